This is an optimization exercise on Yosys and OpenROAD, whose aim is small area, a short achievable clock period and few clock cycles per item, not a production implementation.
The RTL was checked by simulation tests, not by an equivalence proof against the original design.
Runs are listed by start time; runs that overlapped did not see each other's results, and the first one shown may already differ from the original design.
Some runs may be left out. An edit can pass the tests and still lose a function that they never use.
Power figures rest on the tool's default switching activity, not on a simulated workload.

## config.mk

```make
export PLATFORM = sky130hd
export DESIGN_NAME = polar_decoder
export DESIGN_NICKNAME = polar_decoder
export VERILOG_FILES = /design/flow/design.v
export SDC_FILE = /design/flow/constraint.sdc
export NUM_CORES = 8
export LEC_CHECK = 0
export CAP_MARGIN = 20
export CORE_MARGIN = 2
export CORE_UTILIZATION = 40
export SLEW_MARGIN = 20
```

## constraint.sdc

```tcl
create_clock -name core_clock -period 12.0 [get_ports {clk}]
set_input_delay 2.4000 -clock core_clock [delete_from_list [all_inputs] [get_ports {clk}]]
set_output_delay 2.4000 -clock core_clock [all_outputs]
set_load 0.01 [all_outputs]
```

## design.v

```verilog
module reliability_LUT(
    input   [6:0]   K,
    output  [127:0] fz,
    output  [31:0]  r0_4,
    output  [15:0]  r0_8,
    output  [7:0]   r0_16,
    output  [3:0]   r0_32,
    output  [1:0]   r0_64,
    output  [15:0]  r1_8
);
    wire [128:1] lt;
    genvar c;
    generate for (c = 1; c <= 128; c = c + 1) begin: g_lt
        assign lt[c] = ({1'b0, K} < c);
    end endgenerate
    assign fz[0] = lt[128];
    assign fz[1] = lt[127];
    assign fz[2] = lt[126];
    assign fz[3] = lt[124];
    assign fz[4] = lt[120];
    assign fz[5] = lt[112];
    assign fz[6] = lt[96];
    assign fz[7] = lt[125];
    assign fz[8] = lt[123];
    assign fz[9] = lt[64];
    assign fz[10] = lt[119];
    assign fz[11] = lt[122];
    assign fz[12] = lt[111];
    assign fz[13] = lt[118];
    assign fz[14] = lt[110];
    assign fz[15] = lt[116];
    assign fz[16] = lt[95];
    assign fz[17] = lt[63];
    assign fz[18] = lt[108];
    assign fz[19] = lt[94];
    assign fz[20] = lt[104];
    assign fz[21] = lt[92];
    assign fz[22] = lt[121];
    assign fz[23] = lt[62];
    assign fz[24] = lt[117];
    assign fz[25] = lt[88];
    assign fz[26] = lt[60];
    assign fz[27] = lt[109];
    assign fz[28] = lt[115];
    assign fz[29] = lt[80];
    assign fz[30] = lt[114];
    assign fz[31] = lt[56];
    assign fz[32] = lt[107];
    assign fz[33] = lt[93];
    assign fz[34] = lt[102];
    assign fz[35] = lt[48];
    assign fz[36] = lt[91];
    assign fz[37] = lt[103];
    assign fz[38] = lt[106];
    assign fz[39] = lt[90];
    assign fz[40] = lt[32];
    assign fz[41] = lt[61];
    assign fz[42] = lt[87];
    assign fz[43] = lt[100];
    assign fz[44] = lt[59];
    assign fz[45] = lt[86];
    assign fz[46] = lt[79];
    assign fz[47] = lt[54];
    assign fz[48] = lt[58];
    assign fz[49] = lt[84];
    assign fz[50] = lt[47];
    assign fz[51] = lt[78];
    assign fz[52] = lt[55];
    assign fz[53] = lt[113];
    assign fz[54] = lt[76];
    assign fz[55] = lt[105];
    assign fz[56] = lt[52];
    assign fz[57] = lt[46];
    assign fz[58] = lt[72];
    assign fz[59] = lt[101];
    assign fz[60] = lt[31];
    assign fz[61] = lt[89];
    assign fz[62] = lt[44];
    assign fz[63] = lt[99];
    assign fz[64] = lt[85];
    assign fz[65] = lt[30];
    assign fz[66] = lt[40];
    assign fz[67] = lt[98];
    assign fz[68] = lt[57];
    assign fz[69] = lt[83];
    assign fz[70] = lt[28];
    assign fz[71] = lt[77];
    assign fz[72] = lt[82];
    assign fz[73] = lt[53];
    assign fz[74] = lt[24];
    assign fz[75] = lt[75];
    assign fz[76] = lt[51];
    assign fz[77] = lt[74];
    assign fz[78] = lt[45];
    assign fz[79] = lt[71];
    assign fz[80] = lt[16];
    assign fz[81] = lt[50];
    assign fz[82] = lt[43];
    assign fz[83] = lt[70];
    assign fz[84] = lt[29];
    assign fz[85] = lt[42];
    assign fz[86] = lt[68];
    assign fz[87] = lt[39];
    assign fz[88] = lt[27];
    assign fz[89] = lt[97];
    assign fz[90] = lt[38];
    assign fz[91] = lt[26];
    assign fz[92] = lt[23];
    assign fz[93] = lt[36];
    assign fz[94] = lt[81];
    assign fz[95] = lt[22];
    assign fz[96] = lt[73];
    assign fz[97] = lt[15];
    assign fz[98] = lt[49];
    assign fz[99] = lt[20];
    assign fz[100] = lt[69];
    assign fz[101] = lt[14];
    assign fz[102] = lt[41];
    assign fz[103] = lt[12];
    assign fz[104] = lt[67];
    assign fz[105] = lt[37];
    assign fz[106] = lt[8];
    assign fz[107] = lt[66];
    assign fz[108] = lt[25];
    assign fz[109] = lt[35];
    assign fz[110] = lt[21];
    assign fz[111] = lt[34];
    assign fz[112] = lt[19];
    assign fz[113] = lt[13];
    assign fz[114] = lt[18];
    assign fz[115] = lt[11];
    assign fz[116] = lt[10];
    assign fz[117] = lt[7];
    assign fz[118] = lt[6];
    assign fz[119] = lt[65];
    assign fz[120] = lt[4];
    assign fz[121] = lt[33];
    assign fz[122] = lt[17];
    assign fz[123] = lt[9];
    assign fz[124] = lt[5];
    assign fz[125] = lt[3];
    assign fz[126] = lt[2];
    assign fz[127] = lt[1];
    assign r0_4[0] = lt[124];
    assign r0_4[1] = lt[96];
    assign r0_4[2] = lt[64];
    assign r0_4[3] = lt[110];
    assign r0_4[4] = lt[63];
    assign r0_4[5] = lt[62];
    assign r0_4[6] = lt[60];
    assign r0_4[7] = lt[56];
    assign r0_4[8] = lt[48];
    assign r0_4[9] = lt[90];
    assign r0_4[10] = lt[32];
    assign r0_4[11] = lt[54];
    assign r0_4[12] = lt[47];
    assign r0_4[13] = lt[55];
    assign r0_4[14] = lt[46];
    assign r0_4[15] = lt[31];
    assign r0_4[16] = lt[30];
    assign r0_4[17] = lt[28];
    assign r0_4[18] = lt[24];
    assign r0_4[19] = lt[45];
    assign r0_4[20] = lt[16];
    assign r0_4[21] = lt[29];
    assign r0_4[22] = lt[26];
    assign r0_4[23] = lt[22];
    assign r0_4[24] = lt[15];
    assign r0_4[25] = lt[12];
    assign r0_4[26] = lt[8];
    assign r0_4[27] = lt[21];
    assign r0_4[28] = lt[11];
    assign r0_4[29] = lt[6];
    assign r0_4[30] = lt[4];
    assign r0_4[31] = lt[1];
    assign r0_8[0] = lt[96];
    assign r0_8[1] = lt[64];
    assign r0_8[2] = lt[62];
    assign r0_8[3] = lt[56];
    assign r0_8[4] = lt[48];
    assign r0_8[5] = lt[32];
    assign r0_8[6] = lt[47];
    assign r0_8[7] = lt[31];
    assign r0_8[8] = lt[28];
    assign r0_8[9] = lt[24];
    assign r0_8[10] = lt[16];
    assign r0_8[11] = lt[22];
    assign r0_8[12] = lt[12];
    assign r0_8[13] = lt[8];
    assign r0_8[14] = lt[6];
    assign r0_8[15] = lt[1];
    assign r0_16[0] = lt[64];
    assign r0_16[1] = lt[56];
    assign r0_16[2] = lt[32];
    assign r0_16[3] = lt[31];
    assign r0_16[4] = lt[24];
    assign r0_16[5] = lt[16];
    assign r0_16[6] = lt[8];
    assign r0_16[7] = lt[1];
    assign r0_32[0] = lt[56];
    assign r0_32[1] = lt[31];
    assign r0_32[2] = lt[16];
    assign r0_32[3] = lt[1];
    assign r0_64[0] = lt[31];
    assign r0_64[1] = lt[1];
    assign r1_8[0] = ~lt[128];
    assign r1_8[1] = ~lt[123];
    assign r1_8[2] = ~lt[121];
    assign r1_8[3] = ~lt[117];
    assign r1_8[4] = ~lt[107];
    assign r1_8[5] = ~lt[100];
    assign r1_8[6] = ~lt[113];
    assign r1_8[7] = ~lt[101];
    assign r1_8[8] = ~lt[98];
    assign r1_8[9] = ~lt[82];
    assign r1_8[10] = ~lt[70];
    assign r1_8[11] = ~lt[97];
    assign r1_8[12] = ~lt[73];
    assign r1_8[13] = ~lt[67];
    assign r1_8[14] = ~lt[65];
    assign r1_8[15] = ~lt[33];
endmodule
module pe #(parameter W = 14) (
    input  signed [W-1:0] a,
    input  signed [W-1:0] b,
    input                 g,       
    input                 u,
    output signed [W:0]   z,
    output                sS,      
    output                sD       
);
    wire signed [W:0] S = a + b;
    wire signed [W:0] D = b - a;
    wire sa = a[W-1];
    wire sb = b[W-1];
    wire sel = (sa == sb) ? (D[W] ^ ~sa) : (S[W] ^ sa);
    wire signed [W-1:0] m = sel ? a : b;
    wire neg = m[W-1] ^ sa ^ sb;
    wire signed [W:0] mx = m;
    wire signed [W:0] fz = neg ? -mx : mx;
    assign z  = g ? (u ? D : S) : fz;
    assign sS = S[W];
    assign sD = D[W];
endmodule
module polar_decoder (
    input           clk,
    input           rst_n,
    input           module_en,
    output          proc_done,
    output  [ 10:0] raddr,
    input   [191:0] rdata,
    output  [  5:0] waddr,
    output  [139:0] wdata
);
    integer i, j;
    genvar gi;
    localparam ST_IDLE = 3'd0, ST_P1 = 3'd1, ST_PZ = 3'd2, ST_TOP = 3'd3,
               ST_TREE = 3'd4, ST_CWZ = 3'd5, ST_KF = 3'd6, ST_DONE = 3'd7;
    reg [2:0]  st;
    reg [6:0]  K, Kn, P;
    reg        knv, kf2, pcap;
    reg [5:0]  p;
    reg [10:0] cwbase;       
    reg [1:0]  q;
    reg [3:0]  ts;
    reg [2:0]  lv;
    reg [2:0]  pos;
    reg        actg;
    reg [1:0]  lstep;
    reg [1:0]  blr, ul;
    reg [10:0] raddr_r;
    reg [5:0]  waddr_r;
    reg        wd_clr;
    reg        done;
    reg [126:0] wd;
    reg [6:0]  dec_idx;
    assign raddr = raddr_r;
    assign waddr = waddr_r;
    assign wdata = {13'd0, wd};
    assign proc_done = done;
    reg [191:0] hold, hold2;
    reg signed [13:0] B5 [0:31];
    reg signed [14:0] B4 [0:15];
    reg signed [15:0] B3 [0:7];
    reg signed [16:0] B2 [0:3];
    reg signed [17:0] B1 [0:1];
    reg [3:0]  PS4;
    reg [7:0]  PS8;
    reg [15:0] PS16;
    reg [31:0] PS32;
    reg [63:0] PS64;
    wire [127:0] fz;
    wire [31:0]  r0_4;
    wire [15:0]  r0_8, r1_8;
    wire [7:0]   r0_16;
    wire [3:0]   r0_32;
    wire [1:0]   r0_64;
    reliability_LUT lut (.K(K), .fz(fz), .r0_4(r0_4), .r0_8(r0_8), .r0_16(r0_16),
                         .r0_32(r0_32), .r0_64(r0_64), .r1_8(r1_8));
    wire [6:0] Kx = (st == ST_KF) ? rdata[16:10] : Kn;
    wire [127:0] fzx_unused;
    wire [31:0]  r0x_4;
    wire [15:0]  r0x_8, r1x_8;
    wire [7:0]   r0x_16;
    wire [3:0]   r0x_32;
    wire [1:0]   r0x_64;
    reliability_LUT lutx (.K(Kx), .fz(fzx_unused), .r0_4(r0x_4), .r0_8(r0x_8), .r0_16(r0x_16),
                          .r0_32(r0x_32), .r0_64(r0x_64), .r1_8(r1x_8));
    wire [1:0] firstq_x = !r0x_32[0] ? 2'd0 : !r0x_32[1] ? 2'd1 : !r0x_32[2] ? 2'd2 : 2'd3;
    wire       zero_x   = (Kx == 7'd0);
    wire [1:0] firstq   = !r0_32[0] ? 2'd0 : !r0_32[1] ? 2'd1 : !r0_32[2] ? 2'd2 : 2'd3;
    wire [4:0] Q  = {q, pos};           
    wire [3:0] fzq = fz[{Q, 2'b00} +: 4];
    wire in_top  = (st == ST_TOP);
    wire in_tree = (st == ST_TREE);
    wire m_topa  = in_top & ts[0] & (ts != 4'd1) & (ts != 4'd11);    
    wire m_topb  = in_top & ((ts == 4'd6) | (ts == 4'd10));
    wire m_l5    = in_tree & (lv == 3'd5);
    wire m_l4    = in_tree & (lv == 3'd4);
    wire m_l3    = in_tree & (lv == 3'd3);
    wire m_l2    = in_tree & (lv == 3'd2);
    reg r0left;
    always @* begin
        case (lv)
        3'd5: r0left = r0_16[{q, 1'b0}];
        3'd4: r0left = r0_8[{q, pos[2], 1'b0}];
        default: r0left = r0_4[{q, pos[2:1], 1'b0}];
        endcase
    end
    wire tree_g = actg | r0left;              
    wire tree_u_en = actg & ~r0left;
    reg [1:0] topk;
    always @* begin
        case (ts)
        4'd3: topk = 2'd2;
        4'd5: topk = 2'd0;
        4'd7: topk = 2'd3;
        default: topk = 2'd1;
        endcase
    end
    wire signed [18:0] pz [0:15];
    wire ps_S [0:15];
    wire ps_D [0:15];
    generate for (gi = 0; gi < 16; gi = gi + 1) begin: g_pe
        localparam W = (gi < 2) ? 17 : (gi < 4) ? 16 : (gi < 8) ? 15 : 14;
        localparam [3:0] GI = gi;
        reg signed [W-1:0] a, b;
        reg gg, uu;
        wire signed [W-1:0] la, lb;
        wire lg, lu;
        if (gi >= 8) begin: c5
            assign la = B5[16 + gi]; assign lb = B5[gi];
            assign lg = tree_g; assign lu = tree_u_en & PS16[gi];
        end else if (gi >= 4) begin: c4
            assign la = m_l5 ? B5[16 + gi] : B4[gi];
            assign lb = m_l5 ? B5[gi]      : B4[8 + gi];
            assign lg = tree_g;
            assign lu = tree_u_en & (m_l5 ? PS16[gi] : PS8[gi]);
        end else if (gi >= 2) begin: c3
            assign la = m_l5 ? B5[16 + gi] : m_l4 ? B4[gi]     : B3[gi];
            assign lb = m_l5 ? B5[gi]      : m_l4 ? B4[8 + gi] : B3[4 + gi];
            assign lg = tree_g;
            assign lu = tree_u_en & (m_l5 ? PS16[gi] : m_l4 ? PS8[gi] : PS4[gi]);
        end else begin: c2
            assign la = m_l5 ? B5[16 + gi] : m_l4 ? B4[gi]     : m_l3 ? B3[gi]     : B2[gi];
            assign lb = m_l5 ? B5[gi]      : m_l4 ? B4[8 + gi] : m_l3 ? B3[4 + gi] : B2[2 + gi];
            assign lg = m_l2 ? lstep[1] : tree_g;
            assign lu = m_l2 ? blr[gi] : tree_u_en & (m_l5 ? PS16[gi] : m_l4 ? PS8[gi] : PS4[gi]);
        end
        always @* begin
            if (m_topa) begin
                a = $signed(hold2[12*gi +: 12]);
                b = $signed(hold[12*gi +: 12]);
                gg = q[1];
                uu = q[1] & ~r0_64[0] & PS64[{topk, GI}];
            end else if (m_topb) begin
                a = B4[gi];
                b = B5[gi];
                gg = q[0];
                uu = q[0] & ~r0_32[{q[1], 1'b0}] & PS32[{ts[3], GI}];
            end else begin
                a = la; b = lb; gg = lg; uu = lu;
            end
        end
        wire signed [W:0] z;
        pe #(.W(W)) u_pe (.a(a), .b(b), .g(gg), .u(uu), .z(z), .sS(ps_S[gi]), .sD(ps_D[gi]));
        assign pz[gi] = z;
    end endgenerate
    wire [3:0] sgn2, nz2;
    generate for (gi = 0; gi < 4; gi = gi + 1) begin: g_l2
        assign sgn2[gi] = B2[gi][16];
        assign nz2[gi]  = |B2[gi];
    end endgenerate
    wire caseL = fzq[0] & ~fzq[1];
    wire caseR = fzq[2] & ~fzq[3];
    wire signed [18:0] b1sum = B1[0] + B1[1];
    wire sl0 = (sgn2[0] ^ sgn2[2]) & nz2[0] & nz2[2];
    wire sl1 = (sgn2[1] ^ sgn2[3]) & nz2[1] & nz2[3];
    wire lu0 = ~fzq[0] & (sl0 ^ sl1);
    wire lu1 = ~fzq[1] & (fzq[0] ? b1sum[18] : sl1);
    wire lbl0 = lu0 ^ lu1;
    wire lbl1 = lu1;
    wire sr0 = lbl0 ? ps_D[0] : ps_S[0];
    wire sr1 = lbl1 ? ps_D[1] : ps_S[1];
    wire lu2 = ~fzq[2] & (sr0 ^ sr1);
    wire lu3 = ~fzq[3] & sr1;            
    wire [7:0] sgn3;
    wire nozero3;
    reg  [7:0] nz3;
    generate for (gi = 0; gi < 8; gi = gi + 1) begin: g_l3
        assign sgn3[gi] = B3[gi][15];
        always @* nz3[gi] = |B3[gi];
    end endgenerate
    assign nozero3 = &nz3;
    wire r1ok = m_l3 & ~actg & r1_8[{q, pos[2:1]}] & nozero3;
    reg [7:0] r1u;
    always @* begin
        r1u = sgn3;
        for (i = 0; i < 8; i = i + 1) if ((i & 1) == 0) r1u[i] = r1u[i] ^ r1u[i+1];
        for (i = 0; i < 8; i = i + 1) if ((i & 2) == 0) r1u[i] = r1u[i] ^ r1u[i+2];
        for (i = 0; i < 8; i = i + 1) if ((i & 4) == 0) r1u[i] = r1u[i] ^ r1u[i+4];
    end
    reg [2:0]  st_n;
    reg [6:0]  K_n, Kn_n, P_n;
    reg        knv_n, kf2_n, pcap_n;
    reg [5:0]  p_n;
    reg [10:0] cwbase_n, raddr_n;
    reg [1:0]  q_n;
    reg [3:0]  ts_n;
    reg [2:0]  lv_n, pos_n;
    reg        actg_n;
    reg [1:0]  lstep_n, blr_n, ul_n;
    reg        wd_clr_n, done_n;
    reg        fin;           
    reg [2:0]  fs;            
    reg [3:0]  leafu;         
    reg [3:0]  b4;
    reg [7:0]  b8;
    reg [15:0] b16;
    reg [31:0] b32;
    reg [63:0] b64;
    reg        w4, w8, w16, w32, w64;
    reg        cw_done;
    reg [7:0]  outc;          
    reg [3:0]  outn;
    reg        go;
    reg [2:0]  k;
    always @* begin
        st_n = st; K_n = K; Kn_n = Kn; P_n = P; knv_n = knv; kf2_n = 1'b0; pcap_n = 1'b0;
        p_n = p; cwbase_n = cwbase; raddr_n = raddr_r; q_n = q; ts_n = ts;
        lv_n = lv; pos_n = pos; actg_n = actg; lstep_n = lstep; blr_n = blr; ul_n = ul;
        wd_clr_n = 1'b0; done_n = 1'b0;
        fin = 1'b0; fs = 3'd2; leafu = 4'd0;
        b4 = 0; b8 = 0; b16 = 0; b32 = 0; b64 = 0;
        w4 = 0; w8 = 0; w16 = 0; w32 = 0; w64 = 0;
        cw_done = 1'b0; outc = 8'd0; outn = 4'd0; go = 1'b0;
        case (st)
        ST_IDLE: begin
            raddr_n = 11'd1;
            if (module_en && !done) begin
                K_n = rdata[16:10];
                p_n = 6'd0;
                cwbase_n = 11'd2;
                knv_n = 1'b0;
                wd_clr_n = 1'b1;
                raddr_n = 11'd0;
                st_n = ST_P1;
            end
        end
        ST_P1: begin
            if (K == 7'd0) begin
                st_n = ST_PZ;
            end else begin
                st_n = ST_TOP; ts_n = 4'd0; q_n = firstq;
                raddr_n = cwbase + 11'd2;
                pcap_n = 1'b1;
            end
        end
        ST_PZ: begin
            P_n = rdata[6:0];
            st_n = ST_CWZ;
        end
        ST_CWZ: begin
            cw_done = 1'b1;
        end
        ST_KF: begin
            if (kf2) begin
                K_n = rdata[16:10];
                if (zero_x) st_n = ST_CWZ;
                else begin
                    st_n = ST_TOP; ts_n = 4'd0; q_n = firstq_x;
                    raddr_n = cwbase + 11'd2;
                end
            end else kf2_n = 1'b1;
        end
        ST_TOP: begin
            if (pcap) P_n = rdata[6:0];
            ts_n = ts + 4'd1;
            case (ts)
            4'd0: raddr_n = cwbase + 11'd6;
            4'd1: raddr_n = cwbase + 11'd0;
            4'd2: raddr_n = cwbase + 11'd4;
            4'd3: raddr_n = cwbase + 11'd3;
            4'd4: raddr_n = cwbase + 11'd7;
            4'd5: raddr_n = cwbase + 11'd1;
            4'd6: raddr_n = cwbase + 11'd5;
            4'd7: raddr_n = cwbase + 11'd32;     
            default: ;
            endcase
            if (ts == 4'd9) begin
                Kn_n = rdata[16:10];
                knv_n = 1'b1;
            end
            if (ts == 4'd10) begin
                st_n = ST_TREE; lv_n = 3'd5; pos_n = 3'd0; actg_n = 1'b0; lstep_n = 2'd0;
            end
        end
        ST_TREE: begin
            if (lv == 3'd2) begin
                case (lstep)
                2'd0, 2'd1: begin
                    if (lstep == 2'd0 && caseL) begin
                        lstep_n = 2'd1;
                    end else if (caseR) begin
                        ul_n = {lu1, lu0};
                        blr_n = {lbl1, lbl0};
                        lstep_n = 2'd2;
                    end else begin
                        fin = 1'b1; fs = 3'd2;
                        leafu = {lu3, lu2, lu1, lu0};
                    end
                end
                2'd2: lstep_n = 2'd3;
                default: begin
                    fin = 1'b1; fs = 3'd2;
                    leafu = {~fzq[3] & b1sum[18], 1'b0, ul[1], ul[0]};
                end
                endcase
            end else if (r1ok) begin
                fin = 1'b1; fs = 3'd3;
            end else begin
                lv_n = lv - 3'd1;
                actg_n = 1'b0;
                lstep_n = 2'd0;
                if (tree_g) begin
                    case (lv)
                    3'd5: pos_n = pos + 3'd4;
                    3'd4: pos_n = pos + 3'd2;
                    default: pos_n = pos + 3'd1;
                    endcase
                end
            end
        end
        ST_DONE: begin
            done_n = 1'b1;
            st_n = ST_IDLE;
            raddr_n = 11'd1;
        end
        default: st_n = ST_IDLE;
        endcase
        if (fin) begin
            lstep_n = 2'd0;
            if (fs == 3'd2) begin
                b4 = {leafu[3], leafu[2] ^ leafu[3], leafu[1] ^ leafu[3],
                      leafu[0] ^ leafu[1] ^ leafu[2] ^ leafu[3]};
                k = 3'd0;
                for (i = 0; i < 4; i = i + 1) begin
                    if (!fzq[i]) begin
                        outc[k] = leafu[i];
                        k = k + 3'd1;
                    end
                end
                outn = {1'b0, k};
            end else begin
                b8 = sgn3;
                outc = r1u;
                outn = 4'd8;
            end
        end
        go = fin & (fs == 3'd2);
        if (go) begin
            if (pos[0]) begin
                b8 = {b4, (PS4 & {4{~r0_4[{Q[4:1], 1'b0}]}}) ^ b4};
            end else if (!r0_4[{Q[4:1], 1'b1}]) begin
                w4 = 1'b1; go = 1'b0;
                lv_n = 3'd3; pos_n = {pos[2:1], 1'b0}; actg_n = 1'b1;
            end else begin
                b8 = {4'd0, b4};
            end
        end
        go = go | (fin & (fs == 3'd3));
        if (go) begin
            if (pos[1]) begin
                b16 = {b8, (PS8 & {8{~r0_8[{q, pos[2], 1'b0}]}}) ^ b8};
            end else if (!r0_8[{q, pos[2], 1'b1}]) begin
                w8 = 1'b1; go = 1'b0;
                lv_n = 3'd4; pos_n = {pos[2], 2'b00}; actg_n = 1'b1;
            end else begin
                b16 = {8'd0, b8};
            end
        end
        if (go) begin
            if (pos[2]) begin
                b32 = {b16, (PS16 & {16{~r0_16[{q, 1'b0}]}}) ^ b16};
            end else if (!r0_16[{q, 1'b1}]) begin
                w16 = 1'b1; go = 1'b0;
                lv_n = 3'd5; pos_n = 3'd0; actg_n = 1'b1;
            end else begin
                b32 = {16'd0, b16};
            end
        end
        if (go) begin
            if (q[0]) begin
                b64 = {b32, (PS32 & {32{~r0_32[{q[1], 1'b0}]}}) ^ b32};
            end else if (!r0_32[{q[1], 1'b1}]) begin
                w32 = 1'b1; go = 1'b0;
                st_n = ST_TOP; ts_n = 4'd0; q_n = {q[1], 1'b1};
                raddr_n = cwbase + 11'd2;
            end else begin
                b64 = {32'd0, b32};
            end
        end
        if (go) begin
            if (!q[1] && !r0_64[1]) begin
                w64 = 1'b1; go = 1'b0;
                st_n = ST_TOP; ts_n = 4'd0; q_n = r0_32[2] ? 2'd3 : 2'd2;
                raddr_n = cwbase + 11'd2;
            end else begin
                cw_done = 1'b1;
            end
        end
        if (cw_done) begin
            if (p == P - 7'd1) begin
                st_n = ST_DONE;
            end else begin
                p_n = p + 6'd1;
                cwbase_n = cwbase + 11'd33;
                wd_clr_n = 1'b1;
                knv_n = 1'b0;
                if (knv) begin
                    K_n = Kn;
                    if (zero_x) st_n = ST_CWZ;
                    else begin
                        st_n = ST_TOP; ts_n = 4'd0; q_n = firstq_x;
                        raddr_n = cwbase + 11'd35;
                    end
                end else begin
                    st_n = ST_KF;
                    raddr_n = cwbase + 11'd32;
                end
            end
        end
    end
    always @(posedge clk or negedge rst_n) begin
        if (!rst_n) begin
            st <= ST_IDLE; K <= 0; Kn <= 0; P <= 0; knv <= 0; kf2 <= 0; pcap <= 0;
            p <= 0; cwbase <= 0; raddr_r <= 11'd1; q <= 0; ts <= 0;
            lv <= 0; pos <= 0; actg <= 0; lstep <= 0; blr <= 0; ul <= 0;
            wd_clr <= 0; done <= 0; waddr_r <= 0;
        end else begin
            st <= st_n; K <= K_n; Kn <= Kn_n; P <= P_n; knv <= knv_n; kf2 <= kf2_n; pcap <= pcap_n;
            p <= p_n; cwbase <= cwbase_n; raddr_r <= raddr_n; q <= q_n; ts <= ts_n;
            lv <= lv_n; pos <= pos_n; actg <= actg_n; lstep <= lstep_n; blr <= blr_n; ul <= ul_n;
            wd_clr <= wd_clr_n; done <= done_n; waddr_r <= p;
        end
    end
    wire [127:0] onehot = 128'd1 << dec_idx;
    reg  [126:0] wd_n;
    always @* begin
        for (i = 0; i < 127; i = i + 1) begin
            wd_n[i] = wd[i];
            for (j = 0; j < 8; j = j + 1)
                if (i >= j) wd_n[i] = wd_n[i] | (onehot[i-j] & outc[j]);
        end
    end
    always @(posedge clk) begin
        if (wd_clr) begin
            wd <= 0;
            dec_idx <= 0;
        end else if (fin) begin
            wd <= wd_n;
            dec_idx <= dec_idx + outn;
        end
    end
    always @(posedge clk) begin
        hold  <= rdata;
        hold2 <= hold;
        if (w4)  PS4  <= b4;
        if (w8)  PS8  <= b8;
        if (w16) PS16 <= b16;
        if (w32) PS32 <= b32;
        if (w64) PS64 <= b64;
        for (i = 0; i < 16; i = i + 1) begin
            if ((m_topa && (ts == 4'd3 || ts == 4'd7)) || (m_topb && ts == 4'd10))
                B5[i] <= pz[i][13:0];
            if (m_topb && ts == 4'd6)
                B5[16+i] <= pz[i][13:0];
            if ((m_topa && (ts == 4'd5 || ts == 4'd9)) || m_l5)
                B4[i] <= pz[i][14:0];
        end
        for (i = 0; i < 8; i = i + 1)
            if (m_l4) B3[i] <= pz[i][15:0];
        for (i = 0; i < 4; i = i + 1)
            if (m_l3) B2[i] <= pz[i][16:0];
        for (i = 0; i < 2; i = i + 1)
            if (m_l2 && (lstep == 2'd0 || lstep == 2'd2)) B1[i] <= pz[i][17:0];
    end
endmodule
```

## run.sh

```bash
#!/bin/bash
# synth_recipe.tcl (not shown) runs the flow's synth.tcl, then flattens the netlist and writes it again
# the make line also repeats each setting of config.mk as NAME=value (left out here)
make -C /OpenROAD-flow-scripts/flow DESIGN_CONFIG=/design/flow/config.mk WORK_HOME=/design/flow/orfs CLKGATE_MAP_FILE= SYNTH_SCRIPT=/design/flow/synth_recipe.tcl finish
```

==> impl_metrics.py, run 1 <==
metrics = {
    "synth": {
        "synth_area_per_cell_um2": 8.78,
        "yosys_warnings": 11,
        "ys_ff_latch": 1643,
        "ys_seq_area_share_pct": 40.9,
        "yosysUniqueCellTypes": 122,
        "syn_inst": 12200,
        "synth-edff-count": 1044,
        "synth_area_um2": 107000,
        "synth-main-ff-cell": "edfxtp_1",
        "async_reset_ff_share_pct": 4.93,
        "synth_top_area_share_pct": 29.3,
        "synth_top_area_cell": "edfxtp_1",
        "synth.area.top_cells": "edfxtp_1 29%, dfxtp_1 9.7%, ha_1 6.4%",
    },
    "drt": {
        "first_iter_violations": 10500,
        "vias": 96600,
        "drt-wirelength-per-cell_um": 24.7,
        "routed_wl_mm": 392,
        "via_per_inst": 6.09,
        "first_pass_iters": 9,
        "route.detailed.drc": 0,
        "ant_nets": 0,
    },
    "timing": {
        "fin_skew_ns": 0.0910,
        "maxSlewHeadroom_pct": 17.5,
        "tightest_slew_ns": 1.22,
        "setup_violations": 0,
        "rsz0062_at_grt": "no",
        "hold_violations": 0,
        "fmax_mhz": 108,
        "period_minus_slack_ns": 9.30,
        "post-route-period-util_pct": 77.5,
        "drv_slew": 0,
        "tns_ns": 0,
    },
    "floorplan": {
        "rows": 189,
        "core_area_um2": 266000,
        "ios": 353,
        "die_w_um": 521,
        "die_area_um2": 272000,
        "start_util_pct": 40.3,
        "die_h_um": 521,
    },
    "clocking": {
        "postCtsSetupRepairBufs": 0,
        "cts_made_buffers": 199,
        "clock_latency_ns": 0.93,
        "ctsResizeCount": 0,
        "postCtsHoldBufs": 0,
        "clock-root-buffer": "clkbuf_16",
        "htree_levels": 4,
        "clockBufferDepth": 4,
        "cts_tree": "done",
        "path_clk_slew_ns": 0.06,
        "cts_sinks": 1643,
    },
    "setup_path": {
        "max_stage_delay_ns": 0.83,
        "critPathMaxFanout": 84,
        "cp_data_required_time_ns": 12.82,
        "cpMostUsedCell": "buf_4",
        "end_kind": "flip-flop",
        "start_kind": "flip-flop",
        "cp_slowest_cell": "buf_4",
        "worstSetupPathType": "reg -> reg",
        "arrival_ns": 10.11,
    },
    "power": {
        "power_density_nw_per_um2": 293,
        "leakagePower_nw": 45.5,
        "vdd_drop_max_uv": 368,
    },
    "grt": {
        "grt_max_degree": 155,
        "grt_pass1_wl_mm": 587,
        "antenna_found_initial": 21,
        "grt_pass1_vias": 92700,
        "gr-total-overflow": 0,
        "grt_usage_pct": 27.8,
    },
    "placed_design": {
        "gp_congestion": 0.965,
        "io_buffers": 339,
        "dpl.hpwl_mm": 279,
    },
    "cells_and_area": {
        "fin_util_pct": 45.3,
        "final_layout_size_suffix_gt1_share_pct": 6.05,
        "nNetsFinal": 12900,
        "area_delta_synth_final_pct": 12.4,
        "fill_cells": 25400,
    },
    "status": {
        "status": "timing/DRC/antenna clean",
    },
    "flow_run": {
        "maxCapViolations": 0,
    },
    "min_path": {
        "holdCritPathClass": "reg -> reg",
    },
}
-- routing by layer --
metal | track usage (%) | routed length, um
met1 | 36.5 | 162000
met2 | 44.5 | 177000
met3 | 4.36 | 31400
met4 | 13.5 | 21300
met5 | 0 | 117
-- power breakdown --
part	switching [mW]	leakage, nW	total (mW)	internal (mW)
Combinational	13.6	27.7	20.0	6.33
Sequential	0.477	14.6	9.15	8.68
Clock	2.57	3.20	6.14	3.57
Total	16.7	45.5	35.2	18.6
-- cell usage after synthesis, drive strengths merged (89+ instances only) --
library cell	instances
o21ai	675
a22oi	289
dfxtp	518
a31oi	286
clkbuf	511
a221oi	114
nand2	1501
nor3	249
edfxtp	1044
nor4	108
a21oi	1058
xor2	106
o211ai	89
inv	646
nor2	1388
mux2i	348
o21bai	123
a211oi	190
xnor2	388
nand3	227
ha	548
buf	246
a21o	157
-- per-stage QoR --
step,power (mW),instances,hold slack [ns],setup slack [ns],area (um2)
5_1_grt,37.3,15900,0.319,2.19,120000
6_report,35.2,15900,0.296,2.70,120000
3_5_place_dp,28.7,15500,0.338,2.90,114000
4_1_cts,34.9,15900,0.305,2.91,120000
2_1_floorplan,22.6,12200,0.323,1.37,107000
3_3_place_gp,28.4,15500,0.339,3.02,114000
-- path summary, 6_finish.rpt --
kind / depth (start not counted) / startpoint / slack (ns) / end
worst max-delay path: 29 / st[1] / 2.70 / wd[57]
worst min-delay path: 0 / hold[144] / 0.30 / hold2[144]
min in group asynchronous: 1 / rst_n / 1.50 / raddr_r[5]
worst min register to register: 0 / hold[144] / 0.30 / hold2[144]
max in group asynchronous: 2 / rst_n / 9.36 / wd_clr
worst max register to register: 29 / st[1] / 2.70 / wd[57]
-- critical path: cells and delay by family (launching register included) --
family / cells / cell delay (ns)
buffers and inverters: 8 / 3.35
AOI/OAI and AO/OA: 12 / 2.97
and+or+nand+nor: 8 / 1.80
DFF: 1 / 0.58
adders and majority gates: 1 / 0.23
-- area by class of cell --
cell class                      instances  area (um2)  area share, %
Tap cell                             3533        4420           3.67
Clock inverter                        112        1120          0.933
Inverter                              653        2460           2.05
Multi-Input combinational cell       9158       58300           48.5
Timing Repair Buffer                  510        4800           3.99
Antenna cell                           13        32.5         0.0270
Clock buffer                          252        5410           4.50
Sequential cell                      1643       43800           36.4
-- state kept, by name, summed over array words and instances, names as in the netlist, 16 cells and up --
| name | flops |
|---|---|
| B1 | 36 |
| PS16 | 16 |
| wd | 127 |
| hold | 192 |
| PS64 | 64 |
| B5 | 448 |
| PS32 | 32 |
| hold2 | 192 |
| B4 | 240 |
| B2 | 68 |
| B3 | 128 |
-- kinds of logic (layout without fill, tap and decap cells) --
| kind of cell | after synthesis | count (layout) | share of synthesized area [%] |
|---|---|---|---|
| AOI/OAI and AO/OA | 3640 | 3640 | 22.1 |
| xor gates and xnor gates | 495 | 495 | 4.06 |
| adders and majority gates | 594 | 594 | 7.16 |
| buffers and inverters | 1410 | 1527 | 5.20 |
| DFF | 1643 | 1643 | 40.9 |
| muxes | 438 | 438 | 4.46 |
| other | 1 | 26 | 0.00350 |
| and+or+nand+nor | 3978 | 3978 | 16.2 |
-- layout by cell type (no fill, tap or decap), types with 64 or more instances in the layout --
master,synthesis,layout
a211o_1,79,79
buf_4,25,159
clkbuf_16,0,202
nand3_1,226,222
a22oi_1,289,283
o211ai_1,89,89
mux2i_1,346,346
dfxtp_1,518,518
o31ai_1,72,71
inv_1,642,641
mux2_2,65,65
xnor2_1,388,375
nand2b_1,64,64
o21bai_1,123,123
o21ai_0,645,633
nand4_1,83,83
and2_1,70,68
nor2b_1,78,76
a31oi_1,285,284
nor2_1,1387,1381
dfrtp_1,80,78
a211oi_1,189,189
nor3_1,247,244
xor2_1,106,106
a221oi_1,112,112
clkdlybuf4s50_1,0,338
a21oi_1,1054,1050
a21o_1,157,157
ha_1,548,548
edfxtp_1,1044,1044
nand2_1,1499,1496
nor4_1,105,105
Testbench counts, summed over its fixed seeds: cycles 79,943, packets 864.
==> run 2: changes to the inputs <==
--- a/design.v
+++ b/design.v
@@ -236,6 +236,7 @@
     wire sel = (sa == sb) ? (D[W] ^ ~sa) : (S[W] ^ sa);
-    wire signed [W-1:0] m = sel ? a : b;
-    wire neg = m[W-1] ^ sa ^ sb;
-    wire signed [W:0] mx = m;
-    wire signed [W:0] fz = neg ? -mx : mx;
+    wire signed [W:0] ax = a;
+    wire signed [W:0] bx = b;
+    wire signed [W:0] na = sb ? -ax : ax;
+    wire signed [W:0] nb = sa ? -bx : bx;
+    wire signed [W:0] fz = sel ? na : nb;
     assign z  = g ? (u ? D : S) : fz;
@@ -272,3 +273,4 @@
     reg [5:0]  waddr_r;
-    reg        wd_clr;
+    reg        wd_clr, cwd1, dn1;
+    reg [5:0]  p_d;
     reg        done;
@@ -285,2 +287,3 @@
     reg signed [16:0] B2 [0:3];
+    reg [3:0] nz2r;
     reg signed [17:0] B1 [0:1];
@@ -291,2 +294,9 @@
     reg [63:0] PS64;
+    reg        pv, pfs3;
+    reg [7:0]  praw;
+    reg [3:0]  pfz, pcomb, pmask;
+    reg [4:0]  pw;
+    wire [3:0]  PS4e;
+    wire [7:0]  PS8e;
+    wire [15:0] PS16e;
     wire [127:0] fz;
@@ -315,8 +325,4 @@
     wire in_tree = (st == ST_TREE);
-    wire m_topa  = in_top & ts[0] & (ts != 4'd1) & (ts != 4'd11);    
-    wire m_topb  = in_top & ((ts == 4'd6) | (ts == 4'd10));
-    wire m_l5    = in_tree & (lv == 3'd5);
-    wire m_l4    = in_tree & (lv == 3'd4);
-    wire m_l3    = in_tree & (lv == 3'd3);
-    wire m_l2    = in_tree & (lv == 3'd2);
+    reg m_topa, m_topb, m_l5, m_l4, m_l3, m_l2;
+    reg we5a, we5b, we4;
     reg r0left;
@@ -348,37 +354,43 @@
         reg gg, uu;
-        wire signed [W-1:0] la, lb;
-        wire lg, lu;
+        wire signed [W-1:0] h2 = $signed(hold2[12*gi +: 12]);
+        wire signed [W-1:0] h1 = $signed(hold[12*gi +: 12]);
+        wire [W-1:0] b5hi = B5[16 + gi];
+        wire [W-1:0] b5lo = B5[gi];
+        wire [W-1:0] b4lo = B4[gi];
+        wire tg = m_topa ? q[1] : m_topb ? q[0] : (tree_g & ~m_l2);
+        wire tu = (m_topa & q[1] & ~r0_64[0] & PS64[{topk, GI}]) |
+                  (m_topb & q[0] & ~r0_32[{q[1], 1'b0}] & PS32[{ts[3], GI}]) |
+                  (tree_u_en & ((m_l5 & PS16e[gi]) | (m_l4 & PS8e[gi & 7]) | (m_l3 & PS4e[gi & 3])));
         if (gi >= 8) begin: c5
-            assign la = B5[16 + gi]; assign lb = B5[gi];
-            assign lg = tree_g; assign lu = tree_u_en & PS16[gi];
+            always @* begin
+                a = ({W{m_topa}} & h2) | ({W{m_topb}} & b4lo) | ({W{m_l5}} & b5hi);
+                b = ({W{m_topa}} & h1) | ({W{m_topb | m_l5}} & b5lo);
+            end
         end else if (gi >= 4) begin: c4
-            assign la = m_l5 ? B5[16 + gi] : B4[gi];
-            assign lb = m_l5 ? B5[gi]      : B4[8 + gi];
-            assign lg = tree_g;
-            assign lu = tree_u_en & (m_l5 ? PS16[gi] : PS8[gi]);
+            wire [W-1:0] b4hi = B4[8 + gi];
+            always @* begin
+                a = ({W{m_topa}} & h2) | ({W{m_topb | m_l4}} & b4lo) | ({W{m_l5}} & b5hi);
+                b = ({W{m_topa}} & h1) | ({W{m_topb | m_l5}} & b5lo) | ({W{m_l4}} & b4hi);
+            end
         end else if (gi >= 2) begin: c3
-            assign la = m_l5 ? B5[16 + gi] : m_l4 ? B4[gi]     : B3[gi];
-            assign lb = m_l5 ? B5[gi]      : m_l4 ? B4[8 + gi] : B3[4 + gi];
-            assign lg = tree_g;
-            assign lu = tree_u_en & (m_l5 ? PS16[gi] : m_l4 ? PS8[gi] : PS4[gi]);
+            wire [W-1:0] b4hi = B4[8 + gi];
+            wire [W-1:0] b3lo = B3[gi];
+            wire [W-1:0] b3hi = B3[4 + gi];
+            always @* begin
+                a = ({W{m_topa}} & h2) | ({W{m_topb | m_l4}} & b4lo) | ({W{m_l5}} & b5hi) | ({W{m_l3}} & b3lo);
+                b = ({W{m_topa}} & h1) | ({W{m_topb | m_l5}} & b5lo) | ({W{m_l4}} & b4hi) | ({W{m_l3}} & b3hi);
+            end
         end else begin: c2
-            assign la = m_l5 ? B5[16 + gi] : m_l4 ? B4[gi]     : m_l3 ? B3[gi]     : B2[gi];
-            assign lb = m_l5 ? B5[gi]      : m_l4 ? B4[8 + gi] : m_l3 ? B3[4 + gi] : B2[2 + gi];
-            assign lg = m_l2 ? lstep[1] : tree_g;
-            assign lu = m_l2 ? blr[gi] : tree_u_en & (m_l5 ? PS16[gi] : m_l4 ? PS8[gi] : PS4[gi]);
+            wire [W-1:0] b4hi = B4[8 + gi];
+            wire [W-1:0] b3lo = B3[gi];
+            wire [W-1:0] b3hi = B3[4 + gi];
+            wire [W-1:0] b2lo = B2[gi];
+            wire [W-1:0] b2hi = B2[2 + gi];
+            always @* begin
+                a = ({W{m_topa}} & h2) | ({W{m_topb | m_l4}} & b4lo) | ({W{m_l5}} & b5hi) | ({W{m_l3}} & b3lo) | ({W{m_l2}} & b2lo);
+                b = ({W{m_topa}} & h1) | ({W{m_topb | m_l5}} & b5lo) | ({W{m_l4}} & b4hi) | ({W{m_l3}} & b3hi) | ({W{m_l2}} & b2hi);
+            end
         end
         always @* begin
-            if (m_topa) begin
-                a = $signed(hold2[12*gi +: 12]);
-                b = $signed(hold[12*gi +: 12]);
-                gg = q[1];
-                uu = q[1] & ~r0_64[0] & PS64[{topk, GI}];
-            end else if (m_topb) begin
-                a = B4[gi];
-                b = B5[gi];
-                gg = q[0];
-                uu = q[0] & ~r0_32[{q[1], 1'b0}] & PS32[{ts[3], GI}];
-            end else begin
-                a = la; b = lb; gg = lg; uu = lu;
-            end
+            gg = tg; uu = tu;
         end
@@ -391,3 +403,3 @@
         assign sgn2[gi] = B2[gi][16];
-        assign nz2[gi]  = |B2[gi];
+        assign nz2[gi]  = nz2r[gi];
     end endgenerate
@@ -402,6 +414,21 @@
     wire lbl1 = lu1;
-    wire sr0 = lbl0 ? ps_D[0] : ps_S[0];
-    wire sr1 = lbl1 ? ps_D[1] : ps_S[1];
+    wire signed [17:0] S02 = B2[0] + B2[2];
+    wire signed [17:0] D02 = B2[2] - B2[0];
+    wire signed [17:0] S13 = B2[1] + B2[3];
+    wire signed [17:0] D13 = B2[3] - B2[1];
+    wire sr0 = lbl0 ? D02[17] : S02[17];
+    wire sr1 = lbl1 ? D13[17] : S13[17];
     wire lu2 = ~fzq[2] & (sr0 ^ sr1);
-    wire lu3 = ~fzq[3] & sr1;            
+    wire n0 = (lstep == 2'd2) ? blr[0] : lbl0;
+    wire n1 = (lstep == 2'd2) ? blr[1] : lbl1;
+    wire [18:0] x0 = {{2{B2[0][16]}}, B2[0]} ^ {19{n0}};
+    wire [18:0] x1 = {{2{B2[1][16]}}, B2[1]} ^ {19{n1}};
+    wire [18:0] x2 = {{2{B2[2][16]}}, B2[2]};
+    wire [18:0] x3 = {{2{B2[3][16]}}, B2[3]};
+    wire [18:0] cs1s = x0 ^ x2 ^ x3;
+    wire [18:0] cs1c = {(x0[17:0] & x2[17:0]) | (x0[17:0] & x3[17:0]) | (x2[17:0] & x3[17:0]), n0};
+    wire [18:0] cs2s = cs1s ^ cs1c ^ x1;
+    wire [18:0] cs2c = {(cs1s[17:0] & cs1c[17:0]) | (cs1s[17:0] & x1[17:0]) | (cs1c[17:0] & x1[17:0]), n1};
+    wire [18:0] sum4 = cs2s + cs2c;
+    wire lu3 = ~fzq[3] & (fzq[2] ? sum4[18] : sr1);
     wire [7:0] sgn3;
@@ -415,9 +442,2 @@
     wire r1ok = m_l3 & ~actg & r1_8[{q, pos[2:1]}] & nozero3;
-    reg [7:0] r1u;
-    always @* begin
-        r1u = sgn3;
-        for (i = 0; i < 8; i = i + 1) if ((i & 1) == 0) r1u[i] = r1u[i] ^ r1u[i+1];
-        for (i = 0; i < 8; i = i + 1) if ((i & 2) == 0) r1u[i] = r1u[i] ^ r1u[i+2];
-        for (i = 0; i < 8; i = i + 1) if ((i & 4) == 0) r1u[i] = r1u[i] ^ r1u[i+4];
-    end
     reg [2:0]  st_n;
@@ -432,3 +452,3 @@
     reg [1:0]  lstep_n, blr_n, ul_n;
-    reg        wd_clr_n, done_n;
+    reg        wd_clr_n, done_n, cwd1_n, dn1_n;
     reg        fin;           
@@ -436,11 +456,6 @@
     reg [3:0]  leafu;         
-    reg [3:0]  b4;
-    reg [7:0]  b8;
-    reg [15:0] b16;
-    reg [31:0] b32;
-    reg [63:0] b64;
-    reg        w4, w8, w16, w32, w64;
+    reg [7:0]  nb;            
+    reg [3:0]  ccomb, cmask;  
+    reg [4:0]  cw;            
     reg        cw_done;
-    reg [7:0]  outc;          
-    reg [3:0]  outn;
     reg        go;
@@ -451,7 +466,6 @@
         lv_n = lv; pos_n = pos; actg_n = actg; lstep_n = lstep; blr_n = blr; ul_n = ul;
-        wd_clr_n = 1'b0; done_n = 1'b0;
+        wd_clr_n = cwd1; cwd1_n = 1'b0; dn1_n = dn1; done_n = 1'b0;
         fin = 1'b0; fs = 3'd2; leafu = 4'd0;
-        b4 = 0; b8 = 0; b16 = 0; b32 = 0; b64 = 0;
-        w4 = 0; w8 = 0; w16 = 0; w32 = 0; w64 = 0;
-        cw_done = 1'b0; outc = 8'd0; outn = 4'd0; go = 1'b0;
+        nb = 0; ccomb = 0; cmask = 0; cw = 0;
+        cw_done = 1'b0; go = 1'b0;
         case (st)
@@ -520,6 +534,12 @@
                 case (lstep)
-                2'd0, 2'd1: begin
-                    if (lstep == 2'd0 && caseL) begin
+                2'd0: begin
+                    if (caseL) begin
                         lstep_n = 2'd1;
-                    end else if (caseR) begin
+                    end else begin
+                        fin = 1'b1; fs = 3'd2;
+                        leafu = {lu3, lu2, lu1, lu0};
+                    end
+                end
+                2'd1: begin
+                    if (caseR) begin
                         ul_n = {lu1, lu0};
@@ -532,6 +552,5 @@
                 end
-                2'd2: lstep_n = 2'd3;
                 default: begin
                     fin = 1'b1; fs = 3'd2;
-                    leafu = {~fzq[3] & b1sum[18], 1'b0, ul[1], ul[0]};
+                    leafu = {lu3, 1'b0, ul[1], ul[0]};
                 end
@@ -554,4 +573,8 @@
         ST_DONE: begin
-            done_n = 1'b1;
-            st_n = ST_IDLE;
+            dn1_n = 1'b1;
+            if (dn1) begin
+                done_n = 1'b1;
+                st_n = ST_IDLE;
+                dn1_n = 1'b0;
+            end
             raddr_n = 11'd1;
@@ -562,19 +585,5 @@
             lstep_n = 2'd0;
-            if (fs == 3'd2) begin
-                b4 = {leafu[3], leafu[2] ^ leafu[3], leafu[1] ^ leafu[3],
-                      leafu[0] ^ leafu[1] ^ leafu[2] ^ leafu[3]};
-                k = 3'd0;
-                for (i = 0; i < 4; i = i + 1) begin
-                    if (!fzq[i]) begin
-                        outc[k] = leafu[i];
-                        k = k + 3'd1;
-                    end
-                end
-                outn = {1'b0, k};
-            end else begin
-                b8 = sgn3;
-                outc = r1u;
-                outn = 4'd8;
-            end
+            nb = (fs == 3'd2) ? {4'd0, leafu} : sgn3;
         end
+        cmask = {~r0_32[{q[1], 1'b0}], ~r0_16[{q, 1'b0}], ~r0_8[{q, pos[2], 1'b0}], ~r0_4[{Q[4:1], 1'b0}]};
         go = fin & (fs == 3'd2);
@@ -582,8 +591,6 @@
             if (pos[0]) begin
-                b8 = {b4, (PS4 & {4{~r0_4[{Q[4:1], 1'b0}]}}) ^ b4};
+                ccomb[0] = 1'b1;
             end else if (!r0_4[{Q[4:1], 1'b1}]) begin
-                w4 = 1'b1; go = 1'b0;
+                cw[0] = 1'b1; go = 1'b0;
                 lv_n = 3'd3; pos_n = {pos[2:1], 1'b0}; actg_n = 1'b1;
-            end else begin
-                b8 = {4'd0, b4};
             end
@@ -593,8 +600,6 @@
             if (pos[1]) begin
-                b16 = {b8, (PS8 & {8{~r0_8[{q, pos[2], 1'b0}]}}) ^ b8};
+                ccomb[1] = 1'b1;
             end else if (!r0_8[{q, pos[2], 1'b1}]) begin
-                w8 = 1'b1; go = 1'b0;
+                cw[1] = 1'b1; go = 1'b0;
                 lv_n = 3'd4; pos_n = {pos[2], 2'b00}; actg_n = 1'b1;
-            end else begin
-                b16 = {8'd0, b8};
             end
@@ -603,8 +608,6 @@
             if (pos[2]) begin
-                b32 = {b16, (PS16 & {16{~r0_16[{q, 1'b0}]}}) ^ b16};
+                ccomb[2] = 1'b1;
             end else if (!r0_16[{q, 1'b1}]) begin
-                w16 = 1'b1; go = 1'b0;
+                cw[2] = 1'b1; go = 1'b0;
                 lv_n = 3'd5; pos_n = 3'd0; actg_n = 1'b1;
-            end else begin
-                b32 = {16'd0, b16};
             end
@@ -613,9 +616,7 @@
             if (q[0]) begin
-                b64 = {b32, (PS32 & {32{~r0_32[{q[1], 1'b0}]}}) ^ b32};
+                ccomb[3] = 1'b1;
             end else if (!r0_32[{q[1], 1'b1}]) begin
-                w32 = 1'b1; go = 1'b0;
+                cw[3] = 1'b1; go = 1'b0;
                 st_n = ST_TOP; ts_n = 4'd0; q_n = {q[1], 1'b1};
                 raddr_n = cwbase + 11'd2;
-            end else begin
-                b64 = {32'd0, b32};
             end
@@ -624,3 +625,3 @@
             if (!q[1] && !r0_64[1]) begin
-                w64 = 1'b1; go = 1'b0;
+                cw[4] = 1'b1; go = 1'b0;
                 st_n = ST_TOP; ts_n = 4'd0; q_n = r0_32[2] ? 2'd3 : 2'd2;
@@ -637,3 +638,3 @@
                 cwbase_n = cwbase + 11'd33;
-                wd_clr_n = 1'b1;
+                cwd1_n = 1'b1;
                 knv_n = 1'b0;
@@ -658,3 +659,4 @@
             lv <= 0; pos <= 0; actg <= 0; lstep <= 0; blr <= 0; ul <= 0;
-            wd_clr <= 0; done <= 0; waddr_r <= 0;
+            wd_clr <= 0; done <= 0; waddr_r <= 0; cwd1 <= 0; dn1 <= 0; p_d <= 0;
+            pv <= 0;
         end else begin
@@ -663,5 +665,69 @@
             lv <= lv_n; pos <= pos_n; actg <= actg_n; lstep <= lstep_n; blr <= blr_n; ul <= ul_n;
-            wd_clr <= wd_clr_n; done <= done_n; waddr_r <= p;
+            wd_clr <= wd_clr_n; done <= done_n; cwd1 <= cwd1_n; dn1 <= dn1_n;
+            p_d <= p; waddr_r <= p_d;
+            pv <= fin;
+        end
+    end
+    wire tn = (st_n == ST_TOP);
+    wire rn = (st_n == ST_TREE);
+    always @(posedge clk or negedge rst_n) begin
+        if (!rst_n) begin
+            m_topa <= 0; m_topb <= 0; m_l5 <= 0; m_l4 <= 0; m_l3 <= 0; m_l2 <= 0;
+            we5a <= 0; we5b <= 0; we4 <= 0;
+        end else begin
+            m_topa <= tn & ((ts_n == 4'd3) | (ts_n == 4'd5) | (ts_n == 4'd7) | (ts_n == 4'd9));
+            m_topb <= tn & ((ts_n == 4'd6) | (ts_n == 4'd10));
+            m_l5   <= rn & (lv_n == 3'd5);
+            m_l4   <= rn & (lv_n == 3'd4);
+            m_l3   <= rn & (lv_n == 3'd3);
+            m_l2   <= rn & (lv_n == 3'd2);
+            we5a   <= tn & ((ts_n == 4'd3) | (ts_n == 4'd7) | (ts_n == 4'd10));
+            we5b   <= tn & (ts_n == 4'd6);
+            we4    <= (tn & ((ts_n == 4'd5) | (ts_n == 4'd9))) | (rn & (lv_n == 3'd5));
         end
     end
+    always @(posedge clk) begin
+        pfs3 <= (fs == 3'd3);
+        praw <= nb; pfz <= fzq;
+        pcomb <= ccomb; pmask <= cmask; pw <= cw & {5{fin}};
+    end
+    wire        pwv = pv;
+    reg  [7:0] pbt;
+    reg  [7:0] poutc;
+    reg  [3:0] poutn;
+    reg  [2:0] kk;
+    always @* begin
+        pbt = praw;
+        for (i = 0; i < 8; i = i + 1) if ((i & 1) == 0) pbt[i] = pbt[i] ^ pbt[i+1];
+        for (i = 0; i < 8; i = i + 1) if ((i & 2) == 0) pbt[i] = pbt[i] ^ pbt[i+2];
+        for (i = 0; i < 8; i = i + 1) if ((i & 4) == 0 && pfs3) pbt[i] = pbt[i] ^ pbt[i+4];
+        poutc = 8'd0;
+        if (pfs3) begin
+            poutc = pbt;
+            poutn = 4'd8;
+        end else begin
+            kk = 3'd0;
+            for (i = 0; i < 4; i = i + 1) begin
+                if (!pfz[i]) begin
+                    poutc[kk] = praw[i];
+                    kk = kk + 3'd1;
+                end
+            end
+            poutn = {1'b0, kk};
+        end
+    end
+    wire [7:0]  pb = pfs3 ? praw : {4'd0, pbt[3:0]};
+    wire [3:0]  pb4  = pb[3:0];
+    wire [7:0]  pb8  = pfs3 ? pb : pcomb[0] ? {pb4, (PS4 & {4{pmask[0]}}) ^ pb4} : {4'd0, pb4};
+    wire [15:0] pb16 = pcomb[1] ? {pb8, (PS8 & {8{pmask[1]}}) ^ pb8} : {8'd0, pb8};
+    wire [31:0] pb32 = pcomb[2] ? {pb16, (PS16 & {16{pmask[2]}}) ^ pb16} : {16'd0, pb16};
+    wire [63:0] pb64 = pcomb[3] ? {pb32, (PS32 & {32{pmask[3]}}) ^ pb32} : {32'd0, pb32};
+    wire w4  = pwv & pw[0];
+    wire w8  = pwv & pw[1];
+    wire w16 = pwv & pw[2];
+    wire w32 = pwv & pw[3];
+    wire w64 = pwv & pw[4];
+    assign PS4e  = w4  ? pb4  : PS4;
+    assign PS8e  = w8  ? pb8  : PS8;
+    assign PS16e = w16 ? pb16 : PS16;
     wire [127:0] onehot = 128'd1 << dec_idx;
@@ -672,3 +738,3 @@
             for (j = 0; j < 8; j = j + 1)
-                if (i >= j) wd_n[i] = wd_n[i] | (onehot[i-j] & outc[j]);
+                if (i >= j) wd_n[i] = wd_n[i] | (onehot[i-j] & poutc[j]);
         end
@@ -679,5 +745,5 @@
             dec_idx <= 0;
-        end else if (fin) begin
+        end else if (pwv) begin
             wd <= wd_n;
-            dec_idx <= dec_idx + outn;
+            dec_idx <= dec_idx + poutn;
         end
@@ -687,14 +753,11 @@
         hold2 <= hold;
-        if (w4)  PS4  <= b4;
-        if (w8)  PS8  <= b8;
-        if (w16) PS16 <= b16;
-        if (w32) PS32 <= b32;
-        if (w64) PS64 <= b64;
+        if (w4)  PS4  <= pb4;
+        if (w8)  PS8  <= pb8;
+        if (w16) PS16 <= pb16;
+        if (w32) PS32 <= pb32;
+        if (w64) PS64 <= pb64;
         for (i = 0; i < 16; i = i + 1) begin
-            if ((m_topa && (ts == 4'd3 || ts == 4'd7)) || (m_topb && ts == 4'd10))
-                B5[i] <= pz[i][13:0];
-            if (m_topb && ts == 4'd6)
-                B5[16+i] <= pz[i][13:0];
-            if ((m_topa && (ts == 4'd5 || ts == 4'd9)) || m_l5)
-                B4[i] <= pz[i][14:0];
+            if (we5a) B5[i] <= pz[i][13:0];
+            if (we5b) B5[16+i] <= pz[i][13:0];
+            if (we4)  B4[i] <= pz[i][14:0];
         end
@@ -703,5 +766,8 @@
         for (i = 0; i < 4; i = i + 1)
-            if (m_l3) B2[i] <= pz[i][16:0];
+            if (m_l3) begin
+                B2[i] <= pz[i][16:0];
+                nz2r[i] <= |pz[i][16:0];
+            end
         for (i = 0; i < 2; i = i + 1)
-            if (m_l2 && (lstep == 2'd0 || lstep == 2'd2)) B1[i] <= pz[i][17:0];
+            if (m_l2 && lstep == 2'd0) B1[i] <= pz[i][17:0];
     end
==> run 2 against run 1 <==
  * Fmax rose by 21%
  * Clock skew fell by 0.019 ns
  * Core utilization fell by 0.29 points
  * Register-to-register slack improved by 1.6 ns
  * Critical path depth fell by 10
  * Global-route usage rose by 0.23 points
  * Flip-flop and latch count rose by 48
  * Via count rose by 4.2%
  * Die area rose by 3.9%
  * Hold slack improved by 0.033 ns
  * Non-clock buffer count rose by 3
  * Count of clock-buffer cells in the layout rose by 25
==> impl_metrics.py, run 2 <==
metrics = {
    "drt": {
        "vias": 101000,
        "via_per_inst": 6.30,
        "routed_wl_mm": 415,
        "first_pass_iters": 10,
        "drt-wirelength-per-cell_um": 26.0,
        "route.detailed.drc": 0,
        "first_iter_violations": 13700,
        "ant_nets": 0,
    },
    "placed_design": {
        "dpl.hpwl_mm": 296,
        "io_buffers": 339,
        "gp_congestion": 0.957,
    },
    "timing": {
        "drv_slew": 0,
        "tightest_slew_ns": 1.23,
        "fmax_mhz": 130,
        "hold_violations": 0,
        "post-route-period-util_pct": 64.2,
        "maxSlewHeadroom_pct": 18.2,
        "fin_skew_ns": 0.0717,
        "period_minus_slack_ns": 7.71,
        "whs_ns": 0.329,
        "setup_violations": 0,
        "rsz0062_at_grt": "no",
        "tns_ns": 0,
    },
    "grt": {
        "grt_usage_pct": 28.0,
        "gr-total-overflow": 0,
        "grt_pass1_vias": 96100,
        "grt_max_degree": 136,
        "grt_pass1_wl_mm": 618,
        "antenna_found_initial": 34,
    },
    "clocking": {
        "cts_sinks": 1691,
        "clock-root-buffer": "clkbuf_16",
        "ctsResizeCount": 0,
        "postCtsSetupRepairBufs": 0,
        "htree_levels": 4,
        "postCtsHoldBufs": 0,
        "cts_made_buffers": 197,
        "clock_latency_ns": 0.92,
        "path_clk_slew_ns": 0.06,
        "cts_tree": "done",
        "clockBufferDepth": 4,
    },
    "setup_path": {
        "cp_num_buf_inv": 5,
        "path_cells": "buf_12, or2_4, buf_12, a222oi_1, inv_1, ha_1, inv_1, o21bai_1, a21o_1, a2111oi_0, nor3_1, a2111oi_0, a21oi_1, a311oi_4, buf_4, xnor2_1, nor2_1, a21oi_1, o21ai_0",
        "arrival_ns": 8.36,
        "cp_data_required_time_ns": 12.65,
        "cp_slowest_cell": "a222oi_1",
        "critPathMaxFanout": 89,
        "crit_family": "compound AO/OA/AOI/OAI gates",
        "start_kind": "flip-flop",
        "max_stage_delay_ns": 0.97,
        "end_kind": "flip-flop",
        "worstSetupPathType": "reg -> reg",
    },
    "floorplan": {
        "core_area_um2": 277000,
        "start_util_pct": 40.2,
        "ios": 353,
        "rows": 193,
        "die_w_um": 531,
        "die_h_um": 531,
        "die_area_um2": 282000,
    },
    "synth": {
        "synth-edff-count": 1020,
        "yosys_warnings": 19,
        "synth_commonest_cells": "1148 x nor2_1, 1020 x edfxtp_1, 1008 x nand2_1",
        "yosysMostFrequentCell": "nor2_1",
        "ys_ff_latch": 1691,
        "ys_seq_area_share_pct": 40.0,
        "synth-main-ff-cell": "edfxtp_1",
        "synth.area.top_cells": "edfxtp_1 28%, dfxtp_1 10%, ha_1 6.9%",
        "syn_inst": 12100,
        "async_reset_ff_share_pct": 5.85,
        "synth_area_um2": 111000,
        "synth_area_per_cell_um2": 9.17,
        "synth_top_area_cell": "edfxtp_1",
        "synth_top_area_share_pct": 27.5,
        "yosysUniqueCellTypes": 118,
    },
    "cells_and_area": {
        "layout_commonest_cell": "nor2_1",
        "fill_cells": 26500,
        "multi_input_area_um2": 61000,
        "final_layout_size_suffix_gt1_share_pct": 5.95,
        "nNetsFinal": 13000,
        "largest_register_ffs": 448,
        "layout_common_cells": "1146 x nor2_1, 1020 x edfxtp_1, 1008 x nand2_1",
        "top_regs": "B5 (448), B4 (240)",
        "area_delta_synth_final_pct": 11.9,
        "register_area_um2": 44600,
        "largest_register": "B5",
    },
    "flow_run": {
        "maxCapViolations": 0,
    },
    "status": {
        "status": "timing/DRC/antenna clean",
    },
    "min_path": {
        "holdCritPathClass": "reg -> reg",
    },
}
## run 2: cell count changes after synthesis, moves of 109 or more
cell / before / now
xnor2_1: 388 / 618
nand2_1: 1499 / 1008
mux2i_1: 346 / 174
a222oi_1: 9 / 254
a2111oi_0: 41 / 150
nor2_1: 1387 / 1148
a211oi_1: 189 / 306
a21oi_1: 1054 / 742
a31oi_1: 285 / 157
o22ai_1: 31 / 287
inv_1: 642 / 762
## run 2: routing by layer
layer  global-route usage (%)  share of wire (%)
met5                        0              0.036
met4                     10.6                4.0
met2                     45.0                 45
met1                     38.3                 42
met3                     3.71                8.2
## run 2: area by class of cell
class | instances | share of cell area, %
antenna | 34 | 0.0683
clock buffer | 277 | 4.54
clock inverter | 86 | 0.682
inverter | 776 | 2.34
multi-input combinational | 8909 | 48.9
sequential | 1691 | 35.8
tap | 3705 | 3.72
timing repair buffer | 513 | 3.89
## run 2: worst reg2reg max path, cell delays in order, from the launching register on
cell and delay [ns]:
dfrtp_4 0.69, buf_12 0.32, or2_4 0.43, buf_12 0.28
a222oi_1 1.06, inv_1 0.23, ha_1 0.36, inv_1 0.13
o21bai_1 0.12, a21o_1 0.21, a2111oi_0 0.62, nor3_1 0.12
a2111oi_0 0.78, a21oi_1 0.32, a311oi_4 0.35, buf_4 0.48
xnor2_1 0.31, nor2_1 0.18, a21oi_1 0.05, o21ai_0 0.42
## run 2: worst paths after layout
path	start	endpoint	slack [ns]	cells after the start
hold reg to reg	hold[62]	hold2[62]	0.33	0
setup / recovery	m_topb	B4[6][7]	4.29	19
setup reg to reg	m_topb	B4[6][7]	4.29	19
hold / removal	hold[62]	hold2[62]	0.33	0
min in group asynchronous	rst_n	raddr_r[5]	1.52	1
max in group asynchronous	rst_n	we5a	9.13	2
## run 2: cell families after synthesis
kind of cell	synth area share, %
compound gates	23.7
xor+xnor	5.95
fa+ha+maj	8.15
buf+inv	5.50
flops	40.0
mux	2.65
other cells	0.00337
simple gates	14.0
## run 2: through the flow
stage               util, %  setup slack [ns]  std cells  area, um2
global route           45.0              3.94      16000     125000
detailed placement     42.6              4.50      15600     118000
finish                 45.0              4.29      16000     125000
global placement       42.6              4.44      15600     118000
CTS                    45.0              4.49      16000     124000
floorplan                 -              3.59      12200     111000
Testbench counts for the RTL of run 2, summed over its fixed seeds: cycles 75,350, packets 864.
Power of run 2 is not shown: the default activity estimate is doubtful for this run.
==> run 3: changes to the inputs <==
--- a/config.mk
+++ b/config.mk
@@ -10,2 +10,3 @@
 export CORE_UTILIZATION = 40
+export SETUP_SLACK_MARGIN = 4
 export SLEW_MARGIN = 20
==> run 3 against run 2 <==
  * Synthesized area unchanged
  * Worst setup slack improved by 0.039 ns
  * Flip-flop and latch count unchanged
  * Non-clock buffer count decreased by 6
  * Hold slack improved by 0.014 ns
  * Clock skew increased by 0.011 ns
  * Critical endpoint is now nz2r[1]
==> impl_metrics.py, run 3 <==
metrics = {
    "timing": {
        "hold_violations": 0,
        "fmax_mhz": 130,
        "post-route-period-util_pct": 63.9,
        "tns_ns": 0,
        "drv_slew": 0,
        "setup_violations": 0,
        "fin_skew_ns": 0.0826,
        "rsz0062_at_grt": "no",
        "period_minus_slack_ns": 7.67,
        "maxSlewHeadroom_pct": 9.42,
        "tightest_slew_ns": 1.35,
    },
    "synth": {
        "synth_area_per_cell_um2": 9.17,
        "synth_commonest_cells": "1148 x nor2_1, 1020 x edfxtp_1, 1008 x nand2_1",
        "synth_area_um2": 111000,
        "synth-edff-count": 1020,
        "synth_top_area_share_pct": 27.5,
        "synth_top_area_cell": "edfxtp_1",
        "yosysUniqueCellTypes": 118,
        "syn_inst": 12100,
        "yosysMostFrequentCell": "nor2_1",
        "async_reset_ff_share_pct": 5.85,
        "ys_seq_area_share_pct": 40.0,
        "synth-main-ff-cell": "edfxtp_1",
        "ys_ff_latch": 1691,
        "yosys_warnings": 19,
        "synth.area.top_cells": "edfxtp_1 28%, dfxtp_1 10%, ha_1 6.9%",
    },
    "setup_path": {
        "ff2ff_path_depth": 18,
        "critPathMaxFanout": 112,
        "path_cells": "buf_4, or2_4, buf_12, a211oi_1, inv_1, ha_1, nor2_1, o311ai_0, a211oi_1, o2111ai_1, a211o_1, and3_1, xnor2_1, nand2b_1, o21ai_0, a221o_1, or4_1, or4_1",
        "end_kind": "flip-flop",
        "worstSetupPathType": "reg -> reg",
        "max_stage_delay_ns": 1.02,
        "crit_cells": 18,
        "arrival_ns": 8.30,
        "start_kind": "flip-flop",
        "cp_slowest_cell": "xnor2_1",
        "cp_data_required_time_ns": 12.63,
        "crit_family": "compound AO/OA/AOI/OAI gates",
        "cp_num_buf_inv": 3,
        "r2r_slack_ns": 4.33,
    },
    "flow_run": {
        "maxCapViolations": 0,
    },
    "drt": {
        "first_pass_iters": 12,
        "via_per_inst": 6.29,
        "first_iter_violations": 13800,
        "routed_wl_mm": 410,
        "vias": 101000,
        "drt-wirelength-per-cell_um": 25.7,
        "route.detailed.drc": 0,
        "ant_nets": 0,
    },
    "floorplan": {
        "rows": 193,
        "ios": 353,
        "start_util_pct": 40.2,
        "die_area_um2": 282000,
        "core_area_um2": 277000,
        "die_w_um": 531,
        "die_h_um": 531,
    },
    "grt": {
        "grtUsageMet1_pct": 38.1,
        "grt_pass1_vias": 95200,
        "use_met3_pct": 4.34,
        "antenna_found_initial": 25,
        "grt_pass1_wl_mm": 613,
        "gr-total-overflow": 0,
        "grt_use_met2_pct": 43.3,
        "top_usage_layer": "met2",
        "grt_usage_pct": 27.7,
        "grt_max_degree": 139,
    },
    "cells_and_area": {
        "layout_commonest_cell": "nor2_1",
        "largest_register_ffs": 448,
        "layout_common_cells": "1146 x nor2_1, 1020 x edfxtp_1, 1008 x nand2_1",
        "final_layout_size_suffix_gt1_share_pct": 6.01,
        "top_regs": "B5 (448), B4 (240)",
        "area_delta_synth_final_pct": 12.0,
        "fill_cells": 26300,
        "nNetsFinal": 13000,
        "largest_register": "B5",
    },
    "placed_design": {
        "gp_congestion": 0.985,
        "dpl.hpwl_mm": 292,
        "io_buffers": 339,
    },
    "clocking": {
        "clock-root-buffer": "clkbuf_16",
        "cts_made_buffers": 197,
        "clock_latency_ns": 0.92,
        "postCtsHoldBufs": 0,
        "clockBufferDepth": 4,
        "cts_sinks": 1691,
        "htree_levels": 4,
        "path_clk_slew_ns": 0.07,
        "cts_tree": "done",
    },
    "min_path": {
        "hold_path_depth": 0,
        "holdCritPathClass": "reg -> reg",
    },
    "status": {
        "status": "timing/DRC/antenna clean",
    },
}
run 3: cell counts after synthesis:
Identical to the previous run, type by type.
run 3: cell type report:
| cell class | count | area (um2) | area share [%] |
|---|---|---|---|
| Clock buffer | 247 | 5360 | 4.30 |
| Timing Repair Buffer | 507 | 4760 | 3.82 |
| Antenna cell | 26 | 65.1 | 0.0522 |
| Multi-Input combinational cell | 8909 | 61000 | 48.9 |
| Sequential cell | 1691 | 44600 | 35.8 |
| Inverter | 776 | 2910 | 2.34 |
| Clock inverter | 119 | 1350 | 1.08 |
| Tap cell | 3705 | 4640 | 3.72 |
run 3: final timing paths:
check	endpoint	startpoint
max	nz2r[1]	m_topb
min	hold2[64]	hold[64]
max reg2reg	nz2r[1]	m_topb
min reg2reg	hold2[64]	hold[64]
max in group asynchronous	wd_clr	rst_n
min in group asynchronous	cwbase[6]	rst_n
run 3: cells by family after synthesis:
family	Yosys count	synth area share, %
adders and majority gates	683	8.15
DFF	1691	40.0
buffers and inverters	1551	5.50
other	1	0.00337
and+or+nand+nor	3423	14.0
xor gates and xnor gates	754	5.95
AOI/OAI and AO/OA	3783	23.7
muxes	253	2.65
run 3: worst reg2reg max path: cells and delay by family, from the launching register on:
kind / cells / cell delay [ns]
AOI/OAI and AO/OA: 7 / 2.64
xor gates and xnor gates: 1 / 1.03
adders and majority gates: 1 / 0.38
buffers and inverters: 3 / 0.83
DFF: 1 / 0.47
and+or+nand+nor: 6 / 2.09
run 3: through the flow:
step           utilization, %  setup WS, ns  cell area (um2)  cells  hold WS, ns
2_1_floorplan               -          4.80           111000  12200        0.324
3_3_place_gp             42.6          4.61           118000  15600        0.332
3_5_place_dp             42.6          4.49           118000  15600        0.336
4_1_cts                  45.0          4.49           125000  16000        0.343
5_1_grt                  45.0          3.97           125000  16000        0.353
6_report                 45.0          4.33           125000  16000        0.343
run 3: per-layer routing:
layer	share of wire [%]	wire [um]	up-vias
met1	42	174000	49100
met5	0.019	80	-
li1	-	-	45300
met2	45	183000	5255
met3	8.7	35700	795
met4	4.3	17700	10
run 3: timing repair:
| action | 4_1_cts | 5_1_grt |
|---|---|---|
| buffers inserted | 0 | 3 |
| resized for setup | 0 | 0 |
| endpoints found under the setup margin | 0 | 4 |
Power of run 3 is not shown: the default activity estimate is doubtful for this run.
==> run 4: changes to the inputs <==
--- a/design.v
+++ b/design.v
@@ -8,3 +8,5 @@
     output  [1:0]   r0_64,
-    output  [15:0]  r1_8
+    output  [15:0]  r1_8,
+    output  [7:0]   r1_16,
+    output  [3:0]   r1_32
 );
@@ -221,2 +223,14 @@
     assign r1_8[15] = ~lt[33];
+    assign r1_16[0] = ~lt[128];
+    assign r1_16[1] = ~lt[121];
+    assign r1_16[2] = ~lt[107];
+    assign r1_16[3] = ~lt[113];
+    assign r1_16[4] = ~lt[98];
+    assign r1_16[5] = ~lt[97];
+    assign r1_16[6] = ~lt[73];
+    assign r1_16[7] = ~lt[65];
+    assign r1_32[0] = ~lt[128];
+    assign r1_32[1] = ~lt[113];
+    assign r1_32[2] = ~lt[98];
+    assign r1_32[3] = ~lt[73];
 endmodule
@@ -229,3 +243,4 @@
     output                sS,      
-    output                sD       
+    output                sD,      
+    output                nzo      
 );
@@ -244,2 +259,6 @@
     assign sD = D[W];
+    wire [W:0] ax1 = ax, bx1 = bx;
+    wire sz = ((ax1 ^ bx1) == {(ax1[W-1:0] | bx1[W-1:0]), 1'b0});
+    wire dz = (a == b);
+    assign nzo = g ? ~(u ? dz : sz) : (|a & |b);
 endmodule
@@ -294,4 +313,6 @@
     reg [63:0] PS64;
-    reg        pv, pfs3;
-    reg [7:0]  praw;
+    reg        pv, pvo, pr1;
+    reg [2:0]  pfs;
+    reg [1:0]  pchunk;
+    reg [3:0]  praw;
     reg [3:0]  pfz, pcomb, pmask;
@@ -301,2 +322,3 @@
     wire [15:0] PS16e;
+    wire [63:0] PS64e;
     wire [127:0] fz;
@@ -307,4 +329,6 @@
     wire [1:0]   r0_64;
+    wire [7:0]   r1_16;
+    wire [3:0]   r1_32;
     reliability_LUT lut (.K(K), .fz(fz), .r0_4(r0_4), .r0_8(r0_8), .r0_16(r0_16),
-                         .r0_32(r0_32), .r0_64(r0_64), .r1_8(r1_8));
+                         .r0_32(r0_32), .r0_64(r0_64), .r1_8(r1_8), .r1_16(r1_16), .r1_32(r1_32));
     wire [6:0] Kx = (st == ST_KF) ? rdata[16:10] : Kn;
@@ -316,4 +340,6 @@
     wire [1:0]   r0x_64;
+    wire [7:0]   r1x_16;
+    wire [3:0]   r1x_32;
     reliability_LUT lutx (.K(Kx), .fz(fzx_unused), .r0_4(r0x_4), .r0_8(r0x_8), .r0_16(r0x_16),
-                          .r0_32(r0x_32), .r0_64(r0x_64), .r1_8(r1x_8));
+                          .r0_32(r0x_32), .r0_64(r0x_64), .r1_8(r1x_8), .r1_16(r1x_16), .r1_32(r1x_32));
     wire [1:0] firstq_x = !r0x_32[0] ? 2'd0 : !r0x_32[1] ? 2'd1 : !r0x_32[2] ? 2'd2 : 2'd3;
@@ -326,2 +352,3 @@
     reg m_topa, m_topb, m_l5, m_l4, m_l3, m_l2;
+    reg s_b5lo, s_b4lo;        
     reg we5a, we5b, we4;
@@ -349,2 +376,3 @@
     wire ps_D [0:15];
+    wire [15:0] pnz;
     generate for (gi = 0; gi < 16; gi = gi + 1) begin: g_pe
@@ -360,3 +388,3 @@
         wire tg = m_topa ? q[1] : m_topb ? q[0] : (tree_g & ~m_l2);
-        wire tu = (m_topa & q[1] & ~r0_64[0] & PS64[{topk, GI}]) |
+        wire tu = (m_topa & q[1] & ~r0_64[0] & PS64e[{topk, GI}]) |
                   (m_topb & q[0] & ~r0_32[{q[1], 1'b0}] & PS32[{ts[3], GI}]) |
@@ -366,3 +394,3 @@
                 a = ({W{m_topa}} & h2) | ({W{m_topb}} & b4lo) | ({W{m_l5}} & b5hi);
-                b = ({W{m_topa}} & h1) | ({W{m_topb | m_l5}} & b5lo);
+                b = ({W{m_topa}} & h1) | ({W{s_b5lo}} & b5lo);
             end
@@ -371,4 +399,4 @@
             always @* begin
-                a = ({W{m_topa}} & h2) | ({W{m_topb | m_l4}} & b4lo) | ({W{m_l5}} & b5hi);
-                b = ({W{m_topa}} & h1) | ({W{m_topb | m_l5}} & b5lo) | ({W{m_l4}} & b4hi);
+                a = ({W{m_topa}} & h2) | ({W{s_b4lo}} & b4lo) | ({W{m_l5}} & b5hi);
+                b = ({W{m_topa}} & h1) | ({W{s_b5lo}} & b5lo) | ({W{m_l4}} & b4hi);
             end
@@ -379,4 +407,4 @@
             always @* begin
-                a = ({W{m_topa}} & h2) | ({W{m_topb | m_l4}} & b4lo) | ({W{m_l5}} & b5hi) | ({W{m_l3}} & b3lo);
-                b = ({W{m_topa}} & h1) | ({W{m_topb | m_l5}} & b5lo) | ({W{m_l4}} & b4hi) | ({W{m_l3}} & b3hi);
+                a = ({W{m_topa}} & h2) | ({W{s_b4lo}} & b4lo) | ({W{m_l5}} & b5hi) | ({W{m_l3}} & b3lo);
+                b = ({W{m_topa}} & h1) | ({W{s_b5lo}} & b5lo) | ({W{m_l4}} & b4hi) | ({W{m_l3}} & b3hi);
             end
@@ -389,4 +417,4 @@
             always @* begin
-                a = ({W{m_topa}} & h2) | ({W{m_topb | m_l4}} & b4lo) | ({W{m_l5}} & b5hi) | ({W{m_l3}} & b3lo) | ({W{m_l2}} & b2lo);
-                b = ({W{m_topa}} & h1) | ({W{m_topb | m_l5}} & b5lo) | ({W{m_l4}} & b4hi) | ({W{m_l3}} & b3hi) | ({W{m_l2}} & b2hi);
+                a = ({W{m_topa}} & h2) | ({W{s_b4lo}} & b4lo) | ({W{m_l5}} & b5hi) | ({W{m_l3}} & b3lo) | ({W{m_l2}} & b2lo);
+                b = ({W{m_topa}} & h1) | ({W{s_b5lo}} & b5lo) | ({W{m_l4}} & b4hi) | ({W{m_l3}} & b3hi) | ({W{m_l2}} & b2hi);
             end
@@ -397,3 +425,3 @@
         wire signed [W:0] z;
-        pe #(.W(W)) u_pe (.a(a), .b(b), .g(gg), .u(uu), .z(z), .sS(ps_S[gi]), .sD(ps_D[gi]));
+        pe #(.W(W)) u_pe (.a(a), .b(b), .g(gg), .u(uu), .z(z), .sS(ps_S[gi]), .sD(ps_D[gi]), .nzo(pnz[gi]));
         assign pz[gi] = z;
@@ -441,3 +469,31 @@
     assign nozero3 = &nz3;
-    wire r1ok = m_l3 & ~actg & r1_8[{q, pos[2:1]}] & nozero3;
+    wire [15:0] sgn4;
+    wire [31:0] sgn5;
+    reg  [15:0] nz4;
+    reg  [31:0] nz5;
+    generate for (gi = 0; gi < 16; gi = gi + 1) begin: g_l4
+        assign sgn4[gi] = B4[gi][14];
+        always @* nz4[gi] = |B4[gi];
+    end endgenerate
+    generate for (gi = 0; gi < 32; gi = gi + 1) begin: g_l5
+        assign sgn5[gi] = B5[(gi + 16) % 32][13];
+        always @* nz5[gi] = |B5[gi];
+    end endgenerate
+    wire r1ok3 = m_l3 & ~actg & r1_8[{q, pos[2:1]}] & nozero3;
+    wire r1ok4 = m_l4 & ~actg & r1_16[{q, pos[2]}] & (&nz4);
+    wire r1ok5 = m_l5 & ~actg & r1_32[q] & (&nz5);
+    wire r1ok = r1ok3 | r1ok4 | r1ok5;
+    wire r1last = (lv == 3'd3) | ((lv == 3'd4) & (lstep == 2'd1)) | ((lv == 3'd5) & (lstep == 2'd3));
+    reg [31:0] lastq;
+    always @* begin
+        for (i = 0; i < 32; i = i + 1) begin
+            lastq[i] = 1'b1;
+            for (j = 0; j < 32; j = j + 1)
+                if (j > i && (j / 8) == (i / 8)) lastq[i] = lastq[i] & r0_4[j];
+        end
+    end
+    wire [3:0] moreq = {1'b0, ~r0_32[3], ~(r0_32[3] & r0_32[2]), ~(r0_32[3] & r0_32[2] & r0_32[1])};
+    wire [10:0] nbase = moreq[q] ? cwbase : cwbase + 11'd33;
+    wire [3:0]  entry_ts  = early ? 4'd3 : alt ? 4'd2 : 4'd1;
+    wire [10:0] entry_off = early ? 11'd4 : alt ? 11'd0 : 11'd6;
     reg [2:0]  st_n;
@@ -456,3 +512,5 @@
     reg [3:0]  leafu;         
-    reg [7:0]  nb;            
+    reg        oute;          
+    reg        early, early_n;    
+    reg        alt, alt_n;        
     reg [3:0]  ccomb, cmask;  
@@ -466,5 +524,6 @@
         lv_n = lv; pos_n = pos; actg_n = actg; lstep_n = lstep; blr_n = blr; ul_n = ul;
+        alt_n = ~alt;
         wd_clr_n = cwd1; cwd1_n = 1'b0; dn1_n = dn1; done_n = 1'b0;
         fin = 1'b0; fs = 3'd2; leafu = 4'd0;
-        nb = 0; ccomb = 0; cmask = 0; cw = 0;
+        oute = 1'b0; ccomb = 0; cmask = 0; cw = 0;
         cw_done = 1'b0; go = 1'b0;
@@ -528,2 +587,3 @@
             if (ts == 4'd10) begin
+                raddr_n = nbase + 11'd2; alt_n = 1'b0;
                 st_n = ST_TREE; lv_n = 3'd5; pos_n = 3'd0; actg_n = 1'b0; lstep_n = 2'd0;
@@ -532,2 +592,3 @@
         ST_TREE: begin
+            raddr_n = alt ? nbase + 11'd2 : nbase + 11'd6;
             if (lv == 3'd2) begin
@@ -558,3 +619,8 @@
             end else if (r1ok) begin
-                fin = 1'b1; fs = 3'd3;
+                oute = 1'b1;
+                if (r1last) begin
+                    fin = 1'b1; fs = lv;
+                end else begin
+                    lstep_n = lstep + 2'd1;
+                end
             end else begin
@@ -585,4 +651,4 @@
             lstep_n = 2'd0;
-            nb = (fs == 3'd2) ? {4'd0, leafu} : sgn3;
         end
+        if (fin && fs == 3'd2) oute = 1'b1;
         cmask = {~r0_32[{q[1], 1'b0}], ~r0_16[{q, 1'b0}], ~r0_8[{q, pos[2], 1'b0}], ~r0_4[{Q[4:1], 1'b0}]};
@@ -606,2 +672,3 @@
         end
+        go = go | (fin & (fs == 3'd4));
         if (go) begin
@@ -614,2 +681,3 @@
         end
+        go = go | (fin & (fs == 3'd5));
         if (go) begin
@@ -619,4 +687,4 @@
                 cw[3] = 1'b1; go = 1'b0;
-                st_n = ST_TOP; ts_n = 4'd0; q_n = {q[1], 1'b1};
-                raddr_n = cwbase + 11'd2;
+                st_n = ST_TOP; ts_n = entry_ts; q_n = {q[1], 1'b1};
+                raddr_n = cwbase + entry_off;
             end
@@ -626,4 +694,4 @@
                 cw[4] = 1'b1; go = 1'b0;
-                st_n = ST_TOP; ts_n = 4'd0; q_n = r0_32[2] ? 2'd3 : 2'd2;
-                raddr_n = cwbase + 11'd2;
+                st_n = ST_TOP; ts_n = entry_ts; q_n = r0_32[2] ? 2'd3 : 2'd2;
+                raddr_n = cwbase + entry_off;
             end else begin
@@ -644,4 +712,4 @@
                     else begin
-                        st_n = ST_TOP; ts_n = 4'd0; q_n = firstq_x;
-                        raddr_n = cwbase + 11'd35;
+                        st_n = ST_TOP; ts_n = (st == ST_TREE) ? entry_ts : 4'd0; q_n = firstq_x;
+                        raddr_n = cwbase + 11'd33 + ((st == ST_TREE) ? entry_off : 11'd2);
                     end
@@ -653,5 +721,15 @@
         end
+        early_n = 1'b0;
+        if (st_n == ST_TREE && lv_n == 3'd2 && nx_one && lastq[{q_n, pos_n}]) begin
+            if (alt && (moreq[q_n] || (p != P - 7'd1 && knv && Kn != 7'd0))) begin
+                early_n = 1'b1; raddr_n = nbase;
+            end
+        end
     end
+    wire [3:0] fzq_n = fz[{q_n, pos_n, 2'b00} +: 4];
+    wire nx_one = (lstep_n == 2'd0) ? ~(fzq_n[0] & ~fzq_n[1]) :
+                  (lstep_n == 2'd1) ? ~(fzq_n[2] & ~fzq_n[3]) : 1'b1;
     always @(posedge clk or negedge rst_n) begin
         if (!rst_n) begin
+            early <= 1'b0; alt <= 1'b0;
             st <= ST_IDLE; K <= 0; Kn <= 0; P <= 0; knv <= 0; kf2 <= 0; pcap <= 0;
@@ -660,3 +738,3 @@
             wd_clr <= 0; done <= 0; waddr_r <= 0; cwd1 <= 0; dn1 <= 0; p_d <= 0;
-            pv <= 0;
+            pv <= 0; pvo <= 0;
         end else begin
@@ -666,4 +744,4 @@
             wd_clr <= wd_clr_n; done <= done_n; cwd1 <= cwd1_n; dn1 <= dn1_n;
-            p_d <= p; waddr_r <= p_d;
-            pv <= fin;
+            p_d <= p; waddr_r <= p_d; early <= early_n; alt <= alt_n;
+            pv <= fin; pvo <= oute;
         end
@@ -674,3 +752,3 @@
         if (!rst_n) begin
-            m_topa <= 0; m_topb <= 0; m_l5 <= 0; m_l4 <= 0; m_l3 <= 0; m_l2 <= 0;
+            s_b5lo <= 0; s_b4lo <= 0; m_topa <= 0; m_topb <= 0; m_l5 <= 0; m_l4 <= 0; m_l3 <= 0; m_l2 <= 0;
             we5a <= 0; we5b <= 0; we4 <= 0;
@@ -679,2 +757,4 @@
             m_topb <= tn & ((ts_n == 4'd6) | (ts_n == 4'd10));
+            s_b5lo <= (tn & ((ts_n == 4'd6) | (ts_n == 4'd10))) | (rn & (lv_n == 3'd5));
+            s_b4lo <= (tn & ((ts_n == 4'd6) | (ts_n == 4'd10))) | (rn & (lv_n == 3'd4));
             m_l5   <= rn & (lv_n == 3'd5);
@@ -689,4 +769,4 @@
     always @(posedge clk) begin
-        pfs3 <= (fs == 3'd3);
-        praw <= nb; pfz <= fzq;
+        pfs <= lv; pr1 <= (lv != 3'd2); pchunk <= lstep;
+        praw <= leafu; pfz <= fzq;
         pcomb <= ccomb; pmask <= cmask; pw <= cw & {5{fin}};
@@ -694,2 +774,17 @@
     wire        pwv = pv;
+    reg  [7:0] X;
+    always @* begin
+        case (pfs)
+        3'd3: X = sgn3;
+        3'd4: X = pchunk[0] ? sgn4[15:8] : (sgn4[7:0] ^ sgn4[15:8]);
+        default: begin
+            case (pchunk)
+            2'd0: X = sgn5[7:0] ^ sgn5[15:8] ^ sgn5[23:16] ^ sgn5[31:24];
+            2'd1: X = sgn5[15:8] ^ sgn5[31:24];
+            2'd2: X = sgn5[23:16] ^ sgn5[31:24];
+            default: X = sgn5[31:24];
+            endcase
+        end
+        endcase
+    end
     reg  [7:0] pbt;
@@ -699,8 +794,8 @@
     always @* begin
-        pbt = praw;
+        pbt = pr1 ? X : {4'd0, praw};
         for (i = 0; i < 8; i = i + 1) if ((i & 1) == 0) pbt[i] = pbt[i] ^ pbt[i+1];
         for (i = 0; i < 8; i = i + 1) if ((i & 2) == 0) pbt[i] = pbt[i] ^ pbt[i+2];
-        for (i = 0; i < 8; i = i + 1) if ((i & 4) == 0 && pfs3) pbt[i] = pbt[i] ^ pbt[i+4];
+        for (i = 0; i < 8; i = i + 1) if ((i & 4) == 0) pbt[i] = pbt[i] ^ pbt[i+4];
         poutc = 8'd0;
-        if (pfs3) begin
+        if (pr1) begin
             poutc = pbt;
@@ -718,7 +813,6 @@
     end
-    wire [7:0]  pb = pfs3 ? praw : {4'd0, pbt[3:0]};
-    wire [3:0]  pb4  = pb[3:0];
-    wire [7:0]  pb8  = pfs3 ? pb : pcomb[0] ? {pb4, (PS4 & {4{pmask[0]}}) ^ pb4} : {4'd0, pb4};
-    wire [15:0] pb16 = pcomb[1] ? {pb8, (PS8 & {8{pmask[1]}}) ^ pb8} : {8'd0, pb8};
-    wire [31:0] pb32 = pcomb[2] ? {pb16, (PS16 & {16{pmask[2]}}) ^ pb16} : {16'd0, pb16};
+    wire [3:0]  pb4  = pbt[3:0];
+    wire [7:0]  pb8  = (pfs == 3'd3) ? sgn3 : pcomb[0] ? {pb4, (PS4 & {4{pmask[0]}}) ^ pb4} : {4'd0, pb4};
+    wire [15:0] pb16 = (pfs == 3'd4) ? sgn4 : pcomb[1] ? {pb8, (PS8 & {8{pmask[1]}}) ^ pb8} : {8'd0, pb8};
+    wire [31:0] pb32 = (pfs == 3'd5) ? sgn5 : pcomb[2] ? {pb16, (PS16 & {16{pmask[2]}}) ^ pb16} : {16'd0, pb16};
     wire [63:0] pb64 = pcomb[3] ? {pb32, (PS32 & {32{pmask[3]}}) ^ pb32} : {32'd0, pb32};
@@ -732,2 +826,3 @@
     assign PS16e = w16 ? pb16 : PS16;
+    assign PS64e = w64 ? pb64 : PS64;
     wire [127:0] onehot = 128'd1 << dec_idx;
@@ -745,3 +840,3 @@
             dec_idx <= 0;
-        end else if (pwv) begin
+        end else if (pvo) begin
             wd <= wd_n;
@@ -768,3 +863,3 @@
                 B2[i] <= pz[i][16:0];
-                nz2r[i] <= |pz[i][16:0];
+                nz2r[i] <= pnz[i];
             end
--- a/config.mk
+++ b/config.mk
@@ -10,3 +10,3 @@
 export CORE_UTILIZATION = 40
-export SETUP_SLACK_MARGIN = 4
+export SETUP_SLACK_MARGIN = 5
 export SLEW_MARGIN = 20
==> run 4 against run 3 <==
  * Via count is 9.3% higher
  * Count of clock-buffer cells in the layout is 7 higher
  * Wire length is 15% higher
  * Clock skew is 0.0043 ns lower
  * First-iteration DRC count is 14% higher
  * Cell area is 7.1% higher
  * Still clean on timing, DRC and antenna
  * Die area is 6.4% higher
  * Critical path depth is 12 higher
  * Hold slack worse by 0.010 ns
  * Synthesized area is 6.4% higher
  * Worst setup slack better by 0.75 ns
  * Global-route usage is 2.2 points higher
==> impl_metrics.py, run 4 <==
metrics = {
    "floorplan": {
        "die_h_um": 548,
        "rows": 199,
        "die_w_um": 548,
        "start_util_pct": 40.3,
        "ios": 353,
        "die_area_um2": 301000,
        "core_area_um2": 294000,
    },
    "status": {
        "status": "timing/DRC/antenna clean",
    },
    "clocking": {
        "cts_tree": "done",
        "htree_levels": 4,
        "path_clk_slew_ns": 0.07,
        "postCtsHoldBufs": 0,
        "cts_sinks": 1697,
        "cts_made_buffers": 195,
        "clock_latency_ns": 0.92,
        "clockBufferDepth": 4,
        "clock-root-buffer": "clkbuf_16",
    },
    "grt": {
        "grt_max_degree": 118,
        "antenna_found_initial": 35,
        "grt_pass1_wl_mm": 685,
        "gr-total-overflow": 0,
        "grt_pass1_vias": 101000,
        "grt_usage_pct": 29.9,
    },
    "timing": {
        "setup_violations": 0,
        "fin_skew_ns": 0.0782,
        "period_minus_slack_ns": 6.93,
        "fmax_mhz": 144,
        "tns_ns": 0,
        "setup_ws_ns": 5.07,
        "rsz0062_at_grt": "yes",
        "tightest_slew_ns": 1.18,
        "post-route-period-util_pct": 57.7,
        "hold_violations": 0,
        "drv_slew": 0,
        "maxSlewHeadroom_pct": 21.2,
    },
    "drt": {
        "first_pass_iters": 13,
        "route.detailed.drc": 0,
        "ant_nets": 0,
        "vias": 110000,
        "via_per_inst": 6.33,
        "first_iter_violations": 15700,
        "drt-wirelength-per-cell_um": 27.3,
        "routed_wl_mm": 473,
    },
    "synth": {
        "synth_top_area_share_pct": 24.2,
        "yosys_warnings": 11,
        "synth_top_area_cell": "edfxtp_1",
        "ys_seq_area_share_pct": 37.2,
        "syn_inst": 13300,
        "yosysUniqueCellTypes": 119,
        "synth.area.top_cells": "edfxtp_1 24%, dfxtp_1 11%, ha_1 7.3%",
        "ys_ff_latch": 1697,
        "synth-edff-count": 956,
        "synth_area_um2": 118000,
        "synth_area_per_cell_um2": 8.93,
        "async_reset_ff_share_pct": 6.13,
        "synth_commonest_cells": "1209 x nor2_1, 1151 x nand2_1, 956 x edfxtp_1",
        "synth-main-ff-cell": "edfxtp_1",
        "yosysMostFrequentCell": "nor2_1",
    },
    "cells_and_area": {
        "largest_register_ffs": 448,
        "fill_cells": 28600,
        "nNetsFinal": 14200,
        "largest_register": "B5",
        "layout_commonest_cell": "nor2_1",
        "top_regs": "B5 (448), B4 (240)",
        "fin_util_pct": 45.4,
        "layout_common_cells": "1201 x nor2_1, 1144 x nand2_1, 956 x edfxtp_1",
        "area_delta_synth_final_pct": 12.7,
        "final_layout_size_suffix_gt1_share_pct": 6.86,
    },
    "setup_path": {
        "end_kind": "flip-flop",
        "start_kind": "flip-flop",
        "cp_data_required_time_ns": 12.73,
        "max_stage_delay_ns": 0.60,
        "critPathMaxFanout": 49,
        "arrival_ns": 7.65,
        "cp_slowest_cell": "dfrtp_4",
        "cpMostUsedCell": "a21o_1",
        "worstSetupPathType": "reg -> reg",
    },
    "placed_design": {
        "io_buffers": 339,
        "dpl.hpwl_mm": 350,
        "post-place-ws_ns": 3.59,
        "gp_congestion": 0.999,
    },
    "flow_run": {
        "maxCapViolations": 0,
    },
    "min_path": {
        "holdCritPathClass": "reg -> reg",
    },
}
==> run 4: cell count changes after synthesis, moves of 86 or more <==
cell,delta
a221o_1,+220
o22ai_1,-238
nand2_1,+143
nor4_1,+182
mux2i_1,+93
o21bai_1,+149
nand4_1,+105
clkbuf_1,+144
o221ai_1,+95
a2111oi_0,-114
nor3_1,+117
a21oi_1,+86
==> run 4: cell families after synthesis <==
logic type | after synthesis | share of synthesized area (%)
AOI/OAI and AO/OA | 4010 | 24.2
xor gates and xnor gates | 822 | 6.21
adders and majority gates | 768 | 8.57
buffers and inverters | 1693 | 5.52
DFF | 1697 | 37.2
muxes | 324 | 2.89
other | 1 | 0.00317
and+or+nand+nor | 3956 | 15.4
==> run 4: worst max-delay path: cells and delay by family, from the launching register on <==
kind	cells	cell delay [ns]
AND/OR/NAND/NOR	6	1.00
flip-flops	1	0.60
AO/OA/AOI/OAI	16	2.95
XOR/XNOR	2	0.63
buffers and inverters	4	0.99
multiplexers	1	0.33
adder cells (fa/ha/maj)	1	0.27
==> run 4: worst paths after layout <==
kind                        start    endpoint  slack [ns]  cells after the start
hold reg to reg            p_d[4]  waddr_r[4]        0.33                      0
max in group asynchronous   rst_n        m_l3        8.99                      2
hold / removal             p_d[4]  waddr_r[4]        0.33                      0
setup reg to reg             K[6]     praw[2]        5.07                     30
setup / recovery             K[6]     praw[2]        5.07                     30
min in group asynchronous   rst_n        done        1.67                      1
==> run 4: area by class of cell <==
type	instances	area (um2)	share of cell area, %
Antenna cell	49	123	0.0919
Multi-Input combinational cell	9894	68900	51.6
Inverter	809	3040	2.28
Clock inverter	106	1210	0.909
Sequential cell	1697	44100	33.1
Tap cell	3919	4900	3.67
Clock buffer	254	5460	4.09
Timing Repair Buffer	614	5740	4.30
==> run 4: stage by stage <==
stage          instances  hold slack [ns]  cell area (um2)
2_1_floorplan      13300            0.324           119000
3_3_place_gp       16900            0.335           125000
3_5_place_dp       16900            0.335           126000
4_1_cts            17300            0.334           133000
5_1_grt            17300            0.342           133000
6_report           17300            0.332           133000
==> run 4: repair_timing <==
action,CTS,global route
resized for setup,77,96
setup buffers,9,28
gates cloned,1,2
setup endpoints to repair,556,737
pin swaps,6,15
==> run 4: routing by layer <==
metal / global-route usage [%] / part of all wire (%) / wire [um]
met1: 41.1 / 41 / 194000
met2: 45.6 / 43 / 202000
met5: 0 / 0.014 / 65
met4: 14.1 / 5.7 / 26900
met3: 5.25 / 11 / 49700
Testbench counts for the RTL of run 4, summed over its fixed seeds: cycles 65,847, packets 864.
Power of run 4 is left out: the tool's default activity adds up to more than one toggle a clock period on the data nets, which glitch-free logic cannot reach.
==> run 5: changes to the inputs <==
--- a/config.mk
+++ b/config.mk
@@ -10,3 +10,2 @@
 export CORE_UTILIZATION = 40
-export SETUP_SLACK_MARGIN = 5
 export SLEW_MARGIN = 20
==> run 5 against run 4 <==
  * Wire length down 0.45%
  * Die area unchanged
  * Clock skew up 0.012 ns
  * Cell area down 0.99%
  * Non-clock buffer count down 45
  * Cell count down 0.27%
  * Fmax down 16%
  * Flip-flop and latch count unchanged
  * Still clean on timing, DRC and antenna
  * Critical endpoint is now praw[3]
  * Critical path depth up 3
  * Hold slack better by 0.0069 ns
==> impl_metrics.py, run 5 <==
metrics = {
    "status": {
        "status": "timing/DRC/antenna clean",
    },
    "timing": {
        "rsz0062_at_grt": "no",
        "setup_violations": 0,
        "post-route-period-util_pct": 69.0,
        "maxSlewHeadroom_pct": 16.1,
        "drv_slew": 0,
        "fmax_mhz": 121,
        "tns_ns": 0,
        "period_minus_slack_ns": 8.28,
        "tightest_slew_ns": 1.25,
        "fin_skew_ns": 0.0900,
        "hold_violations": 0,
    },
    "synth": {
        "synth_commonest_cells": "1209 x nor2_1, 1151 x nand2_1, 956 x edfxtp_1",
        "ys_seq_area_share_pct": 37.2,
        "synth-edff-count": 956,
        "synth-main-ff-cell": "edfxtp_1",
        "syn_inst": 13300,
        "synth_area_um2": 118000,
        "synth.area.top_cells": "edfxtp_1 24%, dfxtp_1 11%, ha_1 7.3%",
        "yosys_warnings": 11,
        "synth_area_per_cell_um2": 8.93,
        "synth_top_area_share_pct": 24.2,
        "async_reset_ff_share_pct": 6.13,
        "synth_top_area_cell": "edfxtp_1",
        "yosysMostFrequentCell": "nor2_1",
        "yosysUniqueCellTypes": 119,
        "ys_ff_latch": 1697,
    },
    "drt": {
        "route.detailed.drc": 0,
        "routed_wl_mm": 471,
        "drt-wirelength-per-cell_um": 27.2,
        "first_iter_violations": 16800,
        "first_pass_iters": 14,
        "vias": 110000,
        "ant_nets": 0,
        "via_per_inst": 6.34,
    },
    "cells_and_area": {
        "largest_register_ffs": 448,
        "layout_common_cells": "1202 x nor2_1, 1149 x nand2_1, 956 x edfxtp_1",
        "final_layout_size_suffix_gt1_share_pct": 5.69,
        "fill_cells": 28700,
        "top_regs": "B5 (448), B4 (240)",
        "nNetsFinal": 14100,
        "largest_register": "B5",
        "area_delta_synth_final_pct": 11.6,
        "layout_commonest_cell": "nor2_1",
    },
    "setup_path": {
        "cp_slowest_cell": "dfrtp_1",
        "critPathMaxFanout": 26,
        "end_kind": "flip-flop",
        "ff2ff_path_depth": 33,
        "max_stage_delay_ns": 0.89,
        "start_kind": "flip-flop",
        "worstSetupPathType": "reg -> reg",
        "arrival_ns": 9.06,
        "cp_data_required_time_ns": 12.78,
    },
    "clocking": {
        "postCtsHoldBufs": 0,
        "ctsResizeCount": 0,
        "clockBufferDepth": 4,
        "cts_tree": "done",
        "path_clk_slew_ns": 0.06,
        "htree_levels": 4,
        "postCtsSetupRepairBufs": 0,
        "cts_made_buffers": 195,
        "clock_latency_ns": 0.92,
        "clock-root-buffer": "clkbuf_16",
        "cts_sinks": 1697,
    },
    "grt": {
        "grt_pass1_wl_mm": 687,
        "grt_pass1_vias": 101000,
        "grt_usage_pct": 30.0,
        "grt_max_degree": 130,
        "antenna_found_initial": 26,
        "gr-total-overflow": 0,
    },
    "min_path": {
        "hold_path_depth": 0,
        "holdCritPathClass": "reg -> reg",
    },
    "floorplan": {
        "die_w_um": 548,
        "die_area_um2": 301000,
        "core_area_um2": 294000,
        "start_util_pct": 40.3,
        "rows": 199,
        "die_h_um": 548,
        "ios": 353,
    },
    "placed_design": {
        "dpl.hpwl_mm": 350,
        "gp_congestion": 0.978,
        "io_buffers": 339,
    },
    "flow_run": {
        "maxCapViolations": 0,
    },
}
-- run 5: path summary, 6_finish.rpt --
path	startpoint	end	slack (ns)
setup / recovery	K[1]	praw[3]	3.72
hold / removal	hold[174]	hold2[174]	0.34
max in group asynchronous	rst_n	m_topb	8.95
hold reg to reg	hold[174]	hold2[174]	0.34
setup reg to reg	K[1]	praw[3]	3.72
min in group asynchronous	rst_n	p_d[2]	1.64
-- run 5: logic make-up (layout without fill, tap and decap cells) --
family	Yosys count	count (layout)	synth area share [%]
multiplexers	324	324	2.89
flip-flops	1697	1697	37.2
AO/OA/AOI/OAI	4010	4010	24.2
adder cells (fa/ha/maj)	768	768	8.57
buffers and inverters	1693	1740	5.52
AND/OR/NAND/NOR	3956	3956	15.4
other	1	60	0.00317
XOR/XNOR	822	822	6.21
-- run 5: worst max-delay path: cells and delay by family, from the launching register on --
family / cells / cell delay [ns]
compound gates: 12 / 2.54
simple gates: 8 / 1.16
flops: 1 / 0.89
fa+ha+maj: 3 / 1.26
xor+xnor: 3 / 0.91
mux: 2 / 0.26
buf+inv: 5 / 1.16
-- run 5: cell type report --
cell class,count,area (um2),area share (%)
antenna,47,118,0.0890
clock buffer,254,5370,4.06
clock inverter,108,1100,0.831
inverter,809,3040,2.30
multi-input combinational,9893,68200,51.6
sequential,1697,44100,33.4
tap,3919,4900,3.71
timing repair buffer,569,5280,4.00
-- run 5: per-stage QoR --
stage	hold WS, ns	utilization, %	setup WS, ns	cells	area, um2
2_1_floorplan	0.324	-	3.82	13300	119000
3_3_place_gp	0.341	42.6	3.94	16900	126000
3_5_place_dp	0.336	42.7	3.89	16900	126000
4_1_cts	0.329	44.9	3.86	17200	132000
5_1_grt	0.341	44.9	3.20	17300	132000
6_report	0.339	44.9	3.72	17300	132000
-- run 5: metal layers --
metal / global-route usage, % / vias to the layer above / part of all wire (%)
li1: - / 49500 / -
met1: 41.5 / 52800 / 42
met2: 45.6 / 6286 / 43
met3: 5.03 / 978 / 10
met4: 13.7 / 16 / 5.2
met5: 0 / - / 0.023
Power of run 5 is left out for the same reason.
==> run 6: changes to the inputs <==
--- a/design.v
+++ b/design.v
@@ -244,3 +244,5 @@
     output                sD,      
-    output                nzo      
+    output                nzo,     
+    output                zS,      
+    output                zD       
 );
@@ -263,2 +265,4 @@
     assign nzo = g ? ~(u ? dz : sz) : (|a & |b);
+    assign zS = sz;
+    assign zD = dz;
 endmodule
@@ -301,3 +305,3 @@
     assign proc_done = done;
-    reg [191:0] hold, hold2;
+    reg [191:0] hold;
     reg signed [13:0] B5 [0:31];
@@ -307,3 +311,2 @@
     reg [3:0] nz2r;
-    reg signed [17:0] B1 [0:1];
     reg [3:0]  PS4;
@@ -348,3 +351,3 @@
     wire [4:0] Q  = {q, pos};           
-    wire [3:0] fzq = fz[{Q, 2'b00} +: 4];
+    reg  [3:0] fzq;                     
     wire in_top  = (st == ST_TOP);
@@ -367,5 +370,5 @@
         case (ts)
-        4'd3: topk = 2'd2;
-        4'd5: topk = 2'd0;
-        4'd7: topk = 2'd3;
+        4'd2: topk = 2'd2;
+        4'd4: topk = 2'd0;
+        4'd6: topk = 2'd3;
         default: topk = 2'd1;
@@ -376,5 +379,7 @@
     wire ps_D [0:15];
-    wire [15:0] pnz;
+    wire [15:0] pnz, ps_zS, ps_zD;
     generate for (gi = 0; gi < 16; gi = gi + 1) begin: g_pe
-        localparam W = (gi < 2) ? 17 : (gi < 4) ? 16 : (gi < 8) ? 15 : 14;
+        localparam W = (gi < 6) ? 17 : (gi < 8) ? 15 : 14;
+        localparam LX = (gi == 0) ? 0 : (gi == 1) ? 1 : (gi == 2) ? 0 : (gi == 3) ? 0 : 2;
+        localparam LY = (gi == 0) ? 2 : (gi == 1) ? 3 : (gi == 2) ? 1 : (gi == 3) ? 3 : (gi == 4) ? 1 : 3;
         localparam [3:0] GI = gi;
@@ -382,4 +387,4 @@
         reg gg, uu;
-        wire signed [W-1:0] h2 = $signed(hold2[12*gi +: 12]);
-        wire signed [W-1:0] h1 = $signed(hold[12*gi +: 12]);
+        wire signed [W-1:0] h2 = $signed(hold[12*gi +: 12]);
+        wire signed [W-1:0] h1 = $signed(rdata[12*gi +: 12]);
         wire [W-1:0] b5hi = B5[16 + gi];
@@ -396,3 +401,3 @@
             end
-        end else if (gi >= 4) begin: c4
+        end else if (gi >= 6) begin: c4
             wire [W-1:0] b4hi = B4[8 + gi];
@@ -402,2 +407,10 @@
             end
+        end else if (gi >= 4) begin: c4l
+            wire [W-1:0] b4hi = B4[8 + gi];
+            wire [W-1:0] b2lo = B2[LX];
+            wire [W-1:0] b2hi = B2[LY];
+            always @* begin
+                a = ({W{m_topa}} & h2) | ({W{s_b4lo}} & b4lo) | ({W{m_l5}} & b5hi) | ({W{m_l2}} & b2lo);
+                b = ({W{m_topa}} & h1) | ({W{s_b5lo}} & b5lo) | ({W{m_l4}} & b4hi) | ({W{m_l2}} & b2hi);
+            end
         end else if (gi >= 2) begin: c3
@@ -406,5 +419,7 @@
             wire [W-1:0] b3hi = B3[4 + gi];
+            wire [W-1:0] b2lo = B2[LX];
+            wire [W-1:0] b2hi = B2[LY];
             always @* begin
-                a = ({W{m_topa}} & h2) | ({W{s_b4lo}} & b4lo) | ({W{m_l5}} & b5hi) | ({W{m_l3}} & b3lo);
-                b = ({W{m_topa}} & h1) | ({W{s_b5lo}} & b5lo) | ({W{m_l4}} & b4hi) | ({W{m_l3}} & b3hi);
+                a = ({W{m_topa}} & h2) | ({W{s_b4lo}} & b4lo) | ({W{m_l5}} & b5hi) | ({W{m_l3}} & b3lo) | ({W{m_l2}} & b2lo);
+                b = ({W{m_topa}} & h1) | ({W{s_b5lo}} & b5lo) | ({W{m_l4}} & b4hi) | ({W{m_l3}} & b3hi) | ({W{m_l2}} & b2hi);
             end
@@ -414,4 +429,4 @@
             wire [W-1:0] b3hi = B3[4 + gi];
-            wire [W-1:0] b2lo = B2[gi];
-            wire [W-1:0] b2hi = B2[2 + gi];
+            wire [W-1:0] b2lo = B2[LX];
+            wire [W-1:0] b2hi = B2[LY];
             always @* begin
@@ -425,3 +440,3 @@
         wire signed [W:0] z;
-        pe #(.W(W)) u_pe (.a(a), .b(b), .g(gg), .u(uu), .z(z), .sS(ps_S[gi]), .sD(ps_D[gi]), .nzo(pnz[gi]));
+        pe #(.W(W)) u_pe (.a(a), .b(b), .g(gg), .u(uu), .z(z), .sS(ps_S[gi]), .sD(ps_D[gi]), .nzo(pnz[gi]), .zS(ps_zS[gi]), .zD(ps_zD[gi]));
         assign pz[gi] = z;
@@ -435,3 +450,18 @@
     wire caseR = fzq[2] & ~fzq[3];
-    wire signed [18:0] b1sum = B1[0] + B1[1];
+    function gtf(input sx, input sy, input sS, input sD, input zS, input zD);
+        gtf = (!sx && !sy) ? sD : (sx && sy) ? (!sD && !zD) : (!sx && sy) ? (!sS && !zS) : sS;
+    endfunction
+    function ltf(input sx, input sy, input sS, input sD, input zS, input zD);
+        ltf = (!sx && !sy) ? (!sD && !zD) : (sx && sy) ? sD : (!sx && sy) ? sS : (!sS && !zS);
+    endfunction
+    wire gt01 = gtf(sgn2[0], sgn2[1], ps_S[2], ps_D[2], ps_zS[2], ps_zD[2]);
+    wire gt10 = ltf(sgn2[0], sgn2[1], ps_S[2], ps_D[2], ps_zS[2], ps_zD[2]);
+    wire gt03 = gtf(sgn2[0], sgn2[3], ps_S[3], ps_D[3], ps_zS[3], ps_zD[3]);
+    wire gt30 = ltf(sgn2[0], sgn2[3], ps_S[3], ps_D[3], ps_zS[3], ps_zD[3]);
+    wire gt21 = gtf(sgn2[2], sgn2[1], ps_S[4], ps_D[4], ps_zS[4], ps_zD[4]);
+    wire gt12 = ltf(sgn2[2], sgn2[1], ps_S[4], ps_D[4], ps_zS[4], ps_zD[4]);
+    wire gt23 = gtf(sgn2[2], sgn2[3], ps_S[5], ps_D[5], ps_zS[5], ps_zD[5]);
+    wire gt32 = ltf(sgn2[2], sgn2[3], ps_S[5], ps_D[5], ps_zS[5], ps_zD[5]);
+    wire G01 = (gt01 | gt03) & (gt21 | gt23);
+    wire G10 = (gt10 | gt12) & (gt30 | gt32);
     wire sl0 = (sgn2[0] ^ sgn2[2]) & nz2[0] & nz2[2];
@@ -439,14 +469,12 @@
     wire lu0 = ~fzq[0] & (sl0 ^ sl1);
-    wire lu1 = ~fzq[1] & (fzq[0] ? b1sum[18] : sl1);
+    wire sumL = (sl0 & sl1) | (sl0 & ~sl1 & G01) | (~sl0 & sl1 & G10);
+    wire lu1 = ~fzq[1] & (fzq[0] ? sumL : sl1);
     wire lbl0 = lu0 ^ lu1;
     wire lbl1 = lu1;
-    wire signed [17:0] S02 = B2[0] + B2[2];
-    wire signed [17:0] D02 = B2[2] - B2[0];
-    wire signed [17:0] S13 = B2[1] + B2[3];
-    wire signed [17:0] D13 = B2[3] - B2[1];
-    wire sr0 = lbl0 ? D02[17] : S02[17];
-    wire sr1 = lbl1 ? D13[17] : S13[17];
+    wire sr0 = lbl0 ? ps_D[0] : ps_S[0];
+    wire sr1 = lbl1 ? ps_D[1] : ps_S[1];
     wire lu2 = ~fzq[2] & (sr0 ^ sr1);
-    wire n0 = (lstep == 2'd2) ? blr[0] : lbl0;
-    wire n1 = (lstep == 2'd2) ? blr[1] : lbl1;
+    wire lu1f = ~fzq[0] & ~fzq[1] & sl1;
+    wire n0 = (lstep == 2'd2) ? blr[0] : (lu0 ^ lu1f);
+    wire n1 = (lstep == 2'd2) ? blr[1] : lu1f;
     wire [18:0] x0 = {{2{B2[0][16]}}, B2[0]} ^ {19{n0}};
@@ -486,14 +514,4 @@
     wire r1last = (lv == 3'd3) | ((lv == 3'd4) & (lstep == 2'd1)) | ((lv == 3'd5) & (lstep == 2'd3));
-    reg [31:0] lastq;
-    always @* begin
-        for (i = 0; i < 32; i = i + 1) begin
-            lastq[i] = 1'b1;
-            for (j = 0; j < 32; j = j + 1)
-                if (j > i && (j / 8) == (i / 8)) lastq[i] = lastq[i] & r0_4[j];
-        end
-    end
     wire [3:0] moreq = {1'b0, ~r0_32[3], ~(r0_32[3] & r0_32[2]), ~(r0_32[3] & r0_32[2] & r0_32[1])};
     wire [10:0] nbase = moreq[q] ? cwbase : cwbase + 11'd33;
-    wire [3:0]  entry_ts  = early ? 4'd3 : alt ? 4'd2 : 4'd1;
-    wire [10:0] entry_off = early ? 11'd4 : alt ? 11'd0 : 11'd6;
     reg [2:0]  st_n;
@@ -513,3 +531,3 @@
     reg        oute;          
-    reg        early, early_n;    
+    reg        sym;               
     reg        alt, alt_n;        
@@ -528,3 +546,3 @@
         oute = 1'b0; ccomb = 0; cmask = 0; cw = 0;
-        cw_done = 1'b0; go = 1'b0;
+        cw_done = 1'b0; go = 1'b0; sym = 1'b0;
         case (st)
@@ -586,3 +604,3 @@
             end
-            if (ts == 4'd10) begin
+            if (ts == 4'd9) begin
                 raddr_n = nbase + 11'd2; alt_n = 1'b0;
@@ -596,11 +614,3 @@
                 2'd0: begin
-                    if (caseL) begin
-                        lstep_n = 2'd1;
-                    end else begin
-                        fin = 1'b1; fs = 3'd2;
-                        leafu = {lu3, lu2, lu1, lu0};
-                    end
-                end
-                2'd1: begin
-                    if (caseR) begin
+                    if (caseL && caseR) begin
                         ul_n = {lu1, lu0};
@@ -687,4 +697,5 @@
                 cw[3] = 1'b1; go = 1'b0;
-                st_n = ST_TOP; ts_n = entry_ts; q_n = {q[1], 1'b1};
-                raddr_n = cwbase + entry_off;
+                sym = ~q[1] | r0_64[0];
+                st_n = ST_TOP; ts_n = (alt | sym) ? 4'd2 : 4'd1; q_n = {q[1], 1'b1};
+                raddr_n = cwbase + ((alt | sym) ? 11'd0 : 11'd6);
             end
@@ -694,4 +705,5 @@
                 cw[4] = 1'b1; go = 1'b0;
-                st_n = ST_TOP; ts_n = entry_ts; q_n = r0_32[2] ? 2'd3 : 2'd2;
-                raddr_n = cwbase + entry_off;
+                sym = r0_64[0];
+                st_n = ST_TOP; ts_n = (alt | sym) ? 4'd2 : 4'd1; q_n = r0_32[2] ? 2'd3 : 2'd2;
+                raddr_n = cwbase + ((alt | sym) ? 11'd0 : 11'd6);
             end else begin
@@ -712,4 +724,5 @@
                     else begin
-                        st_n = ST_TOP; ts_n = (st == ST_TREE) ? entry_ts : 4'd0; q_n = firstq_x;
-                        raddr_n = cwbase + 11'd33 + ((st == ST_TREE) ? entry_off : 11'd2);
+                        sym = 1'b1;
+                        st_n = ST_TOP; ts_n = (st == ST_TREE) ? ((alt | sym) ? 4'd2 : 4'd1) : 4'd0; q_n = firstq_x;
+                        raddr_n = cwbase + 11'd33 + ((st == ST_TREE) ? ((alt | sym) ? 11'd0 : 11'd6) : 11'd2);
                     end
@@ -721,15 +734,7 @@
         end
-        early_n = 1'b0;
-        if (st_n == ST_TREE && lv_n == 3'd2 && nx_one && lastq[{q_n, pos_n}]) begin
-            if (alt && (moreq[q_n] || (p != P - 7'd1 && knv && Kn != 7'd0))) begin
-                early_n = 1'b1; raddr_n = nbase;
-            end
-        end
     end
     wire [3:0] fzq_n = fz[{q_n, pos_n, 2'b00} +: 4];
-    wire nx_one = (lstep_n == 2'd0) ? ~(fzq_n[0] & ~fzq_n[1]) :
-                  (lstep_n == 2'd1) ? ~(fzq_n[2] & ~fzq_n[3]) : 1'b1;
     always @(posedge clk or negedge rst_n) begin
         if (!rst_n) begin
-            early <= 1'b0; alt <= 1'b0;
+            alt <= 1'b0; fzq <= 4'd0;
             st <= ST_IDLE; K <= 0; Kn <= 0; P <= 0; knv <= 0; kf2 <= 0; pcap <= 0;
@@ -744,3 +749,3 @@
             wd_clr <= wd_clr_n; done <= done_n; cwd1 <= cwd1_n; dn1 <= dn1_n;
-            p_d <= p; waddr_r <= p_d; early <= early_n; alt <= alt_n;
+            p_d <= p; waddr_r <= p_d; alt <= alt_n; fzq <= fzq_n;
             pv <= fin; pvo <= oute;
@@ -755,6 +760,6 @@
         end else begin
-            m_topa <= tn & ((ts_n == 4'd3) | (ts_n == 4'd5) | (ts_n == 4'd7) | (ts_n == 4'd9));
-            m_topb <= tn & ((ts_n == 4'd6) | (ts_n == 4'd10));
-            s_b5lo <= (tn & ((ts_n == 4'd6) | (ts_n == 4'd10))) | (rn & (lv_n == 3'd5));
-            s_b4lo <= (tn & ((ts_n == 4'd6) | (ts_n == 4'd10))) | (rn & (lv_n == 3'd4));
+            m_topa <= tn & ((ts_n == 4'd2) | (ts_n == 4'd4) | (ts_n == 4'd6) | (ts_n == 4'd8));
+            m_topb <= tn & ((ts_n == 4'd5) | (ts_n == 4'd9));
+            s_b5lo <= (tn & ((ts_n == 4'd5) | (ts_n == 4'd9))) | (rn & (lv_n == 3'd5));
+            s_b4lo <= (tn & ((ts_n == 4'd5) | (ts_n == 4'd9))) | (rn & (lv_n == 3'd4));
             m_l5   <= rn & (lv_n == 3'd5);
@@ -763,5 +768,5 @@
             m_l2   <= rn & (lv_n == 3'd2);
-            we5a   <= tn & ((ts_n == 4'd3) | (ts_n == 4'd7) | (ts_n == 4'd10));
-            we5b   <= tn & (ts_n == 4'd6);
-            we4    <= (tn & ((ts_n == 4'd5) | (ts_n == 4'd9))) | (rn & (lv_n == 3'd5));
+            we5a   <= tn & ((ts_n == 4'd2) | (ts_n == 4'd6) | (ts_n == 4'd9));
+            we5b   <= tn & (ts_n == 4'd5);
+            we4    <= (tn & ((ts_n == 4'd4) | (ts_n == 4'd8))) | (rn & (lv_n == 3'd5));
         end
@@ -847,3 +852,2 @@
         hold  <= rdata;
-        hold2 <= hold;
         if (w4)  PS4  <= pb4;
@@ -865,4 +869,2 @@
             end
-        for (i = 0; i < 2; i = i + 1)
-            if (m_l2 && lstep == 2'd0) B1[i] <= pz[i][17:0];
     end
--- a/config.mk
+++ b/config.mk
@@ -10,2 +10,3 @@
 export CORE_UTILIZATION = 40
+export SETUP_SLACK_MARGIN = 5
 export SLEW_MARGIN = 20
==> run 6 against run 5 <==
  * Count of clock-buffer cells in the layout shrank 24
  * Flip-flop and latch count shrank 225
  * Highest routed layer unchanged
  * Critical endpoint is now B5[2][8]
  * Critical path type unchanged
  * Worst setup slack gained 1.3 ns
  * Fmax grew 18%
==> impl_metrics.py, run 6 <==
metrics = {
    "status": {
        "status": "timing/DRC/antenna clean",
    },
    "timing": {
        "post-route-period-util_pct": 58.2,
        "fin_skew_ns": 0.0918,
        "hold_violations": 0,
        "drv_slew": 0,
        "fmax_mhz": 143,
        "setup_violations": 0,
        "period_minus_slack_ns": 6.99,
        "setup_ws_ns": 5.01,
        "rsz0062_at_grt": "no",
        "tightest_slew_ns": 1.26,
        "tns_ns": 0,
        "maxSlewHeadroom_pct": 15.8,
    },
    "grt": {
        "grt_pass1_vias": 99100,
        "gr-total-overflow": 0,
        "grt_usage_pct": 32.9,
        "grt_pass1_wl_mm": 706,
        "antenna_found_initial": 43,
        "grt_max_degree": 148,
    },
    "setup_path": {
        "crit_start": "pchunk[0]",
        "end_kind": "flip-flop",
        "cp_data_required_time_ns": 12.53,
        "cp_slowest_cell": "o21ai_1",
        "r2r_slack_ns": 5.01,
        "r2r-end": "B5[2][8]",
        "ff2ff_path_depth": 19,
        "worstSetupPathType": "reg -> reg",
        "cpMostUsedCell": "o31ai_4",
        "max_stage_delay_ns": 0.69,
        "critPathMaxFanout": 24,
        "reg2reg_from": "pchunk[0]",
        "path_cells": "inv_1, ha_4, and2b_1, a222oi_1, o21ai_0, a31o_1, buf_4, xnor2_2, xor3_2, xnor2_1, a221o_1, o31ai_4, a22o_1, nor2_1, o31ai_4, a21o_4, mux2i_1, xor2_1, o21ai_1",
        "start_kind": "flip-flop",
        "crit_end": "B5[2][8]",
        "arrival_ns": 7.52,
    },
    "drt": {
        "vias": 108000,
        "wl_met1_mm": 199,
        "met3_length_mm": 50.4,
        "drt-wirelength-per-cell_um": 29.0,
        "route.detailed.drc": 0,
        "routed_wl_mm": 492,
        "first_pass_iters": 17,
        "top_layer_used": "met5",
        "ant_nets": 0,
        "first_iter_violations": 14700,
        "via_per_inst": 6.38,
        "wl_met2_mm": 208,
    },
    "synth": {
        "synth.area.top_cells": "edfxtp_1 25%, dfxtp_1 7.9%, ha_1 7.8%",
        "synth_area_um2": 113000,
        "synth_top_area_cell": "edfxtp_1",
        "synth_commonest_cells": "1340 x nand2_1, 1099 x nor2_1, 920 x edfxtp_1",
        "yosysUniqueCellTypes": 117,
        "async_reset_ff_share_pct": 7.27,
        "synth-edff-count": 920,
        "ys_seq_area_share_pct": 34.8,
        "syn_inst": 13100,
        "ys_ff_latch": 1472,
        "yosys_warnings": 9,
        "synth_area_per_cell_um2": 8.62,
        "yosysMostFrequentCell": "nand2_1",
        "synth_top_area_share_pct": 24.5,
        "synth-main-ff-cell": "edfxtp_1",
    },
    "placed_design": {
        "io_buffers": 339,
        "dpl.hpwl_mm": 370,
        "gp_congestion": 1.03,
        "post-place-ws_ns": 3.13,
    },
    "cells_and_area": {
        "final_layout_size_suffix_gt1_share_pct": 6.93,
        "largest_register": "B5",
        "area_delta_synth_final_pct": 12.9,
        "register_area_um2": 39300,
        "fill_cells": 27400,
        "largest_register_ffs": 448,
        "multi_input_area_um2": 68300,
        "layout_commonest_cell": "nand2_1",
        "nNetsFinal": 14000,
        "top_regs": "B5 (448), B4 (240), hold (192)",
        "fin_util_pct": 45.5,
        "layout_common_cells": "1328 x nand2_1, 1095 x nor2_1, 920 x edfxtp_1",
    },
    "clocking": {
        "postCtsHoldBufs": 0,
        "cts_sinks": 1472,
        "clockBufferDepth": 4,
        "clock_latency_ns": 0.93,
        "clock-root-buffer": "clkbuf_16",
        "path_clk_slew_ns": 0.06,
        "cts_made_buffers": 178,
        "htree_levels": 4,
        "cts_tree": "done",
    },
    "floorplan": {
        "start_util_pct": 40.3,
        "die_h_um": 535,
        "ios": 353,
        "die_area_um2": 286000,
        "core_area_um2": 280000,
        "rows": 194,
        "die_w_um": 535,
    },
    "min_path": {
        "holdCritPathClass": "reg -> reg",
    },
    "flow_run": {
        "maxCapViolations": 0,
    },
}
[run 6: area by class of cell]
| type | instances | share of cell area, % |
|---|---|---|
| diodes | 23 | 0.0452 |
| clock buffers | 230 | 3.81 |
| clock inverters | 97 | 0.909 |
| inverters | 845 | 2.50 |
| multi-input cells | 9915 | 53.7 |
| flip-flops and latches | 1472 | 30.9 |
| well taps | 3724 | 3.66 |
| repair buffers | 625 | 4.55 |
[run 6: cell families (layout without fill, tap and decap cells)]
logic type	count (synthesis)	in the layout	synth area share [%]
compound gates	3710	3710	23.1
flops	1472	1472	34.8
simple gates	4281	4281	17.9
buf+inv	1701	1797	5.77
other cells	1	36	0.00333
xor+xnor	847	847	6.75
mux	289	289	2.66
fa+ha+maj	775	775	9.08
[run 6: worst min path at each step]
| stage | start | depth (start not counted) | slack, ns | end |
|---|---|---|---|---|
| after global placement | p_d[0] | 0 | 0.34 | waddr_r[0] |
| after floorplan | p_d[0] | 0 | 0.33 | waddr_r[0] |
| final | p_d[4] | 0 | 0.34 | waddr_r[4] |
| after global routing | p_d[4] | 0 | 0.35 | waddr_r[4] |
| after detailed placement | p_d[4] | 0 | 0.34 | waddr_r[4] |
| after CTS | p_d[4] | 0 | 0.34 | waddr_r[4] |
[run 6: what timing repair did]
| action | 4_1_cts | 5_1_grt |
|---|---|---|
| setup endpoints to repair | 462 | 703 |
| setup buffers | 10 | 32 |
| endpoints found under the hold margin | 0 | 0 |
| pin swaps | 8 | 22 |
| resized for setup | 111 | 153 |
[run 6: worst max-delay path: cells and delay by family, from the launching register on]
family	cells	cell delay, ns
AO/OA/AOI/OAI	9	3.39
XOR/XNOR	4	1.31
flip-flops	1	0.47
adder cells (fa/ha/maj)	1	0.45
AND/OR/NAND/NOR	2	0.40
buffers and inverters	2	0.32
multiplexers	1	0.26
[run 6: metrics by stage]
step	instance area, um2	hold slack [ns]	cells
detailed placement	120000	0.339	16500
CTS	126000	0.345	16900
floorplan	113000	0.331	13100
global placement	120000	0.336	16500
finish	127000	0.343	16900
global route	127000	0.349	16900
[run 6: routing by layer]
| metal | up-vias | track usage (%) |
|---|---|---|
| met5 | - | 0 |
| met4 | 34 | 18.7 |
| met1 | 52100 | 44.3 |
| met3 | 1189 | 6.33 |
| met2 | 6190 | 49.3 |
| li1 | 48500 | - |
Testbench counts for the RTL of run 6, summed over its fixed seeds: cycles 60,770, packets 864.
Power of run 6 is left out for the same reason.
==> run 7: changes to the inputs <==
--- a/design.v
+++ b/design.v
@@ -350,3 +350,18 @@
     wire [1:0] firstq   = !r0_32[0] ? 2'd0 : !r0_32[1] ? 2'd1 : !r0_32[2] ? 2'd2 : 2'd3;
-    wire [4:0] Q  = {q, pos};           
+    reg [31:0] s_fz;
+    reg [7:0]  s_r0_4;
+    reg [3:0]  s_r0_8, s_r1_8;
+    reg [1:0]  s_r0_16, s_r1_16;
+    reg        s_r1_32;
+    always @(posedge clk) begin
+        if (st == ST_TOP && ts == 4'd2) begin
+            s_fz    <= fz[{q, 5'd0} +: 32];
+            s_r0_4  <= r0_4[{q, 3'd0} +: 8];
+            s_r0_8  <= r0_8[{q, 2'd0} +: 4];
+            s_r1_8  <= r1_8[{q, 2'd0} +: 4];
+            s_r0_16 <= r0_16[{q, 1'd0} +: 2];
+            s_r1_16 <= r1_16[{q, 1'd0} +: 2];
+            s_r1_32 <= r1_32[q];
+        end
+    end
     reg  [3:0] fzq;                     
@@ -360,5 +375,5 @@
         case (lv)
-        3'd5: r0left = r0_16[{q, 1'b0}];
-        3'd4: r0left = r0_8[{q, pos[2], 1'b0}];
-        default: r0left = r0_4[{q, pos[2:1], 1'b0}];
+        3'd5: r0left = s_r0_16[0];
+        3'd4: r0left = s_r0_8[{pos[2], 1'b0}];
+        default: r0left = s_r0_4[{pos[2:1], 1'b0}];
         endcase
@@ -509,5 +524,5 @@
     end endgenerate
-    wire r1ok3 = m_l3 & ~actg & r1_8[{q, pos[2:1]}] & nozero3;
-    wire r1ok4 = m_l4 & ~actg & r1_16[{q, pos[2]}] & (&nz4);
-    wire r1ok5 = m_l5 & ~actg & r1_32[q] & (&nz5);
+    wire r1ok3 = m_l3 & ~actg & s_r1_8[pos[2:1]] & nozero3;
+    wire r1ok4 = m_l4 & ~actg & s_r1_16[pos[2]] & (&nz4);
+    wire r1ok5 = m_l5 & ~actg & s_r1_32 & (&nz5);
     wire r1ok = r1ok3 | r1ok4 | r1ok5;
@@ -663,3 +678,3 @@
         if (fin && fs == 3'd2) oute = 1'b1;
-        cmask = {~r0_32[{q[1], 1'b0}], ~r0_16[{q, 1'b0}], ~r0_8[{q, pos[2], 1'b0}], ~r0_4[{Q[4:1], 1'b0}]};
+        cmask = {~r0_32[{q[1], 1'b0}], ~s_r0_16[0], ~s_r0_8[{pos[2], 1'b0}], ~s_r0_4[{pos[2:1], 1'b0}]};
         go = fin & (fs == 3'd2);
@@ -668,3 +683,3 @@
                 ccomb[0] = 1'b1;
-            end else if (!r0_4[{Q[4:1], 1'b1}]) begin
+            end else if (!s_r0_4[{pos[2:1], 1'b1}]) begin
                 cw[0] = 1'b1; go = 1'b0;
@@ -677,3 +692,3 @@
                 ccomb[1] = 1'b1;
-            end else if (!r0_8[{q, pos[2], 1'b1}]) begin
+            end else if (!s_r0_8[{pos[2], 1'b1}]) begin
                 cw[1] = 1'b1; go = 1'b0;
@@ -686,3 +701,3 @@
                 ccomb[2] = 1'b1;
-            end else if (!r0_16[{q, 1'b1}]) begin
+            end else if (!s_r0_16[1]) begin
                 cw[2] = 1'b1; go = 1'b0;
@@ -735,3 +750,3 @@
     end
-    wire [3:0] fzq_n = fz[{q_n, pos_n, 2'b00} +: 4];
+    wire [3:0] fzq_n = s_fz[{pos_n, 2'b00} +: 4];
     always @(posedge clk or negedge rst_n) begin
==> run 7 against run 6 <==
  * Via count is 2.0% lower
  * Wire length shrank 5.9%
  * Hold slack gained 0.0030 ns
  * Worst setup slack worse by 0.024 ns
  * Fmax is 0.34% lower
==> impl_metrics.py, run 7 <==
metrics = {
    "floorplan": {
        "die_h_um": 537,
        "start_util_pct": 40.2,
        "die_w_um": 537,
        "ios": 353,
        "rows": 195,
        "core_area_um2": 283000,
        "die_area_um2": 288000,
    },
    "setup_path": {
        "critPathMaxFanout": 40,
        "ff2ff_path_depth": 19,
        "start_kind": "primary input",
        "crit_family": "compound AO/OA/AOI/OAI gates",
        "arrival_ns": 7.62,
        "cp_slowest_cell": "clkdlybuf4s50_1",
        "path_cells": "clkdlybuf4s50_1, a22oi_1, nand3_1, ha_1, inv_1, o21bai_1, a21oi_1, o31ai_2, o41ai_4, o21ai_0, a21oi_2, buf_4, nand2_1, o21ai_0, nand2_1, a32o_1, a211oi_1",
        "reg2reg_from": "B4[5][1]",
        "max_stage_delay_ns": 0.74,
        "cp_num_buf_inv": 3,
        "r2r-end": "m_topa",
        "r2r_slack_ns": 5.00,
        "end_kind": "flip-flop",
        "cp_data_required_time_ns": 12.60,
        "worstSetupPathType": "in -> reg",
        "crit_cells": 17,
    },
    "drt": {
        "routed_wl_mm": 463,
        "first_pass_iters": 10,
        "via_per_inst": 6.29,
        "wl_met1_mm": 184,
        "top_layer_used": "met5",
        "drt-wirelength-per-cell_um": 27.5,
        "route.detailed.drc": 0,
        "met3_length_mm": 48.4,
        "wl_met2_mm": 197,
        "vias": 106000,
        "ant_nets": 0,
        "first_iter_violations": 14600,
    },
    "min_path": {
        "whs_endpoint": "waddr_r[3]",
        "holdCritPathClass": "reg -> reg",
        "hold_path_depth": 0,
        "hp-start": "p_d[3]",
    },
    "grt": {
        "antenna_found_initial": 39,
        "grt_max_degree": 188,
        "grt_usage_pct": 30.7,
        "gr-total-overflow": 0,
        "grt_pass1_vias": 97300,
        "grt_pass1_wl_mm": 668,
    },
    "synth": {
        "synth-main-ff-cell": "edfxtp_1",
        "ys_ff_latch": 1521,
        "synth_area_per_cell_um2": 8.77,
        "synth_top_area_cell": "edfxtp_1",
        "async_reset_ff_share_pct": 7.03,
        "ys_seq_area_share_pct": 35.8,
        "yosysMostFrequentCell": "nor2_1",
        "synth-edff-count": 969,
        "synth_area_um2": 114000,
        "yosysUniqueCellTypes": 138,
        "synth_top_area_share_pct": 25.6,
        "syn_inst": 13000,
        "synth.area.top_cells": "edfxtp_1 26%, dfxtp_1 7.8%, ha_1 7.7%",
        "synth_commonest_cells": "1189 x nor2_1, 1179 x nand2_1, 969 x edfxtp_1",
        "yosys_warnings": 9,
    },
    "timing": {
        "setup_violations": 0,
        "post-route-period-util_pct": 58.4,
        "drv_slew": 0,
        "tns_ns": 0,
        "period_minus_slack_ns": 7.01,
        "fin_skew_ns": 0.0740,
        "whs_ns": 0.346,
        "tightest_slew_ns": 1.25,
        "maxSlewHeadroom_pct": 16.1,
        "fmax_mhz": 143,
        "hold_violations": 0,
        "rsz0062_at_grt": "yes",
    },
    "clocking": {
        "clock_latency_ns": 0.90,
        "cts_made_buffers": 180,
        "cts_tree": "done",
        "path_clk_slew_ns": 0.06,
        "clockBufferDepth": 4,
        "clock-root-buffer": "clkbuf_16",
        "postCtsHoldBufs": 0,
        "htree_levels": 4,
        "cts_sinks": 1521,
    },
    "cells_and_area": {
        "fin_util_pct": 45.1,
        "final_layout_size_suffix_gt1_share_pct": 6.69,
        "nNetsFinal": 13900,
        "area_delta_synth_final_pct": 12.2,
        "largest_register": "B5",
        "layout_commonest_cell": "nor2_1",
        "top_regs": "B5 (448), B4 (240), hold (192)",
        "largest_register_ffs": 448,
        "layout_common_cells": "1183 x nor2_1, 1170 x nand2_1, 969 x edfxtp_1",
    },
    "placed_design": {
        "dpl.hpwl_mm": 350,
        "io_buffers": 339,
        "gp_congestion": 1.04,
    },
    "status": {
        "status": "timing/DRC/antenna clean",
    },
    "flow_run": {
        "maxCapViolations": 0,
    },
}
==> run 7: timing repair <==
item / 4_1_cts / 5_1_grt
pin swaps: 8 / 16
cloned: 0 / 2
gates resized for setup: 52 / 140
buffers inserted: 11 / 25
endpoints found under the setup margin: 514 / 601
==> run 7: routing by layer <==
metal  vias to the layer above  GRT usage [%]
met1                     50600           40.5
li1                      47900              -
met3                      1124           6.49
met4                        24           18.8
met2                      6180           46.0
met5                         -              0
==> run 7: worst max path at each step <==
stage,startpoint,endpoint,slack (ns)
after floorplan,rdata[13],B2[1][1],5.06
after global placement,rdata[13],B2[1][12],3.15
after detailed placement,rdata[13],B5[17][12],3.19
after CTS,rdata[37],praw[2],5.01
after global routing,rdata[85],B3[7][3],4.85
final,rdata[57],B3[4][14],4.99
==> run 7: final cells by class <==
type                            count  area, um2
Tap cell                         3743       4680
Antenna cell                       21       52.6
Fill cell                       27600     155000
Inverter                          833       3130
Timing Repair Buffer              583       5410
Clock buffer                      220       4870
Multi-Input combinational cell   9786      67400
Sequential cell                  1521      40700
Clock inverter                    113       1280
==> run 7: metrics by stage <==
step                worst slack, ns  instance area (um2)  std cells
floorplan                      5.06               114000      13000
global placement               3.15               120000      16400
detailed placement             3.19               120000      16400
CTS                            5.01               127000      16800
global route                   4.85               127000      16800
finish                         4.99               128000      16800
==> run 7: logic make-up after synthesis <==
group                      synth area share [%]
and+or+nand+nor                            16.1
AOI/OAI and AO/OA                          23.5
buffers and inverters                      5.86
DFF                                        35.8
xor gates and xnor gates                   6.67
adders and majority gates                  9.01
muxes                                      3.08
other                                   0.00330
Testbench counts for the RTL of run 7, summed over its fixed seeds: cycles 60,770, packets 864.
Power of run 7 is left out for the same reason.
==> run 8: changes to the inputs <==
--- a/design.v
+++ b/design.v
@@ -488,8 +488,10 @@
     wire lbl1 = lu1;
-    wire sr0 = lbl0 ? ps_D[0] : ps_S[0];
-    wire sr1 = lbl1 ? ps_D[1] : ps_S[1];
-    wire lu2 = ~fzq[2] & (sr0 ^ sr1);
-    wire lu1f = ~fzq[0] & ~fzq[1] & sl1;
-    wire n0 = (lstep == 2'd2) ? blr[0] : (lu0 ^ lu1f);
-    wire n1 = (lstep == 2'd2) ? blr[1] : lu1f;
+    wire lu1x = ~fzq[0] & ~fzq[1] & sl1;
+    wire bl0x = lu0 ^ lu1x;
+    wire sr0 = bl0x ? ps_D[0] : ps_S[0];
+    wire sr1 = lu1x ? ps_D[1] : ps_S[1];
+    wire sr1L = sumL ? ps_D[1] : ps_S[1];
+    wire lu2 = ~fzq[2] & (caseL ? (sumL ? (ps_D[0] ^ ps_D[1]) : (ps_S[0] ^ ps_S[1])) : (sr0 ^ sr1));
+    wire n0 = (lstep == 2'd2) ? blr[0] : bl0x;
+    wire n1 = (lstep == 2'd2) ? blr[1] : lu1x;
     wire [18:0] x0 = {{2{B2[0][16]}}, B2[0]} ^ {19{n0}};
@@ -503,3 +505,3 @@
     wire [18:0] sum4 = cs2s + cs2c;
-    wire lu3 = ~fzq[3] & (fzq[2] ? sum4[18] : sr1);
+    wire lu3 = ~fzq[3] & (fzq[2] ? sum4[18] : (caseL ? sr1L : sr1));
     wire [7:0] sgn3;
@@ -833,3 +835,3 @@
     end
-    wire [3:0]  pb4  = pbt[3:0];
+    wire [3:0]  pb4  = {praw[3], praw[2] ^ praw[3], praw[1] ^ praw[3], praw[0] ^ praw[1] ^ praw[2] ^ praw[3]};
     wire [7:0]  pb8  = (pfs == 3'd3) ? sgn3 : pcomb[0] ? {pb4, (PS4 & {4{pmask[0]}}) ^ pb4} : {4'd0, pb4};
==> run 8 against run 7 <==
  * Worst setup slack gained 0.088 ns
  * Critical path depth down 1
  * Hold slack got worse by 0.0011 ns
  * Flip-flop and latch count stayed put
  * Sequential share of layout area is 0.36 points lower
  * Highest routed layer unchanged
  * Core utilization down 0.33 points
  * Via count rose by 4.1%
  * Die area is 1.7% higher
  * Synthesized cell count rose by 2.4%
  * Critical path type unchanged
  * Non-clock buffer count is 28 lower
  * Synthesized area up 1.8%
==> impl_metrics.py, run 8 <==
metrics = {
    "flow_run": {
        "maxCapViolations": 0,
    },
    "synth": {
        "yosys_warnings": 9,
        "yosysMostFrequentCell": "nand2_1",
        "syn_inst": 13300,
        "async_reset_ff_share_pct": 7.03,
        "synth-edff-count": 969,
        "synth_commonest_cells": "1294 x nand2_1, 1121 x nor2_1, 969 x edfxtp_1",
        "synth-main-ff-cell": "edfxtp_1",
        "yosysUniqueCellTypes": 113,
        "synth_top_area_share_pct": 25.2,
        "ys_ff_latch": 1521,
        "synth.area.top_cells": "edfxtp_1 25%, dfxtp_1 7.7%, ha_1 7.6%",
        "synth_area_um2": 116000,
        "synth_top_area_cell": "edfxtp_1",
        "synth_area_per_cell_um2": 8.72,
        "ys_seq_area_share_pct": 35.2,
    },
    "placed_design": {
        "io_buffers": 339,
        "gp_congestion": 1.05,
        "dpl.hpwl_mm": 377,
    },
    "floorplan": {
        "start_util_pct": 40.2,
        "die_h_um": 542,
        "rows": 197,
        "ios": 353,
        "die_w_um": 542,
        "core_area_um2": 288000,
        "die_area_um2": 293000,
    },
    "clocking": {
        "clock-root-buffer": "clkbuf_16",
        "clockBufferDepth": 4,
        "clock_latency_ns": 0.92,
        "postCtsHoldBufs": 0,
        "cts_made_buffers": 178,
        "path_clk_slew_ns": 0.06,
        "cts_tree": "done",
        "htree_levels": 4,
        "cts_sinks": 1521,
    },
    "timing": {
        "maxSlewHeadroom_pct": 12.4,
        "fin_skew_ns": 0.0860,
        "tns_ns": 0,
        "hold_violations": 0,
        "setup_violations": 0,
        "post-route-period-util_pct": 57.7,
        "tightest_slew_ns": 1.30,
        "fmax_mhz": 144,
        "whs_ns": 0.345,
        "period_minus_slack_ns": 6.93,
        "drv_slew": 0,
        "rsz0062_at_grt": "yes",
    },
    "grt": {
        "grt_pass1_vias": 99900,
        "antenna_found_initial": 44,
        "grt_usage_pct": 32.4,
        "grt_pass1_wl_mm": 711,
        "gr-total-overflow": 0,
        "grt_max_degree": 192,
    },
    "setup_path": {
        "path_cells": "clkdlybuf4s50_1, nand2_1, nand4_1, ha_1, nor2_1, o21a_1, a31oi_1, o41a_1, nand3_1, a21oi_1, and2_1, mux2i_1, nor3b_1, o32ai_4, mux2_2, o31ai_1",
        "worstSetupPathType": "in -> reg",
        "start_kind": "primary input",
        "cp_data_required_time_ns": 12.82,
        "max_stage_delay_ns": 0.75,
        "arrival_ns": 7.75,
        "cp_slowest_cell": "clkdlybuf4s50_1",
        "critPathMaxFanout": 7,
        "end_kind": "flip-flop",
    },
    "drt": {
        "ant_nets": 0,
        "via_per_inst": 6.43,
        "route.detailed.drc": 0,
        "vias": 110000,
        "first_iter_violations": 16500,
        "routed_wl_mm": 498,
        "first_pass_iters": 12,
        "drt-wirelength-per-cell_um": 29.1,
    },
    "cells_and_area": {
        "nNetsFinal": 14100,
        "top_regs": "B5 (448), B4 (240), hold (192)",
        "layout_common_cells": "1289 x nand2_1, 1117 x nor2_1, 969 x edfxtp_1",
        "area_delta_synth_final_pct": 11.5,
        "largest_register_ffs": 448,
        "fill_cells": 28100,
        "final_layout_size_suffix_gt1_share_pct": 5.86,
        "largest_register": "B5",
        "layout_commonest_cell": "nand2_1",
    },
    "status": {
        "status": "timing/DRC/antenna clean",
    },
    "min_path": {
        "holdCritPathClass": "reg -> reg",
    },
}
run 8: changes by cell type in the layout (fill, tap and decap cells not counted), sizes merged, moves of 50 or more:
cell,before,now
or3,44,94
o21bai,230,117
nor2,1191,1123
a211oi,280,210
o211ai,80,167
a21oi,878,753
xor2,229,175
a31oi,104,173
nand2,1180,1295
run 8: critical path, delay by kind of cell:
family	cells	cell delay [ns]
AO/OA/AOI/OAI	6	2.17
buffers and inverters	1	0.75
AND/OR/NAND/NOR	6	1.12
multiplexers	2	0.65
adder cells (fa/ha/maj)	1	0.62
run 8: path summary, 6_finish.rpt:
check	startpoint	endpoint	slack, ns	depth (start not counted)
max	rdata[64]	praw[2]	5.07	16
min	p_d[2]	waddr_r[2]	0.35	0
max reg2reg	m_l3	B5[16][8]	5.26	16
min reg2reg	p_d[2]	waddr_r[2]	0.35	0
max in group asynchronous	rst_n	m_topb	9.13	2
min in group asynchronous	rst_n	P[0]	1.61	1
run 8: cell families (layout without fill, tap and decap cells):
logic type                 Yosys count  count (layout)  share of synthesized area (%)
AOI/OAI and AO/OA                 3785            3787                           23.1
xor gates and xnor gates           847             847                           6.53
adders and majority gates          773             773                           8.83
buffers and inverters             1683            1709                           5.59
DFF                               1521            1521                           35.2
muxes                              388             389                           3.51
other                                1              47                        0.00324
and+or+nand+nor                   4273            4273                           17.3
run 8: layout make-up:
class	count	area, um2	share of cell area [%]
timing repair buffer	555	5180	4.01
inverter	829	3110	2.41
clock buffer	231	4860	3.76
antenna	34	85.1	0.0660
clock inverter	94	1170	0.905
multi-input combinational	10100	69100	53.6
sequential	1521	40700	31.6
tap	3781	4730	3.67
run 8: metal layers:
| metal | track usage [%] | share of wire (%) | vias up |
|---|---|---|---|
| met1 | 43.5 | 40 | 53200 |
| met3 | 7.64 | 11 | 1116 |
| met4 | 18.1 | 6.3 | 20 |
| met2 | 47.6 | 42 | 6623 |
| li1 | - | - | 49100 |
| met5 | 0 | 0.028 | - |
run 8: timing repair:
| action | in CTS | in global routing |
|---|---|---|
| cloned | 2 | 1 |
| setup endpoints to repair | 182 | 404 |
| gates resized for setup | 13 | 41 |
| setup buffers | 0 | 23 |
| hold endpoints to repair | 0 | 0 |
| pin swaps | 1 | 10 |
run 8: stage by stage:
| step | std cells | setup WS [ns] | instance area [um2] | util, % |
|---|---|---|---|---|
| after floorplan | 13300 | 5.07 | 116000 | - |
| after global placement | 16700 | 3.85 | 122000 | 42.5 |
| after detailed placement | 16700 | 3.67 | 122000 | 42.5 |
| after CTS | 17100 | 5.00 | 128000 | 44.6 |
| after global routing | 17100 | 4.98 | 129000 | 44.8 |
| final | 17100 | 5.07 | 129000 | 44.8 |
Testbench counts for the RTL of run 8, summed over its fixed seeds: cycles 60,770, packets 864.
Power of run 8 is not shown: the default activity estimate is doubtful for this run.
==> run 9: changes to the inputs <==
--- a/design.v
+++ b/design.v
@@ -241,3 +241,6 @@
     input                 u,
+    input                 na,      
+    input                 nb,      
     output signed [W:0]   z,
+    output                nz,      
     output                sS,      
@@ -255,6 +258,5 @@
     wire signed [W:0] bx = b;
-    wire signed [W:0] na = sb ? -ax : ax;
-    wire signed [W:0] nb = sa ? -bx : bx;
-    wire signed [W:0] fz = sel ? na : nb;
-    assign z  = g ? (u ? D : S) : fz;
+    wire sp = u ^ na ^ nb;
+    assign z  = g ? (sp ? D : S) : (sel ? ax : bx);
+    assign nz = g ? nb : ((sel ? sb : sa) ^ na ^ nb);
     assign sS = S[W];
@@ -264,3 +266,3 @@
     wire dz = (a == b);
-    assign nzo = g ? ~(u ? dz : sz) : (|a & |b);
+    assign nzo = g ? ~(sp ? dz : sz) : (|a & |b);
     assign zS = sz;
@@ -311,2 +313,6 @@
     reg [3:0] nz2r;
+    reg [31:0] F5;
+    reg [15:0] F4;
+    reg [7:0]  F3;
+    reg [3:0]  F2;
     reg [3:0]  PS4;
@@ -394,3 +400,3 @@
     wire ps_D [0:15];
-    wire [15:0] pnz, ps_zS, ps_zD;
+    wire [15:0] pnz, ps_zS, ps_zD, pzf;
     generate for (gi = 0; gi < 16; gi = gi + 1) begin: g_pe
@@ -407,2 +413,3 @@
         wire [W-1:0] b4lo = B4[gi];
+        reg af, bf;
         wire tg = m_topa ? q[1] : m_topb ? q[0] : (tree_g & ~m_l2);
@@ -413,2 +420,4 @@
             always @* begin
+                af = (s_b4lo & F4[gi]) | (m_l5 & F5[16 + gi]);
+                bf = s_b5lo & F5[gi];
                 a = ({W{m_topa}} & h2) | ({W{m_topb}} & b4lo) | ({W{m_l5}} & b5hi);
@@ -419,2 +428,4 @@
             always @* begin
+                af = (s_b4lo & F4[gi]) | (m_l5 & F5[16 + gi]);
+                bf = (s_b5lo & F5[gi]) | (m_l4 & F4[8 + gi]);
                 a = ({W{m_topa}} & h2) | ({W{s_b4lo}} & b4lo) | ({W{m_l5}} & b5hi);
@@ -427,2 +438,4 @@
             always @* begin
+                af = (s_b4lo & F4[gi]) | (m_l5 & F5[16 + gi]) | (m_l2 & F2[LX]);
+                bf = (s_b5lo & F5[gi]) | (m_l4 & F4[8 + gi]) | (m_l2 & F2[LY]);
                 a = ({W{m_topa}} & h2) | ({W{s_b4lo}} & b4lo) | ({W{m_l5}} & b5hi) | ({W{m_l2}} & b2lo);
@@ -437,2 +450,4 @@
             always @* begin
+                af = (s_b4lo & F4[gi]) | (m_l5 & F5[16 + gi]) | (m_l3 & F3[gi]) | (m_l2 & F2[LX]);
+                bf = (s_b5lo & F5[gi]) | (m_l4 & F4[8 + gi]) | (m_l3 & F3[4 + gi]) | (m_l2 & F2[LY]);
                 a = ({W{m_topa}} & h2) | ({W{s_b4lo}} & b4lo) | ({W{m_l5}} & b5hi) | ({W{m_l3}} & b3lo) | ({W{m_l2}} & b2lo);
@@ -447,2 +462,4 @@
             always @* begin
+                af = (s_b4lo & F4[gi]) | (m_l5 & F5[16 + gi]) | (m_l3 & F3[gi]) | (m_l2 & F2[LX]);
+                bf = (s_b5lo & F5[gi]) | (m_l4 & F4[8 + gi]) | (m_l3 & F3[4 + gi]) | (m_l2 & F2[LY]);
                 a = ({W{m_topa}} & h2) | ({W{s_b4lo}} & b4lo) | ({W{m_l5}} & b5hi) | ({W{m_l3}} & b3lo) | ({W{m_l2}} & b2lo);
@@ -455,8 +472,9 @@
         wire signed [W:0] z;
-        pe #(.W(W)) u_pe (.a(a), .b(b), .g(gg), .u(uu), .z(z), .sS(ps_S[gi]), .sD(ps_D[gi]), .nzo(pnz[gi]), .zS(ps_zS[gi]), .zD(ps_zD[gi]));
+        pe #(.W(W)) u_pe (.a(a), .b(b), .g(gg), .u(uu), .na(af), .nb(bf), .z(z), .nz(pzf[gi]), .sS(ps_S[gi]), .sD(ps_D[gi]), .nzo(pnz[gi]), .zS(ps_zS[gi]), .zD(ps_zD[gi]));
         assign pz[gi] = z;
     end endgenerate
-    wire [3:0] sgn2, nz2;
+    wire [3:0] sgn2, es2, nz2;
     generate for (gi = 0; gi < 4; gi = gi + 1) begin: g_l2
         assign sgn2[gi] = B2[gi][16];
+        assign es2[gi]  = B2[gi][16] ^ F2[gi];
         assign nz2[gi]  = nz2r[gi];
@@ -471,2 +489,5 @@
     endfunction
+    function srf(input bl, input fx, input fy, input sS, input sD, input zS, input zD);
+        srf = ((bl ^ fx ^ fy) ? (sD & ~zD) : (sS & ~zS)) ^ (fy & ~((bl ^ fx ^ fy) ? zD : zS));
+    endfunction
     wire gt01 = gtf(sgn2[0], sgn2[1], ps_S[2], ps_D[2], ps_zS[2], ps_zD[2]);
@@ -481,4 +502,4 @@
     wire G10 = (gt10 | gt12) & (gt30 | gt32);
-    wire sl0 = (sgn2[0] ^ sgn2[2]) & nz2[0] & nz2[2];
-    wire sl1 = (sgn2[1] ^ sgn2[3]) & nz2[1] & nz2[3];
+    wire sl0 = (es2[0] ^ es2[2]) & nz2[0] & nz2[2];
+    wire sl1 = (es2[1] ^ es2[3]) & nz2[1] & nz2[3];
     wire lu0 = ~fzq[0] & (sl0 ^ sl1);
@@ -490,12 +511,18 @@
     wire bl0x = lu0 ^ lu1x;
-    wire sr0 = bl0x ? ps_D[0] : ps_S[0];
-    wire sr1 = lu1x ? ps_D[1] : ps_S[1];
-    wire sr1L = sumL ? ps_D[1] : ps_S[1];
-    wire lu2 = ~fzq[2] & (caseL ? (sumL ? (ps_D[0] ^ ps_D[1]) : (ps_S[0] ^ ps_S[1])) : (sr0 ^ sr1));
-    wire n0 = (lstep == 2'd2) ? blr[0] : bl0x;
-    wire n1 = (lstep == 2'd2) ? blr[1] : lu1x;
+    wire sr0_0 = srf(1'b0, F2[0], F2[2], ps_S[0], ps_D[0], ps_zS[0], ps_zD[0]);
+    wire sr0_1 = srf(1'b1, F2[0], F2[2], ps_S[0], ps_D[0], ps_zS[0], ps_zD[0]);
+    wire sr1_0 = srf(1'b0, F2[1], F2[3], ps_S[1], ps_D[1], ps_zS[1], ps_zD[1]);
+    wire sr1_1 = srf(1'b1, F2[1], F2[3], ps_S[1], ps_D[1], ps_zS[1], ps_zD[1]);
+    wire sr0 = bl0x ? sr0_1 : sr0_0;
+    wire sr1 = lu1x ? sr1_1 : sr1_0;
+    wire sr1L = sumL ? sr1_1 : sr1_0;
+    wire lu2 = ~fzq[2] & (caseL ? (sumL ? (sr0_1 ^ sr1_1) : (sr0_0 ^ sr1_0)) : (sr0 ^ sr1));
+    wire n0 = ((lstep == 2'd2) ? blr[0] : bl0x) ^ F2[0];
+    wire n1 = ((lstep == 2'd2) ? blr[1] : lu1x) ^ F2[1];
+    wire n2 = F2[2];
+    wire n3 = F2[3];
     wire [18:0] x0 = {{2{B2[0][16]}}, B2[0]} ^ {19{n0}};
     wire [18:0] x1 = {{2{B2[1][16]}}, B2[1]} ^ {19{n1}};
-    wire [18:0] x2 = {{2{B2[2][16]}}, B2[2]};
-    wire [18:0] x3 = {{2{B2[3][16]}}, B2[3]};
+    wire [18:0] x2 = {{2{B2[2][16]}}, B2[2]} ^ {19{n2}};
+    wire [18:0] x3 = {{2{B2[3][16]}}, B2[3]} ^ {19{n3}};
     wire [18:0] cs1s = x0 ^ x2 ^ x3;
@@ -504,3 +531,6 @@
     wire [18:0] cs2c = {(cs1s[17:0] & cs1c[17:0]) | (cs1s[17:0] & x1[17:0]) | (cs1c[17:0] & x1[17:0]), n1};
-    wire [18:0] sum4 = cs2s + cs2c;
+    wire [18:0] k23  = {17'd0, n2 & n3, n2 ^ n3};
+    wire [18:0] cs3s = cs2s ^ cs2c ^ k23;
+    wire [18:0] cs3c = {(cs2s[17:0] & cs2c[17:0]) | (cs2s[17:0] & k23[17:0]) | (cs2c[17:0] & k23[17:0]), 1'b0};
+    wire [18:0] sum4 = cs3s + cs3c;
     wire lu3 = ~fzq[3] & (fzq[2] ? sum4[18] : (caseL ? sr1L : sr1));
@@ -510,3 +540,3 @@
     generate for (gi = 0; gi < 8; gi = gi + 1) begin: g_l3
-        assign sgn3[gi] = B3[gi][15];
+        assign sgn3[gi] = B3[gi][15] ^ F3[gi];
         always @* nz3[gi] = |B3[gi];
@@ -519,3 +549,3 @@
     generate for (gi = 0; gi < 16; gi = gi + 1) begin: g_l4
-        assign sgn4[gi] = B4[gi][14];
+        assign sgn4[gi] = B4[gi][14] ^ F4[gi];
         always @* nz4[gi] = |B4[gi];
@@ -523,3 +553,3 @@
     generate for (gi = 0; gi < 32; gi = gi + 1) begin: g_l5
-        assign sgn5[gi] = B5[(gi + 16) % 32][13];
+        assign sgn5[gi] = B5[(gi + 16) % 32][13] ^ F5[(gi + 16) % 32];
         always @* nz5[gi] = |B5[gi];
@@ -875,8 +905,8 @@
         for (i = 0; i < 16; i = i + 1) begin
-            if (we5a) B5[i] <= pz[i][13:0];
-            if (we5b) B5[16+i] <= pz[i][13:0];
-            if (we4)  B4[i] <= pz[i][14:0];
+            if (we5a) begin B5[i] <= pz[i][13:0]; F5[i] <= pzf[i]; end
+            if (we5b) begin B5[16+i] <= pz[i][13:0]; F5[16+i] <= pzf[i]; end
+            if (we4)  begin B4[i] <= pz[i][14:0]; F4[i] <= pzf[i]; end
         end
         for (i = 0; i < 8; i = i + 1)
-            if (m_l4) B3[i] <= pz[i][15:0];
+            if (m_l4) begin B3[i] <= pz[i][15:0]; F3[i] <= pzf[i]; end
         for (i = 0; i < 4; i = i + 1)
@@ -884,2 +914,3 @@
                 B2[i] <= pz[i][16:0];
+                F2[i] <= pzf[i];
                 nz2r[i] <= pnz[i];
==> run 9 against run 8 <==
  * Still clean
  * Core utilization up 0.34 points
  * Worst setup slack better by 0.029 ns
  * Via count down 5.7%
  * Global-route usage up 1.4 points
  * First-iteration DRC count down 2.4%
  * Count of clock-buffer cells in the layout up 2
  * Cell count down 7.4%
  * Die area down 4.6%
  * Synthesized area down 4.7%
  * Hold slack better by 0.0018 ns
  * Clock skew down 0.018 ns
  * Highest routed layer unchanged
==> impl_metrics.py, run 9 <==
metrics = {
    "status": {
        "status": "timing/DRC/antenna clean",
    },
    "drt": {
        "drt-wirelength-per-cell_um": 31.3,
        "wl_met2_mm": 212,
        "route.detailed.drc": 0,
        "via_per_inst": 6.55,
        "first_pass_iters": 16,
        "met3_length_mm": 55.9,
        "routed_wl_mm": 495,
        "wl_met1_mm": 196,
        "vias": 104000,
        "ant_nets": 0,
        "top_layer_used": "met5",
        "first_iter_violations": 16100,
    },
    "setup_path": {
        "ff2ff_path_depth": 18,
        "crit_family": "compound AO/OA/AOI/OAI gates",
        "end_kind": "flip-flop",
        "worstSetupPathType": "reg -> reg",
        "cpMostUsedCell": "o21ai_0",
        "max_stage_delay_ns": 0.74,
        "path_cells": "buf_4, buf_16, a22oi_1, nand3_1, inv_1, ha_1, a211oi_1, o21ai_0, a41o_1, o21ai_0, a21oi_1, o2111a_1, a31oi_1, or4b_2, o22ai_2, a311o_1, mux2i_1, o21a_1",
        "cp_data_required_time_ns": 12.80,
        "r2r_slack_ns": 5.10,
        "start_kind": "flip-flop",
        "critPathMaxFanout": 118,
        "cp_slowest_cell": "dfrtp_4",
        "r2r-end": "praw[3]",
        "arrival_ns": 7.70,
        "reg2reg_from": "m_l4",
        "cp_num_buf_inv": 3,
    },
    "clocking": {
        "path_clk_slew_ns": 0.07,
        "clockBufferDepth": 4,
        "htree_levels": 4,
        "cts_made_buffers": 186,
        "clock-root-buffer": "clkbuf_16",
        "cts_sinks": 1581,
        "clock_latency_ns": 0.93,
        "cts_tree": "done",
    },
    "cells_and_area": {
        "nNetsFinal": 13000,
        "register_area_um2": 42500,
        "fin_util_pct": 45.1,
        "largest_register": "B5",
        "top_regs": "B5 (448), B4 (240), hold (192)",
        "layout_common_cells": "1141 x nand2_1, 1074 x nor2_1, 1029 x edfxtp_1",
        "final_layout_size_suffix_gt1_share_pct": 6.39,
        "area_delta_synth_final_pct": 12.1,
        "layout_commonest_cell": "nand2_1",
        "multi_input_area_um2": 62600,
        "largest_register_ffs": 448,
        "fill_cells": 26100,
    },
    "grt": {
        "grt_pass1_wl_mm": 700,
        "antenna_found_initial": 66,
        "grt_max_degree": 164,
        "grt_pass1_vias": 96900,
        "gr-total-overflow": 0,
        "grt_usage_pct": 33.8,
    },
    "timing": {
        "tightest_slew_ns": 1.25,
        "fin_skew_ns": 0.0684,
        "tns_ns": 0,
        "setup_violations": 0,
        "rsz0062_at_grt": "no",
        "drv_slew": 0,
        "fmax_mhz": 145,
        "maxSlewHeadroom_pct": 16.3,
        "hold_violations": 0,
        "post-route-period-util_pct": 57.5,
        "period_minus_slack_ns": 6.90,
    },
    "floorplan": {
        "ios": 353,
        "die_w_um": 529,
        "die_h_um": 529,
        "start_util_pct": 40.3,
        "core_area_um2": 274000,
        "rows": 192,
        "die_area_um2": 280000,
    },
    "synth": {
        "ys_ff_latch": 1581,
        "ys_seq_area_share_pct": 38.5,
        "syn_inst": 12100,
        "synth-main-ff-cell": "edfxtp_1",
        "synth_top_area_cell": "edfxtp_1",
        "synth_commonest_cells": "1142 x nand2_1, 1078 x nor2_1, 1029 x edfxtp_1",
        "synth.area.top_cells": "edfxtp_1 28%, dfxtp_1 8.1%, ha_1 7.6%",
        "yosysMostFrequentCell": "nand2_1",
        "yosysUniqueCellTypes": 119,
        "synth_area_per_cell_um2": 9.11,
        "synth_top_area_share_pct": 28.0,
        "yosys_warnings": 9,
        "synth-edff-count": 1029,
        "async_reset_ff_share_pct": 6.77,
        "synth_area_um2": 110000,
    },
    "min_path": {
        "holdCritPathClass": "reg -> reg",
        "hp-start": "p_d[0]",
        "whs_endpoint": "waddr_r[0]",
        "hold_path_depth": 0,
    },
    "flow_run": {
        "maxCapViolations": 0,
    },
    "placed_design": {
        "gp_congestion": 1.04,
        "dpl.hpwl_mm": 368,
        "io_buffers": 339,
    },
}
==> run 9: cell count changes in the layout (fill, tap and decap cells not counted), moves of 80 or more <==
cell / change
inv_1: -113
nand3_1: -88
nand2_1: -148
o22ai_1: +110
a211oi_1: -129
o21ai_0: -105
a21oi_1: -114
a221o_1: -108
a31oi_1: -85
mux2i_1: +80
o221ai_1: +187
xnor2_1: -296
a221oi_1: -94
nor2b_1: +89
==> run 9: cell families (layout without fill, tap and decap cells) <==
group,after synthesis,after routing,synth area share (%)
other,1,32,0.00340
XOR/XNOR,612,614,5.03
AND/OR/NAND/NOR,3966,3966,16.8
adder cells (fa/ha/maj),764,764,9.13
multiplexers,483,483,4.62
AO/OA/AOI/OAI,3228,3228,20.6
buffers and inverters,1464,1595,5.21
flip-flops,1581,1581,38.5
==> run 9: worst max-delay path by stage <==
| stage | cells past startpoint | from | slack [ns] | to |
|---|---|---|---|---|
| 6_report | 18 | m_l4 | 5.10 | praw[3] |
| 5_1_grt | 17 | rdata[49] | 5.02 | praw[3] |
| 3_3_place_gp | 15 | rdata[33] | 3.87 | praw[3] |
| 2_1_floorplan | 21 | m_l3 | 5.11 | B2[2][10] |
| 3_5_place_dp | 16 | rdata[33] | 3.81 | praw[3] |
| 4_1_cts | 18 | rdata[1] | 5.00 | B2[0][7] |
==> run 9: metal layers <==
layer | GRT usage (%) | up-vias
met5 | 0 | -
met4 | 18.2 | 68
met3 | 7.94 | 1221
met2 | 50.8 | 6850
met1 | 44.8 | 50700
li1 | - | 45000
==> run 9: layout make-up <==
type / instances / share of cell area, %
Clock buffer: 233 / 4.10
Timing Repair Buffer: 536 / 4.11
Sequential cell: 1581 / 34.4
Clock inverter: 112 / 0.917
Tap cell: 3589 / 3.63
Inverter: 714 / 2.17
Multi-Input combinational cell: 9068 / 50.6
Antenna cell: 19 / 0.0385
==> run 9: worst register-to-register path, cell delays in order, from the launching register on <==
cell      delay, ns
dfrtp_4        0.74
buf_4          0.52
buf_16         0.43
a22oi_1        0.56
nand3_1        0.34
inv_1          0.12
ha_1           0.42
a211oi_1       0.33
o21ai_0        0.22
a41o_1         0.31
o21ai_0        0.37
a21oi_1        0.31
o2111a_1       0.40
a31oi_1        0.15
or4b_2         0.61
o22ai_2        0.33
a311o_1        0.32
mux2i_1        0.09
o21a_1         0.20
==> run 9: per-stage QoR <==
step / setup WS, ns / cells / hold slack [ns] / cell area (um2)
floorplan: 5.11 / 12100 / 0.331 / 110000
global placement: 3.87 / 15500 / 0.333 / 117000
detailed placement: 3.81 / 15500 / 0.336 / 117000
CTS: 5.00 / 15800 / 0.349 / 123000
global route: 5.02 / 15800 / 0.360 / 124000
finish: 5.10 / 15900 / 0.347 / 124000
==> run 9: what timing repair did <==
| action | CTS | global route |
|---|---|---|
| hold buffers | 0 | 0 |
| setup endpoints to repair | 4 | 281 |
| cloned | 0 | 3 |
| pin swaps | 0 | 3 |
| gates resized for setup | 1 | 20 |
| setup buffers | 0 | 9 |
| hold endpoints to repair | 0 | 0 |
Testbench counts for the RTL of run 9, summed over its fixed seeds: cycles 60,770, packets 864.
Power of run 9 is left out: the tool's default activity adds up to more than one toggle a clock period on the data nets, which glitch-free logic cannot reach.
==> run 10: changes to the inputs <==
--- a/design.v
+++ b/design.v
@@ -879,3 +879,4 @@
     assign PS64e = w64 ? pb64 : PS64;
-    wire [127:0] onehot = 128'd1 << dec_idx;
+    wire [15:0] win = {8'd0, poutc} << dec_idx[2:0];
+    wire [15:0] blk = 16'd1 << dec_idx[6:3];
     reg  [126:0] wd_n;
@@ -883,5 +884,4 @@
         for (i = 0; i < 127; i = i + 1) begin
-            wd_n[i] = wd[i];
-            for (j = 0; j < 8; j = j + 1)
-                if (i >= j) wd_n[i] = wd_n[i] | (onehot[i-j] & poutc[j]);
+            wd_n[i] = wd[i] | (blk[i / 8] & win[i % 8]);
+            if (i >= 8) wd_n[i] = wd_n[i] | (blk[i / 8 - 1] & win[8 + i % 8]);
         end
==> run 10 against run 9 <==
  * Non-clock buffer count shrank 3
  * Worst setup slack got worse by 0.016 ns
  * Global-route usage decreased by 1.6 points
  * Sequential share of layout area grew 2.0 points
  * First-iteration DRC count decreased by 20%
  * Flip-flop and latch count did not move
  * Cell area down 5.6%
  * Wire length down 11%
  * Count of clock-buffer cells in the layout increased by 21
  * Critical endpoint is now F4[4]
==> impl_metrics.py, run 10 <==
metrics = {
    "synth": {
        "synth_commonest_cells": "1040 x nand2_1, 1029 x edfxtp_1, 804 x nor2_1",
        "syn_inst": 10900,
        "synth.area.top_cells": "edfxtp_1 30%, dfxtp_1 8.7%, ha_1 8.2%",
        "ys_seq_area_share_pct": 41.3,
        "synth_area_um2": 103000,
        "async_reset_ff_share_pct": 6.77,
        "synth-edff-count": 1029,
        "yosys_warnings": 9,
        "yosysUniqueCellTypes": 110,
        "ys_ff_latch": 1581,
        "synth_area_per_cell_um2": 9.44,
        "synth-main-ff-cell": "edfxtp_1",
        "synth_top_area_share_pct": 30.0,
        "yosysMostFrequentCell": "nand2_1",
        "synth_top_area_cell": "edfxtp_1",
    },
    "clocking": {
        "cts_made_buffers": 183,
        "htree_levels": 4,
        "path_clk_slew_ns": 0.06,
        "cts_tree": "done",
        "clock-root-buffer": "clkbuf_16",
        "postCtsHoldBufs": 0,
        "clockBufferDepth": 3,
        "clock_latency_ns": 0.89,
        "cts_sinks": 1581,
    },
    "setup_path": {
        "cp_num_buf_inv": 2,
        "ff2ff_path_depth": 18,
        "path_cells": "clkdlybuf4s50_1, a22oi_1, nand3_1, ha_1, or3_1, nor3_1, o21a_1, nor4_1, a21oi_1, buf_4, nand2b_1, nand2_1, a21oi_1, a21boi_0, o21bai_1, xnor2_1, nor2_1, xnor2_1",
        "critPathMaxFanout": 7,
        "worstSetupPathType": "in -> reg",
        "arrival_ns": 7.49,
        "end_kind": "flip-flop",
        "start_kind": "primary input",
        "cp_slowest_cell": "a21oi_1",
        "cp_data_required_time_ns": 12.58,
        "max_stage_delay_ns": 0.83,
        "r2r-end": "B5[19][3]",
        "r2r_slack_ns": 5.15,
        "reg2reg_from": "m_l3",
        "crit_family": "compound AO/OA/AOI/OAI gates",
    },
    "placed_design": {
        "dpl.hpwl_mm": 335,
        "io_buffers": 339,
        "gp_congestion": 1.04,
        "post-place-ws_ns": 4.01,
    },
    "drt": {
        "vias": 92100,
        "via_per_inst": 6.32,
        "drt-wirelength-per-cell_um": 30.1,
        "route.detailed.drc": 0,
        "routed_wl_mm": 439,
        "first_iter_violations": 13000,
        "ant_nets": 0,
        "first_pass_iters": 13,
    },
    "grt": {
        "grt_pass1_wl_mm": 623,
        "gr-total-overflow": 0,
        "grt_max_degree": 132,
        "antenna_found_initial": 39,
        "grt_pass1_vias": 86400,
        "grt_usage_pct": 32.2,
    },
    "cells_and_area": {
        "fill_cells": 24300,
        "register_area_um2": 42500,
        "layout_commonest_cell": "nand2_1",
        "layout_common_cells": "1039 x nand2_1, 1029 x edfxtp_1, 801 x nor2_1",
        "multi_input_area_um2": 55900,
        "top_regs": "B5 (448), B4 (240), hold (192)",
        "largest_register": "B5",
        "nNetsFinal": 12000,
        "area_delta_synth_final_pct": 13.4,
        "final_layout_size_suffix_gt1_share_pct": 6.86,
        "largest_register_ffs": 448,
    },
    "min_path": {
        "whs_endpoint": "waddr_r[3]",
        "hp-start": "p_d[3]",
        "hold_path_depth": 0,
        "holdCritPathClass": "reg -> reg",
    },
    "timing": {
        "fmax_mhz": 145,
        "rsz0062_at_grt": "yes",
        "tightest_slew_ns": 1.23,
        "setup_violations": 0,
        "drv_slew": 0,
        "setup_ws_ns": 5.09,
        "fin_skew_ns": 0.0779,
        "post-route-period-util_pct": 57.6,
        "tns_ns": 0,
        "maxSlewHeadroom_pct": 17.5,
        "hold_violations": 0,
        "period_minus_slack_ns": 6.91,
    },
    "floorplan": {
        "die_area_um2": 261000,
        "start_util_pct": 40.1,
        "core_area_um2": 256000,
        "rows": 186,
        "die_h_um": 511,
        "ios": 353,
        "die_w_um": 511,
    },
    "flow_run": {
        "maxCapViolations": 0,
    },
    "status": {
        "status": "timing/DRC/antenna clean",
    },
}
## run 10: layout make-up
cell class | instances | area share (%)
Antenna cell | 19 | 0.0407
Clock buffer | 254 | 4.50
Clock inverter | 91 | 0.955
Inverter | 726 | 2.33
Multi-Input combinational cell | 7995 | 47.9
Sequential cell | 1581 | 36.4
Tap cell | 3384 | 3.63
Timing Repair Buffer | 533 | 4.23
## run 10: worst register-to-register path, delay by kind of cell (launching register included)
family	cells	cell delay (ns)
flops	1	0.95
simple gates	4	0.92
buf+inv	3	1.25
xor+xnor	1	0.17
compound gates	9	2.91
fa+ha+maj	1	0.37
## run 10: per-stage QoR
stage | cells | util, % | hold slack, ns | instance area [um2]
after CTS | 14500 | 45.4 | 0.329 | 116000
after global placement | 14200 | 42.9 | 0.338 | 110000
after global routing | 14600 | 45.5 | 0.352 | 117000
after detailed placement | 14200 | 42.9 | 0.335 | 110000
final | 14600 | 45.5 | 0.329 | 117000
after floorplan | 10900 | - | 0.331 | 103000
## run 10: worst max-delay path by stage
stage | from | to | slack, ns | cells after the start
finish | rdata[57] | F4[4] | 5.09 | 18
global placement | rdata[13] | praw[2] | 4.18 | 19
CTS | rdata[24] | B3[2][8] | 5.00 | 20
global route | rdata[57] | F4[4] | 4.98 | 18
floorplan | m_l4 | B3[7][11] | 5.15 | 24
detailed placement | rdata[13] | praw[2] | 4.01 | 19
## run 10: cells by family after synthesis
kind of cell | after synthesis | synth area share, %
and+or+nand+nor | 3116 | 14.1
AOI/OAI and AO/OA | 3044 | 20.1
DFF | 1581 | 41.3
buffers and inverters | 1341 | 4.98
adders and majority gates | 764 | 9.79
xor gates and xnor gates | 662 | 5.80
muxes | 395 | 4.02
other | 1 | 0.00364
## run 10: repair_timing
item	CTS	global route
buffers inserted	0	9
pin swaps	0	2
endpoints found under the hold margin	0	0
gates resized for setup	1	19
gates cloned	0	1
setup endpoints to repair	1	231
## run 10: metal layers
| layer | GRT usage [%] | wire length, um | share of wire (%) |
|---|---|---|---|
| met1 | 43.4 | 179000 | 41 |
| met2 | 48.4 | 188000 | 43 |
| met3 | 7.61 | 47600 | 11 |
| met4 | 15.7 | 24700 | 5.6 |
| met5 | 0 | 224 | 0.051 |
Testbench counts for the RTL of run 10, summed over its fixed seeds: cycles 60,770, packets 864.
Power of run 10 is not shown: the default activity estimate is doubtful for this run.
==> run 11: changes to the inputs <==
--- a/design.v
+++ b/design.v
@@ -562,3 +562,4 @@
     wire [3:0] moreq = {1'b0, ~r0_32[3], ~(r0_32[3] & r0_32[2]), ~(r0_32[3] & r0_32[2] & r0_32[1])};
-    wire [10:0] nbase = moreq[q] ? cwbase : cwbase + 11'd33;
+    wire [10:0] nxb = cwbase + 11'd33;      
+    wire        nbn = ~moreq[q];              
     reg [2:0]  st_n;
@@ -567,3 +568,6 @@
     reg [5:0]  p_n;
-    reg [10:0] cwbase_n, raddr_n;
+    reg [10:0] cwbase_n;
+    reg [1:0]  rsel;          
+    reg        rabs;
+    reg [5:0]  roff;
     reg [1:0]  q_n;
@@ -587,3 +591,3 @@
         st_n = st; K_n = K; Kn_n = Kn; P_n = P; knv_n = knv; kf2_n = 1'b0; pcap_n = 1'b0;
-        p_n = p; cwbase_n = cwbase; raddr_n = raddr_r; q_n = q; ts_n = ts;
+        p_n = p; cwbase_n = cwbase; rsel = 2'd0; rabs = 1'b0; roff = 6'd0; q_n = q; ts_n = ts;
         lv_n = lv; pos_n = pos; actg_n = actg; lstep_n = lstep; blr_n = blr; ul_n = ul;
@@ -596,3 +600,3 @@
         ST_IDLE: begin
-            raddr_n = 11'd1;
+            rsel = 2'd1; rabs = 1'b1;
             if (module_en && !done) begin
@@ -603,3 +607,3 @@
                 wd_clr_n = 1'b1;
-                raddr_n = 11'd0;
+                rsel = 2'd1; rabs = 1'b0;
                 st_n = ST_P1;
@@ -612,3 +616,3 @@
                 st_n = ST_TOP; ts_n = 4'd0; q_n = firstq;
-                raddr_n = cwbase + 11'd2;
+                begin rsel = 2'd2; roff = 6'd2; end
                 pcap_n = 1'b1;
@@ -629,3 +633,3 @@
                     st_n = ST_TOP; ts_n = 4'd0; q_n = firstq_x;
-                    raddr_n = cwbase + 11'd2;
+                    begin rsel = 2'd2; roff = 6'd2; end
                 end
@@ -637,10 +641,10 @@
             case (ts)
-            4'd0: raddr_n = cwbase + 11'd6;
-            4'd1: raddr_n = cwbase + 11'd0;
-            4'd2: raddr_n = cwbase + 11'd4;
-            4'd3: raddr_n = cwbase + 11'd3;
-            4'd4: raddr_n = cwbase + 11'd7;
-            4'd5: raddr_n = cwbase + 11'd1;
-            4'd6: raddr_n = cwbase + 11'd5;
-            4'd7: raddr_n = cwbase + 11'd32;     
+            4'd0: begin rsel = 2'd2; roff = 6'd6; end
+            4'd1: begin rsel = 2'd2; roff = 6'd0; end
+            4'd2: begin rsel = 2'd2; roff = 6'd4; end
+            4'd3: begin rsel = 2'd2; roff = 6'd3; end
+            4'd4: begin rsel = 2'd2; roff = 6'd7; end
+            4'd5: begin rsel = 2'd2; roff = 6'd1; end
+            4'd6: begin rsel = 2'd2; roff = 6'd5; end
+            4'd7: begin rsel = 2'd2; roff = 6'd32; end     
             default: ;
@@ -652,3 +656,3 @@
             if (ts == 4'd9) begin
-                raddr_n = nbase + 11'd2; alt_n = 1'b0;
+                rsel = {1'b1, nbn}; roff = 6'd2; alt_n = 1'b0;
                 st_n = ST_TREE; lv_n = 3'd5; pos_n = 3'd0; actg_n = 1'b0; lstep_n = 2'd0;
@@ -657,3 +661,3 @@
         ST_TREE: begin
-            raddr_n = alt ? nbase + 11'd2 : nbase + 11'd6;
+            rsel = {1'b1, nbn}; roff = alt ? 6'd2 : 6'd6;
             if (lv == 3'd2) begin
@@ -702,3 +706,3 @@
             end
-            raddr_n = 11'd1;
+            rsel = 2'd1; rabs = 1'b1;
         end
@@ -746,3 +750,3 @@
                 st_n = ST_TOP; ts_n = (alt | sym) ? 4'd2 : 4'd1; q_n = {q[1], 1'b1};
-                raddr_n = cwbase + ((alt | sym) ? 11'd0 : 11'd6);
+                begin rsel = 2'd2; roff = (alt | sym) ? 6'd0 : 6'd6; end
             end
@@ -754,3 +758,3 @@
                 st_n = ST_TOP; ts_n = (alt | sym) ? 4'd2 : 4'd1; q_n = r0_32[2] ? 2'd3 : 2'd2;
-                raddr_n = cwbase + ((alt | sym) ? 11'd0 : 11'd6);
+                begin rsel = 2'd2; roff = (alt | sym) ? 6'd0 : 6'd6; end
             end else begin
@@ -764,3 +768,3 @@
                 p_n = p + 6'd1;
-                cwbase_n = cwbase + 11'd33;
+                cwbase_n = nxb;
                 cwd1_n = 1'b1;
@@ -773,3 +777,3 @@
                         st_n = ST_TOP; ts_n = (st == ST_TREE) ? ((alt | sym) ? 4'd2 : 4'd1) : 4'd0; q_n = firstq_x;
-                        raddr_n = cwbase + 11'd33 + ((st == ST_TREE) ? ((alt | sym) ? 11'd0 : 11'd6) : 11'd2);
+                        begin rsel = 2'd3; roff = (st == ST_TREE) ? ((alt | sym) ? 6'd0 : 6'd6) : 6'd2; end
                     end
@@ -777,3 +781,3 @@
                     st_n = ST_KF;
-                    raddr_n = cwbase + 11'd32;
+                    begin rsel = 2'd2; roff = 6'd32; end
                 end
@@ -782,2 +786,4 @@
     end
+    wire [10:0] raddr_n = (rsel == 2'd0) ? raddr_r : (rsel == 2'd1) ? {10'd0, rabs} :
+                          ((rsel[0] ? nxb : cwbase) + {5'd0, roff});
     wire [3:0] fzq_n = s_fz[{pos_n, 2'b00} +: 4];
@@ -802,7 +808,4 @@
     wire rn = (st_n == ST_TREE);
-    always @(posedge clk or negedge rst_n) begin
-        if (!rst_n) begin
-            s_b5lo <= 0; s_b4lo <= 0; m_topa <= 0; m_topb <= 0; m_l5 <= 0; m_l4 <= 0; m_l3 <= 0; m_l2 <= 0;
-            we5a <= 0; we5b <= 0; we4 <= 0;
-        end else begin
+    always @(posedge clk) begin
+        begin
             m_topa <= tn & ((ts_n == 4'd2) | (ts_n == 4'd4) | (ts_n == 4'd6) | (ts_n == 4'd8));
--- a/config.mk
+++ b/config.mk
@@ -10,2 +10,4 @@
 export CORE_UTILIZATION = 40
+export CTS_CLUSTER_DIAMETER = 100
+export CTS_CLUSTER_SIZE = 20
 export SETUP_SLACK_MARGIN = 5
==> run 11 against run 10 <==
  * Still clean
  * Cell area down 5.7%
  * Hold slack better by 0.016 ns
  * First-iteration DRC count down 8.4%
  * Via count down 6.7%
  * Worst setup slack worse by 0.077 ns
  * Sequential share of layout area up 2.2 points
  * Clock skew down 0.028 ns
  * Largest cell class unchanged
==> impl_metrics.py, run 11 <==
metrics = {
    "timing": {
        "rsz0062_at_grt": "yes",
        "period_minus_slack_ns": 6.99,
        "hold_violations": 0,
        "post-route-period-util_pct": 58.2,
        "drv_slew": 0,
        "tightest_slew_ns": 1.27,
        "fmax_mhz": 143,
        "setup_violations": 0,
        "fin_skew_ns": 0.0498,
        "whs_ns": 0.345,
        "tns_ns": 0,
        "maxSlewHeadroom_pct": 14.9,
    },
    "synth": {
        "yosysUniqueCellTypes": 116,
        "synth_area_um2": 99300,
        "synth_top_area_share_pct": 31.1,
        "async_reset_ff_share_pct": 6.07,
        "syn_inst": 10300,
        "synth_top_area_cell": "edfxtp_1",
        "yosysMostFrequentCell": "edfxtp_1",
        "synth-main-ff-cell": "edfxtp_1",
        "synth_area_per_cell_um2": 9.62,
        "ys_ff_latch": 1581,
        "yosys_warnings": 9,
        "synth-edff-count": 1029,
        "synth.area.top_cells": "edfxtp_1 31%, dfxtp_1 9.2%, ha_1 8.4%",
        "ys_seq_area_share_pct": 42.7,
        "synth_commonest_cells": "1029 x edfxtp_1, 998 x nand2_1, 763 x a21oi_1",
    },
    "placed_design": {
        "dpl.hpwl_mm": 313,
        "gp_congestion": 1.01,
        "dp.cells": 13600,
        "place_area_um2": 106000,
        "io_buffers": 339,
    },
    "clocking": {
        "clockBufferDepth": 3,
        "clock-root-buffer": "clkbuf_16",
        "cts_made_buffers": 99,
        "path_clk_slew_ns": 0.09,
        "postCtsHoldBufs": 0,
        "cts_sinks": 1581,
        "htree_levels": 3,
        "cts_tree": "done",
        "clock_latency_ns": 0.81,
    },
    "cells_and_area": {
        "final_layout_size_suffix_gt1_share_pct": 5.68,
        "layout_commonest_cell": "edfxtp_1",
        "area_delta_synth_final_pct": 10.9,
        "nNetsFinal": 11300,
        "layout_common_cells": "1029 x edfxtp_1, 996 x nand2_1, 743 x a21oi_1",
        "layoutNonFillerInstCount": 13800,
        "largest_register_ffs": 448,
        "fill_cells": 23600,
        "largest_register": "B5",
        "top_regs": "B5 (448), B4 (240), hold (192)",
        "final_area_um2": 110000,
    },
    "setup_path": {
        "critPathMaxFanout": 5,
        "max_stage_delay_ns": 0.67,
        "start_kind": "primary input",
        "r2r_slack_ns": 5.07,
        "r2r-end": "F4[2]",
        "cp_data_required_time_ns": 12.50,
        "arrival_ns": 7.49,
        "end_kind": "flip-flop",
        "cp_slowest_cell": "xnor2_1",
        "worstSetupPathType": "in -> reg",
        "path_cells": "clkdlybuf4s50_1, nand2_1, and4_1, ha_1, a21o_1, a21oi_1, o21a_1, o21ba_2, o21ai_0, a31oi_1, o21ai_0, a211oi_1, o211ai_1, buf_4, a21oi_2, xor2_1, nand2_1, xnor2_1",
        "ff2ff_path_depth": 19,
        "crit_start": "rdata[25]",
        "crit_end": "F4[2]",
        "reg2reg_from": "m_l4",
    },
    "floorplan": {
        "die_h_um": 502,
        "die_area_um2": 252000,
        "start_util_pct": 40.3,
        "rows": 182,
        "ios": 353,
        "die_w_um": 502,
        "core_area_um2": 246000,
    },
    "min_path": {
        "holdCritPathClass": "reg -> reg",
        "hp-start": "p_d[4]",
    },
    "grt": {
        "grt_usage_pct": 31.5,
        "gr-total-overflow": 0,
        "grt_pass1_vias": 80800,
        "grt_max_degree": 142,
        "grt_pass1_wl_mm": 583,
        "antenna_found_initial": 56,
    },
    "drt": {
        "first_pass_iters": 9,
        "route.detailed.drc": 0,
        "routed_wl_mm": 412,
        "vias": 85900,
        "via_per_inst": 6.23,
        "drt-wirelength-per-cell_um": 29.9,
        "first_iter_violations": 11900,
        "ant_nets": 0,
    },
    "flow_run": {
        "maxCapViolations": 0,
    },
    "status": {
        "status": "timing/DRC/antenna clean",
    },
}
## run 11: cell type report
cell class                      count  area [um2]  area share [%]
Antenna cell                       24        60.1          0.0546
Clock buffer                      146        2730            2.48
Clock inverter                     38         437           0.397
Inverter                          735        2760            2.51
Multi-Input combinational cell   7433       52500            47.7
Sequential cell                  1581       42500            38.6
Tap cell                         3312        4140            3.76
Timing Repair Buffer              521        4950            4.50
## run 11: layer usage
layer / vias up / global-route usage [%] / wire (um)
li1: 37900 / - / -
met1: 42300 / 42.3 / 167000
met2: 4880 / 47.4 / 177000
met3: 776 / 7.83 / 45000
met4: 36 / 14.6 / 22400
met5: - / 0.579 / 450
## run 11: worst min path at each step
stage                     depth (start not counted)  slack (ns)    endpoint
after floorplan                                   0        0.33  waddr_r[0]
after global placement                            0        0.34  waddr_r[5]
after detailed placement                          0        0.34  waddr_r[4]
after CTS                                         0        0.35  waddr_r[4]
after global routing                              0        0.36  waddr_r[4]
final                                             0        0.35  waddr_r[4]
## run 11: through the flow
stage / utilization (%) / setup WS [ns]
2_1_floorplan: - / 5.35
3_3_place_gp: 43.1 / 3.40
3_5_place_dp: 43.1 / 3.65
4_1_cts: 44.5 / 4.77
5_1_grt: 44.7 / 4.90
6_report: 44.7 / 5.01
## run 11: critical path: cells and delay by family
kind            cells  cell delay [ns]
compound gates     10             2.48
xor+xnor            2             0.88
buf+inv             2             0.86
simple gates        3             0.49
fa+ha+maj           1             0.38
## run 11: cell families after synthesis
kind of cell / Yosys count / share of synthesized area [%]
muxes: 382 / 4.08
DFF: 1581 / 42.7
AOI/OAI and AO/OA: 2829 / 19.1
buffers and inverters: 1317 / 5.12
xor gates and xnor gates: 632 / 5.84
adders and majority gates: 748 / 9.93
other: 1 / 0.00378
and+or+nand+nor: 2827 / 13.2
## run 11: repair_timing
action / CTS / global route
gates resized for setup: 22 / 62
pin swaps: 4 / 7
cloned: 2 / 0
buffers inserted: 11 / 7
endpoints found under the setup margin: 142 / 399
Testbench counts for the RTL of run 11, summed over its fixed seeds: cycles 60,770, packets 864.
Power of run 11 is not shown: the default activity estimate is doubtful for this run.
==> run 12: changes to the inputs <==
==> flow/run.sh (new file) <==
#!/bin/bash
set -euo pipefail
export SETUP_SLACK_MARGIN=6
bash standard.sh > standard.log 2>&1
==> standard.sh (new file) <==
#!/bin/bash
# synth_recipe.tcl (not shown) runs the flow's synth.tcl, then flattens the netlist and writes it again
# the make line also repeats each setting of config.mk as NAME=value (left out here)
make -C /OpenROAD-flow-scripts/flow DESIGN_CONFIG=/design/flow/config.mk WORK_HOME=/design/flow/orfs CLKGATE_MAP_FILE= SYNTH_SCRIPT=/design/flow/synth_recipe.tcl "${@:-finish}"
--- a/config.mk
+++ b/config.mk
@@ -12,3 +12,2 @@
 export CTS_CLUSTER_SIZE = 20
-export SETUP_SLACK_MARGIN = 5
 export SLEW_MARGIN = 20
removed: run.sh
==> run 12 against run 11 <==
  * Now fails the layout checks on max-slew violations
  * Synthesized area stayed put
  * Global-route usage is 0.33 points higher
  * Via count is 1.4% higher
  * Critical path depth is 2 lower
  * Cell count is 1.1% higher
  * Count of clock-buffer cells in the layout is 11 higher
  * Critical endpoint is now praw[2]
==> impl_metrics.py, run 12 <==
metrics = {
    "synth": {
        "synthSimpleGateAreaFrac_pct": 13.2,
        "synth-edff-count": 1029,
        "synth_area_um2": 99300,
        "async_reset_ff_share_pct": 6.07,
        "ys_seq_area_share_pct": 42.7,
        "synth-main-ff-cell": "edfxtp_1",
        "yosys_warnings": 9,
        "synth_top_area_share_pct": 31.1,
        "synth_xor_area_share_pct": 5.84,
        "synth_top_family_by_area": "compound AO/OA/AOI/OAI gates",
        "synth_top_area_cell": "edfxtp_1",
        "synthMuxAreaShare_pct": 4.08,
        "synth.area.top_cells": "edfxtp_1 31%, dfxtp_1 9.2%, ha_1 8.4%",
        "synth_commonest_cells": "1029 x edfxtp_1, 998 x nand2_1, 763 x a21oi_1",
        "syn_inst": 10300,
        "yosysUniqueCellTypes": 116,
        "synth-adder-area-share_pct": 9.93,
        "ys_ff_latch": 1581,
        "yosysMostFrequentCell": "edfxtp_1",
        "synth_compound_area_share_pct": 19.1,
        "synth_area_per_cell_um2": 9.62,
    },
    "setup_path": {
        "cp_slowest_cell": "clkdlybuf4s50_1",
        "end_kind": "flip-flop",
        "max_stage_delay_ns": 0.56,
        "cp_num_buf_inv": 1,
        "path_cells": "clkdlybuf4s50_1, a22oi_2, nand3_2, ha_4, a21oi_1, o31a_1, a211oi_2, nor3_1, a21oi_2, a21oi_1, o221a_2, a2111oi_4, a211oi_2, a31oi_4, mux2_4, a2111oi_4",
        "r2r_slack_ns": 5.74,
        "worstSetupPathType": "in -> reg",
        "crit_family": "compound AO/OA/AOI/OAI gates",
        "start_kind": "primary input",
        "cp_data_required_time_ns": 12.69,
        "critPathMaxFanout": 6,
        "arrival_ns": 7.12,
    },
    "floorplan": {
        "start_util_pct": 40.3,
        "rows": 182,
        "core_area_um2": 246000,
        "die_h_um": 502,
        "die_w_um": 502,
        "die_area_um2": 252000,
        "ios": 353,
    },
    "cells_and_area": {
        "largest_register_ffs": 448,
        "fin_util_pct": 46.2,
        "largest_register": "B5",
        "nNetsFinal": 11400,
        "layout_common_cells": "1029 x edfxtp_1, 986 x nand2_1, 731 x nor2_1",
        "fill_cells": 23300,
        "area_delta_synth_final_pct": 14.6,
        "final_layout_size_suffix_gt1_share_pct": 9.94,
        "layout_commonest_cell": "edfxtp_1",
        "top_regs": "B5 (448), B4 (240), hold (192)",
    },
    "flow_run": {
        "maxCapViolations": 0,
    },
    "placed_design": {
        "dpl.hpwl_mm": 313,
        "gp_congestion": 1.05,
        "io_buffers": 339,
    },
    "grt": {
        "use_met3_pct": 8.32,
        "grt_pass1_wl_mm": 587,
        "top_usage_layer": "met2",
        "grt_usage_pct": 31.8,
        "antenna_found_initial": 56,
        "grtUsageMet1_pct": 41.1,
        "grt_use_met2_pct": 48.8,
        "grt_pass1_vias": 81600,
        "gr-total-overflow": 0,
        "grt_max_degree": 112,
    },
    "timing": {
        "tightest_slew_ns": 1.66,
        "drv_slew": 5,
        "rsz0062_at_grt": "yes",
        "period_minus_slack_ns": 6.43,
        "tns_ns": 0,
        "fmax_mhz": 156,
        "maxSlewHeadroom_pct": -10.4,
        "fin_skew_ns": 0.0868,
        "hold_violations": 0,
        "post-route-period-util_pct": 53.6,
        "setup_violations": 0,
    },
    "clocking": {
        "cts_sinks": 1581,
        "cts_tree": "done",
        "clock-root-buffer": "clkbuf_16",
        "cts_made_buffers": 97,
        "path_clk_slew_ns": 0.09,
        "clock_latency_ns": 0.83,
        "htree_levels": 3,
        "clockBufferDepth": 3,
    },
    "drt": {
        "vias": 87100,
        "drt-wirelength-per-cell_um": 30.0,
        "route.detailed.drc": 0,
        "first_iter_violations": 12200,
        "first_pass_iters": 10,
        "ant_nets": 0,
        "routed_wl_mm": 419,
        "via_per_inst": 6.25,
    },
    "status": {
        "status": "finished with violations",
        "check.faults": "max-slew violations",
    },
    "min_path": {
        "holdCritPathClass": "reg -> reg",
    },
}
## run 12: cell types whose count changed in the layout (fill, tap and decap cells not counted), sizes merged, moves of 3 or more
cell,previous run,this run
xnor2,423,430
bufinv,4,1
clkdlybuf4s50,335,300
buf,183,322
dlygate4sd2,0,15
dlymetal6s2s,3,17
inv,746,741
diode,24,29
clkinv,17,12
clkbuf,146,165
## run 12: worst paths after layout
check	from	to	cells after the start
worst max-delay path	rdata[50]	praw[2]	16
worst min-delay path	p_d[4]	waddr_r[4]	0
worst max register to register	B2[3][16]	praw[3]	26
worst min register to register	p_d[4]	waddr_r[4]	0
max in group asynchronous	rst_n	wd_clr	2
min in group asynchronous	rst_n	cwbase[5]	1
## run 12: metrics by stage
stage / cells / cell area, um2 / setup slack [ns] / hold WS, ns
CTS: 13800 / 112000 / 5.82 / 0.355
global placement: 13600 / 106000 / 3.96 / 0.340
detailed placement: 13600 / 106000 / 3.96 / 0.335
global route: 13900 / 114000 / 5.63 / 0.364
finish: 13900 / 114000 / 5.57 / 0.354
floorplan: 10300 / 99600 / 5.98 / 0.331
## run 12: cell type report
| class | count | area [um2] | area share [%] |
|---|---|---|---|
| inverter | 735 | 2770 | 2.43 |
| antenna | 29 | 72.6 | 0.0638 |
| timing repair buffer | 664 | 6320 | 5.56 |
| multi-input combinational | 7441 | 54900 | 48.2 |
| clock buffer | 157 | 2820 | 2.48 |
| tap | 3312 | 4140 | 3.64 |
| sequential | 1581 | 42500 | 37.3 |
| clock inverter | 23 | 287 | 0.252 |
## run 12: kinds of logic after synthesis
logic type,after synthesis
adders and majority gates,748
buffers and inverters,1317
other,1
DFF,1581
and+or+nand+nor,2827
xor gates and xnor gates,632
AOI/OAI and AO/OA,2829
muxes,382
## run 12: worst reg2reg max path, cell delays in order (launching register included)
cell and delay, ns:
edfxtp_1 0.42, buf_12 0.17, xnor2_4 0.29, xnor2_2 0.16, nand3_2 0.19, or3_4 0.41, buf_4 0.15, o21ai_0 0.66
xor2_2 0.17, buf_4 0.36, xor2_1 0.28, fa_1 0.49, ha_4 0.29, ha_4 0.20, a21oi_2 0.14, nor2b_1 0.06
o21ai_1 0.15, nand2b_1 0.07, a21oi_1 0.13, nor2b_1 0.06, o21ai_1 0.15, nand2b_1 0.09, a221oi_2 0.37, o31ai_4 0.14
xnor2_4 0.21, a211oi_2 0.25, o21a_1 0.15
## run 12: per-layer routing
layer	up-vias	wire, um
li1	38200	-
met3	881	45300
met4	58	26600
met5	-	722
met1	43000	164000
met2	5045	182000
## run 12: timing repair
item                                    4_1_cts  5_1_grt
hold buffers                                  0        0
setup buffers                                90       64
endpoints found under the setup margin      928      929
gates cloned                                 10        6
pin swaps                                    69      138
resized for setup                           294      297
Power of run 12 is left out: the tool's default activity adds up to more than one toggle a clock period on the data nets, which glitch-free logic cannot reach.
==> run 13: changes to the inputs <==
==> flow/run.sh (replaced) <==
#!/bin/bash
set -euo pipefail
export SETUP_SLACK_MARGIN=6.5
bash standard.sh > standard.log 2>&1
==> run 13 against run 12 <==
  * Worst setup slack gained 0.51 ns
  * Critical path type unchanged
  * Non-clock buffer count increased by 284
  * Cell count is 1.9% higher
  * Die area did not move
  * Wire length grew 1.3%
  * Flip-flop and latch count is the same
  * Via count up 1.8%
  * The run now finishes clean
==> impl_metrics.py, run 13 <==
metrics = {
    "status": {
        "status": "timing/DRC/antenna clean",
    },
    "drt": {
        "route.detailed.drc": 0,
        "first_pass_iters": 9,
        "drt-wirelength-per-cell_um": 29.8,
        "via_per_inst": 6.24,
        "first_iter_violations": 11900,
        "vias": 88700,
        "routed_wl_mm": 424,
        "ant_nets": 0,
    },
    "cells_and_area": {
        "final_layout_size_suffix_gt1_share_pct": 16.9,
        "nNetsFinal": 11700,
        "largest_register_ffs": 448,
        "top_regs": "B5 (448), B4 (240), hold (192)",
        "area_delta_synth_final_pct": 20.8,
        "largest_register": "B5",
        "layout_common_cells": "1029 x edfxtp_1, 965 x nand2_1, 706 x inv_1",
        "layout_commonest_cell": "edfxtp_1",
    },
    "grt": {
        "grt_pass1_wl_mm": 591,
        "grt_pass1_vias": 82600,
        "grt_usage_pct": 31.8,
        "grt_max_degree": 148,
        "gr-total-overflow": 0,
        "antenna_found_initial": 29,
    },
    "synth": {
        "ys_seq_area_share_pct": 42.7,
        "synth_top_area_share_pct": 31.1,
        "yosysMostFrequentCell": "edfxtp_1",
        "synth_area_um2": 99300,
        "synth_commonest_cells": "1029 x edfxtp_1, 998 x nand2_1, 763 x a21oi_1",
        "yosys_warnings": 9,
        "yosysUniqueCellTypes": 116,
        "synth.area.top_cells": "edfxtp_1 31%, dfxtp_1 9.2%, ha_1 8.4%",
        "syn_inst": 10300,
        "async_reset_ff_share_pct": 6.07,
        "synth_top_area_cell": "edfxtp_1",
        "synth-main-ff-cell": "edfxtp_1",
        "synth_area_per_cell_um2": 9.62,
        "ys_ff_latch": 1581,
        "synth-edff-count": 1029,
    },
    "clocking": {
        "clock-root-buffer": "clkbuf_16",
        "clock_latency_ns": 0.85,
        "clockBufferDepth": 3,
        "postCtsHoldBufs": 0,
        "path_clk_slew_ns": 0.09,
        "cts_made_buffers": 98,
        "cts_tree": "done",
        "htree_levels": 3,
        "cts_sinks": 1581,
    },
    "floorplan": {
        "die_w_um": 502,
        "core_area_um2": 246000,
        "die_area_um2": 252000,
        "die_h_um": 502,
        "start_util_pct": 40.3,
        "ios": 353,
        "rows": 182,
    },
    "min_path": {
        "holdCritPathClass": "reg -> reg",
        "hold_path_depth": 0,
    },
    "timing": {
        "rsz0062_at_grt": "yes",
        "fin_skew_ns": 0.0698,
        "tightest_slew_ns": 1.23,
        "fmax_mhz": 169,
        "maxSlewHeadroom_pct": 18.0,
        "post-route-period-util_pct": 49.4,
        "hold_violations": 0,
        "tns_ns": 0,
        "drv_slew": 0,
        "setup_violations": 0,
        "period_minus_slack_ns": 5.92,
    },
    "setup_path": {
        "worstSetupPathType": "in -> reg",
        "ff2ff_path_depth": 22,
        "critPathMaxFanout": 6,
        "end_kind": "flip-flop",
        "arrival_ns": 6.72,
        "cp_slowest_cell": "mux4_2",
        "start_kind": "primary input",
        "cp_data_required_time_ns": 12.79,
        "max_stage_delay_ns": 0.54,
        "cpMostUsedCell": "nand2_1",
        "path_cells": "clkdlybuf4s50_1, nand2_1, nand4_1, a21oi_4, ha_4, or3_1, o41a_1, o211a_1, a21oi_2, nand2_1, mux4_2, a211oi_2, a31oi_4, buf_12, buf_6, o21ai_4, mux2i_1, o21a_1",
    },
    "placed_design": {
        "io_buffers": 339,
        "gp_congestion": 1.01,
        "dpl.hpwl_mm": 306,
    },
    "flow_run": {
        "maxCapViolations": 0,
    },
}
## run 13: worst paths after layout
| path | start | to | slack, ns |
|---|---|---|---|
| worst max-delay path | rdata[47] | praw[3] | 6.08 |
| worst min-delay path | p_d[0] | waddr_r[0] | 0.35 |
| worst max register to register | m_l3 | praw[3] | 6.09 |
| worst min register to register | p_d[0] | waddr_r[0] | 0.35 |
| max in group asynchronous | rst_n | wd_clr | 9.14 |
| min in group asynchronous | rst_n | K[3] | 1.50 |
## run 13: cell type report
| cell class | instances | area (um2) |
|---|---|---|
| fillers | 22600 | 127000 |
| diodes | 9 | 22.5 |
| inverters | 735 | 2780 |
| flip-flops and latches | 1581 | 42500 |
| multi-input cells | 7441 | 58100 |
| clock buffers | 155 | 2760 |
| repair buffers | 948 | 9220 |
| well taps | 3312 | 4140 |
| clock inverters | 29 | 425 |
## run 13: kinds of logic (layout without fill, tap and decap cells)
kind of cell,after synthesis,count (layout),synth area share (%)
compound gates,2829,2830,19.1
simple gates,2827,2827,13.2
flops,1581,1581,42.7
buf+inv,1317,1867,5.12
fa+ha+maj,748,748,9.93
xor+xnor,632,641,5.84
mux,382,382,4.08
other cells,1,22,0.00378
## run 13: critical path, delay by kind of cell
kind / cells / cell delay (ns)
simple gates: 4 / 0.72
buf+inv: 3 / 0.75
fa+ha+maj: 1 / 0.26
mux: 2 / 0.75
compound gates: 8 / 1.83
## run 13: metal layers
layer	routed length (um)	GRT usage, %	vias to the layer above
met5	96	0	-
met4	28400	17.2	14
met3	46400	6.76	888
met2	181000	47.3	5153
met1	169000	43.1	43900
li1	-	-	38700
## run 13: timing repair
item / CTS / global route
setup buffers: 227 / 198
gates cloned: 22 / 10
pin swaps: 268 / 410
hold endpoints to repair: 0 / 0
resized for setup: 682 / 707
setup endpoints to repair: 1043 / 1010
## run 13: per-stage QoR
stage | setup slack, ns | instance area, um2 | hold WS, ns | utilization [%] | cells
6_report | 6.08 | 120000 | 0.354 | 48.7 | 14200
5_1_grt | 5.95 | 120000 | 0.357 | 48.6 | 14200
4_1_cts | 6.04 | 115000 | 0.354 | 46.8 | 14000
3_5_place_dp | 4.05 | 107000 | 0.335 | 43.4 | 13600
3_3_place_gp | 3.99 | 107000 | 0.335 | 43.4 | 13600
2_1_floorplan | 5.95 | 101000 | 0.331 | - | 10300
Power of run 13 is left out for the same reason.
==> run 14: changes to the inputs <==
==> flow/run.sh (replaced) <==
#!/bin/bash
set -euo pipefail
export SETUP_SLACK_MARGIN=6
export POST_GLOBAL_ROUTE_TCL="$(pwd)/flow/post_grt.tcl"
bash standard.sh > standard.log 2>&1
==> flow/post_grt.tcl (new file) <==
# Hook run by ORFS at the end of global routing (POST_GLOBAL_ROUTE_TCL): the timing repair
# just before can leave a few max-slew/max-capacitance violations, so repair the design
# once more with global-route parasitics and re-route the changed nets incrementally,
# the same sequence global_route.tcl uses after its own repairs.
estimate_parasitics -global_routing
puts "post-grt slew violations before: [sta::max_slew_violation_count]"
repair_design -slew_margin 20 -cap_margin 20 -verbose
global_route -start_incremental
detailed_placement
global_route -end_incremental
estimate_parasitics -global_routing
puts "post-grt slew violations after: [sta::max_slew_violation_count]"
write_guides $::env(RESULTS_DIR)/route.guide
==> run 14 against run 13 <==
  * Cell area down 5.1%
  * Synthesized cell count stayed put
  * Worst setup slack got worse by 0.46 ns
  * Clock skew increased by 0.011 ns
  * Highest routed layer unchanged
  * Core utilization is 2.5 points lower
  * Wire length shrank 1.2%
  * Count of clock-buffer cells in the layout rose by 2
  * Hold slack lost 0.00092 ns
  * First-iteration DRC count fell by 2.2%
  * Critical path depth is 2 lower
  * Synthesized area stayed put
  * Cell count is 1.9% lower
  * Still clean on timing, DRC and antenna
==> impl_metrics.py, run 14 <==
metrics = {
    "cells_and_area": {
        "layoutNonFillerInstCount": 13900,
        "layout_commonest_cell": "edfxtp_1",
        "nNetsFinal": 11500,
        "largest_register": "B5",
        "largest_register_ffs": 448,
        "top_regs": "B5 (448), B4 (240), hold (192)",
        "layout_common_cells": "1029 x edfxtp_1, 986 x nand2_1, 731 x nor2_1",
        "final_layout_size_suffix_gt1_share_pct": 9.97,
        "area_delta_synth_final_pct": 14.6,
    },
    "drt": {
        "routed_wl_mm": 419,
        "first_iter_violations": 11600,
        "first_pass_iters": 9,
        "via_per_inst": 6.25,
        "vias": 87200,
        "ant_nets": 0,
        "drt-wirelength-per-cell_um": 30.1,
        "route.detailed.drc": 0,
    },
    "floorplan": {
        "start_util_pct": 40.3,
        "core_area_um2": 246000,
        "rows": 182,
        "die_h_um": 502,
        "die_w_um": 502,
        "ios": 353,
        "die_area_um2": 252000,
    },
    "clocking": {
        "postCtsHoldBufs": 0,
        "ctsResizeCount": 294,
        "htree_levels": 3,
        "clock_latency_ns": 0.82,
        "clockBufferDepth": 3,
        "cts_sinks": 1581,
        "path_clk_slew_ns": 0.09,
        "cts_made_buffers": 97,
        "postCtsSetupRepairBufs": 90,
        "cts_tree": "done",
        "clock-root-buffer": "clkbuf_16",
    },
    "setup_path": {
        "r2r_slack_ns": 5.73,
        "start_kind": "primary input",
        "arrival_ns": 7.07,
        "crit_start": "rdata[50]",
        "ff2ff_path_depth": 26,
        "reg2reg_from": "B2[3][16]",
        "critPathMaxFanout": 6,
        "crit_cells": 16,
        "max_stage_delay_ns": 0.55,
        "cp_data_required_time_ns": 12.69,
        "path_cells": "clkdlybuf4s50_1, a22oi_2, nand3_2, ha_4, a21oi_1, o31a_1, a211oi_2, nor3_1, a21oi_2, a21oi_1, o221a_2, a2111oi_4, a211oi_2, a31oi_4, mux2_4, a2111oi_4",
        "worstSetupPathType": "in -> reg",
        "crit_family": "compound AO/OA/AOI/OAI gates",
        "crit_end": "praw[2]",
        "r2r-end": "praw[3]",
        "end_kind": "flip-flop",
        "cp_num_buf_inv": 1,
        "cp_slowest_cell": "clkdlybuf4s50_1",
    },
    "min_path": {
        "holdCritPathClass": "reg -> reg",
    },
    "synth": {
        "async_reset_ff_share_pct": 6.07,
        "synth_compound_area_share_pct": 19.1,
        "synthMuxAreaShare_pct": 4.08,
        "yosysUniqueCellTypes": 116,
        "synth_area_um2": 99300,
        "syn_inst": 10300,
        "yosys_warnings": 9,
        "synth-main-ff-cell": "edfxtp_1",
        "yosysMostFrequentCell": "edfxtp_1",
        "synth_area_per_cell_um2": 9.62,
        "synth_top_family_by_area": "compound AO/OA/AOI/OAI gates",
        "synth_top_area_share_pct": 31.1,
        "synth_commonest_cells": "1029 x edfxtp_1, 998 x nand2_1, 763 x a21oi_1",
        "synth.area.top_cells": "edfxtp_1 31%, dfxtp_1 9.2%, ha_1 8.4%",
        "synth_xor_area_share_pct": 5.84,
        "synth-edff-count": 1029,
        "synthSimpleGateAreaFrac_pct": 13.2,
        "synth_top_area_cell": "edfxtp_1",
        "synth-adder-area-share_pct": 9.93,
        "ys_seq_area_share_pct": 42.7,
        "ys_ff_latch": 1581,
    },
    "placed_design": {
        "dp.cells": 13600,
        "dpl.hpwl_mm": 313,
        "gp_congestion": 1.05,
        "io_buffers": 339,
    },
    "timing": {
        "drv_slew": 0,
        "fmax_mhz": 157,
        "tns_ns": 0,
        "post-route-period-util_pct": 53.2,
        "maxSlewHeadroom_pct": 12.7,
        "period_minus_slack_ns": 6.38,
        "hold_violations": 0,
        "fin_skew_ns": 0.0806,
        "setup_violations": 0,
        "tightest_slew_ns": 1.30,
    },
    "grt": {
        "grt_usage_pct": 31.8,
        "gr-total-overflow": 0,
        "grt_pass1_wl_mm": 587,
        "antenna_found_initial": 56,
        "grt_pass1_vias": 81600,
        "grt_max_degree": 112,
    },
    "status": {
        "status": "timing/DRC/antenna clean",
    },
    "flow_run": {
        "maxCapViolations": 0,
    },
}
run 14: cell type report:
class / instances / area, um2
Antenna cell: 21 / 52.6
Clock buffer: 157 / 2820
Clock inverter: 23 / 287
Fill cell: 23300 / 133000
Inverter: 735 / 2770
Multi-Input combinational cell: 7441 / 54900
Sequential cell: 1581 / 42500
Tap cell: 3312 / 4140
Timing Repair Buffer: 667 / 6340
run 14: worst min path at each step:
stage,endpoint,slack [ns],from,cells past startpoint
2_1_floorplan,waddr_r[0],0.33,p_d[0],0
3_3_place_gp,waddr_r[0],0.34,p_d[0],0
3_5_place_dp,waddr_r[4],0.33,p_d[4],0
4_1_cts,waddr_r[4],0.35,p_d[4],0
6_report,waddr_r[3],0.35,p_d[3],0
run 14: through the flow:
stage	util, %	worst slack (ns)	hold slack [ns]	cell area (um2)
after floorplan	-	5.98	0.331	99600
after global placement	43.1	3.96	0.340	106000
after detailed placement	43.2	3.96	0.335	106000
after CTS	45.3	5.82	0.355	112000
final	46.2	5.62	0.353	114000
run 14: logic make-up after synthesis:
| logic type | Yosys count |
|---|---|
| compound gates | 2829 |
| xor+xnor | 632 |
| fa+ha+maj | 748 |
| buf+inv | 1317 |
| flops | 1581 |
| mux | 382 |
| other cells | 1 |
| simple gates | 2827 |
run 14: metal layers:
layer	up-vias	GRT usage [%]	wire (um)
li1	38200	-	-
met2	5001	48.8	182000
met4	54	16.4	26600
met1	43100	41.1	164000
met3	874	8.32	45200
met5	-	0	383
Power of run 14 is left out for the same reason.
==> run 15: changes to the inputs <==
--- a/design.v
+++ b/design.v
@@ -527,9 +527,9 @@
     wire [18:0] x3 = {{2{B2[3][16]}}, B2[3]} ^ {19{n3}};
-    wire [18:0] cs1s = x0 ^ x2 ^ x3;
-    wire [18:0] cs1c = {(x0[17:0] & x2[17:0]) | (x0[17:0] & x3[17:0]) | (x2[17:0] & x3[17:0]), n0};
-    wire [18:0] cs2s = cs1s ^ cs1c ^ x1;
-    wire [18:0] cs2c = {(cs1s[17:0] & cs1c[17:0]) | (cs1s[17:0] & x1[17:0]) | (cs1c[17:0] & x1[17:0]), n1};
     wire [18:0] k23  = {17'd0, n2 & n3, n2 ^ n3};
-    wire [18:0] cs3s = cs2s ^ cs2c ^ k23;
-    wire [18:0] cs3c = {(cs2s[17:0] & cs2c[17:0]) | (cs2s[17:0] & k23[17:0]) | (cs2c[17:0] & k23[17:0]), 1'b0};
+    wire [18:0] cs1s = x2 ^ x3 ^ k23;
+    wire [18:0] cs1c = {(x2[17:0] & x3[17:0]) | (x2[17:0] & k23[17:0]) | (x3[17:0] & k23[17:0]), n0};
+    wire [18:0] cs2s = cs1s ^ cs1c ^ x0;
+    wire [18:0] cs2c = {(cs1s[17:0] & cs1c[17:0]) | (cs1s[17:0] & x0[17:0]) | (cs1c[17:0] & x0[17:0]), n1};
+    wire [18:0] cs3s = cs2s ^ cs2c ^ x1;
+    wire [18:0] cs3c = {(cs2s[17:0] & cs2c[17:0]) | (cs2s[17:0] & x1[17:0]) | (cs2c[17:0] & x1[17:0]), 1'b0};
     wire [18:0] sum4 = cs3s + cs3c;
==> flow/run.sh (replaced) <==
#!/bin/bash
set -euo pipefail
export SETUP_SLACK_MARGIN=6.5
export POST_GLOBAL_ROUTE_TCL="$(pwd)/flow/post_grt.tcl"
bash standard.sh > standard.log 2>&1
==> run 15 against run 14 <==
  * Sequential share of layout area fell by 2.3 points
  * Worst setup slack improved by 0.42 ns
  * Largest cell class unchanged
  * Still clean on timing, DRC and antenna
  * Clock skew down 0.0093 ns
  * Synthesized cell count up 1.5%
  * Flip-flop and latch count unchanged
  * Core utilization up 2.1 points
  * Hold slack gained 0.0015 ns
  * First-iteration DRC count increased by 9.6%
  * Critical path depth grew 8
==> impl_metrics.py, run 15 <==
metrics = {
    "floorplan": {
        "rows": 184,
        "start_util_pct": 40.1,
        "die_area_um2": 255000,
        "ios": 353,
        "die_w_um": 505,
        "core_area_um2": 251000,
        "die_h_um": 505,
    },
    "timing": {
        "tightest_slew_ns": 1.37,
        "tns_ns": 0,
        "setup_violations": 0,
        "maxSlewHeadroom_pct": 8.63,
        "hold_violations": 0,
        "post-route-period-util_pct": 49.7,
        "fin_skew_ns": 0.0713,
        "fmax_mhz": 168,
        "period_minus_slack_ns": 5.96,
        "drv_slew": 0,
    },
    "min_path": {
        "whs_endpoint": "waddr_r[2]",
        "hp-start": "p_d[2]",
        "hold_path_depth": 0,
        "holdCritPathClass": "reg -> reg",
    },
    "drt": {
        "ant_nets": 0,
        "route.detailed.drc": 0,
        "via_per_inst": 6.35,
        "first_pass_iters": 11,
        "drt-wirelength-per-cell_um": 30.9,
        "routed_wl_mm": 444,
        "first_iter_violations": 12800,
        "vias": 91300,
    },
    "clocking": {
        "clock-root-buffer": "clkbuf_16",
        "clockBufferDepth": 3,
        "path_clk_slew_ns": 0.10,
        "ctsResizeCount": 656,
        "postCtsSetupRepairBufs": 206,
        "cts_tree": "done",
        "clock_latency_ns": 0.84,
        "htree_levels": 3,
        "cts_made_buffers": 100,
        "cts_sinks": 1581,
        "postCtsHoldBufs": 0,
    },
    "grt": {
        "antenna_found_initial": 54,
        "gr-total-overflow": 0,
        "grt_max_degree": 138,
        "grt_pass1_vias": 84200,
        "grt_pass1_wl_mm": 613,
        "grt_usage_pct": 32.6,
    },
    "cells_and_area": {
        "layout_commonest_cell": "edfxtp_1",
        "final_layout_size_suffix_gt1_share_pct": 17.1,
        "area_delta_synth_final_pct": 20.4,
        "largest_register": "B5",
        "largest_register_ffs": 448,
        "nNetsFinal": 11800,
        "layout_common_cells": "1029 x edfxtp_1, 932 x nand2_1, 721 x inv_1",
        "top_regs": "B5 (448), B4 (240), hold (192)",
    },
    "setup_path": {
        "arrival_ns": 6.70,
        "reg2reg_from": "F2[1]",
        "worstSetupPathType": "reg -> reg",
        "r2r-end": "praw[3]",
        "end_kind": "flip-flop",
        "start_kind": "flip-flop",
        "crit_start": "F2[1]",
        "ff2ff_path_depth": 24,
        "critPathMaxFanout": 8,
        "cp_data_required_time_ns": 12.74,
        "r2r_slack_ns": 6.04,
    },
    "placed_design": {
        "io_buffers": 339,
        "dpl.hpwl_mm": 322,
        "gp_congestion": 1.06,
    },
    "status": {
        "status": "timing/DRC/antenna clean",
    },
    "synth": {
        "yosys_warnings": 9,
        "async_reset_ff_share_pct": 6.07,
        "synth_area_per_cell_um2": 9.60,
        "synth_top_area_cell": "edfxtp_1",
        "ys_ff_latch": 1581,
        "synth_area_um2": 101000,
        "synth_top_area_share_pct": 30.7,
        "synth_commonest_cells": "1029 x edfxtp_1, 973 x nand2_1, 753 x inv_1",
        "synth-main-ff-cell": "edfxtp_1",
        "synth-edff-count": 1029,
        "synth.area.top_cells": "edfxtp_1 31%, dfxtp_1 9.1%, ha_1 8.2%",
        "yosysUniqueCellTypes": 103,
        "ys_seq_area_share_pct": 42.2,
        "yosysMostFrequentCell": "edfxtp_1",
        "syn_inst": 10500,
    },
    "flow_run": {
        "maxCapViolations": 0,
    },
}
[run 15: cell types whose count changed in the layout (fill, tap and decap cells not counted), moves of 28 or more]
cell             change
nand2_1             -54
buf_6               +54
a22oi_2             +28
xnor2_1             -54
ha_1                -75
a21oi_2             +70
a21oi_1            -135
o211ai_1            +28
a21oi_4             +28
o21ai_0            -130
ha_4                +56
buf_4              +169
clkdlybuf4s50_1     -62
a221oi_1            -42
[run 15: layer usage]
| layer | global-route usage [%] | routed length (um) | up-vias |
|---|---|---|---|
| li1 | - | - | 39500 |
| met1 | 44.0 | 176000 | 45200 |
| met2 | 48.0 | 188000 | 5574 |
| met3 | 8.18 | 50800 | 1036 |
| met4 | 16.6 | 29100 | 40 |
| met5 | 0 | 320 | - |
[run 15: final cells by class]
| type | instances | area [um2] |
|---|---|---|
| diodes | 29 | 72.6 |
| multi-input cells | 7560 | 59400 |
| flip-flops and latches | 1581 | 42500 |
| clock buffers | 152 | 2750 |
| fillers | 22900 | 130000 |
| repair buffers | 921 | 8940 |
| inverters | 756 | 2840 |
| clock inverters | 31 | 379 |
| well taps | 3348 | 4190 |
[run 15: worst max-delay path by stage]
stage,slack (ns),depth (start not counted),to
CTS,6.18,27,praw[3]
detailed placement,4.23,19,praw[3]
floorplan,6.00,18,B2[0][10]
finish,6.04,24,praw[3]
global placement,4.31,19,praw[3]
[run 15: stage by stage]
step / hold WS (ns) / util [%] / setup slack (ns) / area [um2] / std cells
global placement: 0.339 / 43.1 / 4.31 / 108000 / 13700
finish: 0.355 / 48.3 / 6.04 / 121000 / 14400
detailed placement: 0.335 / 43.2 / 4.23 / 108000 / 13700
floorplan: 0.331 / - / 6.00 / 102000 / 10500
CTS: 0.356 / 46.3 / 6.18 / 116000 / 14100
[run 15: cells by family (layout without fill, tap and decap cells)]
family,Yosys count,count (layout),share of synthesized area [%]
other,1,42,0.00373
adders and majority gates,751,751,9.81
AOI/OAI and AO/OA,2847,2847,19.4
DFF,1581,1581,42.2
buffers and inverters,1346,1860,5.12
muxes,426,428,4.51
xor gates and xnor gates,605,606,5.42
and+or+nand+nor,2915,2915,13.5
[run 15: worst max-delay path: stages, from the launching register on]
cell and delay (ns):
edfxtp_1 0.55, xnor2_2 0.30, xnor2_2 0.15, and3_4 0.21, inv_2 0.04, or3_4 0.38, mux2_4 0.32, mux2_4 0.33
xnor2_2 0.17, buf_6 0.20, buf_12 0.15, buf_4 0.13, xor2_1 0.23, fa_1 0.46, inv_1 0.10, fa_1 0.40
ha_1 0.30, nor2b_1 0.13, o21ai_1 0.14, nand2b_1 0.12, a211oi_4 0.34, o31ai_4 0.10, xnor2_2 0.34, nand4b_1 0.18
o41ai_2 0.09
Testbench counts for the RTL of run 15, summed over its fixed seeds: cycles 60,770, packets 864.
Power of run 15 is left out for the same reason.
==> run 16: changes to the inputs <==
--- a/design.v
+++ b/design.v
@@ -527,9 +527,9 @@
     wire [18:0] x3 = {{2{B2[3][16]}}, B2[3]} ^ {19{n3}};
+    wire [18:0] cs1s = x0 ^ x2 ^ x3;
+    wire [18:0] cs1c = {(x0[17:0] & x2[17:0]) | (x0[17:0] & x3[17:0]) | (x2[17:0] & x3[17:0]), n0};
+    wire [18:0] cs2s = cs1s ^ cs1c ^ x1;
+    wire [18:0] cs2c = {(cs1s[17:0] & cs1c[17:0]) | (cs1s[17:0] & x1[17:0]) | (cs1c[17:0] & x1[17:0]), n1};
     wire [18:0] k23  = {17'd0, n2 & n3, n2 ^ n3};
-    wire [18:0] cs1s = x2 ^ x3 ^ k23;
-    wire [18:0] cs1c = {(x2[17:0] & x3[17:0]) | (x2[17:0] & k23[17:0]) | (x3[17:0] & k23[17:0]), n0};
-    wire [18:0] cs2s = cs1s ^ cs1c ^ x0;
-    wire [18:0] cs2c = {(cs1s[17:0] & cs1c[17:0]) | (cs1s[17:0] & x0[17:0]) | (cs1c[17:0] & x0[17:0]), n1};
-    wire [18:0] cs3s = cs2s ^ cs2c ^ x1;
-    wire [18:0] cs3c = {(cs2s[17:0] & cs2c[17:0]) | (cs2s[17:0] & x1[17:0]) | (cs2c[17:0] & x1[17:0]), 1'b0};
+    wire [18:0] cs3s = cs2s ^ cs2c ^ k23;
+    wire [18:0] cs3c = {(cs2s[17:0] & cs2c[17:0]) | (cs2s[17:0] & k23[17:0]) | (cs2c[17:0] & k23[17:0]), 1'b0};
     wire [18:0] sum4 = cs3s + cs3c;
==> flow/run.sh (replaced) <==
#!/bin/bash
set -euo pipefail
export SETUP_SLACK_MARGIN=6.5
bash standard.sh > standard.log 2>&1
--- a/config.mk
+++ b/config.mk
@@ -9,3 +9,3 @@
 export CORE_MARGIN = 2
-export CORE_UTILIZATION = 40
+export CORE_UTILIZATION = 50
 export CTS_CLUSTER_DIAMETER = 100
removed: flow/post_grt.tcl
==> run 16 against run 15 <==
  * The layout now fails its checks (max-slew violations)
  * Global-route usage rose by 8.0 points
  * Synthesized area down 1.3%
  * Critical path type is now in -> reg
  * Flip-flop and latch count stayed put
  * Core utilization up 13 points
==> impl_metrics.py, run 16 <==
metrics = {
    "setup_path": {
        "arrival_ns": 6.74,
        "start_kind": "primary input",
        "cp_num_buf_inv": 3,
        "critPathMaxFanout": 5,
        "cpMostUsedCell": "o21a_1",
        "worstSetupPathType": "in -> reg",
        "path_cells": "clkdlybuf4s50_1, a22oi_1, nand3_2, ha_4, nor4_2, o211ai_1, a221oi_2, o21ai_2, a211o_1, o21a_1, mux4_2, a211oi_4, a31oi_4, buf_12, buf_6, o21ai_4, mux2i_1, o21a_1",
        "end_kind": "flip-flop",
        "max_stage_delay_ns": 0.52,
        "cp_slowest_cell": "clkdlybuf4s50_1",
        "crit_family": "compound AO/OA/AOI/OAI gates",
        "cp_data_required_time_ns": 12.69,
    },
    "timing": {
        "tightest_slew_ns": 1.58,
        "fin_skew_ns": 0.0377,
        "period_minus_slack_ns": 6.05,
        "maxSlewHeadroom_pct": -5.39,
        "setup_violations": 0,
        "fmax_mhz": 165,
        "post-route-period-util_pct": 50.4,
        "hold_violations": 0,
        "rsz0062_at_grt": "yes",
        "drv_slew": 64,
        "tns_ns": 0,
    },
    "clocking": {
        "clockBufferDepth": 3,
        "clock-root-buffer": "clkbuf_16",
        "cts_tree": "done",
        "cts_sinks": 1581,
        "postCtsHoldBufs": 0,
        "cts_made_buffers": 93,
        "path_clk_slew_ns": 0.09,
        "htree_levels": 3,
        "clock_latency_ns": 0.81,
    },
    "synth": {
        "yosysUniqueCellTypes": 116,
        "synth_area_per_cell_um2": 9.62,
        "async_reset_ff_share_pct": 6.07,
        "yosysMostFrequentCell": "edfxtp_1",
        "synth_top_area_share_pct": 31.1,
        "ys_ff_latch": 1581,
        "synth-main-ff-cell": "edfxtp_1",
        "synth_area_um2": 99300,
        "ys_seq_area_share_pct": 42.7,
        "synth_top_area_cell": "edfxtp_1",
        "synth-edff-count": 1029,
        "yosys_warnings": 9,
        "synth.area.top_cells": "edfxtp_1 31%, dfxtp_1 9.2%, ha_1 8.4%",
        "syn_inst": 10300,
        "synth_commonest_cells": "1029 x edfxtp_1, 998 x nand2_1, 763 x a21oi_1",
    },
    "cells_and_area": {
        "largest_register_ffs": 448,
        "area_delta_synth_final_pct": 20.9,
        "nNetsFinal": 11800,
        "layout_commonest_cell": "edfxtp_1",
        "layout_common_cells": "1029 x edfxtp_1, 961 x nand2_1, 697 x nor2_1",
        "register_area_um2": 42500,
        "final_layout_size_suffix_gt1_share_pct": 18.0,
        "largest_register": "B5",
        "fill_cells": 16700,
        "multi_input_area_um2": 58500,
        "top_regs": "B5 (448), B4 (240), hold (192)",
    },
    "floorplan": {
        "die_h_um": 450,
        "rows": 163,
        "start_util_pct": 50.3,
        "ios": 353,
        "core_area_um2": 197000,
        "die_area_um2": 202000,
        "die_w_um": 450,
    },
    "grt": {
        "grt_pass1_vias": 84000,
        "grt_pass1_wl_mm": 602,
        "antenna_found_initial": 45,
        "grt_max_degree": 134,
        "gr-total-overflow": 0,
        "grt_usage_pct": 40.5,
    },
    "drt": {
        "via_per_inst": 6.64,
        "route.detailed.drc": 0,
        "top_layer_used": "met5",
        "first_pass_iters": 8,
        "wl_met2_mm": 186,
        "ant_nets": 0,
        "met3_length_mm": 53.5,
        "drt-wirelength-per-cell_um": 32.1,
        "first_iter_violations": 13000,
        "vias": 90500,
        "wl_met1_mm": 163,
        "routed_wl_mm": 438,
    },
    "status": {
        "status": "finished with violations",
        "check.faults": "max-slew violations",
    },
    "placed_design": {
        "dpl.hpwl_mm": 312,
        "io_buffers": 339,
        "gp_congestion": 1.07,
    },
    "min_path": {
        "holdCritPathClass": "reg -> reg",
    },
    "flow_run": {
        "maxCapViolations": 0,
    },
}
==> run 16: kinds of logic after synthesis <==
group | Yosys count | synth area share, %
buf+inv | 1317 | 5.12
xor+xnor | 632 | 5.84
fa+ha+maj | 748 | 9.93
compound gates | 2829 | 19.1
simple gates | 2827 | 13.2
flops | 1581 | 42.7
mux | 382 | 4.08
other cells | 1 | 0.00378
==> run 16: cell type report <==
class,count,share of cell area [%]
sequential,1581,35.4
multi-input combinational,7448,48.7
clock inverter,19,0.210
clock buffer,153,2.15
inverter,735,2.31
tap,2640,2.75
antenna,22,0.0459
timing repair buffer,1020,8.40
==> run 16: per-layer routing <==
layer / GRT usage [%] / vias up
li1: - / 38900
met1: 51.8 / 44400
met2: 60.4 / 5907
met3: 11.6 / 1260
met4: 25.2 / 22
met5: 0 / -
==> run 16: path summary, 6_finish.rpt <==
path                       slack [ns]      start  cells past startpoint    endpoint
max                              5.95  rdata[45]                     18     praw[3]
min                              0.35     p_d[2]                      0  waddr_r[2]
max reg2reg                      6.01      F2[1]                     23     praw[3]
min reg2reg                      0.35     p_d[2]                      0  waddr_r[2]
max in group asynchronous        9.44      rst_n                      2      wd_clr
min in group asynchronous        1.49      rst_n                      1        K[5]
==> run 16: worst reg2reg max path, cell delays in order (launching register included) <==
cell      delay, ns
edfxtp_1       0.55
xor2_2         0.22
xnor2_1        0.22
nand3_2        0.17
or3_4          0.39
mux2i_4        0.21
o21ai_4        0.20
xor2_2         0.20
buf_12         0.17
buf_12         0.12
xnor2_1        0.09
fa_1           0.65
inv_1          0.09
fa_1           0.48
ha_1           0.38
ha_1           0.33
nor2b_1        0.15
o21ai_1        0.15
nand2b_1       0.11
a221oi_4       0.37
o31ai_2        0.12
xnor2_2        0.18
a211oi_2       0.25
o21a_1         0.14
==> run 16: per-stage QoR <==
| step | area (um2) | std cells | setup slack, ns | utilization [%] | hold WS (ns) |
|---|---|---|---|---|---|
| 5_1_grt | 120000 | 13600 | 5.89 | 60.8 | 0.364 |
| 2_1_floorplan | 101000 | 10300 | 5.95 | - | 0.331 |
| 6_report | 120000 | 13600 | 5.95 | 60.8 | 0.352 |
| 3_5_place_dp | 106000 | 12900 | 3.96 | 53.7 | 0.335 |
| 4_1_cts | 115000 | 13400 | 5.95 | 58.2 | 0.354 |
| 3_3_place_gp | 106000 | 12900 | 3.92 | 53.7 | 0.335 |
==> run 16: repair_timing <==
| action | CTS | global route |
|---|---|---|
| resized for setup | 716 | 740 |
| setup buffers | 305 | 203 |
| pin swaps | 294 | 449 |
| setup endpoints to repair | 1057 | 1005 |
| cloned | 23 | 17 |
Testbench counts for the RTL of run 16, summed over its fixed seeds: cycles 60,770, packets 864.
Power of run 16 is left out for the same reason.
==> run 17: changes to the inputs <==
--- a/design.v
+++ b/design.v
@@ -527,9 +527,9 @@
     wire [18:0] x3 = {{2{B2[3][16]}}, B2[3]} ^ {19{n3}};
-    wire [18:0] cs1s = x0 ^ x2 ^ x3;
-    wire [18:0] cs1c = {(x0[17:0] & x2[17:0]) | (x0[17:0] & x3[17:0]) | (x2[17:0] & x3[17:0]), n0};
-    wire [18:0] cs2s = cs1s ^ cs1c ^ x1;
-    wire [18:0] cs2c = {(cs1s[17:0] & cs1c[17:0]) | (cs1s[17:0] & x1[17:0]) | (cs1c[17:0] & x1[17:0]), n1};
     wire [18:0] k23  = {17'd0, n2 & n3, n2 ^ n3};
-    wire [18:0] cs3s = cs2s ^ cs2c ^ k23;
-    wire [18:0] cs3c = {(cs2s[17:0] & cs2c[17:0]) | (cs2s[17:0] & k23[17:0]) | (cs2c[17:0] & k23[17:0]), 1'b0};
+    wire [18:0] cs1s = x2 ^ x3 ^ k23;
+    wire [18:0] cs1c = {(x2[17:0] & x3[17:0]) | (x2[17:0] & k23[17:0]) | (x3[17:0] & k23[17:0]), n0};
+    wire [18:0] cs2s = cs1s ^ cs1c ^ x0;
+    wire [18:0] cs2c = {(cs1s[17:0] & cs1c[17:0]) | (cs1s[17:0] & x0[17:0]) | (cs1c[17:0] & x0[17:0]), n1};
+    wire [18:0] cs3s = cs2s ^ cs2c ^ x1;
+    wire [18:0] cs3c = {(cs2s[17:0] & cs2c[17:0]) | (cs2s[17:0] & x1[17:0]) | (cs2c[17:0] & x1[17:0]), 1'b0};
     wire [18:0] sum4 = cs3s + cs3c;
==> flow/run.sh (replaced) <==
#!/bin/bash
set -euo pipefail
export SETUP_SLACK_MARGIN=6.5
export POST_GLOBAL_ROUTE_TCL="$(pwd)/flow/post_grt.tcl"
bash standard.sh > standard.log 2>&1
==> flow/post_grt.tcl (new file) <==
# Hook run by ORFS at the end of global routing (POST_GLOBAL_ROUTE_TCL): the timing repair
# just before can leave a few max-slew/max-capacitance violations, so repair the design
# once more with global-route parasitics and re-route the changed nets incrementally,
# the same sequence global_route.tcl uses after its own repairs.
estimate_parasitics -global_routing
puts "post-grt slew violations before: [sta::max_slew_violation_count]"
repair_design -slew_margin 20 -cap_margin 20 -verbose
global_route -start_incremental
detailed_placement
global_route -end_incremental
estimate_parasitics -global_routing
puts "post-grt slew violations after: [sta::max_slew_violation_count]"
write_guides $::env(RESULTS_DIR)/route.guide
==> run 17 against run 16 <==
  * Now clean on timing, DRC and antenna
  * Fmax fell by 5.7%
  * Synthesized cell count rose by 1.5%
  * Core utilization fell by 0.80 points
  * Worst setup slack got worse by 0.37 ns
  * Wire length fell by 1.2%
  * Synthesized area rose by 1.3%
  * Clock skew rose by 0.0083 ns
  * Register-to-register slack got worse by 0.42 ns
  * Via count rose by 0.35%
==> impl_metrics.py, run 17 <==
metrics = {
    "synth": {
        "yosys_warnings": 9,
        "yosysMostFrequentCell": "edfxtp_1",
        "yosysUniqueCellTypes": 103,
        "synth_compound_area_share_pct": 19.4,
        "synth-main-ff-cell": "edfxtp_1",
        "async_reset_ff_share_pct": 6.07,
        "ys_seq_area_share_pct": 42.2,
        "synth_area_per_cell_um2": 9.60,
        "synthSimpleGateAreaFrac_pct": 13.5,
        "synth-edff-count": 1029,
        "synth-adder-area-share_pct": 9.81,
        "synth_commonest_cells": "1029 x edfxtp_1, 973 x nand2_1, 753 x inv_1",
        "synth_area_um2": 101000,
        "synth_xor_area_share_pct": 5.42,
        "syn_inst": 10500,
        "synth_top_area_share_pct": 30.7,
        "synth_top_area_cell": "edfxtp_1",
        "ys_ff_latch": 1581,
        "synthMuxAreaShare_pct": 4.51,
        "synth.area.top_cells": "edfxtp_1 31%, dfxtp_1 9.1%, ha_1 8.2%",
        "synth_top_family_by_area": "compound AO/OA/AOI/OAI gates",
    },
    "setup_path": {
        "critPathMaxFanout": 5,
        "cp_data_required_time_ns": 12.71,
        "arrival_ns": 7.12,
        "crit_family": "adder cells",
        "r2r-end": "praw[3]",
        "cp_slowest_cell": "edfxtp_1",
        "reg2reg_from": "B2[3][16]",
        "ff2ff_path_depth": 27,
        "r2r_slack_ns": 5.59,
        "cp_num_buf_inv": 3,
        "max_stage_delay_ns": 0.56,
        "worstSetupPathType": "reg -> reg",
        "end_kind": "flip-flop",
        "start_kind": "flip-flop",
    },
    "grt": {
        "grt_usage_pct": 40.0,
        "gr-total-overflow": 0,
        "antenna_found_initial": 34,
        "grt_pass1_vias": 84400,
        "grt_max_degree": 140,
        "grt_pass1_wl_mm": 602,
    },
    "cells_and_area": {
        "top_regs": "B5 (448), B4 (240), hold (192)",
        "final_layout_size_suffix_gt1_share_pct": 16.8,
        "nNetsFinal": 11900,
        "layout_commonest_cell": "edfxtp_1",
        "layout_common_cells": "1029 x edfxtp_1, 939 x nand2_1, 719 x nor2_1",
        "largest_register_ffs": 448,
        "largest_register": "B5",
        "area_delta_synth_final_pct": 19.2,
    },
    "status": {
        "status": "timing/DRC/antenna clean",
    },
    "clocking": {
        "postCtsSetupRepairBufs": 297,
        "clock_latency_ns": 0.80,
        "ctsResizeCount": 781,
        "cts_tree": "done",
        "cts_made_buffers": 95,
        "cts_sinks": 1581,
        "path_clk_slew_ns": 0.10,
        "clock-root-buffer": "clkbuf_16",
        "postCtsHoldBufs": 0,
        "clockBufferDepth": 3,
        "htree_levels": 3,
    },
    "drt": {
        "first_iter_violations": 13400,
        "vias": 90800,
        "via_per_inst": 6.63,
        "route.detailed.drc": 0,
        "drt-wirelength-per-cell_um": 31.6,
        "first_pass_iters": 10,
        "ant_nets": 0,
        "routed_wl_mm": 432,
    },
    "min_path": {
        "holdCritPathClass": "reg -> reg",
        "hold_path_depth": 0,
        "whs_endpoint": "waddr_r[5]",
        "hp-start": "p_d[5]",
    },
    "floorplan": {
        "rows": 164,
        "die_h_um": 452,
        "die_w_um": 452,
        "die_area_um2": 205000,
        "start_util_pct": 50.3,
        "core_area_um2": 200000,
        "ios": 353,
    },
    "timing": {
        "setup_violations": 0,
        "post-route-period-util_pct": 53.5,
        "hold_violations": 0,
        "fmax_mhz": 156,
        "maxSlewHeadroom_pct": 12.6,
        "drv_slew": 0,
        "fin_skew_ns": 0.0459,
        "period_minus_slack_ns": 6.41,
        "tightest_slew_ns": 1.30,
        "tns_ns": 0,
    },
    "placed_design": {
        "dpl.hpwl_mm": 313,
        "gp_congestion": 1.03,
        "io_buffers": 339,
    },
    "flow_run": {
        "maxCapViolations": 0,
    },
}
## run 17: layer usage
| layer | share of wire [%] | global-route usage, % | vias up |
|---|---|---|---|
| li1 | - | - | 39500 |
| met1 | 39 | 53.7 | 44900 |
| met2 | 42 | 58.8 | 5443 |
| met3 | 12 | 9.87 | 998 |
| met4 | 6.8 | 23.0 | 12 |
| met5 | 0.018 | 0 | - |
## run 17: kinds of logic (layout without fill, tap and decap cells)
kind of cell	after synthesis	in the layout
muxes	426	427
xor gates and xnor gates	605	609
DFF	1581	1581
AOI/OAI and AO/OA	2847	2847
other	1	34
buffers and inverters	1346	1866
adders and majority gates	751	751
and+or+nand+nor	2915	2915
## run 17: layout make-up
class                   instances  area [um2]
clock buffers                 158        2730
fillers                     17000       80000
clock inverters                20         194
well taps                    2656        3320
repair buffers                932        8860
diodes                         21        52.6
flip-flops and latches       1581       42500
multi-input cells            7562       59400
inverters                     756        2850
## run 17: through the flow
step           hold WS, ns  setup slack (ns)  area, um2  std cells  utilization (%)
3_3_place_gp         0.333              4.37     107000      13000             53.7
2_1_floorplan        0.331              6.00     102000      10500                -
3_5_place_dp         0.339              4.27     107000      13000             53.7
4_1_cts              0.358              5.92     116000      13500             58.1
6_report             0.355              5.59     120000      13700             60.0
## run 17: worst max-delay path by stage
stage	cells after the start	startpoint	endpoint
after floorplan	18	rdata[1]	B2[0][10]
after detailed placement	15	rdata[45]	praw[3]
final	27	B2[3][16]	praw[3]
after global placement	15	rdata[45]	praw[3]
after CTS	27	B2[3][16]	praw[3]
Testbench counts for the RTL of run 17, summed over its fixed seeds: cycles 60,770, packets 864.
Power of run 17 is left out for the same reason.
==> run 18: changes to the inputs <==
--- a/design.v
+++ b/design.v
@@ -560,3 +560,3 @@
     wire r1ok = r1ok3 | r1ok4 | r1ok5;
-    wire r1last = (lv == 3'd3) | ((lv == 3'd4) & (lstep == 2'd1)) | ((lv == 3'd5) & (lstep == 2'd3));
+    wire r1last = (lv != 3'd5) | (lstep == 2'd1);
     wire [3:0] moreq = {1'b0, ~r0_32[3], ~(r0_32[3] & r0_32[2]), ~(r0_32[3] & r0_32[2] & r0_32[1])};
@@ -829,30 +829,24 @@
     wire        pwv = pv;
-    reg  [7:0] X;
+    reg  [15:0] X;
     always @* begin
         case (pfs)
-        3'd3: X = sgn3;
-        3'd4: X = pchunk[0] ? sgn4[15:8] : (sgn4[7:0] ^ sgn4[15:8]);
-        default: begin
-            case (pchunk)
-            2'd0: X = sgn5[7:0] ^ sgn5[15:8] ^ sgn5[23:16] ^ sgn5[31:24];
-            2'd1: X = sgn5[15:8] ^ sgn5[31:24];
-            2'd2: X = sgn5[23:16] ^ sgn5[31:24];
-            default: X = sgn5[31:24];
-            endcase
-        end
+        3'd3: X = {8'd0, sgn3};
+        3'd4: X = {sgn4[15:8], sgn4[7:0] ^ sgn4[15:8]};
+        default: X = pchunk[0] ? {sgn5[31:24], sgn5[23:16] ^ sgn5[31:24]} :
+                                 {sgn5[15:8] ^ sgn5[31:24], sgn5[7:0] ^ sgn5[15:8] ^ sgn5[23:16] ^ sgn5[31:24]};
         endcase
     end
-    reg  [7:0] pbt;
-    reg  [7:0] poutc;
-    reg  [3:0] poutn;
-    reg  [2:0] kk;
+    reg  [15:0] pbt;
+    reg  [15:0] poutc;
+    reg  [4:0]  poutn;
+    reg  [2:0]  kk;
     always @* begin
-        pbt = pr1 ? X : {4'd0, praw};
-        for (i = 0; i < 8; i = i + 1) if ((i & 1) == 0) pbt[i] = pbt[i] ^ pbt[i+1];
-        for (i = 0; i < 8; i = i + 1) if ((i & 2) == 0) pbt[i] = pbt[i] ^ pbt[i+2];
-        for (i = 0; i < 8; i = i + 1) if ((i & 4) == 0) pbt[i] = pbt[i] ^ pbt[i+4];
-        poutc = 8'd0;
+        pbt = X;
+        for (i = 0; i < 16; i = i + 1) if ((i & 1) == 0) pbt[i] = pbt[i] ^ pbt[i+1];
+        for (i = 0; i < 16; i = i + 1) if ((i & 2) == 0) pbt[i] = pbt[i] ^ pbt[i+2];
+        for (i = 0; i < 16; i = i + 1) if ((i & 4) == 0) pbt[i] = pbt[i] ^ pbt[i+4];
+        poutc = 16'd0;
         if (pr1) begin
             poutc = pbt;
-            poutn = 4'd8;
+            poutn = (pfs == 3'd3) ? 5'd8 : 5'd16;
         end else begin
@@ -865,3 +859,3 @@
             end
-            poutn = {1'b0, kk};
+            poutn = {2'd0, kk};
         end
@@ -882,3 +876,3 @@
     assign PS64e = w64 ? pb64 : PS64;
-    wire [15:0] win = {8'd0, poutc} << dec_idx[2:0];
+    wire [23:0] win = {8'd0, poutc} << dec_idx[2:0];
     wire [15:0] blk = 16'd1 << dec_idx[6:3];
@@ -888,3 +882,4 @@
             wd_n[i] = wd[i] | (blk[i / 8] & win[i % 8]);
-            if (i >= 8) wd_n[i] = wd_n[i] | (blk[i / 8 - 1] & win[8 + i % 8]);
+            if (i >= 8)  wd_n[i] = wd_n[i] | (blk[i / 8 - 1] & win[8 + i % 8]);
+            if (i >= 16) wd_n[i] = wd_n[i] | (blk[i / 8 - 2] & win[16 + i % 8]);
         end
--- a/config.mk
+++ b/config.mk
@@ -9,3 +9,3 @@
 export CORE_MARGIN = 2
-export CORE_UTILIZATION = 50
+export CORE_UTILIZATION = 40
 export CTS_CLUSTER_DIAMETER = 100
==> run 18 against run 17 <==
  * Cell area grew 1.8%
  * Hold slack is essentially flat
  * Core utilization shrank 12 points
  * Via count grew 3.1%
  * Count of clock-buffer cells in the layout shrank 4
  * Critical path depth shrank 14
  * Global-route usage shrank 6.4 points
  * Register-to-register slack gained 0.45 ns
  * Critical endpoint is now B5[16][13]
  * Largest cell class unchanged
  * Highest routed layer unchanged
==> impl_metrics.py, run 18 <==
metrics = {
    "status": {
        "status": "timing/DRC/antenna clean",
    },
    "drt": {
        "routed_wl_mm": 459,
        "first_iter_violations": 13400,
        "drt-wirelength-per-cell_um": 31.2,
        "via_per_inst": 6.36,
        "vias": 93600,
        "ant_nets": 0,
        "first_pass_iters": 11,
        "route.detailed.drc": 0,
    },
    "floorplan": {
        "core_area_um2": 254000,
        "rows": 185,
        "die_h_um": 510,
        "die_w_um": 510,
        "start_util_pct": 40.3,
        "ios": 353,
        "die_area_um2": 260000,
    },
    "synth": {
        "synth-edff-count": 1029,
        "synth.area.top_cells": "edfxtp_1 30%, dfxtp_1 8.9%, ha_1 8.0%",
        "ys_ff_latch": 1580,
        "synth_top_area_cell": "edfxtp_1",
        "synth-main-ff-cell": "edfxtp_1",
        "yosysUniqueCellTypes": 105,
        "synth_area_um2": 102000,
        "async_reset_ff_share_pct": 6.08,
        "syn_inst": 10800,
        "yosys_warnings": 9,
        "synth_area_per_cell_um2": 9.46,
        "yosysMostFrequentCell": "edfxtp_1",
        "synth_top_area_share_pct": 30.2,
        "ys_seq_area_share_pct": 41.4,
        "synth_commonest_cells": "1029 x edfxtp_1, 1016 x nand2_1, 854 x nor2_1",
    },
    "clocking": {
        "cts_tree": "done",
        "clock_latency_ns": 0.84,
        "clockBufferDepth": 3,
        "postCtsSetupRepairBufs": 269,
        "ctsResizeCount": 629,
        "htree_levels": 3,
        "cts_sinks": 1580,
        "cts_made_buffers": 100,
        "path_clk_slew_ns": 0.09,
        "postCtsHoldBufs": 0,
        "clock-root-buffer": "clkbuf_16",
    },
    "setup_path": {
        "ff2ff_path_depth": 13,
        "cp_slowest_cell": "dfxtp_1",
        "start_kind": "flip-flop",
        "end_kind": "flip-flop",
        "max_stage_delay_ns": 0.92,
        "crit_family": "compound AO/OA/AOI/OAI gates",
        "crit_cells": 13,
        "reg2reg_from": "praw[3]",
        "worstSetupPathType": "reg -> reg",
        "crit_start": "praw[3]",
        "cpMostUsedCell": "mux2i_1",
        "cp_data_required_time_ns": 12.50,
        "cp_num_buf_inv": 0,
        "critPathMaxFanout": 14,
        "path_cells": "xnor2_2, xnor3_2, a21oi_4, a211oi_1, o21ai_0, o311ai_0, mux2i_1, a41oi_1, o41a_1, nand2_1, mux2i_1, xnor2_1, o21ai_1",
        "arrival_ns": 6.46,
    },
    "grt": {
        "grt_max_degree": 130,
        "antenna_found_initial": 46,
        "grt_usage_pct": 33.7,
        "grt_pass1_vias": 87300,
        "gr-total-overflow": 0,
        "grt_pass1_wl_mm": 638,
    },
    "cells_and_area": {
        "layout_commonest_cell": "edfxtp_1",
        "layout_common_cells": "1029 x edfxtp_1, 982 x nand2_1, 813 x nor2_1",
        "top_regs": "B5 (448), B4 (240), hold (192)",
        "area_delta_synth_final_pct": 19.3,
        "final_layout_size_suffix_gt1_share_pct": 16.1,
        "largest_register_ffs": 448,
        "largest_register": "B5",
        "nNetsFinal": 12200,
    },
    "timing": {
        "drv_slew": 0,
        "fin_skew_ns": 0.0530,
        "tightest_slew_ns": 1.22,
        "maxSlewHeadroom_pct": 18.0,
        "hold_violations": 0,
        "tns_ns": 0,
        "setup_violations": 0,
        "fmax_mhz": 168,
        "period_minus_slack_ns": 5.96,
        "post-route-period-util_pct": 49.7,
    },
    "placed_design": {
        "gp_congestion": 1.05,
        "io_buffers": 339,
        "dpl.hpwl_mm": 336,
    },
    "min_path": {
        "holdCritPathClass": "reg -> reg",
        "hp-start": "p_d[1]",
        "hold_path_depth": 0,
    },
    "flow_run": {
        "maxCapViolations": 0,
    },
}
-- run 18: through the flow --
stage,setup WS (ns),hold slack [ns],cells,utilization [%],cell area [um2]
2_1_floorplan,6.14,0.331,10800,-,104000
3_3_place_gp,4.45,0.336,14100,43.4,110000
3_5_place_dp,4.35,0.336,14100,43.4,110000
4_1_cts,6.08,0.356,14500,46.7,119000
6_report,6.04,0.355,14700,48.0,122000
-- run 18: final cells by class --
type / instances / area (um2)
Fill cell: 23600 / 132000
Clock buffer: 154 / 2780
Clock inverter: 30 / 410
Multi-Input combinational cell: 7884 / 60400
Timing Repair Buffer: 940 / 8920
Antenna cell: 22 / 55.1
Inverter: 737 / 2770
Tap cell: 3366 / 4210
Sequential cell: 1580 / 42500
-- run 18: cell families (layout without fill, tap and decap cells) --
group / Yosys count / in the layout / synth area share (%)
adders and majority gates: 744 / 744 / 9.56
DFF: 1580 / 1580 / 41.4
AOI/OAI and AO/OA: 2863 / 2864 / 19.3
buffers and inverters: 1369 / 1861 / 5.12
muxes: 452 / 452 / 4.69
xor gates and xnor gates: 630 / 638 / 5.51
other: 1 / 35 / 0.00366
and+or+nand+nor: 3172 / 3173 / 14.4
-- run 18: metal layers --
| layer | global-route usage, % | vias up | share of wire, % |
|---|---|---|---|
| li1 | - | 40600 | - |
| met1 | 44.5 | 46300 | 40 |
| met2 | 50.4 | 5653 | 43 |
| met3 | 8.13 | 985 | 11 |
| met4 | 19.0 | 26 | 6.7 |
| met5 | 0 | - | 0.033 |
-- run 18: final timing paths --
check                                  end  slack (ns)
worst min-delay path            waddr_r[1]        0.35
worst min register to register  waddr_r[1]        0.35
worst max-delay path            B5[16][13]        6.04
worst max register to register  B5[16][13]        6.04
min in group asynchronous             K[0]        1.52
max in group asynchronous              pvo        9.12
Testbench counts for the RTL of run 18, summed over its fixed seeds: cycles 59,397, packets 864.
Power of run 18 is left out for the same reason.
==> run 19: changes to the inputs <==
==> flow/run.sh (replaced) <==
#!/bin/bash
set -euo pipefail
export SETUP_SLACK_MARGIN=6.5
bash standard.sh > standard.log 2>&1
removed: flow/post_grt.tcl
==> run 19 against run 18 <==
  * Flip-flop and latch count unchanged
  * Non-clock buffer count is 1 lower
  * Register-to-register slack barely moved
  * Worst setup slack got worse by 0.0077 ns
  * Critical path type unchanged
  * Critical endpoint unchanged
==> impl_metrics.py, run 19 <==
metrics = {
    "cells_and_area": {
        "layoutNonFillerInstCount": 14700,
        "area_delta_synth_final_pct": 19.3,
        "final_layout_size_suffix_gt1_share_pct": 16.1,
        "layout_commonest_cell": "edfxtp_1",
        "largest_register": "B5",
        "top_regs": "B5 (448), B4 (240), hold (192)",
        "fin_util_pct": 48.0,
        "multi_input_area_um2": 60400,
        "layout_common_cells": "1029 x edfxtp_1, 982 x nand2_1, 813 x nor2_1",
        "largest_register_ffs": 448,
        "nNetsFinal": 12200,
        "register_area_um2": 42500,
        "fill_cells": 23600,
    },
    "setup_path": {
        "arrival_ns": 6.47,
        "end_kind": "flip-flop",
        "worstSetupPathType": "reg -> reg",
        "start_kind": "flip-flop",
        "critPathMaxFanout": 14,
        "cp_data_required_time_ns": 12.50,
        "ff2ff_path_depth": 13,
    },
    "drt": {
        "vias": 93500,
        "first_pass_iters": 9,
        "route.detailed.drc": 0,
        "drt-wirelength-per-cell_um": 31.2,
        "via_per_inst": 6.35,
        "first_iter_violations": 13400,
        "routed_wl_mm": 459,
        "ant_nets": 0,
    },
    "floorplan": {
        "start_util_pct": 40.3,
        "die_h_um": 510,
        "ios": 353,
        "die_area_um2": 260000,
        "core_area_um2": 254000,
        "rows": 185,
        "die_w_um": 510,
    },
    "synth": {
        "synth_top_area_share_pct": 30.2,
        "ys_seq_area_share_pct": 41.4,
        "synth-main-ff-cell": "edfxtp_1",
        "synth_area_per_cell_um2": 9.46,
        "synth.area.top_cells": "edfxtp_1 30%, dfxtp_1 8.9%, ha_1 8.0%",
        "ys_ff_latch": 1580,
        "yosysUniqueCellTypes": 105,
        "yosysMostFrequentCell": "edfxtp_1",
        "yosys_warnings": 9,
        "synth_top_area_cell": "edfxtp_1",
        "syn_inst": 10800,
        "async_reset_ff_share_pct": 6.08,
        "synth-edff-count": 1029,
        "synth_area_um2": 102000,
        "synth_commonest_cells": "1029 x edfxtp_1, 1016 x nand2_1, 854 x nor2_1",
    },
    "timing": {
        "hold_violations": 0,
        "period_minus_slack_ns": 5.97,
        "setup_ws_ns": 6.03,
        "post-route-period-util_pct": 49.7,
        "fmax_mhz": 168,
        "drv_slew": 0,
        "tns_ns": 0,
        "maxSlewHeadroom_pct": 6.11,
        "setup_violations": 0,
        "fin_skew_ns": 0.0517,
        "rsz0062_at_grt": "yes",
        "tightest_slew_ns": 1.41,
    },
    "grt": {
        "grt_max_degree": 130,
        "antenna_found_initial": 46,
        "gr-total-overflow": 0,
        "grt_pass1_wl_mm": 638,
        "grt_pass1_vias": 87300,
        "grt_usage_pct": 33.7,
    },
    "clocking": {
        "clock-root-buffer": "clkbuf_16",
        "clock_latency_ns": 0.84,
        "postCtsHoldBufs": 0,
        "clockBufferDepth": 3,
        "cts_sinks": 1580,
        "cts_tree": "done",
        "htree_levels": 3,
        "cts_made_buffers": 100,
        "path_clk_slew_ns": 0.09,
    },
    "min_path": {
        "holdCritPathClass": "reg -> reg",
        "hold_path_depth": 0,
    },
    "placed_design": {
        "dp.cells": 14100,
        "post-place-ws_ns": 4.35,
        "io_buffers": 339,
        "dpl.hpwl_mm": 336,
        "gp_congestion": 1.05,
    },
    "flow_run": {
        "maxCapViolations": 0,
    },
    "status": {
        "status": "timing/DRC/antenna clean",
    },
}
==> run 19: cell counts after synthesis <==
Identical to the previous run, type by type.
==> run 19: worst max-delay path: stages, from the launching register on <==
cell,delay (ns)
dfxtp_1,0.92
xnor2_2,0.21
xnor3_2,0.49
a21oi_4,0.32
a211oi_1,0.13
o21ai_0,0.73
o311ai_0,0.55
mux2i_1,0.22
a41oi_1,0.19
o41a_1,0.53
nand2_1,0.60
mux2i_1,0.26
xnor2_1,0.29
o21ai_1,0.19
==> run 19: cell type report <==
cell class                 count  area share (%)
antenna                       25          0.0513
clock buffer                 154            2.28
clock inverter                30           0.336
inverter                     737            2.27
multi-input combinational   7884            49.5
sequential                  1580            34.8
tap                         3366            3.45
timing repair buffer         939            7.31
==> run 19: logic make-up (layout without fill, tap and decap cells) <==
| kind of cell | count (synthesis) | count (layout) | synth area share [%] |
|---|---|---|---|
| buffers and inverters | 1369 | 1860 | 5.12 |
| AOI/OAI and AO/OA | 2863 | 2864 | 19.3 |
| other | 1 | 38 | 0.00366 |
| muxes | 452 | 452 | 4.69 |
| and+or+nand+nor | 3172 | 3173 | 14.4 |
| xor gates and xnor gates | 630 | 638 | 5.51 |
| adders and majority gates | 744 | 744 | 9.56 |
| DFF | 1580 | 1580 | 41.4 |
==> run 19: final timing paths <==
path                          from    endpoint  slack [ns]
max                        praw[3]  B5[16][13]        6.03
min                         p_d[1]  waddr_r[1]        0.35
max reg2reg                praw[3]  B5[16][13]        6.03
min reg2reg                 p_d[1]  waddr_r[1]        0.35
max in group asynchronous    rst_n         pvo        9.13
min in group asynchronous    rst_n        K[0]        1.51
==> run 19: routing by layer <==
metal / up-vias / part of all wire, % / global-route usage, %
met5: - / 0.029 / 0
met4: 22 / 6.7 / 19.0
met3: 943 / 11 / 8.13
met2: 5646 / 43 / 50.4
met1: 46200 / 39 / 44.5
li1: 40600 / - / -
==> run 19: repair_timing <==
action	CTS	global route
buffers inserted	269	140
cloned	18	6
pin swaps	222	288
hold endpoints to repair	0	0
setup endpoints to repair	976	980
gates resized for setup	629	544
==> run 19: per-stage QoR <==
| stage | hold WS [ns] | cell area [um2] |
|---|---|---|
| floorplan | 0.331 | 104000 |
| global placement | 0.336 | 110000 |
| detailed placement | 0.336 | 110000 |
| CTS | 0.356 | 119000 |
| global route | 0.376 | 122000 |
| finish | 0.355 | 122000 |
Power of run 19 is left out for the same reason.

static timing again, ports no longer ideal:
Ports are ideal in the flow. The routed layouts listed here were re-timed in OpenROAD.
Step 1: set_driving_cell puts a clkbuf_16 on clk and a buf_2 on each other input, an assumption about the parent block.
Step 2 times the ports against the registers' clock, not the clock port: input delays grow and output delays shrink by t, the midpoint of the rising clock arrivals with the driver on.
Three values: ideal ports, drivers, drivers and shift; two values: the first two.
run	shift t [ns]	setup WS [ns]	clock arrival spread, ns	pins driven straight from the clock port
run 1	0.984	2.703 / 2.703 / 2.703	0.112 / 0.111	1
run 2	0.986	4.290 / 4.290 / 4.290	0.073 / 0.073	1
run 3	0.978	4.329 / 4.329 / 4.329	0.083 / 0.082	1
run 4	0.985	5.074 / 5.074 / 4.825	0.078 / 0.079	1
run 5	0.970	3.721 / 3.721 / 3.721	0.093 / 0.093	1
run 6	0.988	5.011 / 5.011 / 4.229	0.093 / 0.093	1
run 7	0.965	4.987 / 5.001 / 4.094	0.075 / 0.075	1
run 8	0.970	5.075 / 5.148 / 4.178	0.086 / 0.086	1
run 9	1.011	5.104 / 5.104 / 4.176	0.070 / 0.070	1
run 10	0.948	5.088 / 5.103 / 4.155	0.078 / 0.078	1
run 11	0.881	5.011 / 5.072 / 4.198	0.050 / 0.051	1
run 12	0.889	5.570 / 5.652 / 4.763	0.087 / 0.087	1
run 13	0.908	6.077 / 6.089 / 5.204	0.071 / 0.071	1
run 14	0.889	5.620 / 5.703 / 4.814	0.082 / 0.081	1
run 15	0.913	6.038 / 6.038 / 5.433	0.074 / 0.074	1
run 16	0.891	5.954 / 6.014 / 5.146	0.038 / 0.038	1
run 17	0.873	5.585 / 5.585 / 5.495	0.046 / 0.046	1
run 18	0.923	6.039 / 6.039 / 5.365	0.060 / 0.061	1
run 19	0.926	6.032 / 6.032 / 5.393	0.057 / 0.057	1
For run 10, which loses most, drivers alone change the setup slack by +0.015 ns; drivers and shift together by -0.933 ns.
